Source: an optimization exercise on an open RTL-to-GDS flow (aim: small area and a short achievable clock period). Production flows keep margins and buffers that such runs may drop.
Where RTL was checked, it was by simulation tests only, not by an equivalence proof against the original.
Runs are listed by start time; runs that overlapped did not see each other's results, and the first one shown may already differ from the original design.
The series may have gaps, and a smaller design here may also do less where the tests do not look.
Function not checked in runs 3 to 6, 10, 12 and 14: the RTL went through the layout flow alone.
Power and IR drop assume default switching activity.

==> flow/design.v <==
module ALU (
    input clk, en,    
    input [7:0] a, b,
    input [3:0] s,    
    output reg [15:0] y,  
    output reg carry , zero  
);
reg [7:0] a_in, b_in;  
reg [1:0] flags;
reg [15:0] out_y;  
always @( posedge clk , posedge en) begin
    if (en) begin
        a_in <= 0; b_in <= 0; y <= 0;
        carry <= 0; zero <= 0;
    end
    else begin  
        a_in <= a; b_in <= b; y <= out_y;
        carry <= flags [0]; zero <= flags [1];
    end
end
always @(a_in, b_in, s) begin
flags = 2'b00;
case (s)
    4'd0: begin
        out_y ={7'd0, ( {1'b0, a_in} + {1'b0, b_in} )};  
        flags [0] = out_y [8] ;  
    end
    4'd1: begin
        out_y ={7'd0, ( {1'b0, a_in} - {1'b0, b_in} )};  
        flags [0] = out_y[8] ;  
    end
    4'd2: begin
        out_y = {7'd0 ,({1'b0, a_in} + 9'd1)};  
        flags [0] = out_y[8];  
    end
    4'd3: begin
        out_y = {7'd0, ({1'b0, a_in} - 9'd1)};  
        flags[0] = out_y[8];  
    end
    4'd4: out_y =( a_in * b_in );  
    4'd5: out_y = (b_in == 8'd0) ? 16'd0 : ( a_in / b_in );  
    4'd6: out_y ={8'd0, ( a_in & b_in )};  
    4'd7: out_y ={8'd0, ( a_in | b_in )};  
    4'd8: out_y ={8'd0, ( a_in ^ b_in )};  
    4'd9: out_y ={8'd0, ~( a_in & b_in )};  
    4'd10: out_y ={8'd0, ~( a_in | b_in )};  
    4'd11: out_y ={8'd0, ~( a_in ^ b_in )};  
    4'd12: begin
        flags[0] = a_in[7];  
        out_y = {8'd0 , (a_in<<1)};  
    end
    4'd13: begin
        flags[0] = a_in[0] ;  
        out_y = {8'd0, (a_in>>1)};  
    end
    4'd14: out_y = {8'd0, a_in [0], a_in [7:1]};  
    4'd15: out_y = {8'd0, a_in [6:0], a_in[7]};  
    default : out_y =16'd0;
    endcase  
    if(!out_y) flags[1] = 1;  
    end
endmodule
==> flow/run.sh <==
#!/bin/bash
# synth_recipe.tcl (not shown) runs the flow's synth.tcl, then flattens the netlist and writes it again
# the make line also repeats each setting of config.mk as NAME=value (left out here)
make -C /OpenROAD-flow-scripts/flow DESIGN_CONFIG=/design/flow/config.mk WORK_HOME=/design/flow/orfs CLKGATE_MAP_FILE= SYNTH_SCRIPT=/design/flow/synth_recipe.tcl finish
==> flow/config.mk <==
export PLATFORM = sky130hd
export DESIGN_NAME = ALU
export DESIGN_NICKNAME = ALU
export VERILOG_FILES = /design/flow/design.v
export SDC_FILE = /design/flow/constraint.sdc
export NUM_CORES = 4
export LEC_CHECK = 0
export CAP_MARGIN = 20
export CORE_MARGIN = 2
export CORE_UTILIZATION = 40
export SLEW_MARGIN = 20
==> flow/constraint.sdc <==
create_clock -name core_clock -period 30.0 [get_ports {clk}]
set_input_delay 6.0000 -clock core_clock [delete_from_list [all_inputs] [get_ports {clk}]]
set_output_delay 6.0000 -clock core_clock [all_outputs]
set_load 0.01 [all_outputs]
==> impl_metrics.tcl, run 1 <==
set metrics [dict create \
    status "no timing/DRC/antenna violations" \
    utilization_pct 45.4 \
    drt_iter0_drc 792 \
    pwr-share-comb_pct 91.7 \
    row_count 58 \
    core_area_um2 25100 \
    synth_top_area_cell "ha_1" \
    crit_type "reg -> reg" \
    worstPathArrival_ps 28180 \
    io_pins 40 \
    setup_tns_ps 0 \
    numCtsBuffers 5 \
    syn_area_per_cell_um2 7.57 \
    ys_types 95 \
    drt_first_pass_iters 5 \
    ys_top_cells_by_area "ha_1 20%, dfrtp_1 8.4%, fa_1 7.5%" \
    synth.most_common_cell "ha_1" \
    antenna_found_initial 0 \
    min_period_ps 27990 \
    path_clk_slew_ps 60 \
    seqPwrFrac_pct 4.2 \
    num_vias 10168 \
    yosysSeqAreaShare_pct 8.36 \
    grt_usage_pct 23.9 \
    grtUsageMet3_pct 3.28 \
    synthTopCellsByCount "165 x ha_1, 163 x nor2_1, 123 x nand2_1, 92 x a21oi_1, 88 x inv_1" \
    total_power_mw 1.35 \
    holdWs_ps 931 \
    setup_slack_ps 2010 \
    ys.flop_type "dfrtp_1" \
    fillers 2544 \
    met2_usage_pct 38.3 \
    cts.sinks 34 \
    cp.required_ps 30190 \
    h-tree-depth 2 \
    max_slew_margin_pct 45.6 \
    placed_cell_area_um2 11000 \
    clockBufferDepth 2 \
    drc 0 \
    start_util_pct 40.5 \
    setup_viol 0 \
    leakagePower_nw 5.24 \
    portBuffers 39 \
    ys.warnings.count 1 \
    critPathCaptureType "flip-flop" \
    power_switching_mw 0.702 \
    synth_edf_count 0 \
    cts_tree "done" \
    finalHoldViolCount 0 \
    worst_pin_slew_ps 814 \
    max_clock_freq_mhz 35.7 \
    vias_per_cell 5.91 \
    clock_skew_ps 6.89 \
    grt_max_degree 46 \
    critPathMaxStageDelay_ps 510 \
    dp_hpwl_um 24400 \
    ys_ff_latch 34 \
    hold_path_class "reg -> reg" \
    p_int_mw 0.643 \
    wl_per_cell_um 18.5 \
    ir_drop_mv 0.255 \
    critPathMostFrequentCell "o21a_1" \
    use_met1_pct 33.9 \
    power.share.clock_pct 4.1 \
    final_cell_count_no_fill 1721 \
    routabilityCongestion 0.908 \
    diodes 0 \
    drv_slew 0 \
    grt_pass1_vias 9682 \
    clk_latency_ps 290 \
    finalCritPeriodShare_pct 93.3 \
    drv_cap 0 \
    slowest_stage "dfrtp_2" \
    pre_cts_ws_ps 178 \
    grt-ovfl-total 0 \
    fp.dieW_um 164 \
    powerDensity_nw_per_um2 118 \
    synthToLayoutAreaGrowth_pct 12.0 \
    cp-start-kind "flip-flop" \
    dp_cells 1697 \
    syn_inst 1344 \
    ant_nets 0 \
    globalRoute.busiestLayer "met2" \
    die_area_um2 26700 \
    final_area_um2 11400 \
    die_h_um 164 \
    netSwitchingFraction_pct 52.2 \
    nets 1615 \
    r2r_slack_ps 2010 \
    root_buffer "clkbuf_16" \
    grt_pass1_wl_um 51200 \
    synthArstFlopShare_pct 100 \
    layout-drive-gt1-share_pct 9.35 \
    crit_fanout 19 \
    wirelength_um 31900 \
    synth_top_area_share_pct 20.3 \
    syn_area_um2 10200 \
]
## layer usage
metal | vias to the layer above | part of all wire (%)
li1 | 4993 | -
met1 | 4764 | 46
met2 | 351 | 44
met3 | 60 | 6.8
met4 | 0 | 2.6
met5 | - | 0
## power groups by stage
| stage | clock [mW] | sequential (mW) | combinational [mW] |
|---|---|---|---|
| 2_1_floorplan | 0 | 0.0562 | 0.939 |
| 6_report | 0.0555 | 0.0563 | 1.23 |
| 3_5_place_dp | 0 | 0.0568 | 1.18 |
| 3_3_place_gp | 0 | 0.0569 | 1.16 |
| 5_1_grt | 0.0578 | 0.0568 | 1.39 |
| 4_1_cts | 0.0561 | 0.0561 | 1.18 |
## layout make-up
type,instances,area [um2],share of cell area (%)
Clock buffer,6,139,1.22
Multi-Input combinational cell,1182,8970,78.7
Timing Repair Buffer,75,661,5.80
Clock inverter,2,12.5,0.110
Inverter,92,345,3.03
Sequential cell,34,855,7.50
Tap cell,330,413,3.62
## placed cells by master, fill, tap and decap left out, types with 23 or more instances in the layout
cell type / count
xnor2_1: 46
nor3_1: 40
fa_1: 38
o21ai_0: 62
buf_4: 36
mux2_2: 23
nand2_1: 120
nor2_1: 160
a21oi_1: 89
o21a_1: 37
dfrtp_1: 31
inv_1: 88
clkdlybuf4s50_1: 39
ha_1: 165
## worst max-delay path, delay by kind of cell, from the launching register on
kind,cells,cell delay [ps]
flops,1,510
fa+ha+maj,13,4200
simple gates,36,7080
compound gates,68,13420
mux,5,1570
buf+inv,6,1070
## state kept, by name, indices dropped and copies added, names as in the netlist
name	flops
y	16
a_in	8
carry	1
b_in	8
zero	1
## logic make-up (layout without fill, tap and decap cells)
family / after synthesis / count (layout) / synth area share, %
xor gates and xnor gates: 61 / 61 / 5.25
muxes: 44 / 44 / 4.68
AOI/OAI and AO/OA: 387 / 387 / 26.3
buffers and inverters: 135 / 175 / 5.14
DFF: 34 / 34 / 8.36
adders and majority gates: 203 / 203 / 27.8
and+or+nand+nor: 479 / 479 / 22.4
other: 1 / 8 / 0.0368
## final timing paths
kind / from / endpoint / cells past startpoint
worst max-delay path: b_in[0]$_DFF_PP0_ / zero$_DFF_PP0_ / 128
worst min-delay path: a_in[0]$_DFF_PP0_ / carry$_DFF_PP0_ / 2
worst max register to register: b_in[0]$_DFF_PP0_ / zero$_DFF_PP0_ / 128
worst min register to register: a_in[0]$_DFF_PP0_ / carry$_DFF_PP0_ / 2
max in group asynchronous: en / b_in[1]$_DFF_PP0_ / 3
min in group asynchronous: en / y[8]$_DFF_PP0_ / 3
## timing repair
action,in CTS,in global routing
hold buffers,0,0
setup buffers,0,16
endpoints found under the setup margin,0,3
resized for setup,0,31
hold endpoints to repair,0,0
==> run 2: changes to the inputs <==
==> flow/design.v (replaced) <==
module ALU (
    input clk, en,
    input [7:0] a, b,
    input [3:0] s,
    output reg [15:0] y,
    output reg carry, zero
);
reg [7:0] a_in, b_in;
always @(posedge clk, posedge en) begin
    if (en) begin
        a_in <= 0; b_in <= 0;
    end else begin
        a_in <= a; b_in <= b;
    end
end
wire       sub = s[0];
wire       use_b = ~s[1];
wire [7:0] opb = use_b ? (b_in ^ {8{sub}}) : {8{sub & ~use_b}};
wire       cin = use_b ? sub : ~sub;
wire [8:0] sum = {1'b0, a_in} + {1'b0, opb} + {8'd0, cin};
wire       c9 = sum[8] ^ sub;
wire [15:0] prod = a_in * b_in;
wire [7:0] q;
wire [7:0] r0 = {7'd0, a_in[7]};
wire g0 = (b_in[7:1] == 0) && (a_in[7] >= b_in[0]);
assign q[7] = g0;
wire [0:0] rr0 = g0 ? (a_in[7] - b_in[0]) : a_in[7];
wire [1:0] t1 = {rr0, a_in[6]};
wire [2:0] d1 = {1'b0, t1} - {1'b0, b_in[1:0]};
wire g1 = (b_in[7:2] == 0) && !d1[2];
assign q[6] = g1;
wire [1:0] rr1 = g1 ? d1[1:0] : t1;
wire [2:0] t2 = {rr1, a_in[5]};
wire [3:0] d2 = {1'b0, t2} - {1'b0, b_in[2:0]};
wire g2 = (b_in[7:3] == 0) && !d2[3];
assign q[5] = g2;
wire [2:0] rr2 = g2 ? d2[2:0] : t2;
wire [3:0] t3 = {rr2, a_in[4]};
wire [4:0] d3 = {1'b0, t3} - {1'b0, b_in[3:0]};
wire g3 = (b_in[7:4] == 0) && !d3[4];
assign q[4] = g3;
wire [3:0] rr3 = g3 ? d3[3:0] : t3;
wire [4:0] t4 = {rr3, a_in[3]};
wire [5:0] d4 = {1'b0, t4} - {1'b0, b_in[4:0]};
wire g4 = (b_in[7:5] == 0) && !d4[5];
assign q[3] = g4;
wire [4:0] rr4 = g4 ? d4[4:0] : t4;
wire [5:0] t5 = {rr4, a_in[2]};
wire [6:0] d5 = {1'b0, t5} - {1'b0, b_in[5:0]};
wire g5 = (b_in[7:6] == 0) && !d5[6];
assign q[2] = g5;
wire [5:0] rr5 = g5 ? d5[5:0] : t5;
wire [6:0] t6 = {rr5, a_in[1]};
wire [7:0] d6 = {1'b0, t6} - {1'b0, b_in[6:0]};
wire g6 = (b_in[7] == 0) && !d6[7];
assign q[1] = g6;
wire [6:0] rr6 = g6 ? d6[6:0] : t6;
wire [7:0] t7 = {rr6, a_in[0]};
wire [8:0] d7 = {1'b0, t7} - {1'b0, b_in};
assign q[0] = !d7[8];
wire bz = (b_in == 0);
reg [15:0] out_y;
reg c;
always @(*) begin
    c = 1'b0;
    case (s)
    4'd0, 4'd1, 4'd2, 4'd3: begin out_y = {7'd0, c9, sum[7:0]}; c = c9; end
    4'd4: out_y = prod;
    4'd5: out_y = bz ? 16'd0 : {8'd0, q};
    4'd6: out_y = {8'd0, a_in & b_in};
    4'd7: out_y = {8'd0, a_in | b_in};
    4'd8: out_y = {8'd0, a_in ^ b_in};
    4'd9: out_y = {8'd0, ~(a_in & b_in)};
    4'd10: out_y = {8'd0, ~(a_in | b_in)};
    4'd11: out_y = {8'd0, ~(a_in ^ b_in)};
    4'd12: begin out_y = {8'd0, a_in[6:0], 1'b0}; c = a_in[7]; end
    4'd13: begin out_y = {9'd0, a_in[7:1]}; c = a_in[0]; end
    4'd14: out_y = {8'd0, a_in[0], a_in[7:1]};
    default: out_y = {8'd0, a_in[6:0], a_in[7]};
    endcase
end
always @(posedge clk, posedge en) begin
    if (en) begin
        y <= 0; carry <= 0; zero <= 0;
    end else begin
        y <= out_y; carry <= c; zero <= (out_y == 0);
    end
end
endmodule
==> impl_metrics.tcl, run 2 <==
set metrics [dict create \
    dp_hpwl_um 14100 \
    ys_types 67 \
    numCtsBuffers 5 \
    h-tree-depth 2 \
    min_period_ps 12100 \
    cp-start-kind "flip-flop" \
    layout-drive-gt1-share_pct 5.70 \
    setup_slack_ps 17900 \
    clock_skew_ps 6.83 \
    drt_iter0_drc 448 \
    portBuffers 39 \
    clk_latency_ps 280 \
    ys_top_cells_by_area "ha_1 22%, fa_1 15%, dfrtp_1 14%" \
    syn_area_per_cell_um2 8.70 \
    die_h_um 126 \
    max_slew_margin_pct 20.3 \
    vias_per_cell 5.83 \
    slowest_stage "o31ai_2" \
    synth.area.mux_share_pct 4.96 \
    drc 0 \
    worstPathArrival_ps 12290 \
    finalHoldViolCount 0 \
    synth_top_area_cell "ha_1" \
    antenna_found_initial 0 \
    clockBufferDepth 2 \
    hold_path_class "reg -> reg" \
    rsz0062_at_grt "false" \
    final_cell_mix "105 x ha_1, 89 x inv_1, 71 x nor2_1, 52 x nand2_1, 44 x fa_1" \
    nets 889 \
    dp_cells 895 \
    syn_inst 687 \
    final_cell_count_no_fill 903 \
    critPathCaptureType "flip-flop" \
    syn_area_um2 5980 \
    fp.dieW_um 126 \
    holdPathStages 2 \
    powerDensity_nw_per_um2 47.0 \
    row_count 44 \
    io_pins 40 \
    postCtsSetupRepairBufs 0 \
    drv_slew 0 \
    finalCritPeriodShare_pct 40.3 \
    grt-ovfl-total 0 \
    synth_top_area_share_pct 22.0 \
    synth_edf_count 0 \
    leakagePower_nw 3.21 \
    synthXorXnorAreaFrac_pct 4.98 \
    cts.sinks 34 \
    regMostFlops "y" \
    yosysSeqAreaShare_pct 14.2 \
    cp.required_ps 30180 \
    synth_compound_area_share_pct 18.3 \
    setup_viol 0 \
    synthToLayoutAreaGrowth_pct 12.7 \
    status "no timing/DRC/antenna violations" \
    top_regs "y x16, a_in x8, b_in x8" \
    placed_cell_area_um2 6550 \
    utilization_pct 46.2 \
    wirelength_um 18200 \
    postCtsHoldBufs 0 \
    core_area_um2 14600 \
    worst_pin_slew_ps 1190 \
    layout_commonest_cell "ha_1" \
    final_area_um2 6740 \
    critPathMaxStageDelay_ps 610 \
    drt_first_pass_iters 6 \
    max_clock_freq_mhz 82.6 \
    synthTopCellsByCount "105 x ha_1, 89 x inv_1, 71 x nor2_1, 52 x nand2_1, 44 x fa_1" \
    start_util_pct 41.0 \
    synthAdderAreaFrac_pct 36.7 \
    largest_reg_flops 16 \
    ys.warnings.count 1 \
    holdWs_ps 893 \
    yosys.area_share.simple_pct 13.9 \
    ir_drop_mv 0.0471 \
    pre_cts_ws_ps 18120 \
    root_buffer "clkbuf_16" \
    path_clk_slew_ps 60 \
    cts_resized 0 \
    grt_pass1_wl_um 29600 \
    setup_tns_ps 0 \
    ys.flop_type "dfrtp_1" \
    synth.most_common_cell "ha_1" \
    synthArstFlopShare_pct 100 \
    routabilityCongestion 0.925 \
    cts_tree "done" \
    grt_max_degree 31 \
    crit_fanout 9 \
    ys_ff_latch 34 \
    drv_cap 0 \
    grt_usage_pct 23.4 \
    ant_nets 0 \
    num_vias 5265 \
    diodes 0 \
    reg2reg_depth 47 \
    die_area_um2 15900 \
    crit_type "reg -> reg" \
    wl_per_cell_um 20.2 \
    total_power_mw 0.317 \
    synth_top_family_by_area "adder cells" \
    grt_pass1_vias 5454 \
    critPathMostFrequentCell "ha_1" \
]
-- run 2: changes by cell type after synthesis, moves of 22 or more --
cell	delta
a21oi_1	-57
ha_1	-60
nand2_1	-71
nor2_1	-92
nor3_1	-34
o21a_1	-31
o21ai_0	-34
o31ai_1	-22
xnor2_1	-23
-- run 2: layout make-up --
cell class	count	area, um2
clock inverters	3	68.8
flip-flops and latches	34	851
inverters	91	342
repair buffers	42	413
multi-input cells	544	4710
clock buffers	5	125
well taps	184	230
fillers	1383	7850
-- run 2: cell families after synthesis --
family          count (synthesis)
simple gates                  179
buf+inv                       109
mux                            27
fa+ha+maj                     149
flops                          34
compound gates                155
xor+xnor                       34
-- run 2: final timing paths --
kind	to	start	slack [ps]
max reg2reg	zero$_DFF_PP0_	a_in[7]$_DFF_PP0_	17900
min in group asynchronous	a_in[2]$_DFF_PP0_	en	5990
max in group asynchronous	b_in[0]$_DFF_PP0_	en	23360
max	zero$_DFF_PP0_	a_in[7]$_DFF_PP0_	17900
min reg2reg	carry$_DFF_PP0_	a_in[7]$_DFF_PP0_	890
min	carry$_DFF_PP0_	a_in[7]$_DFF_PP0_	890
-- run 2: worst max-delay path, delay by kind of cell (launching register included) --
| kind | cells | cell delay, ps |
|---|---|---|
| compound gates | 20 | 5400 |
| fa+ha+maj | 8 | 2680 |
| buf+inv | 3 | 440 |
| flops | 1 | 590 |
| mux | 3 | 1100 |
| simple gates | 13 | 1790 |
-- run 2: report_power, final --
part           internal [mW]  switching, mW
registers             0.0502        0.00607
logic                 0.0814          0.112
clock network         0.0477         0.0196
total                  0.179          0.137
-- run 2: per-layer routing --
layer	vias up	wire length, um	track usage [%]
li1	2438	-	-
met1	2583	8120	32.3
met2	197	8430	38.6
met3	47	1060	2.55
met4	0	623	7.24
met5	-	0	0
==> run 3: changes to the inputs <==
==> flow/design.v (replaced) <==
module ALU (
    input clk, en,
    input [7:0] a, b,
    input [3:0] s,
    output reg [15:0] y,
    output reg carry, zero
);
reg [7:0] a_in, b_in;
reg [1:0] qh;    
reg [1:0] rh;    
always @(posedge clk, posedge en) begin
    if (en) begin
        a_in <= 0; b_in <= 0;
    end else begin
        a_in <= a; b_in <= b;
    end
end
wire       ib_hz = (b[7:2] == 6'd0);
reg  [1:0] iq, ir;
always @(*) begin
    iq = 2'd0; ir = a[7:6];
    if (ib_hz) begin
        case (b[1:0])
        2'd0: begin iq = 2'd3; ir = a[7:6]; end      
        2'd1: begin iq = a[7:6]; ir = 2'd0; end
        2'd2: begin iq = {1'b0, a[7]}; ir = {1'b0, a[6]}; end
        2'd3: begin iq = {1'b0, &a[7:6]}; ir = (&a[7:6]) ? 2'd0 : a[7:6]; end
        endcase
    end
end
always @(posedge clk) begin
    qh <= iq;
    rh <= ir;
end
wire [9:0] b3 = {1'b0, b_in, 1'b0} + {2'b00, b_in};
wire [7:0] q;
assign q[7:6] = qh;
genvar gi;
generate for (gi = 2; gi < 8; gi = gi + 2) begin : dstep
    localparam W = gi + 2;
    wire [gi-1:0] r;
    wire [W-1:0] t = {r, a_in[7-gi], a_in[6-gi]};
    wire [W:0] d1 = {1'b0, t} - {1'b0, b_in[W-1:0]};
    wire [W-1:0] d2 = {1'b0, t[W-1:1]} - {1'b0, b_in[W-2:0]};
    wire [W:0] d3 = {1'b0, t} - {1'b0, b3[W-1:0]};
    wire hz1, hz2, hz3;
    if (W == 8) begin : last
        assign hz1 = 1'b1;
        assign hz2 = ~b_in[7];
    end else begin : nl
        assign hz1 = (b_in[7:W] == 0);
        assign hz2 = (b_in[7:W-1] == 0);
    end
    assign hz3 = (b3[9:W] == 0);
    wire c1 = hz1 & ~d1[W];
    wire c2 = hz2 & ~d2[W-1];
    wire c3 = hz3 & ~d3[W];
    assign q[7-gi] = c2;
    assign q[6-gi] = c2 ? c3 : c1;
    wire [W-1:0] rn = c3 ? d3[W-1:0] : c2 ? {d2[W-2:0], t[0]} : c1 ? d1[W-1:0] : t;
    if (gi == 2) begin : first
        assign r = rh;
    end else begin : nf
        assign r = dstep[gi-2].rn[gi-1:0];
    end
end endgenerate
wire bz = (b_in == 8'd0);
wire [7:0] quo = bz ? 8'd0 : q;
wire [8:0] sum  = {1'b0, a_in} + {1'b0, b_in};
wire [8:0] dif  = {1'b0, a_in} - {1'b0, b_in};
wire [8:0] inc  = {1'b0, a_in} + 9'd1;
wire [8:0] dec  = {1'b0, a_in} - 9'd1;
wire [15:0] prod;
alu_mul u_mul (.x(a_in), .y(b_in), .p(prod));
wire za = (a_in == 8'd0);
wire [15:0] zf;
assign zf[0]  = ((a_in | b_in) == 8'd0);
assign zf[1]  = (a_in == b_in);
assign zf[2]  = 1'b0;
assign zf[3]  = (a_in == 8'd1);
assign zf[4]  = za | bz;
assign zf[5]  = bz | dif[8];
assign zf[6]  = ((a_in & b_in) == 8'd0);
assign zf[7]  = zf[0];
assign zf[8]  = zf[1];
assign zf[9]  = ((a_in & b_in) == 8'hff);
assign zf[10] = ((a_in | b_in) == 8'hff);
assign zf[11] = (a_in == ~b_in);
assign zf[12] = (a_in[6:0] == 7'd0);
assign zf[13] = (a_in[7:1] == 7'd0);
assign zf[14] = za;
assign zf[15] = za;
wire [15:0] out_y;
wire c, z;
alu_omux u_omux (
    .s(s), .a_in(a_in), .b_in(b_in),
    .sum(sum), .dif(dif), .inc(inc), .dec(dec), .prod(prod), .quo(quo), .zf(zf),
    .out_y(out_y), .c(c), .z(z)
);
always @(posedge clk, posedge en) begin
    if (en) begin
        y <= 0; carry <= 0; zero <= 0;
    end else begin
        y <= out_y; carry <= c; zero <= z;
    end
end
endmodule
module alu_mul (input [7:0] x, input [7:0] y, output [15:0] p);
wire pp_0_0 = x[0] & y[0];
wire pp_0_1 = x[1] & y[0];
wire pp_0_2 = x[2] & y[0];
wire pp_0_3 = x[3] & y[0];
wire pp_0_4 = x[4] & y[0];
wire pp_0_5 = x[5] & y[0];
wire pp_0_6 = x[6] & y[0];
wire pp_0_7 = x[7] & y[0];
wire pp_1_0 = x[0] & y[1];
wire pp_1_1 = x[1] & y[1];
wire pp_1_2 = x[2] & y[1];
wire pp_1_3 = x[3] & y[1];
wire pp_1_4 = x[4] & y[1];
wire pp_1_5 = x[5] & y[1];
wire pp_1_6 = x[6] & y[1];
wire pp_1_7 = x[7] & y[1];
wire pp_2_0 = x[0] & y[2];
wire pp_2_1 = x[1] & y[2];
wire pp_2_2 = x[2] & y[2];
wire pp_2_3 = x[3] & y[2];
wire pp_2_4 = x[4] & y[2];
wire pp_2_5 = x[5] & y[2];
wire pp_2_6 = x[6] & y[2];
wire pp_2_7 = x[7] & y[2];
wire pp_3_0 = x[0] & y[3];
wire pp_3_1 = x[1] & y[3];
wire pp_3_2 = x[2] & y[3];
wire pp_3_3 = x[3] & y[3];
wire pp_3_4 = x[4] & y[3];
wire pp_3_5 = x[5] & y[3];
wire pp_3_6 = x[6] & y[3];
wire pp_3_7 = x[7] & y[3];
wire pp_4_0 = x[0] & y[4];
wire pp_4_1 = x[1] & y[4];
wire pp_4_2 = x[2] & y[4];
wire pp_4_3 = x[3] & y[4];
wire pp_4_4 = x[4] & y[4];
wire pp_4_5 = x[5] & y[4];
wire pp_4_6 = x[6] & y[4];
wire pp_4_7 = x[7] & y[4];
wire pp_5_0 = x[0] & y[5];
wire pp_5_1 = x[1] & y[5];
wire pp_5_2 = x[2] & y[5];
wire pp_5_3 = x[3] & y[5];
wire pp_5_4 = x[4] & y[5];
wire pp_5_5 = x[5] & y[5];
wire pp_5_6 = x[6] & y[5];
wire pp_5_7 = x[7] & y[5];
wire pp_6_0 = x[0] & y[6];
wire pp_6_1 = x[1] & y[6];
wire pp_6_2 = x[2] & y[6];
wire pp_6_3 = x[3] & y[6];
wire pp_6_4 = x[4] & y[6];
wire pp_6_5 = x[5] & y[6];
wire pp_6_6 = x[6] & y[6];
wire pp_6_7 = x[7] & y[6];
wire pp_7_0 = x[0] & y[7];
wire pp_7_1 = x[1] & y[7];
wire pp_7_2 = x[2] & y[7];
wire pp_7_3 = x[3] & y[7];
wire pp_7_4 = x[4] & y[7];
wire pp_7_5 = x[5] & y[7];
wire pp_7_6 = x[6] & y[7];
wire pp_7_7 = x[7] & y[7];
wire w1, w2;
assign w1 = pp_0_6 ^ pp_1_5;
assign w2 = pp_0_6 & pp_1_5;
wire w3, w4;
assign w3 = pp_0_7 ^ pp_1_6 ^ pp_2_5;
assign w4 = (pp_0_7 & pp_1_6) | (pp_2_5 & (pp_0_7 ^ pp_1_6));
wire w5, w6;
assign w5 = pp_3_4 ^ pp_4_3;
assign w6 = pp_3_4 & pp_4_3;
wire w7, w8;
assign w7 = pp_1_7 ^ pp_2_6 ^ pp_3_5;
assign w8 = (pp_1_7 & pp_2_6) | (pp_3_5 & (pp_1_7 ^ pp_2_6));
wire w9, w10;
assign w9 = pp_4_4 ^ pp_5_3;
assign w10 = pp_4_4 & pp_5_3;
wire w11, w12;
assign w11 = pp_2_7 ^ pp_3_6 ^ pp_4_5;
assign w12 = (pp_2_7 & pp_3_6) | (pp_4_5 & (pp_2_7 ^ pp_3_6));
wire w13, w14;
assign w13 = pp_0_4 ^ pp_1_3;
assign w14 = pp_0_4 & pp_1_3;
wire w15, w16;
assign w15 = pp_0_5 ^ pp_1_4 ^ pp_2_3;
assign w16 = (pp_0_5 & pp_1_4) | (pp_2_3 & (pp_0_5 ^ pp_1_4));
wire w17, w18;
assign w17 = pp_3_2 ^ pp_4_1;
assign w18 = pp_3_2 & pp_4_1;
wire w19, w20;
assign w19 = pp_2_4 ^ pp_3_3 ^ pp_4_2;
assign w20 = (pp_2_4 & pp_3_3) | (pp_4_2 & (pp_2_4 ^ pp_3_3));
wire w21, w22;
assign w21 = pp_5_1 ^ pp_6_0 ^ w1;
assign w22 = (pp_5_1 & pp_6_0) | (w1 & (pp_5_1 ^ pp_6_0));
wire w23, w24;
assign w23 = pp_5_2 ^ pp_6_1 ^ pp_7_0;
assign w24 = (pp_5_2 & pp_6_1) | (pp_7_0 & (pp_5_2 ^ pp_6_1));
wire w25, w26;
assign w25 = w3 ^ w5 ^ w2;
assign w26 = (w3 & w5) | (w2 & (w3 ^ w5));
wire w27, w28;
assign w27 = pp_6_2 ^ pp_7_1 ^ w7;
assign w28 = (pp_6_2 & pp_7_1) | (w7 & (pp_6_2 ^ pp_7_1));
wire w29, w30;
assign w29 = w9 ^ w4 ^ w6;
assign w30 = (w9 & w4) | (w6 & (w9 ^ w4));
wire w31, w32;
assign w31 = pp_5_4 ^ pp_6_3 ^ pp_7_2;
assign w32 = (pp_5_4 & pp_6_3) | (pp_7_2 & (pp_5_4 ^ pp_6_3));
wire w33, w34;
assign w33 = w11 ^ w8 ^ w10;
assign w34 = (w11 & w8) | (w10 & (w11 ^ w8));
wire w35, w36;
assign w35 = pp_3_7 ^ pp_4_6 ^ pp_5_5;
assign w36 = (pp_3_7 & pp_4_6) | (pp_5_5 & (pp_3_7 ^ pp_4_6));
wire w37, w38;
assign w37 = pp_6_4 ^ pp_7_3 ^ w12;
assign w38 = (pp_6_4 & pp_7_3) | (w12 & (pp_6_4 ^ pp_7_3));
wire w39, w40;
assign w39 = pp_4_7 ^ pp_5_6 ^ pp_6_5;
assign w40 = (pp_4_7 & pp_5_6) | (pp_6_5 & (pp_4_7 ^ pp_5_6));
wire w41, w42;
assign w41 = pp_0_3 ^ pp_1_2;
assign w42 = pp_0_3 & pp_1_2;
wire w43, w44;
assign w43 = pp_2_2 ^ pp_3_1 ^ pp_4_0;
assign w44 = (pp_2_2 & pp_3_1) | (pp_4_0 & (pp_2_2 ^ pp_3_1));
wire w45, w46;
assign w45 = pp_5_0 ^ w15 ^ w17;
assign w46 = (pp_5_0 & w15) | (w17 & (pp_5_0 ^ w15));
wire w47, w48;
assign w47 = w19 ^ w21 ^ w16;
assign w48 = (w19 & w21) | (w16 & (w19 ^ w21));
wire w49, w50;
assign w49 = w23 ^ w25 ^ w20;
assign w50 = (w23 & w25) | (w20 & (w23 ^ w25));
wire w51, w52;
assign w51 = w27 ^ w29 ^ w24;
assign w52 = (w27 & w29) | (w24 & (w27 ^ w29));
wire w53, w54;
assign w53 = w31 ^ w33 ^ w28;
assign w54 = (w31 & w33) | (w28 & (w31 ^ w33));
wire w55, w56;
assign w55 = w35 ^ w37 ^ w32;
assign w56 = (w35 & w37) | (w32 & (w35 ^ w37));
wire w57, w58;
assign w57 = pp_7_4 ^ w39 ^ w36;
assign w58 = (pp_7_4 & w39) | (w36 & (pp_7_4 ^ w39));
wire w59, w60;
assign w59 = pp_5_7 ^ pp_6_6 ^ pp_7_5;
assign w60 = (pp_5_7 & pp_6_6) | (pp_7_5 & (pp_5_7 ^ pp_6_6));
wire w61, w62;
assign w61 = pp_0_2 ^ pp_1_1;
assign w62 = pp_0_2 & pp_1_1;
wire w63, w64;
assign w63 = pp_2_1 ^ pp_3_0 ^ w41;
assign w64 = (pp_2_1 & pp_3_0) | (w41 & (pp_2_1 ^ pp_3_0));
wire w65, w66;
assign w65 = w13 ^ w43 ^ w42;
assign w66 = (w13 & w43) | (w42 & (w13 ^ w43));
wire w67, w68;
assign w67 = w14 ^ w45 ^ w44;
assign w68 = (w14 & w45) | (w44 & (w14 ^ w45));
wire w69, w70;
assign w69 = w18 ^ w47 ^ w46;
assign w70 = (w18 & w47) | (w46 & (w18 ^ w47));
wire w71, w72;
assign w71 = w22 ^ w49 ^ w48;
assign w72 = (w22 & w49) | (w48 & (w22 ^ w49));
wire w73, w74;
assign w73 = w26 ^ w51 ^ w50;
assign w74 = (w26 & w51) | (w50 & (w26 ^ w51));
wire w75, w76;
assign w75 = w30 ^ w53 ^ w52;
assign w76 = (w30 & w53) | (w52 & (w30 ^ w53));
wire w77, w78;
assign w77 = w34 ^ w55 ^ w54;
assign w78 = (w34 & w55) | (w54 & (w34 ^ w55));
wire w79, w80;
assign w79 = w38 ^ w57 ^ w56;
assign w80 = (w38 & w57) | (w56 & (w38 ^ w57));
wire w81, w82;
assign w81 = w40 ^ w59 ^ w58;
assign w82 = (w40 & w59) | (w58 & (w40 ^ w59));
wire w83, w84;
assign w83 = pp_6_7 ^ pp_7_6 ^ w60;
assign w84 = (pp_6_7 & pp_7_6) | (w60 & (pp_6_7 ^ pp_7_6));
wire [15:0] ra = {1'b0, pp_7_7, w83, w81, w79, w77, w75, w73, w71, w69, w67, w65, w63, pp_2_0, pp_0_1, pp_0_0};
wire [15:0] rb = {1'b0, w84, w82, w80, w78, w76, w74, w72, w70, w68, w66, w64, w62, w61, pp_1_0, 1'b0};
assign p = ra + rb;
endmodule
module alu_omux (
    input [3:0] s,
    input [7:0] a_in, b_in,
    input [8:0] sum, dif, inc, dec,
    input [15:0] prod,
    input [7:0] quo,
    input [15:0] zf,
    output [15:0] out_y,
    output c, z
);
wire g_ar = (s[3:2] == 2'd0);                  
wire s4   = (s == 4'd4);
wire s5   = (s == 4'd5);
wire s12  = (s == 4'd12);
wire s13  = (s == 4'd13);
wire s14  = (s == 4'd14);
wire s15  = (s == 4'd15);
reg [3:0] tt;
always @(*) begin
    case (s)
    4'd6:  tt = 4'b1000;
    4'd7:  tt = 4'b1110;
    4'd8:  tt = 4'b0110;
    4'd9:  tt = 4'b0111;
    4'd10: tt = 4'b0001;
    4'd11: tt = 4'b1001;
    default: tt = 4'b0000;
    endcase
end
reg [8:0] ar;
always @(*) begin
    case (s[1:0])
    2'd0: ar = sum;
    2'd1: ar = dif;
    2'd2: ar = inc;
    default: ar = dec;
    endcase
end
wire [8:0] arg = g_ar ? ar : 9'd0;
wire [7:0] lut;
wire [7:0] shl = (s12 | s15) ? {a_in[6:0], s15 & a_in[7]} : 8'd0;
wire [7:0] shr = (s13 | s14) ? {s14 & a_in[0], a_in[7:1]} : 8'd0;
genvar j;
generate for (j = 0; j < 8; j = j + 1) begin : lbit
    assign lut[j] = tt[{a_in[j], b_in[j]}];
end endgenerate
wire [15:0] md = s4 ? prod : s5 ? {8'd0, quo} : 16'd0;
assign out_y = {md[15:9], md[8] | arg[8], md[7:0] | arg[7:0] | lut | shl | shr};
assign c = arg[8] | (s12 & a_in[7]) | (s13 & a_in[0]);
assign z = zf[s];
endmodule
==> flow/flow/run.sh (new file) <==
#!/bin/bash
# Layout flow: the standard flow, with two changes.
#  - ABC maps the logic with an area-oriented script (flow/abc.script)
#    instead of ORFS's delay-oriented one.
#  - Ports are buffered with buf_2 cells rather than the buffer cell that
#    buffer_ports picks by itself.
set -euo pipefail
here=$(pwd)
rm -rf "$here/scripts"
cp -r "$FLOW_HOME/scripts" "$here/scripts"
cp "$here/flow/abc.script" "$here/scripts/abc_speed.script"
bash standard.sh SCRIPTS_DIR="$here/scripts" \
  "BUFFER_PORTS_ARGS=-buffer_cell sky130_fd_sc_hd__buf_2" finish > "$here/flow_make.log" 2>&1
==> flow/flow/abc.script (new file) <==
strash
dch
map -a
topo
==> flow/standard.sh (new file) <==
#!/bin/bash
# synth_recipe.tcl (not shown) runs the flow's synth.tcl, then flattens the netlist and writes it again
# the make line also repeats each setting of config.mk as NAME=value (left out here)
make -C /OpenROAD-flow-scripts/flow DESIGN_CONFIG=/design/flow/config.mk WORK_HOME=/design/flow/orfs CLKGATE_MAP_FILE= SYNTH_SCRIPT=/design/flow/synth_recipe.tcl "${@:-finish}"
--- a/flow/config.mk
+++ b/flow/config.mk
@@ -11 +11,3 @@
 export SLEW_MARGIN = 20
+export SYNTH_HIERARCHICAL = 1
+export SYNTH_MINIMUM_KEEP_SIZE = 0
removed: flow/run.sh
==> impl_metrics.tcl, run 3 <==
set metrics [dict create \
    status "no timing/DRC/antenna violations" \
    hold_path_class "reg -> reg" \
    synthAdderAreaFrac_pct 32.8 \
    wirelength_um 20100 \
    synthXorXnorAreaFrac_pct 6.35 \
    syn_inst 940 \
    cp_cell_sequence "buf_2 > clkinv_1 > nor2_1 > a22oi_1 > clkinv_1 > o21ai_0 > o2111ai_1" \
    ant_nets 0 \
    finalHoldViolCount 0 \
    drt_first_pass_iters 7 \
    synth_top_area_cell "ha_1" \
    start_util_pct 40.4 \
    pre_cts_ws_ps 21950 \
    critPathCaptureType "flip-flop" \
    dp_hpwl_um 16000 \
    vias_per_cell 5.44 \
    drv_cap 0 \
    final_area_um2 7610 \
    grt_pass1_vias 6133 \
    largest_reg_flops 16 \
    synth_top_family_by_area "adder cells" \
    grt-ovfl-total 0 \
    yosys.area_share.simple_pct 18.0 \
    startpoint "s[1]" \
    setup_slack_ps 22170 \
    layout_commonest_cell "clkinv_1" \
    cp.required_ps 30200 \
    syn_area_um2 6900 \
    synth_compound_area_share_pct 19.3 \
    route.met2.wl_um 8840 \
    num_vias 6620 \
    grt_usage_pct 22.7 \
    synth.most_common_cell "clkinv_1" \
    total_power_mw 0.330 \
    wl_per_cell_um 16.5 \
    ys.warnings.count 8 \
    wl_met3_um 1250 \
    synth.area.mux_share_pct 0 \
    drt_iter0_drc 569 \
    routed.top_layer "met4" \
    ys.flop_type "dfrtp_1" \
    core_area_um2 17100 \
    h-tree-depth 2 \
    die_area_um2 18300 \
    clk_latency_ps 290 \
    postCtsSetupRepairBufs 0 \
    finalCritPeriodShare_pct 26.1 \
    drc 0 \
    yosysSeqAreaShare_pct 13.5 \
    clockBufferDepth 2 \
    ys_ff_latch 38 \
    setup_viol 0 \
    critPathMaxStageDelay_ps 830 \
    synthTopCellsByCount "180 x clkinv_1, 128 x nor2_1, 109 x ha_1, 99 x nand2_1, 87 x a21oi_1" \
    grt_max_degree 35 \
    routabilityCongestion 0.953 \
    cts.sinks 38 \
    critPathMostFrequentCell "clkinv_1" \
    crit_type "in -> reg" \
    max_slew_margin_pct 29.5 \
    top_regs "y x16, a_in x8, b_in x8" \
    critical_path_buf_inv_count 3 \
    ir_drop_mv 0.0325 \
    portBuffers 39 \
    synth_edf_count 0 \
    reg2reg_from "b_in[2]$_DFF_PP0_" \
    synth_top_area_share_pct 19.8 \
    die_h_um 135 \
    worst_pin_slew_ps 1050 \
    root_buffer "clkbuf_16" \
    path_clk_slew_ps 60 \
    ys_types 38 \
    setup_tns_ps 0 \
    row_count 48 \
    ys_top_cells_by_area "ha_1 20%, fa_1 13%, dfrtp_1 12%" \
    clock_skew_ps 4.73 \
    max_clock_freq_mhz 128 \
    worstPathArrival_ps 8030 \
    drv_slew 0 \
    wl_met1_um 9620 \
    holdWs_ps 814 \
    postCtsHoldBufs 0 \
    fillers 1781 \
    io_pins 40 \
    grt_pass1_wl_um 32600 \
    syn_area_per_cell_um2 7.34 \
    nets 1168 \
    synthToLayoutAreaGrowth_pct 10.4 \
    rsz0062_at_grt "false" \
    crit_fanout 16 \
    fp.dieW_um 135 \
    final_cell_mix "180 x clkinv_1, 127 x nor2_1, 109 x ha_1, 99 x nand2_1, 87 x a21oi_1" \
    numCtsBuffers 5 \
    antenna_found_initial 0 \
    placed_cell_area_um2 7410 \
    diodes 0 \
    synthArstFlopShare_pct 89.5 \
    powerDensity_nw_per_um2 43.4 \
    min_period_ps 7830 \
    slowest_stage "nor2_1" \
    cp-start-kind "input port" \
    worstHoldStart "a_in[2]$_DFF_PP0_" \
    regMostFlops "y" \
    cts_resized 0 \
    leakagePower_nw 3.31 \
    layout-drive-gt1-share_pct 6.95 \
    cts_tree "done" \
    crit_family "simple AND/OR/NAND/NOR gates" \
]
[run 3: cell count changes in the layout (fill, tap and decap cells not counted), moves of 26 or more]
cell	before	now
a21oi_1	35	87
buf_2	0	40
nor2_1	71	127
clkinv_1	1	180
inv_1	89	0
nand2_1	52	99
clkdlybuf4s50_1	39	0
xor2_1	11	37
[run 3: through the flow]
step / utilization [%] / cells
floorplan: - / 940
global placement: 43.4 / 1209
detailed placement: 43.4 / 1209
CTS: 44.6 / 1217
global route: 44.6 / 1218
finish: 44.6 / 1218
[run 3: cell type report]
type,instances,area [um2],share of cell area (%)
Clock buffer,5,125,1.64
Clock inverter,3,68.8,0.904
Inverter,180,676,8.88
Multi-Input combinational cell,721,5280,69.4
Sequential cell,38,931,12.2
Tap cell,225,282,3.70
Timing Repair Buffer,46,245,3.22
[run 3: report_power, final]
| part | switching (mW) | internal, mW | total [mW] |
|---|---|---|---|
| combinational | 0.123 | 0.0764 | 0.199 |
| clock | 0.0221 | 0.0478 | 0.0699 |
| sequential | 0.00600 | 0.0552 | 0.0612 |
| total | 0.151 | 0.179 | 0.330 |
[run 3: logic make-up after synthesis]
logic type / count (synthesis)
compound gates: 220
fa+ha+maj: 154
simple gates: 296
xor+xnor: 50
flops: 38
other cells: 1
buf+inv: 181
[run 3: final timing paths]
path	to	slack, ps	depth (start not counted)
setup reg to reg	y[0]$_DFF_PP0_	22230	40
setup / recovery	y[5]$_DFF_PP0_	22170	7
min in group asynchronous	y[8]$_DFF_PP0_	5790	3
hold reg to reg	y[3]$_DFF_PP0_	810	3
max in group asynchronous	a_in[6]$_DFF_PP0_	23870	3
hold / removal	y[3]$_DFF_PP0_	810	3
[run 3: layer usage]
metal	global-route usage, %	up-vias
met3	3.18	28
met1	33.2	3099
li1	-	3255
met4	5.32	0
met5	0	-
met2	35.3	238
[run 3: tightest hold or removal path: stages, from the launching register on]
cell       delay [ps]
dfrtp_1           330
buf_4             260
a21oi_1           110
o2111ai_1          60
[run 3: Yosys stat by module (local to each module, per instance)]
module / flops+latches / cells / times used / cell area (um2)
alu_mul: 0 / 254 / 1 / 1860
ALU: 38 / 512 / 1 / 4140
alu_omux: 0 / 174 / 1 / 897
==> run 4: changes to the inputs <==
--- a/flow/design.v
+++ b/flow/design.v
@@ -18,14 +18,10 @@
 wire       ib_hz = (b[7:2] == 6'd0);
-reg  [1:0] iq, ir;
-always @(*) begin
-    iq = 2'd0; ir = a[7:6];
-    if (ib_hz) begin
-        case (b[1:0])
-        2'd0: begin iq = 2'd3; ir = a[7:6]; end      
-        2'd1: begin iq = a[7:6]; ir = 2'd0; end
-        2'd2: begin iq = {1'b0, a[7]}; ir = {1'b0, a[6]}; end
-        2'd3: begin iq = {1'b0, &a[7:6]}; ir = (&a[7:6]) ? 2'd0 : a[7:6]; end
-        endcase
-    end
-end
+wire [1:0] iq = !ib_hz          ? 2'd0 :
+                (b[1:0] == 2'd0) ? 2'd3 :          
+                (b[1:0] == 2'd1) ? a[7:6] :
+                (b[1:0] == 2'd2) ? {1'b0, a[7]} : {1'b0, &a[7:6]};
+wire [1:0] ir = !ib_hz          ? a[7:6] :
+                (b[1:0] == 2'd0) ? a[7:6] :
+                (b[1:0] == 2'd1) ? 2'd0 :
+                (b[1:0] == 2'd2) ? {1'b0, a[6]} : ((&a[7:6]) ? 2'd0 : a[7:6]);
 always @(posedge clk) begin
@@ -34,2 +30,32 @@
 end
+wire [7:0] quo;
+alu_div u_div (.a_in(a_in), .b_in(b_in), .qh(qh), .rh(rh), .quo(quo));
+wire [8:0] sum, dif, inc, dec;
+wire [15:0] zf;
+alu_arith u_arith (.a_in(a_in), .b_in(b_in), .sum(sum), .dif(dif), .inc(inc), .dec(dec), .zf(zf));
+wire [15:0] prod;
+alu_mul u_mul (.x(a_in), .y(b_in), .p(prod));
+wire [15:0] pre_y;
+wire pre_c, z;
+alu_omux u_omux (
+    .s(s), .a_in(a_in), .b_in(b_in),
+    .sum(sum), .dif(dif), .inc(inc), .dec(dec), .prod(prod), .zf(zf),
+    .out_y(pre_y), .c(pre_c), .z(z)
+);
+wire [15:0] out_y;
+alu_qmerge u_qm (.s(s), .pre(pre_y[7:0]), .quo(quo), .y(out_y[7:0]));
+assign out_y[15:8] = pre_y[15:8];
+always @(posedge clk, posedge en) begin
+    if (en) begin
+        y <= 0; carry <= 0; zero <= 0;
+    end else begin
+        y <= out_y; carry <= pre_c; zero <= z;
+    end
+end
+endmodule
+module alu_div (
+    input [7:0] a_in, b_in,
+    input [1:0] qh, rh,
+    output [7:0] quo
+);
 wire [9:0] b3 = {1'b0, b_in, 1'b0} + {2'b00, b_in};
@@ -66,12 +92,15 @@
 end endgenerate
-wire bz = (b_in == 8'd0);
-wire [7:0] quo = bz ? 8'd0 : q;
-wire [8:0] sum  = {1'b0, a_in} + {1'b0, b_in};
-wire [8:0] dif  = {1'b0, a_in} - {1'b0, b_in};
-wire [8:0] inc  = {1'b0, a_in} + 9'd1;
-wire [8:0] dec  = {1'b0, a_in} - 9'd1;
-wire [15:0] prod;
-alu_mul u_mul (.x(a_in), .y(b_in), .p(prod));
+assign quo = (b_in == 8'd0) ? 8'd0 : q;
+endmodule
+module alu_arith (
+    input [7:0] a_in, b_in,
+    output [8:0] sum, dif, inc, dec,
+    output [15:0] zf
+);
+assign sum = {1'b0, a_in} + {1'b0, b_in};
+assign dif = {1'b0, a_in} - {1'b0, b_in};
+assign inc = {1'b0, a_in} + 9'd1;
+assign dec = {1'b0, a_in} - 9'd1;
 wire za = (a_in == 8'd0);
-wire [15:0] zf;
+wire bz = (b_in == 8'd0);
 assign zf[0]  = ((a_in | b_in) == 8'd0);
@@ -92,16 +121,10 @@
 assign zf[15] = za;
-wire [15:0] out_y;
-wire c, z;
-alu_omux u_omux (
-    .s(s), .a_in(a_in), .b_in(b_in),
-    .sum(sum), .dif(dif), .inc(inc), .dec(dec), .prod(prod), .quo(quo), .zf(zf),
-    .out_y(out_y), .c(c), .z(z)
+endmodule
+module alu_qmerge (
+    input [3:0] s,
+    input [7:0] pre, quo,
+    output [7:0] y
 );
-always @(posedge clk, posedge en) begin
-    if (en) begin
-        y <= 0; carry <= 0; zero <= 0;
-    end else begin
-        y <= out_y; carry <= c; zero <= z;
-    end
-end
+wire s5 = (s == 4'd5);
+assign y = pre | (quo & {8{s5}});
 endmodule
@@ -307,3 +330,2 @@
     input [15:0] prod,
-    input [7:0] quo,
     input [15:0] zf,
@@ -314,3 +336,2 @@
 wire s4   = (s == 4'd4);
-wire s5   = (s == 4'd5);
 wire s12  = (s == 4'd12);
@@ -319,23 +340,9 @@
 wire s15  = (s == 4'd15);
-reg [3:0] tt;
-always @(*) begin
-    case (s)
-    4'd6:  tt = 4'b1000;
-    4'd7:  tt = 4'b1110;
-    4'd8:  tt = 4'b0110;
-    4'd9:  tt = 4'b0111;
-    4'd10: tt = 4'b0001;
-    4'd11: tt = 4'b1001;
-    default: tt = 4'b0000;
-    endcase
-end
-reg [8:0] ar;
-always @(*) begin
-    case (s[1:0])
-    2'd0: ar = sum;
-    2'd1: ar = dif;
-    2'd2: ar = inc;
-    default: ar = dec;
-    endcase
-end
+wire [3:0] tt = (s == 4'd6)  ? 4'b1000 :
+                (s == 4'd7)  ? 4'b1110 :
+                (s == 4'd8)  ? 4'b0110 :
+                (s == 4'd9)  ? 4'b0111 :
+                (s == 4'd10) ? 4'b0001 :
+                (s == 4'd11) ? 4'b1001 : 4'b0000;
+wire [8:0] ar = s[1] ? (s[0] ? dec : inc) : (s[0] ? dif : sum);
 wire [8:0] arg = g_ar ? ar : 9'd0;
@@ -348,3 +355,3 @@
 end endgenerate
-wire [15:0] md = s4 ? prod : s5 ? {8'd0, quo} : 16'd0;
+wire [15:0] md = s4 ? prod : 16'd0;
 assign out_y = {md[15:9], md[8] | arg[8], md[7:0] | arg[7:0] | lut | shl | shr};
==> flow/flow/run.sh (replaced) <==
#!/bin/bash
# Layout flow: the standard flow (standard.sh), with these changes.
#  - Synthesis maps the timing-critical modules (divider, result
#    multiplexers) with ORFS's delay-oriented ABC script and the rest with
#    an area-oriented one (flow/abc_area.script).
#  - Ports are buffered with buf_2 cells rather than the buffer cell that
#    buffer_ports picks by itself.
# Everything else, including the constraints, is standard.sh's.
set -euo pipefail
here=$(pwd)
rm -rf "$here/scripts"
cp -r "$FLOW_HOME/scripts" "$here/scripts"
cp "$here/flow/abc_speed.script" "$here/scripts/abc_speed_mod.script"
cp "$here/flow/abc_area.script" "$here/scripts/abc_area_mod.script"
python3 "$here/flow/prep.py" "$here/scripts/synth.tcl" > "$here/prep.log" 2>&1
export ABC_SPEED_MODULES="alu_div alu_omux alu_qmerge"
export ABC_AREA_MODULES="ALU alu_mul alu_arith"
bash standard.sh SCRIPTS_DIR="$here/scripts" \
  "BUFFER_PORTS_ARGS=-buffer_cell sky130_fd_sc_hd__buf_2" finish > "$here/flow_make.log" 2>&1
==> flow/flow/abc_area.script (new file) <==
strash
dch
map -a
topo
==> flow/flow/abc_speed.script (new file) <==
&get -n
&st
&dch
&nf
&st
&syn2
&if -g -K 6
&synch2
&nf
&st
&syn2
&if -g -K 6
&synch2
&nf
&st
&syn2
&if -g -K 6
&synch2
&nf
&st
&syn2
&if -g -K 6
&synch2
&nf
&st
&syn2
&if -g -K 6
&synch2
&nf
&put
buffer -c
topo
stime -c
upsize -c
dnsize -c
==> flow/flow/prep.py (new file) <==
# Edit a copy of ORFS's synth.tcl so ABC maps the modules named in
# ABC_SPEED_MODULES with the delay-oriented script and all others with the
# area-oriented one.
import sys
p = sys.argv[1]
s = open(p).read()
old = "  log_cmd abc {*}$abc_args\n"
assert s.count(old) == 1
new = """  set speed_args [lreplace $abc_args 1 1 $::env(SCRIPTS_DIR)/abc_speed_mod.script]
  set area_args [lreplace $abc_args 1 1 $::env(SCRIPTS_DIR)/abc_area_mod.script]
  log_cmd abc {*}$speed_args {*}$::env(ABC_SPEED_MODULES)
  log_cmd abc {*}$area_args {*}$::env(ABC_AREA_MODULES)
"""
open(p, "w").write(s.replace(old, new))
--- a/flow/config.mk
+++ b/flow/config.mk
@@ -9,3 +9,3 @@
 export CORE_MARGIN = 2
-export CORE_UTILIZATION = 40
+export CORE_UTILIZATION = 55
 export SLEW_MARGIN = 20
removed: flow/flow/abc.script
==> impl_metrics.tcl, run 4 <==
set metrics [dict create \
    start_util_pct 55.8 \
    crit_fanout 15 \
    grt_pass1_vias 6945 \
    diodes 0 \
    dp_hpwl_um 17900 \
    numCtsBuffers 5 \
    vias_per_cell 6.04 \
    layout-drive-gt1-share_pct 8.96 \
    drv_slew 0 \
    synthTopCellsByCount "114 x ha_1, 110 x nor2_1, 99 x clkinv_1, 90 x nand2_1, 50 x a21oi_1" \
    row_count 43 \
    finalHoldViolCount 0 \
    setup_tns_ps 0 \
    yosysSeqAreaShare_pct 12.2 \
    synthToLayoutAreaGrowth_pct 6.13 \
    wl_met1_um 10100 \
    drt_first_pass_iters 5 \
    grt_usage_pct 32.4 \
    grt_pass1_wl_um 37100 \
    ys_top_cells_by_area "ha_1 19%, fa_1 12%, dfrtp_1 11%" \
    route.met2.wl_um 11000 \
    ys_ff_latch 38 \
    synth_top_family_by_area "adder cells" \
    synthAdderAreaFrac_pct 30.5 \
    wl_met3_um 1410 \
    routed.top_layer "met4" \
    nets 1162 \
    synth_compound_area_share_pct 17.7 \
    path_clk_slew_ps 70 \
    final_cell_mix "114 x ha_1, 110 x nor2_1, 99 x clkinv_1, 90 x nand2_1, 50 x a21oi_1" \
    clockBufferDepth 2 \
    root_buffer "clkbuf_16" \
    wl_per_cell_um 20.1 \
    worstPathArrival_ps 8150 \
    postCtsHoldBufs 0 \
    ys.warnings.count 7 \
    wirelength_um 23400 \
    max_slew_margin_pct 35.2 \
    routabilityCongestion 0.962 \
    layout_commonest_cell "ha_1" \
    core_area_um2 13700 \
    synth_top_area_share_pct 18.6 \
    ir_drop_mv 0.0220 \
    leakagePower_nw 3.76 \
    regMostFlops "y" \
    synth.most_common_cell "ha_1" \
    yosys.area_share.simple_pct 18.6 \
    fp.dieW_um 122 \
    die_h_um 122 \
    drt_iter0_drc 489 \
    setup_viol 0 \
    cp.required_ps 30230 \
    postCtsSetupRepairBufs 0 \
    cts.sinks 38 \
    synth_edf_count 0 \
    ys.flop_type "dfrtp_1" \
    synth_top_area_cell "ha_1" \
    fillers 1291 \
    drc 0 \
    powerDensity_nw_per_um2 42.0 \
    min_period_ps 7920 \
    critPathCaptureType "flip-flop" \
    num_vias 7023 \
    status "no timing/DRC/antenna violations" \
    finalCritPeriodShare_pct 26.4 \
    io_pins 40 \
    largest_reg_flops 16 \
    cts_resized 0 \
    clk_latency_ps 290 \
    synthArstFlopShare_pct 89.5 \
    rsz0062_at_grt "false" \
    grt-ovfl-total 0 \
    cp-start-kind "flip-flop" \
    portBuffers 39 \
    die_area_um2 14900 \
    ys_types 77 \
    syn_inst 957 \
    worst_pin_slew_ps 972 \
    synthXorXnorAreaFrac_pct 6.28 \
    cts_tree "done" \
    synth.area.mux_share_pct 5.31 \
    grt_max_degree 48 \
    drv_cap 0 \
    clock_skew_ps 7.05 \
    syn_area_um2 7650 \
    antenna_found_initial 0 \
    top_regs "y x16, a_in x8, b_in x8" \
    hold_path_class "reg -> reg" \
    crit_type "reg -> reg" \
    h-tree-depth 2 \
    max_clock_freq_mhz 126 \
    total_power_mw 0.342 \
    ant_nets 0 \
    syn_area_per_cell_um2 8.00 \
]
[run 4: worst paths after layout]
| check | startpoint | end | slack (ps) | cells past startpoint |
|---|---|---|---|---|
| max in group asynchronous | en | a_in[3]$_DFF_PP0_ | 23840 | 3 |
| worst max-delay path | b_in[3]$_DFF_PP0_ | y[0]$_DFF_PP0_ | 22080 | 26 |
| min in group asynchronous | en | b_in[3]$_DFF_PP0_ | 5810 | 3 |
| worst max register to register | b_in[3]$_DFF_PP0_ | y[0]$_DFF_PP0_ | 22080 | 26 |
| worst min-delay path | qh[0]$_SDFF_PP0_ | y[6]$_DFF_PP0_ | 640 | 2 |
| worst min register to register | qh[0]$_SDFF_PP0_ | y[6]$_DFF_PP0_ | 640 | 2 |
[run 4: metal layers]
layer	up-vias	global-route usage [%]
met5	-	0
met4	0	12.0
met3	48	3.56
met2	275	54.8
met1	3373	42.8
li1	3327	-
[run 4: cells by family (layout without fill, tap and decap cells)]
logic type	count (synthesis)	in the layout
muxes	32	32
and+or+nand+nor	307	307
AOI/OAI and AO/OA	207	207
other	1	1
xor gates and xnor gates	54	54
adders and majority gates	160	160
DFF	38	38
buffers and inverters	158	183
[run 4: power breakdown]
part           internal (mW)  leakage (nW)  switching (mW)
logic                 0.0823          3.21           0.126
registers             0.0554         0.455         0.00584
clock network         0.0479        0.0940          0.0238
[run 4: critical path: stages, from the launching register on]
cell	delay, ps
dfrtp_1	820
inv_1	390
ha_1	450
a211oi_1	370
o21bai_1	140
a21oi_1	270
xor2_1	350
and4b_1	470
mux2i_1	550
ha_1	370
o21a_1	120
o31a_1	110
o21a_1	170
o21ai_0	480
buf_4	250
or2b_1	270
nand2b_1	100
mux2i_1	320
ha_1	290
o21ai_0	80
a21boi_0	110
o21ai_0	180
a21oi_1	100
o31a_1	270
or4_1	510
o21ai_0	190
a21o_1	140
[run 4: layout make-up]
type	instances	area, um2	share of cell area, %
clock buffers	5	125	1.54
repair buffers	50	290	3.57
multi-input cells	761	6010	74.0
well taps	180	225	2.77
inverters	125	469	5.78
clock inverters	3	68.8	0.847
flip-flops and latches	38	931	11.5
[run 4: through the flow]
stage	instance area (um2)	setup slack (ps)	util [%]	hold slack (ps)	std cells
finish	8120	22080	59.2	638	1162
global route	8120	21600	59.2	648	1162
CTS	8100	22230	59.0	642	1161
detailed placement	7900	22000	57.6	615	1153
global placement	7900	22040	57.6	613	1153
floorplan	7650	22740	-	525	957
[run 4: modules after synthesis (local to each module, per instance)]
module	times used	flip-flops and latches	cells	area (um2)
alu_mul	1	0	254	1860
alu_omux	1	0	183	1300
alu_div	1	0	276	2170
ALU	1	38	56	1010
alu_arith	1	0	178	1240
alu_qmerge	1	0	10	83.8
==> run 5: changes to the inputs <==
--- a/flow/design.v
+++ b/flow/design.v
@@ -30,32 +30,2 @@
 end
-wire [7:0] quo;
-alu_div u_div (.a_in(a_in), .b_in(b_in), .qh(qh), .rh(rh), .quo(quo));
-wire [8:0] sum, dif, inc, dec;
-wire [15:0] zf;
-alu_arith u_arith (.a_in(a_in), .b_in(b_in), .sum(sum), .dif(dif), .inc(inc), .dec(dec), .zf(zf));
-wire [15:0] prod;
-alu_mul u_mul (.x(a_in), .y(b_in), .p(prod));
-wire [15:0] pre_y;
-wire pre_c, z;
-alu_omux u_omux (
-    .s(s), .a_in(a_in), .b_in(b_in),
-    .sum(sum), .dif(dif), .inc(inc), .dec(dec), .prod(prod), .zf(zf),
-    .out_y(pre_y), .c(pre_c), .z(z)
-);
-wire [15:0] out_y;
-alu_qmerge u_qm (.s(s), .pre(pre_y[7:0]), .quo(quo), .y(out_y[7:0]));
-assign out_y[15:8] = pre_y[15:8];
-always @(posedge clk, posedge en) begin
-    if (en) begin
-        y <= 0; carry <= 0; zero <= 0;
-    end else begin
-        y <= out_y; carry <= pre_c; zero <= z;
-    end
-end
-endmodule
-module alu_div (
-    input [7:0] a_in, b_in,
-    input [1:0] qh, rh,
-    output [7:0] quo
-);
 wire [9:0] b3 = {1'b0, b_in, 1'b0} + {2'b00, b_in};
@@ -92,15 +62,12 @@
 end endgenerate
-assign quo = (b_in == 8'd0) ? 8'd0 : q;
-endmodule
-module alu_arith (
-    input [7:0] a_in, b_in,
-    output [8:0] sum, dif, inc, dec,
-    output [15:0] zf
-);
-assign sum = {1'b0, a_in} + {1'b0, b_in};
-assign dif = {1'b0, a_in} - {1'b0, b_in};
-assign inc = {1'b0, a_in} + 9'd1;
-assign dec = {1'b0, a_in} - 9'd1;
-wire za = (a_in == 8'd0);
 wire bz = (b_in == 8'd0);
+wire [7:0] quo = bz ? 8'd0 : q;
+wire [8:0] sum  = {1'b0, a_in} + {1'b0, b_in};
+wire [8:0] dif  = {1'b0, a_in} - {1'b0, b_in};
+wire [8:0] inc  = {1'b0, a_in} + 9'd1;
+wire [8:0] dec  = {1'b0, a_in} - 9'd1;
+wire [15:0] prod;
+alu_mul u_mul (.x(a_in), .y(b_in), .p(prod));
+wire za = (a_in == 8'd0);
+wire [15:0] zf;
 assign zf[0]  = ((a_in | b_in) == 8'd0);
@@ -121,10 +88,16 @@
 assign zf[15] = za;
-endmodule
-module alu_qmerge (
-    input [3:0] s,
-    input [7:0] pre, quo,
-    output [7:0] y
+wire [15:0] out_y;
+wire c, z;
+alu_omux u_omux (
+    .s(s), .a_in(a_in), .b_in(b_in),
+    .sum(sum), .dif(dif), .inc(inc), .dec(dec), .prod(prod), .quo(quo), .zf(zf),
+    .out_y(out_y), .c(c), .z(z)
 );
-wire s5 = (s == 4'd5);
-assign y = pre | (quo & {8{s5}});
+always @(posedge clk, posedge en) begin
+    if (en) begin
+        y <= 0; carry <= 0; zero <= 0;
+    end else begin
+        y <= out_y; carry <= c; zero <= z;
+    end
+end
 endmodule
@@ -330,2 +303,3 @@
     input [15:0] prod,
+    input [7:0] quo,
     input [15:0] zf,
@@ -336,2 +310,3 @@
 wire s4   = (s == 4'd4);
+wire s5   = (s == 4'd5);
 wire s12  = (s == 4'd12);
@@ -355,3 +330,3 @@
 end endgenerate
-wire [15:0] md = s4 ? prod : 16'd0;
+wire [15:0] md = s4 ? prod : s5 ? {8'd0, quo} : 16'd0;
 assign out_y = {md[15:9], md[8] | arg[8], md[7:0] | arg[7:0] | lut | shl | shr};
==> flow/flow/run.sh (replaced) <==
#!/bin/bash
# Layout flow: the standard flow, with two changes.
#  - ABC maps the logic with an area-oriented script (flow/abc.script)
#    instead of ORFS's delay-oriented one.
#  - Timing repair aims at a setup slack of 23.2 ns (a 6.8 ns cycle).
#  - Ports are buffered with buf_2 cells rather than the buffer cell that
#    buffer_ports picks by itself.
set -euo pipefail
here=$(pwd)
rm -rf "$here/scripts"
cp -r "$FLOW_HOME/scripts" "$here/scripts"
cp "$here/flow/abc.script" "$here/scripts/abc_speed.script"
bash standard.sh SCRIPTS_DIR="$here/scripts" \
  "BUFFER_PORTS_ARGS=-buffer_cell sky130_fd_sc_hd__buf_2" SETUP_SLACK_MARGIN=23.2 finish > "$here/flow_make.log" 2>&1
==> flow/flow/abc.script (new file) <==
strash
dch
map -a
topo
--- a/flow/config.mk
+++ b/flow/config.mk
@@ -9,3 +9,3 @@
 export CORE_MARGIN = 2
-export CORE_UTILIZATION = 55
+export CORE_UTILIZATION = 40
 export SLEW_MARGIN = 20
removed: flow/flow/abc_area.script
removed: flow/flow/abc_speed.script
removed: flow/flow/prep.py
==> impl_metrics.tcl, run 5 <==
set metrics [dict create \
    status "no timing/DRC/antenna violations" \
    powerDensity_nw_per_um2 41.6 \
    grt-ovfl-total 0 \
    routabilityCongestion 0.921 \
    nets 1194 \
    ys_ff_latch 38 \
    core_area_um2 17100 \
    row_count 48 \
    setup_viol 0 \
    drc 0 \
    synth_edf_count 0 \
    root_buffer "clkbuf_16" \
    syn_area_per_cell_um2 7.39 \
    top_regs "y x16, a_in x8, b_in x8" \
    synth_top_area_cell "ha_1" \
    clockBufferDepth 2 \
    numCtsBuffers 5 \
    syn_inst 936 \
    max_clock_freq_mhz 145 \
    grt_pass1_wl_um 34200 \
    finalCritPeriodShare_pct 22.9 \
    yosysSeqAreaShare_pct 13.5 \
    ys.warnings.count 7 \
    synthArstFlopShare_pct 89.5 \
    power.share.clock_pct 20.8 \
    synth.most_common_cell "clkinv_1" \
    drv_cap 0 \
    antenna_found_initial 0 \
    ant_nets 0 \
    h-tree-depth 2 \
    ys_top_cells_by_area "ha_1 20%, fa_1 13%, dfrtp_1 12%" \
    ir_drop_mv 0.0298 \
    cts_tree "done" \
    synthTopCellsByCount "173 x clkinv_1, 144 x nor2_1, 109 x ha_1, 92 x nand2_1, 79 x a21oi_1" \
    holdWs_ps 686 \
    ys.flop_type "dfrtp_1" \
    grt_max_degree 35 \
    leakagePower_nw 3.65 \
    wirelength_um 21600 \
    start_util_pct 40.4 \
    setup_tns_ps 0 \
    syn_area_um2 6920 \
    path_clk_slew_ps 70 \
    pwr-share-comb_pct 61.7 \
    drv_slew 0 \
    power_switching_mw 0.161 \
    cp-start-kind "input port" \
    ys_types 38 \
    worstPathArrival_ps 7030 \
    wl_per_cell_um 17.4 \
    drt_iter0_drc 526 \
    final_cell_mix "154 x clkinv_1, 134 x nor2_1, 109 x ha_1, 92 x nand2_1, 65 x a21oi_1" \
    layout-drive-gt1-share_pct 17.5 \
    cts.sinks 38 \
    total_power_mw 0.348 \
    multi_input_area_um2 5570 \
    finalHoldViolCount 0 \
    layout_commonest_cell "clkinv_1" \
    crit_fanout 15 \
    seqCellArea_um2 942 \
    grt_pass1_vias 6413 \
    largest_reg_flops 16 \
    fp.dieW_um 135 \
    hold_path_class "reg -> reg" \
    clock_skew_ps 14.4 \
    max_slew_margin_pct 30.0 \
    fillers 1714 \
    synth_top_area_share_pct 19.7 \
    die_h_um 135 \
    dp_hpwl_um 16400 \
    critPathCaptureType "flip-flop" \
    vias_per_cell 5.53 \
    portBuffers 39 \
    io_pins 40 \
    diodes 0 \
    die_area_um2 18400 \
    rsz0062_at_grt "true" \
    clk_latency_ps 300 \
    crit_type "in -> reg" \
    netSwitchingFraction_pct 46.4 \
    p_int_mw 0.187 \
    worst_pin_slew_ps 1050 \
    cp.required_ps 30150 \
    regMostFlops "y" \
    min_period_ps 6870 \
    seqPwrFrac_pct 17.5 \
    num_vias 6876 \
    synthToLayoutAreaGrowth_pct 20.9 \
    drt_first_pass_iters 5 \
    grt_usage_pct 23.9 \
]
-- run 5: cells by family (layout without fill, tap and decap cells) --
family / count (synthesis) / after routing / synth area share [%]
compound gates: 210 / 210 / 19.2
simple gates: 311 / 313 / 18.9
flops: 38 / 38 / 13.5
xor+xnor: 48 / 48 / 6.08
other cells: 1 / 1 / 0.0542
fa+ha+maj: 154 / 154 / 32.7
buf+inv: 174 / 255 / 9.50
-- run 5: path summary, 6_finish.rpt --
| path | to | from | slack (ps) | depth (start not counted) |
|---|---|---|---|---|
| worst min-delay path | y[7]$_DFF_PP0_ | qh[1]$_SDFF_PP0_ | 690 | 4 |
| worst min register to register | y[7]$_DFF_PP0_ | qh[1]$_SDFF_PP0_ | 690 | 4 |
| max in group asynchronous | b_in[0]$_DFF_PP0_ | en | 23830 | 3 |
| worst max-delay path | y[3]$_DFF_PP0_ | s[1] | 23130 | 7 |
| worst max register to register | y[0]$_DFF_PP0_ | b_in[1]$_DFF_PP0_ | 23590 | 36 |
| min in group asynchronous | b_in[4]$_DFF_PP0_ | en | 5800 | 3 |
-- run 5: critical path, stage by stage --
cell      delay (ps)
buf_12           120
clkinv_4          60
nor2_4            40
buf_12           140
a22o_2           230
o21ai_1          280
nand4_1          140
-- run 5: area by class of cell --
class / instances / share of cell area (%)
clock buffers: 5 / 1.50
clock inverters: 3 / 0.823
inverters: 173 / 8.89
multi-input cells: 726 / 66.7
flip-flops and latches: 38 / 11.3
well taps: 225 / 3.37
repair buffers: 74 / 7.48
-- run 5: per-module statistics from Yosys (local to each module, per instance) --
| module | copies in the design | flops+latches | cell area (um2) |
|---|---|---|---|
| ALU | 1 | 38 | 4130 |
| alu_mul | 1 | 0 | 1860 |
| alu_omux | 1 | 0 | 925 |
-- run 5: power groups by stage --
stage                     combinational, mW  clock, mW  sequential (mW)
after floorplan                       0.152          0           0.0623
after global placement                0.201          0           0.0621
after detailed placement              0.202          0           0.0622
after CTS                             0.210     0.0731           0.0613
after global routing                  0.242     0.0751           0.0615
final                                 0.215     0.0724           0.0609
-- run 5: timing repair --
item | CTS | global route
setup endpoints to repair | 24 | 24
hold buffers | 0 | 0
gates cloned | 3 | 0
pin swaps | 17 | 12
gates resized for setup | 57 | 39
setup buffers | 20 | 9
-- run 5: metal layers --
metal  track usage (%)  vias up  routed length (um)
met5                 0        -                   0
met2              37.2      258                9610
li1                  -     3314                   -
met1              34.2     3256                9690
met4              7.58        0                 774
met3              3.52       48                1540
-- run 5: through the flow --
stage	util [%]	instance area [um2]	instances	setup slack (ps)
floorplan	-	7050	936	22870
global placement	44.1	7550	1204	22280
detailed placement	44.1	7550	1204	22240
CTS	47.8	8180	1235	23120
global route	48.8	8360	1244	23090
finish	48.8	8360	1244	23130
==> run 6: changes to the inputs <==
--- a/flow/flow/run.sh
+++ b/flow/flow/run.sh
@@ -4,3 +4,3 @@
 #    instead of ORFS's delay-oriented one.
-#  - Timing repair aims at a setup slack of 23.2 ns (a 6.8 ns cycle).
+#  - Timing repair aims at a setup slack of 22.5 ns (a 7.5 ns cycle).
 #  - Ports are buffered with buf_2 cells rather than the buffer cell that
@@ -13,2 +13,2 @@
 bash standard.sh SCRIPTS_DIR="$here/scripts" \
-  "BUFFER_PORTS_ARGS=-buffer_cell sky130_fd_sc_hd__buf_2" SETUP_SLACK_MARGIN=23.2 finish > "$here/flow_make.log" 2>&1
+  "BUFFER_PORTS_ARGS=-buffer_cell sky130_fd_sc_hd__buf_2" SETUP_SLACK_MARGIN=22.5 finish > "$here/flow_make.log" 2>&1
==> impl_metrics.tcl, run 6 <==
set metrics [dict create \
    status "no timing/DRC/antenna violations" \
    holdPathStages 4 \
    diodes 0 \
    fp.dieW_um 135 \
    critical_path_buf_inv_count 2 \
    synthToLayoutAreaGrowth_pct 11.9 \
    routabilityCongestion 0.916 \
    synth_edf_count 0 \
    clk_latency_ps 300 \
    numCtsBuffers 5 \
    finalCritPeriodShare_pct 24.6 \
    wl_per_cell_um 16.6 \
    syn_inst 936 \
    vias_per_cell 5.37 \
    critPathMaxStageDelay_ps 550 \
    rsz0062_at_grt "false" \
    grt-ovfl-total 0 \
    cts.sinks 38 \
    layout_commonest_cell "clkinv_1" \
    hold_path_class "reg -> reg" \
    crit_family "simple AND/OR/NAND/NOR gates" \
    crit_cells 7 \
    row_count 48 \
    holdWs_ps 699 \
    final_cell_count_no_fill 1218 \
    clock_skew_ps 9.82 \
    die_h_um 135 \
    powerDensity_nw_per_um2 42.5 \
    r2r_slack_ps 23200 \
    drc 0 \
    grt_usage_pct 22.7 \
    min_period_ps 7370 \
    drv_slew 0 \
    max_clock_freq_mhz 136 \
    worstPathArrival_ps 7590 \
    dp_cells 1205 \
    nets 1168 \
    die_area_um2 18400 \
    regMostFlops "y" \
    max_slew_margin_pct 44.7 \
    grt_pass1_wl_um 32500 \
    critPathCaptureType "flip-flop" \
    cp_cell_sequence "buf_2 > clkinv_1 > nor2_2 > o21ai_1 > nor2_1 > a311oi_1 > nand4_1" \
    final_cell_mix "168 x clkinv_1, 138 x nor2_1, 109 x ha_1, 92 x nand2_1, 78 x a21oi_1" \
    setup_viol 0 \
    path_clk_slew_ps 60 \
    dp_hpwl_um 15900 \
    reg2reg_depth 34 \
    cp.required_ps 30220 \
    core_area_um2 17100 \
    yosysSeqAreaShare_pct 13.5 \
    drt_first_pass_iters 5 \
    pre_cts_ws_ps 21810 \
    ys_ff_latch 38 \
    leakagePower_nw 3.41 \
    crit_type "in -> reg" \
    ir_drop_mv 0.0274 \
    layout-drive-gt1-share_pct 10.8 \
    wirelength_um 20300 \
    num_vias 6538 \
    ys_types 38 \
    ys.warnings.count 7 \
    clockBufferDepth 2 \
    syn_area_um2 6920 \
    portBuffers 39 \
    ant_nets 0 \
    cts_tree "done" \
    setup_slack_ps 22630 \
    synth.most_common_cell "clkinv_1" \
    grt_max_degree 35 \
    ys_top_cells_by_area "ha_1 20%, fa_1 13%, dfrtp_1 12%" \
    synth_top_area_share_pct 19.7 \
    top_regs "y x16, a_in x8, b_in x8" \
    cp-start-kind "input port" \
    io_pins 40 \
    grt_pass1_vias 6189 \
    setup_tns_ps 0 \
    slowest_stage "nor2_2" \
    synthArstFlopShare_pct 89.5 \
    finalHoldViolCount 0 \
    worst_pin_slew_ps 829 \
    synth_top_area_cell "ha_1" \
    drt_iter0_drc 523 \
    root_buffer "clkbuf_16" \
    h-tree-depth 2 \
    largest_reg_flops 16 \
    fillers 1729 \
    drv_cap 0 \
    postCtsHoldBufs 0 \
    crit_fanout 15 \
    syn_area_per_cell_um2 7.39 \
    antenna_found_initial 0 \
    total_power_mw 0.329 \
    start_util_pct 40.4 \
    ys.flop_type "dfrtp_1" \
    synthTopCellsByCount "173 x clkinv_1, 144 x nor2_1, 109 x ha_1, 92 x nand2_1, 79 x a21oi_1" \
]
[run 6: changes by cell type in the layout (fill, tap and decap cells not counted), moves of 5 or more]
cell,before,now
a21oi_1,65,78
a21oi_2,14,1
a22oi_1,5,12
a22oi_2,7,0
buf_12,6,0
buf_4,24,11
clkinv_1,154,168
clkinv_4,6,0
nor2_4,10,5
o21ai_0,35,45
o21ai_1,9,1
[run 6: worst register-to-register path, delay by kind of cell, from the launching register on]
| family | cells | cell delay [ps] |
|---|---|---|
| compound gates | 11 | 1870 |
| xor+xnor | 1 | 250 |
| fa+ha+maj | 3 | 1130 |
| buf+inv | 4 | 870 |
| flops | 1 | 590 |
| simple gates | 15 | 2030 |
[run 6: power by group]
| group | internal [mW] | leakage, nW | switching, mW |
|---|---|---|---|
| logic | 0.0777 | 2.88 | 0.127 |
| registers | 0.0553 | 0.447 | 0.00528 |
| clock network | 0.0416 | 0.0841 | 0.0226 |
[run 6: timing repair]
item	in CTS	in global routing
endpoints found under the hold margin	0	0
pin swaps	1	2
setup buffers	0	5
endpoints found under the setup margin	8	8
resized for setup	10	16
[run 6: logic make-up after synthesis]
group,share of synthesized area [%]
AO/OA/AOI/OAI,19.2
XOR/XNOR,6.08
adder cells (fa/ha/maj),32.7
buffers and inverters,9.50
flip-flops,13.5
other,0.0542
AND/OR/NAND/NOR,18.9
[run 6: cell type report]
cell class	count	area (um2)	area share [%]
Clock buffer	7	143	1.84
Clock inverter	1	30.0	0.388
Inverter	173	662	8.55
Multi-Input combinational cell	724	5410	69.9
Sequential cell	38	937	12.1
Tap cell	225	282	3.64
Timing Repair Buffer	50	278	3.59
[run 6: Yosys stat by module (local to each module, per instance)]
module	flip-flops and latches	cell area [um2]	times used	cells inside
ALU	38	4130	1	518
alu_mul	0	1860	1	254
alu_omux	0	925	1	164
[run 6: final timing paths]
| kind | from | to |
|---|---|---|
| min in group asynchronous | en | b_in[4]$_DFF_PP0_ |
| setup / recovery | s[0] | y[0]$_DFF_PP0_ |
| hold reg to reg | qh[1]$_SDFF_PP0_ | y[7]$_DFF_PP0_ |
| setup reg to reg | b_in[2]$_DFF_PP0_ | y[0]$_DFF_PP0_ |
| hold / removal | qh[1]$_SDFF_PP0_ | y[7]$_DFF_PP0_ |
| max in group asynchronous | en | b_in[3]$_DFF_PP0_ |
[run 6: layer usage]
layer / part of all wire (%) / global-route usage [%] / up-vias
li1: - / - / 3257
met1: 48 / 32.1 / 3049
met5: 0 / 0 / -
met2: 44 / 35.6 / 201
met4: 2.2 / 6.48 / 0
met3: 5.6 / 3.89 / 31
[run 6: through the flow]
step / util (%) / cell area, um2
after detailed placement: 43.5 / 7440
after global routing: 45.2 / 7740
final: 45.2 / 7740
after global placement: 43.5 / 7440
after CTS: 44.7 / 7650
after floorplan: - / 6930
==> run 7: changes to the inputs <==
--- a/flow/design.v
+++ b/flow/design.v
@@ -30,2 +30,32 @@
 end
+wire [7:0] quo;
+alu_div u_div (.a_in(a_in), .b_in(b_in), .qh(qh), .rh(rh), .quo(quo));
+wire [8:0] sum, dif, inc, dec;
+wire [15:0] zf;
+alu_arith u_arith (.a_in(a_in), .b_in(b_in), .sum(sum), .dif(dif), .inc(inc), .dec(dec), .zf(zf));
+wire [15:0] prod;
+alu_mul u_mul (.x(a_in), .y(b_in), .p(prod));
+wire [15:0] pre_y;
+wire pre_c, z;
+alu_omux u_omux (
+    .s(s), .a_in(a_in), .b_in(b_in),
+    .sum(sum), .dif(dif), .inc(inc), .dec(dec), .prod(prod), .zf(zf),
+    .out_y(pre_y), .c(pre_c), .z(z)
+);
+wire [15:0] out_y;
+alu_qmerge u_qm (.s(s), .pre(pre_y[7:0]), .quo(quo), .y(out_y[7:0]));
+assign out_y[15:8] = pre_y[15:8];
+always @(posedge clk, posedge en) begin
+    if (en) begin
+        y <= 0; carry <= 0; zero <= 0;
+    end else begin
+        y <= out_y; carry <= pre_c; zero <= z;
+    end
+end
+endmodule
+module alu_div (
+    input [7:0] a_in, b_in,
+    input [1:0] qh, rh,
+    output [7:0] quo
+);
 wire [9:0] b3 = {1'b0, b_in, 1'b0} + {2'b00, b_in};
@@ -62,12 +92,32 @@
 end endgenerate
-wire bz = (b_in == 8'd0);
-wire [7:0] quo = bz ? 8'd0 : q;
-wire [8:0] sum  = {1'b0, a_in} + {1'b0, b_in};
-wire [8:0] dif  = {1'b0, a_in} - {1'b0, b_in};
-wire [8:0] inc  = {1'b0, a_in} + 9'd1;
-wire [8:0] dec  = {1'b0, a_in} - 9'd1;
-wire [15:0] prod;
-alu_mul u_mul (.x(a_in), .y(b_in), .p(prod));
+assign quo = (b_in == 8'd0) ? 8'd0 : q;
+endmodule
+module alu_arith (
+    input [7:0] a_in, b_in,
+    output [8:0] sum, dif, inc, dec,
+    output [15:0] zf
+);
+wire [8:0] ca, cs, ci, cd;    
+assign ca[0] = 1'b0;
+assign cs[0] = 1'b1;
+assign ci[0] = 1'b1;
+assign cd[0] = 1'b0;
+genvar j;
+generate for (j = 0; j < 8; j = j + 1) begin : rc
+    wire x = a_in[j] ^ b_in[j];
+    assign sum[j]  = x ^ ca[j];
+    assign ca[j+1] = (a_in[j] & b_in[j]) | (ca[j] & x);
+    assign dif[j]  = ~x ^ cs[j];
+    assign cs[j+1] = (a_in[j] & ~b_in[j]) | (cs[j] & ~x);
+    assign inc[j]  = a_in[j] ^ ci[j];
+    assign ci[j+1] = a_in[j] & ci[j];
+    assign dec[j]  = ~(a_in[j] ^ cd[j]);
+    assign cd[j+1] = a_in[j] | cd[j];
+end endgenerate
+assign sum[8] = ca[8];
+assign dif[8] = ~cs[8];
+assign inc[8] = ci[8];
+assign dec[8] = ~cd[8];
 wire za = (a_in == 8'd0);
-wire [15:0] zf;
+wire bz = (b_in == 8'd0);
 assign zf[0]  = ((a_in | b_in) == 8'd0);
@@ -88,16 +138,10 @@
 assign zf[15] = za;
-wire [15:0] out_y;
-wire c, z;
-alu_omux u_omux (
-    .s(s), .a_in(a_in), .b_in(b_in),
-    .sum(sum), .dif(dif), .inc(inc), .dec(dec), .prod(prod), .quo(quo), .zf(zf),
-    .out_y(out_y), .c(c), .z(z)
+endmodule
+module alu_qmerge (
+    input [3:0] s,
+    input [7:0] pre, quo,
+    output [7:0] y
 );
-always @(posedge clk, posedge en) begin
-    if (en) begin
-        y <= 0; carry <= 0; zero <= 0;
-    end else begin
-        y <= out_y; carry <= c; zero <= z;
-    end
-end
+wire s5 = (s == 4'd5);
+assign y = pre | (quo & {8{s5}});
 endmodule
@@ -303,3 +347,2 @@
     input [15:0] prod,
-    input [7:0] quo,
     input [15:0] zf,
@@ -310,3 +353,2 @@
 wire s4   = (s == 4'd4);
-wire s5   = (s == 4'd5);
 wire s12  = (s == 4'd12);
@@ -330,3 +372,3 @@
 end endgenerate
-wire [15:0] md = s4 ? prod : s5 ? {8'd0, quo} : 16'd0;
+wire [15:0] md = s4 ? prod : 16'd0;
 assign out_y = {md[15:9], md[8] | arg[8], md[7:0] | arg[7:0] | lut | shl | shr};
==> flow/flow/run.sh (replaced) <==
#!/bin/bash
# Layout flow: the standard flow (standard.sh) with these changes:
#  - ABC maps the logic with an area-oriented script (flow/abc.script)
#    instead of ORFS's delay-oriented one;
#  - timing repair aims at a setup slack of 22.8 ns, so that it sizes and
#    buffers the critical paths (the constraints themselves are unchanged);
#  - ports are buffered with buf_2 cells rather than the buffer cell that
#    buffer_ports picks by itself.
set -euo pipefail
here=$(pwd)
rm -rf "$here/scripts"
cp -r "$FLOW_HOME/scripts" "$here/scripts"
cp "$here/flow/abc.script" "$here/scripts/abc_speed.script"
bash standard.sh SCRIPTS_DIR="$here/scripts" \
  "BUFFER_PORTS_ARGS=-buffer_cell sky130_fd_sc_hd__buf_2" \
  SETUP_SLACK_MARGIN=22.8 finish > "$here/flow_make.log" 2>&1
==> flow/flow/abc.script (replaced) <==
strash
&get -n
&dch -f
&nf -R 1000
&put
topo
--- a/flow/config.mk
+++ b/flow/config.mk
@@ -9,5 +9,3 @@
 export CORE_MARGIN = 2
-export CORE_UTILIZATION = 40
+export CORE_UTILIZATION = 55
 export SLEW_MARGIN = 20
-export SYNTH_HIERARCHICAL = 1
-export SYNTH_MINIMUM_KEEP_SIZE = 0
==> impl_metrics.tcl, run 7 <==
set metrics [dict create \
    ys_types 45 \
    diodes 0 \
    cts_tree "done" \
    grt_max_degree 35 \
    routabilityCongestion 0.955 \
    crit_family "compound AO/OA/AOI/OAI gates" \
    cp-start-kind "input port" \
    io_pins 40 \
    antenna_found_initial 0 \
    min_period_ps 7260 \
    synth_top_area_share_pct 23.9 \
    hold_path_class "reg -> reg" \
    slowest_stage "a221oi_2" \
    die_area_um2 12200 \
    status "no timing/DRC/antenna violations" \
    drv_slew 0 \
    grt_pass1_wl_um 32000 \
    postCtsHoldBufs 0 \
    layout-drive-gt1-share_pct 15.4 \
    crit_fanout 10 \
    top_regs "y x16, a_in x8, b_in x8" \
    synth_top_area_cell "ha_1" \
    synth.most_common_cell "ha_1" \
    synth_top_family_by_area "adder cells" \
    clockBufferDepth 2 \
    finalHoldViolCount 0 \
    max_clock_freq_mhz 138 \
    die_h_um 111 \
    setup_tns_ps 0 \
    synthArstFlopShare_pct 89.5 \
    cp_cell_sequence "buf_8 > nor2_4 > buf_6 > buf_6 > a221oi_1 > o211ai_1 > o211ai_1 > a221oi_2 > o221ai_1" \
    final_cell_count_no_fill 941 \
    synth_compound_area_share_pct 18.5 \
    synthToLayoutAreaGrowth_pct 18.1 \
    finalCritPeriodShare_pct 24.2 \
    nets 998 \
    ys.flop_type "dfrtp_1" \
    synthTopCellsByCount "119 x ha_1, 85 x nand2_1, 72 x a21oi_1, 72 x clkinv_1, 57 x fa_1" \
    cts.sinks 38 \
    wirelength_um 20100 \
    grt_usage_pct 33.5 \
    worstPathArrival_ps 7420 \
    drv_cap 0 \
    h-tree-depth 2 \
    cp.required_ps 30160 \
    critPathMaxStageDelay_ps 290 \
    drt_first_pass_iters 5 \
    drt_iter0_drc 514 \
    num_vias 5910 \
    largest_reg_flops 16 \
    ys_ff_latch 38 \
    setup_viol 0 \
    yosysSeqAreaShare_pct 14.9 \
    worst_pin_slew_ps 780 \
    synthXorXnorAreaFrac_pct 4.07 \
    final_cell_mix "119 x ha_1, 82 x nand2_1, 67 x a21oi_1, 64 x clkinv_1, 57 x fa_1" \
    yosys.area_share.simple_pct 15.4 \
    ant_nets 0 \
    ys.warnings.count 1 \
    vias_per_cell 6.28 \
    syn_area_per_cell_um2 8.61 \
    start_util_pct 57.1 \
    clk_latency_ps 310 \
    wl_per_cell_um 21.3 \
    synthAdderAreaFrac_pct 42.1 \
    root_buffer "clkbuf_16" \
    syn_area_um2 6240 \
    layout_commonest_cell "ha_1" \
    critPathCaptureType "flip-flop" \
    ir_drop_mv 0.0446 \
    max_slew_margin_pct 48.0 \
    core_area_um2 10900 \
    grt-ovfl-total 0 \
    grt_pass1_vias 5839 \
    drc 0 \
    syn_inst 725 \
    total_power_mw 0.307 \
    path_clk_slew_ps 70 \
    dp_cells 909 \
    synth_edf_count 0 \
    leakagePower_nw 3.37 \
    crit_type "in -> reg" \
    numCtsBuffers 5 \
    critical_path_buf_inv_count 3 \
    clock_skew_ps 17.3 \
    fp.dieW_um 111 \
    row_count 38 \
    dp_hpwl_um 14900 \
    rsz0062_at_grt "true" \
    powerDensity_nw_per_um2 41.7 \
    ys_top_cells_by_area "ha_1 24%, fa_1 18%, dfrtp_1 14%" \
    regMostFlops "y" \
    synth.area.mux_share_pct 0.662 \
    holdWs_ps 617 \
    portBuffers 39 \
]
## run 7: cell count changes after synthesis, sizes merged, moves of 11 or more
cell / previous run / this run
xor2: 38 / 13
nor2b: 0 / 11
clkinv: 173 / 72
nand4: 21 / 10
a22o: 16 / 0
fa: 45 / 57
nor2: 144 / 55
## run 7: metrics by stage
step,setup slack [ps],utilization [%],instance area (um2)
after floorplan,22810,-,6290
after detailed placement,21940,61.2,6700
after CTS,22780,65.7,7180
final,22740,67.4,7370
after global routing,22700,67.4,7370
after global placement,21900,61.2,6700
## run 7: repair_timing
action	4_1_cts	5_1_grt
gates cloned	0	1
gates resized for setup	44	38
setup buffers	16	7
setup endpoints to repair	9	8
pin swaps	5	11
## run 7: worst min-delay path: cells and delay by family, from the launching register on
kind / cells / cell delay (ps)
AOI/OAI and AO/OA: 2 / 160
DFF: 1 / 420
## run 7: power by group
| part | internal [mW] | leakage (nW) | switching (mW) | total (mW) |
|---|---|---|---|---|
| sequential | 0.0552 | 0.445 | 0.00588 | 0.0611 |
| clock | 0.0479 | 0.0940 | 0.0255 | 0.0734 |
| combinational | 0.0723 | 2.83 | 0.100 | 0.173 |
| total | 0.175 | 3.37 | 0.132 | 0.307 |
## run 7: worst paths after layout
check	from	slack [ps]	depth (start not counted)	end
worst max-delay path	s[0]	22740	9	y[4]$_DFF_PP0_
worst min-delay path	qh[0]$_SDFF_PP0_	620	2	y[6]$_DFF_PP0_
worst max register to register	b_in[0]$_DFF_PP0_	23370	31	y[0]$_DFF_PP0_
worst min register to register	qh[0]$_SDFF_PP0_	620	2	y[6]$_DFF_PP0_
max in group asynchronous	en	23820	3	a_in[4]$_DFF_PP0_
min in group asynchronous	en	5790	3	a_in[6]$_DFF_PP0_
## run 7: final cells by class
type	instances	area, um2
Multi-Input combinational cell	615	5250
Sequential cell	38	938
Clock buffer	5	125
Inverter	72	285
Timing Repair Buffer	68	532
Fill cell	935	3560
Tap cell	140	175
Clock inverter	3	68.8
## run 7: logic make-up (layout without fill, tap and decap cells)
logic type	after synthesis	in the layout
xor gates and xnor gates	29	29
muxes	4	4
adders and majority gates	176	176
and+or+nand+nor	213	213
buffers and inverters	72	148
DFF	38	38
AOI/OAI and AO/OA	193	193
## run 7: metal layers
layer / GRT usage, % / wire (um) / vias up
li1: - / - / 2723
met1: 46.5 / 8430 / 2877
met2: 52.4 / 9290 / 258
met3: 5.54 / 1610 / 52
met4: 13.3 / 752 / 0
met5: 0 / 0 / -
==> run 8: changes to the inputs <==
--- a/flow/flow/run.sh
+++ b/flow/flow/run.sh
@@ -2,2 +2,5 @@
 # Layout flow: the standard flow (standard.sh) with these changes:
+#  - synthesis leaves adders to ABC: no full/half-adder cell extraction
+#    (ADDER_MAP_FILE empty) and no Kogge-Stone carry lookahead map
+#    (SYNTH_OPERATIONS_ARGS replaces the -extra-map default);
 #  - ABC maps the logic with an area-oriented script (flow/abc.script)
@@ -14,2 +17,3 @@
 bash standard.sh SCRIPTS_DIR="$here/scripts" \
+  ADDER_MAP_FILE= SYNTH_OPERATIONS_ARGS=-nofsm \
   "BUFFER_PORTS_ARGS=-buffer_cell sky130_fd_sc_hd__buf_2" \
==> impl_metrics.tcl, run 8 <==
set metrics [dict create \
    p_int_mw 0.147 \
    netSwitchingFraction_pct 45.0 \
    syn_area_um2 5380 \
    ant_nets 0 \
    worstHoldStart "qh[1]$_SDFF_PP0_" \
    yosysSeqAreaShare_pct 17.3 \
    grt-ovfl-total 0 \
    crit_family "simple AND/OR/NAND/NOR gates" \
    holdWs_ps 596 \
    startpoint "s[0]" \
    core_area_um2 9640 \
    cts_tree "done" \
    drc 0 \
    ir_drop_mv 0.0318 \
    clock_skew_ps 20.1 \
    layout_commonest_cell "nand2_1" \
    antenna_found_initial 0 \
    ys_types 49 \
    dp_cells 960 \
    io_pins 40 \
    pre_cts_ws_ps 21960 \
    drv_cap 0 \
    num_vias 6199 \
    setup_tns_ps 0 \
    grt_max_degree 35 \
    root_buffer "clkbuf_8" \
    worst_pin_slew_ps 862 \
    critical_path_buf_inv_count 2 \
    seqPwrFrac_pct 22.0 \
    rsz0062_at_grt "true" \
    h-tree-depth 2 \
    cp_cell_sequence "buf_16 > inv_16 > nand2_8 > or3_1 > or4_4 > a31o_1 > nand4_1" \
    cp.required_ps 30250 \
    vias_per_cell 6.33 \
    status "no timing/DRC/antenna violations" \
    critPathCaptureType "flip-flop" \
    critPathMaxStageDelay_ps 480 \
    synth.most_common_cell "nand2_1" \
    row_count 36 \
    final_cell_mix "105 x nand2_1, 101 x nor2_1, 87 x xnor2_1, 56 x o21ai_0, 55 x a21oi_1" \
    clk_latency_ps 310 \
    routabilityCongestion 1.05 \
    max_clock_freq_mhz 140 \
    power_switching_mw 0.120 \
    fp.dieW_um 103 \
    synthToLayoutAreaGrowth_pct 19.2 \
    synth_top_area_cell "dfrtp_1" \
    ys.warnings.count 1 \
    diodes 0 \
    grt_pass1_wl_um 29500 \
    final_cell_count_no_fill 980 \
    finalCritPeriodShare_pct 23.9 \
    clockBufferDepth 2 \
    dp_hpwl_um 13600 \
    crit_fanout 13 \
    die_h_um 103 \
    synth_top_area_share_pct 15.8 \
    drv_slew 0 \
    ys_top_cells_by_area "dfrtp_1 16%, xnor2_1 14%, xor2_1 9.0%" \
    cts.sinks 38 \
    path_clk_slew_ps 100 \
    powerDensity_nw_per_um2 41.6 \
    pwr-share-comb_pct 60.1 \
    postCtsHoldBufs 0 \
    wirelength_um 19300 \
    hold_path_class "reg -> reg" \
    worstPathArrival_ps 7400 \
    setup_viol 0 \
    syn_area_per_cell_um2 6.97 \
    numCtsBuffers 5 \
    synthTopCellsByCount "109 x nand2_1, 104 x nor2_1, 87 x xnor2_1, 63 x o21ai_0, 58 x a21oi_1" \
    syn_inst 771 \
    synth_edf_count 0 \
    synthArstFlopShare_pct 89.5 \
    largest_reg_flops 16 \
    cp-start-kind "input port" \
    max_slew_margin_pct 42.5 \
    regMostFlops "y" \
    slowest_stage "or4_4" \
    top_regs "y x16, a_in x8, b_in x8" \
    setup_slack_ps 22840 \
    reg2reg_from "b_in[2]$_DFF_PP0_" \
    ys_ff_latch 38 \
    grt_usage_pct 35.9 \
    die_area_um2 10600 \
    portBuffers 39 \
    leakagePower_nw 2.40 \
    nets 868 \
    final_area_um2 6410 \
    fillers 843 \
    drt_first_pass_iters 7 \
    finalHoldViolCount 0 \
    crit_type "in -> reg" \
    layout-drive-gt1-share_pct 12.3 \
    placed_cell_area_um2 5900 \
    grt_pass1_vias 5811 \
    ys.flop_type "dfrtp_1" \
    power.share.clock_pct 18.0 \
    wl_per_cell_um 19.7 \
    drt_iter0_drc 533 \
    start_util_pct 55.8 \
    min_period_ps 7160 \
]
[run 8: cell types whose count changed in the layout (fill, tap and decap cells not counted), moves of 39 or more]
cell,delta
clkinv_1,-39
fa_1,-57
xnor2_1,+71
xor2_1,+41
ha_1,-119
nor2_1,+51
[run 8: layout make-up]
type,count,area (um2),share of cell area (%)
clock buffers,5,68.8,1.07
clock inverters,3,40.0,0.625
inverters,26,114,1.78
multi-input cells,707,4550,71.1
flip-flops and latches,38,932,14.5
well taps,133,166,2.60
repair buffers,68,533,8.32
[run 8: timing repair]
item	in CTS	in global routing
buffers inserted	3	7
gates cloned	0	2
pin swaps	0	10
endpoints found under the setup margin	10	8
gates resized for setup	25	39
[run 8: cells by family (layout without fill, tap and decap cells)]
logic type	count (synthesis)	after routing	synth area share, %
AO/OA/AOI/OAI	206	206	23.7
XOR/XNOR	142	142	23.1
adder cells (fa/ha/maj)	35	35	6.52
buffers and inverters	26	102	1.82
flip-flops	38	38	17.3
multiplexers	5	5	0.931
AND/OR/NAND/NOR	319	319	26.6
[run 8: path summary, 6_finish.rpt]
kind	endpoint	slack (ps)	cells past startpoint
max	zero$_DFF_PP0_	22840	7
min	y[7]$_DFF_PP0_	600	2
max reg2reg	y[0]$_DFF_PP0_	23060	28
min reg2reg	y[7]$_DFF_PP0_	600	2
max in group asynchronous	b_in[1]$_DFF_PP0_	23880	3
min in group asynchronous	b_in[7]$_DFF_PP0_	5770	3
[run 8: power by group through the flow]
stage,logic [mW],clock network [mW],registers [mW]
2_1_floorplan,0.112,0,0.0634
3_3_place_gp,0.146,0,0.0595
3_5_place_dp,0.150,0,0.0595
4_1_cts,0.153,0.0470,0.0585
5_1_grt,0.176,0.0489,0.0590
6_report,0.160,0.0479,0.0586
[run 8: routing by layer]
metal  wire length (um)  GRT usage, %  vias up
li1                   -             -     2900
met1               7520          42.9     2888
met2               9470          64.2      322
met3               1480          5.76       89
met4                853          14.5        0
met5                  0             0        -
[run 8: per-stage QoR]
step | utilization, % | power (mW)
after global routing | 66.5 | 0.284
final | 66.5 | 0.267
after floorplan | - | 0.175
after CTS | 63.6 | 0.259
after global placement | 61.3 | 0.206
after detailed placement | 61.3 | 0.210
[run 8: worst reg2reg max path: cells and delay by family (launching register included)]
| family | cells | cell delay, ps |
|---|---|---|
| simple gates | 11 | 2690 |
| compound gates | 10 | 1880 |
| fa+ha+maj | 2 | 810 |
| xor+xnor | 3 | 650 |
| buf+inv | 2 | 430 |
| flops | 1 | 390 |
==> run 9: changes to the inputs <==
--- a/flow/flow/run.sh
+++ b/flow/flow/run.sh
@@ -7,3 +7,3 @@
 #    instead of ORFS's delay-oriented one;
-#  - timing repair aims at a setup slack of 22.8 ns, so that it sizes and
+#  - timing repair aims at a setup slack of 22.5 ns, so that it sizes and
 #    buffers the critical paths (the constraints themselves are unchanged);
@@ -19,2 +19,2 @@
   "BUFFER_PORTS_ARGS=-buffer_cell sky130_fd_sc_hd__buf_2" \
-  SETUP_SLACK_MARGIN=22.8 finish > "$here/flow_make.log" 2>&1
+  SETUP_SLACK_MARGIN=22.5 finish > "$here/flow_make.log" 2>&1
==> impl_metrics.tcl, run 9 <==
set metrics [dict create \
    grt-ovfl-total 0 \
    synthTopCellsByCount "109 x nand2_1, 104 x nor2_1, 87 x xnor2_1, 63 x o21ai_0, 58 x a21oi_1" \
    final_cell_mix "107 x nand2_1, 103 x nor2_1, 87 x xnor2_1, 59 x o21ai_0, 56 x a21oi_1" \
    max_clock_freq_mhz 135 \
    postCtsHoldBufs 0 \
    critPathMaxStageDelay_ps 470 \
    h-tree-depth 2 \
    reg2reg_depth 28 \
    syn_area_per_cell_um2 6.97 \
    path_clk_slew_ps 90 \
    fillers 899 \
    cp.required_ps 30180 \
    ys_types 49 \
    r2r_end "y[0]$_DFF_PP0_" \
    syn_inst 771 \
    largest_reg_flops 16 \
    synth.most_common_cell "nand2_1" \
    multi_input_area_um2 4420 \
    grt_pass1_vias 5656 \
    wirelength_um 18900 \
    drv_cap 0 \
    wl_per_cell_um 19.6 \
    synth_top_area_cell "dfrtp_1" \
    worst_pin_slew_ps 917 \
    drv_slew 0 \
    worstPathArrival_ps 7570 \
    drc 0 \
    grt_max_degree 35 \
    cts.sinks 38 \
    reg2reg_from "b_in[2]$_DFF_PP0_" \
    setup_viol 0 \
    regMostFlops "y" \
    r2r_slack_ps 23070 \
    critPathMostFrequentCell "nand2_1" \
    cp-start-kind "input port" \
    core_area_um2 9640 \
    yosysSeqAreaShare_pct 17.3 \
    top_regs "y x16, a_in x8, b_in x8" \
    routabilityCongestion 1.01 \
    hold_path_class "reg -> reg" \
    min_period_ps 7390 \
    numCtsBuffers 5 \
    num_vias 6154 \
    ys.warnings.count 1 \
    synth_compound_area_share_pct 23.7 \
    synthToLayoutAreaGrowth_pct 12.2 \
    finalHoldViolCount 0 \
    synth_edf_count 0 \
    syn_area_um2 5380 \
    max_slew_margin_pct 38.9 \
    setup_tns_ps 0 \
    ant_nets 0 \
    finalCritPeriodShare_pct 24.6 \
    grt_pass1_wl_um 28600 \
    ys_top_cells_by_area "dfrtp_1 16%, xnor2_1 14%, xor2_1 9.0%" \
    total_power_mw 0.261 \
    synthAdderAreaFrac_pct 6.52 \
    nets 852 \
    vias_per_cell 6.38 \
    drt_first_pass_iters 9 \
    layout-drive-gt1-share_pct 9.15 \
    die_area_um2 10600 \
    yosys.area_share.simple_pct 26.6 \
    ys.flop_type "dfrtp_1" \
    grt_usage_pct 35.4 \
    critPathCaptureType "flip-flop" \
    fp.dieW_um 103 \
    clock_skew_ps 11.2 \
    worstHoldStart "qh[1]$_SDFF_PP0_" \
    seqCellArea_um2 933 \
    start_util_pct 55.8 \
    crit_fanout 30 \
    portBuffers 39 \
    holdPathEnd "y[7]$_DFF_PP0_" \
    status "no timing/DRC/antenna violations" \
    cts_tree "done" \
    leakagePower_nw 2.24 \
    ys_ff_latch 38 \
    slowest_stage "or4_1" \
    root_buffer "clkbuf_8" \
    synthArstFlopShare_pct 89.5 \
    clockBufferDepth 2 \
    clk_latency_ps 310 \
    cp_cell_sequence "buf_6 > nand2_1 > nor2_1 > a21o_1 > a222oi_1 > nand2_1 > or4_1" \
    io_pins 40 \
    ir_drop_mv 0.0282 \
    synth.area.mux_share_pct 0.931 \
    crit_type "in -> reg" \
    synth_top_family_by_area "simple AND/OR/NAND/NOR gates" \
    antenna_found_initial 0 \
    dp_hpwl_um 13700 \
    diodes 0 \
    row_count 36 \
    rsz0062_at_grt "true" \
    synth_top_area_share_pct 15.8 \
    holdPathStages 2 \
    powerDensity_nw_per_um2 43.2 \
    layout_commonest_cell "nand2_1" \
    die_h_um 103 \
    synthXorXnorAreaFrac_pct 23.1 \
    drt_iter0_drc 671 \
]
## run 9: cell counts after synthesis
No cell type changed its count.
## run 9: logic make-up (layout without fill, tap and decap cells)
| kind of cell | count (synthesis) | count (layout) |
|---|---|---|
| flip-flops | 38 | 38 |
| AO/OA/AOI/OAI | 206 | 206 |
| multiplexers | 5 | 5 |
| AND/OR/NAND/NOR | 319 | 319 |
| buffers and inverters | 26 | 86 |
| XOR/XNOR | 142 | 142 |
| adder cells (fa/ha/maj) | 35 | 35 |
## run 9: area by class of cell
class | instances | area share [%]
Tap cell | 133 | 2.76
Timing Repair Buffer | 52 | 5.06
Sequential cell | 38 | 15.5
Multi-Input combinational cell | 707 | 73.2
Inverter | 26 | 1.66
Clock buffer | 5 | 1.14
Clock inverter | 3 | 0.746
## run 9: per-layer routing
metal	part of all wire, %	track usage, %	vias up
li1	-	-	2872
met4	4.0	16.3	0
met1	39	42.7	2889
met5	0	0	-
met3	8.1	5.15	70
met2	49	62.1	323
## run 9: worst max-delay path: cells and delay by family
kind,cells,cell delay (ps)
AOI/OAI and AO/OA,2,500
and+or+nand+nor,4,880
buffers and inverters,1,160
## run 9: timing repair
action                                  CTS  global route
resized for setup                         7            20
setup buffers                             0             0
endpoints found under the setup margin   11             8
## run 9: power breakdown
group          switching (mW)  internal [mW]
clock network          0.0228         0.0248
registers             0.00452         0.0551
logic                  0.0905         0.0627
## run 9: stage by stage
step | utilization (%) | setup slack, ps | cell area [um2] | cells | hold WS, ps
6_report | 62.6 | 22610 | 6030 | 964 | 599
5_1_grt | 62.6 | 22460 | 6030 | 964 | 617
4_1_cts | 61.8 | 22470 | 5960 | 964 | 585
3_5_place_dp | 60.5 | 21700 | 5840 | 956 | 568
3_3_place_gp | 60.5 | 21730 | 5840 | 956 | 571
2_1_floorplan | - | 22580 | 5380 | 771 | 428
## run 9: how the worst max path moves through the flow
stage / end / slack, ps / from / depth (start not counted)
finish: y[4]$_DFF_PP0_ / 22610 / s[1] / 7
global route: y[0]$_DFF_PP0_ / 22460 / b_in[3]$_DFF_PP0_ / 27
CTS: y[3]$_DFF_PP0_ / 22470 / s[0] / 10
detailed placement: y[3]$_DFF_PP0_ / 21700 / s[0] / 10
global placement: y[3]$_DFF_PP0_ / 21730 / s[0] / 10
floorplan: y[3]$_DFF_PP0_ / 22580 / s[0] / 9
==> run 10: changes to the inputs <==
--- a/flow/design.v
+++ b/flow/design.v
@@ -5,3 +5,4 @@
     output reg [15:0] y,
-    output reg carry, zero
+    output reg carry,
+    output zero
 );
@@ -33,4 +34,3 @@
 wire [8:0] sum, dif, inc, dec;
-wire [15:0] zf;
-alu_arith u_arith (.a_in(a_in), .b_in(b_in), .sum(sum), .dif(dif), .inc(inc), .dec(dec), .zf(zf));
+alu_arith u_arith (.a_in(a_in), .b_in(b_in), .sum(sum), .dif(dif), .inc(inc), .dec(dec));
 wire [15:0] prod;
@@ -38,7 +38,7 @@
 wire [15:0] pre_y;
-wire pre_c, z;
+wire pre_c;
 alu_omux u_omux (
     .s(s), .a_in(a_in), .b_in(b_in),
-    .sum(sum), .dif(dif), .inc(inc), .dec(dec), .prod(prod), .zf(zf),
-    .out_y(pre_y), .c(pre_c), .z(z)
+    .sum(sum), .dif(dif), .inc(inc), .dec(dec), .prod(prod),
+    .out_y(pre_y), .c(pre_c)
 );
@@ -47,9 +47,11 @@
 assign out_y[15:8] = pre_y[15:8];
+reg yv;
 always @(posedge clk, posedge en) begin
     if (en) begin
-        y <= 0; carry <= 0; zero <= 0;
+        y <= 0; carry <= 0; yv <= 0;
     end else begin
-        y <= out_y; carry <= pre_c; zero <= z;
+        y <= out_y; carry <= pre_c; yv <= 1'b1;
     end
 end
+assign zero = yv & (y == 16'd0);
 endmodule
@@ -96,4 +98,3 @@
     input [7:0] a_in, b_in,
-    output [8:0] sum, dif, inc, dec,
-    output [15:0] zf
+    output [8:0] sum, dif, inc, dec
 );
@@ -120,20 +121,2 @@
 assign dec[8] = ~cd[8];
-wire za = (a_in == 8'd0);
-wire bz = (b_in == 8'd0);
-assign zf[0]  = ((a_in | b_in) == 8'd0);
-assign zf[1]  = (a_in == b_in);
-assign zf[2]  = 1'b0;
-assign zf[3]  = (a_in == 8'd1);
-assign zf[4]  = za | bz;
-assign zf[5]  = bz | dif[8];
-assign zf[6]  = ((a_in & b_in) == 8'd0);
-assign zf[7]  = zf[0];
-assign zf[8]  = zf[1];
-assign zf[9]  = ((a_in & b_in) == 8'hff);
-assign zf[10] = ((a_in | b_in) == 8'hff);
-assign zf[11] = (a_in == ~b_in);
-assign zf[12] = (a_in[6:0] == 7'd0);
-assign zf[13] = (a_in[7:1] == 7'd0);
-assign zf[14] = za;
-assign zf[15] = za;
 endmodule
@@ -347,5 +330,4 @@
     input [15:0] prod,
-    input [15:0] zf,
     output [15:0] out_y,
-    output c, z
+    output c
 );
@@ -375,3 +357,2 @@
 assign c = arg[8] | (s12 & a_in[7]) | (s13 & a_in[0]);
-assign z = zf[s];
 endmodule
--- a/flow/flow/run.sh
+++ b/flow/flow/run.sh
@@ -7,3 +7,3 @@
 #    instead of ORFS's delay-oriented one;
-#  - timing repair aims at a setup slack of 22.5 ns, so that it sizes and
+#  - timing repair aims at a setup slack of 22.8 ns, so that it sizes and
 #    buffers the critical paths (the constraints themselves are unchanged);
@@ -19,2 +19,2 @@
   "BUFFER_PORTS_ARGS=-buffer_cell sky130_fd_sc_hd__buf_2" \
-  SETUP_SLACK_MARGIN=22.5 finish > "$here/flow_make.log" 2>&1
+  SETUP_SLACK_MARGIN=22.8 finish > "$here/flow_make.log" 2>&1
==> impl_metrics.tcl, run 10 <==
set metrics [dict create \
    num_vias 5798 \
    hold_path_class "reg -> reg" \
    placed_cell_area_um2 5690 \
    max_clock_freq_mhz 131 \
    largest_reg_flops 16 \
    worst_pin_slew_ps 1020 \
    path_clk_slew_ps 100 \
    finalCritPeriodShare_pct 25.5 \
    grt_usage_pct 33.8 \
    root_buffer "clkbuf_8" \
    top_regs "y x16, a_in x8, b_in x8" \
    regMostFlops "y" \
    critical_path_buf_inv_count 1 \
    cp.required_ps 24000 \
    portBuffers 39 \
    final_cell_mix "103 x nand2_1, 93 x xnor2_1, 77 x nor2_1, 54 x o21ai_0, 46 x a21oi_1" \
    drt_iter0_drc 400 \
    powerDensity_nw_per_um2 42.5 \
    grt-ovfl-total 0 \
    yosysSeqAreaShare_pct 17.8 \
    h-tree-depth 2 \
    synth.most_common_cell "nand2_1" \
    row_count 35 \
    die_h_um 101 \
    grt_max_degree 35 \
    syn_inst 734 \
    ant_nets 0 \
    max_slew_margin_pct 32.3 \
    cts_tree "done" \
    ys_types 49 \
    wirelength_um 17000 \
    ys.warnings.count 1 \
    grt_pass1_wl_um 27400 \
    diodes 0 \
    rsz0062_at_grt "true" \
    cts.sinks 38 \
    clock_skew_ps 12.6 \
    routabilityCongestion 0.943 \
    critPathMaxStageDelay_ps 550 \
    nets 821 \
    slowest_stage "or4_4" \
    critPathCaptureType "primary output" \
    layout-drive-gt1-share_pct 11.9 \
    clockBufferDepth 2 \
    drv_slew 0 \
    synth_edf_count 0 \
    grt_pass1_vias 5537 \
    setup_tns_ps 0 \
    drt_first_pass_iters 6 \
    crit_type "reg -> out" \
    antenna_found_initial 0 \
    worstPathArrival_ps 1640 \
    wl_per_cell_um 18.3 \
    ys_ff_latch 38 \
    layout_commonest_cell "nand2_1" \
    synthArstFlopShare_pct 89.5 \
    final_area_um2 6070 \
    fp.dieW_um 101 \
    start_util_pct 56.5 \
    numCtsBuffers 5 \
    die_area_um2 10300 \
    min_period_ps 7640 \
    status "no timing/DRC/antenna violations" \
    clk_latency_ps 310 \
    synthToLayoutAreaGrowth_pct 16.3 \
    ir_drop_mv 0.0268 \
    io_pins 40 \
    finalHoldViolCount 0 \
    synthTopCellsByCount "107 x nand2_1, 93 x xnor2_1, 81 x nor2_1, 58 x o21ai_0, 50 x a21oi_1" \
    crit_fanout 2 \
    crit_family "simple AND/OR/NAND/NOR gates" \
    setup_viol 0 \
    cp-start-kind "flip-flop" \
    synth_top_area_cell "dfrtp_1" \
    ys_top_cells_by_area "dfrtp_1 16%, xnor2_1 16%, nand2_1 7.7%" \
    drv_cap 0 \
    total_power_mw 0.258 \
    leakagePower_nw 2.24 \
    dp_hpwl_um 12600 \
    syn_area_um2 5220 \
    ys.flop_type "dfrtp_1" \
    drc 0 \
    syn_area_per_cell_um2 7.11 \
    core_area_um2 9240 \
    synth_top_area_share_pct 16.3 \
    vias_per_cell 6.24 \
    cp_cell_sequence "or4_4 > nor4_4 > buf_2" \
]
run 10: cell types whose count changed in the layout (fill, tap and decap cells not counted), sizes merged, moves of 5 or more:
cell / previous run / this run
o21ai: 63 / 58
nor2: 104 / 81
a21oi: 58 / 50
xor2: 55 / 44
buf: 52 / 57
xnor2: 87 / 93
nor3: 20 / 14
run 10: path summary, 6_finish.rpt:
check / slack (ps) / startpoint / endpoint / cells past startpoint
setup / recovery: 22360 / y[3]$_DFF_PP0_ / zero / 3
hold / removal: 550 / qh[0]$_SDFF_PP0_ / y[6]$_DFF_PP0_ / 2
setup reg to reg: 23200 / b_in[2]$_DFF_PP0_ / y[0]$_DFF_PP0_ / 28
hold reg to reg: 550 / qh[0]$_SDFF_PP0_ / y[6]$_DFF_PP0_ / 2
max in group asynchronous: 23920 / en / y[8]$_DFF_PP0_ / 3
min in group asynchronous: 5760 / en / a_in[4]$_DFF_PP0_ / 3
run 10: cell families after synthesis:
| group | Yosys count | share of synthesized area, % |
|---|---|---|
| DFF | 38 | 17.8 |
| adders and majority gates | 32 | 6.14 |
| muxes | 2 | 0.384 |
| AOI/OAI and AO/OA | 205 | 25.1 |
| buffers and inverters | 23 | 1.65 |
| and+or+nand+nor | 296 | 25.8 |
| xor gates and xnor gates | 137 | 23.0 |
| other | 1 | 0.0719 |
run 10: layout make-up:
class / instances / area (um2)
clock buffer: 5 / 68.8
tap: 129 / 161
inverter: 23 / 93.8
timing repair buffer: 58 / 409
sequential: 38 / 931
multi-input combinational: 673 / 4360
clock inverter: 3 / 45.0
fill: 860 / 3170
run 10: per-layer routing:
layer / part of all wire (%) / GRT usage [%] / vias to the layer above
met5: 0 / 0 / -
li1: - / - / 2758
met4: 4.3 / 14.6 / 0
met3: 7.7 / 4.28 / 54
met2: 49 / 59.1 / 288
met1: 39 / 41.6 / 2698
run 10: through the flow:
step | cells | util [%] | setup WS [ps] | hold slack [ps]
after floorplan | 734 | - | 22800 | 431
after global placement | 914 | 61.5 | 22150 | 533
after detailed placement | 914 | 61.5 | 22060 | 521
after CTS | 923 | 63.9 | 22380 | 538
after global routing | 929 | 65.7 | 22300 | 574
final | 929 | 65.7 | 22360 | 551
run 10: report_power, final:
part	leakage, nW	switching [mW]	internal [mW]	total [mW]
clock	0.0504	0.0215	0.0248	0.0463
sequential	0.452	0.00637	0.0550	0.0614
combinational	1.74	0.0886	0.0613	0.150
total	2.24	0.117	0.141	0.258
run 10: timing repair:
item / CTS / global route
cloned: 0 / 1
hold buffers: 0 / 0
endpoints found under the setup margin: 14 / 10
buffers inserted: 1 / 5
endpoints found under the hold margin: 0 / 0
gates resized for setup: 28 / 29
pin swaps: 6 / 10
run 10: worst register-to-register path, delay by kind of cell (launching register included):
kind | cells | cell delay (ps)
adder cells (fa/ha/maj) | 2 | 800
AO/OA/AOI/OAI | 11 | 2900
AND/OR/NAND/NOR | 10 | 1630
buffers and inverters | 2 | 450
flip-flops | 1 | 370
XOR/XNOR | 3 | 600
==> run 11: changes to the inputs <==
--- a/flow/design.v
+++ b/flow/design.v
@@ -5,4 +5,3 @@
     output reg [15:0] y,
-    output reg carry,
-    output zero
+    output reg carry, zero
 );
@@ -34,3 +33,4 @@
 wire [8:0] sum, dif, inc, dec;
-alu_arith u_arith (.a_in(a_in), .b_in(b_in), .sum(sum), .dif(dif), .inc(inc), .dec(dec));
+wire [15:0] zf;
+alu_arith u_arith (.a_in(a_in), .b_in(b_in), .sum(sum), .dif(dif), .inc(inc), .dec(dec), .zf(zf));
 wire [15:0] prod;
@@ -38,7 +38,7 @@
 wire [15:0] pre_y;
-wire pre_c;
+wire pre_c, z;
 alu_omux u_omux (
     .s(s), .a_in(a_in), .b_in(b_in),
-    .sum(sum), .dif(dif), .inc(inc), .dec(dec), .prod(prod),
-    .out_y(pre_y), .c(pre_c)
+    .sum(sum), .dif(dif), .inc(inc), .dec(dec), .prod(prod), .zf(zf),
+    .out_y(pre_y), .c(pre_c), .z(z)
 );
@@ -47,11 +47,9 @@
 assign out_y[15:8] = pre_y[15:8];
-reg yv;
 always @(posedge clk, posedge en) begin
     if (en) begin
-        y <= 0; carry <= 0; yv <= 0;
+        y <= 0; carry <= 0; zero <= 0;
     end else begin
-        y <= out_y; carry <= pre_c; yv <= 1'b1;
+        y <= out_y; carry <= pre_c; zero <= z;
     end
 end
-assign zero = yv & (y == 16'd0);
 endmodule
@@ -98,3 +96,4 @@
     input [7:0] a_in, b_in,
-    output [8:0] sum, dif, inc, dec
+    output [8:0] sum, dif, inc, dec,
+    output [15:0] zf
 );
@@ -121,2 +120,20 @@
 assign dec[8] = ~cd[8];
+wire za = (a_in == 8'd0);
+wire bz = (b_in == 8'd0);
+assign zf[0]  = ((a_in | b_in) == 8'd0);
+assign zf[1]  = (a_in == b_in);
+assign zf[2]  = 1'b0;
+assign zf[3]  = (a_in == 8'd1);
+assign zf[4]  = za | bz;
+assign zf[5]  = bz | dif[8];
+assign zf[6]  = ((a_in & b_in) == 8'd0);
+assign zf[7]  = zf[0];
+assign zf[8]  = zf[1];
+assign zf[9]  = ((a_in & b_in) == 8'hff);
+assign zf[10] = ((a_in | b_in) == 8'hff);
+assign zf[11] = (a_in == ~b_in);
+assign zf[12] = (a_in[6:0] == 7'd0);
+assign zf[13] = (a_in[7:1] == 7'd0);
+assign zf[14] = za;
+assign zf[15] = za;
 endmodule
@@ -330,4 +347,5 @@
     input [15:0] prod,
+    input [15:0] zf,
     output [15:0] out_y,
-    output c
+    output c, z
 );
@@ -357,2 +375,3 @@
 assign c = arg[8] | (s12 & a_in[7]) | (s13 & a_in[0]);
+assign z = zf[s];
 endmodule
--- a/flow/flow/run.sh
+++ b/flow/flow/run.sh
@@ -7,3 +7,3 @@
 #    instead of ORFS's delay-oriented one;
-#  - timing repair aims at a setup slack of 22.8 ns, so that it sizes and
+#  - timing repair aims at a setup slack of 22.0 ns, so that it sizes and
 #    buffers the critical paths (the constraints themselves are unchanged);
@@ -19,2 +19,2 @@
   "BUFFER_PORTS_ARGS=-buffer_cell sky130_fd_sc_hd__buf_2" \
-  SETUP_SLACK_MARGIN=22.8 finish > "$here/flow_make.log" 2>&1
+  SETUP_SLACK_MARGIN=22.0 finish > "$here/flow_make.log" 2>&1
==> impl_metrics.tcl, run 11 <==
set metrics [dict create \
    status "no timing/DRC/antenna violations" \
    path_clk_slew_ps 90 \
    yosysSeqAreaShare_pct 17.3 \
    drt_first_pass_iters 6 \
    syn_inst 771 \
    max_clock_freq_mhz 128 \
    cp.required_ps 30190 \
    setup_tns_ps 0 \
    crit_fanout 25 \
    syn_area_per_cell_um2 6.97 \
    finalCritPeriodShare_pct 26.1 \
    slowest_stage "buf_2" \
    setup_slack_ps 22180 \
    root_buffer "clkbuf_8" \
    cp_cell_sequence "buf_2 > clkinvlp_4 > nand2_1 > a21oi_1 > a22oi_1 > o21ai_0 > a221oi_1 > o21ai_0 > a21oi_1 > o21ai_0" \
    powerDensity_nw_per_um2 43.4 \
    cts.sinks 38 \
    numCtsBuffers 5 \
    seqCellArea_um2 931 \
    ys.warnings.count 1 \
    crit_family "compound AO/OA/AOI/OAI gates" \
    layout-drive-gt1-share_pct 8.02 \
    layout_commonest_cell "nand2_1" \
    wl_per_cell_um 19.4 \
    die_h_um 103 \
    grt_max_degree 35 \
    synth_top_area_cell "dfrtp_1" \
    multi_input_area_um2 4360 \
    finalHoldViolCount 0 \
    synth_compound_area_share_pct 23.7 \
    crit_type "in -> reg" \
    synthXorXnorAreaFrac_pct 23.1 \
    critPathMostFrequentCell "o21ai_0" \
    syn_area_um2 5380 \
    leakagePower_nw 2.23 \
    wirelength_um 18700 \
    ys_ff_latch 38 \
    ys.flop_type "dfrtp_1" \
    grt-ovfl-total 0 \
    grt_pass1_vias 5654 \
    yosys.area_share.simple_pct 26.6 \
    final_area_um2 5990 \
    critPathCaptureType "flip-flop" \
    top_regs "y x16, a_in x8, b_in x8" \
    synth_edf_count 0 \
    clk_latency_ps 310 \
    core_area_um2 9640 \
    pre_cts_ws_ps 21700 \
    rsz0062_at_grt "true" \
    ant_nets 0 \
    synthTopCellsByCount "109 x nand2_1, 104 x nor2_1, 87 x xnor2_1, 63 x o21ai_0, 58 x a21oi_1" \
    total_power_mw 0.260 \
    clock_skew_ps 11.7 \
    portBuffers 39 \
    ir_drop_mv 0.0290 \
    drt_iter0_drc 660 \
    critPathMaxStageDelay_ps 390 \
    worstPathArrival_ps 8010 \
    dp_hpwl_um 13700 \
    synth.most_common_cell "nand2_1" \
    max_slew_margin_pct 32.2 \
    clockBufferDepth 2 \
    vias_per_cell 6.33 \
    routabilityCongestion 1.01 \
    drc 0 \
    drv_slew 0 \
    drv_cap 0 \
    synth_top_family_by_area "simple AND/OR/NAND/NOR gates" \
    regMostFlops "y" \
    synthAdderAreaFrac_pct 6.52 \
    synth_top_area_share_pct 15.8 \
    min_period_ps 7820 \
    final_cell_mix "108 x nand2_1, 104 x nor2_1, 87 x xnor2_1, 62 x o21ai_0, 58 x a21oi_1" \
    die_area_um2 10600 \
    hold_path_class "reg -> reg" \
    worst_pin_slew_ps 1010 \
    utilization_pct 62.1 \
    ys_types 49 \
    cts_tree "done" \
    row_count 36 \
    synthToLayoutAreaGrowth_pct 11.4 \
    grt_pass1_wl_um 28600 \
    cp-start-kind "input port" \
    num_vias 6132 \
    synth.area.mux_share_pct 0.931 \
    placed_cell_area_um2 5840 \
    nets 856 \
    ys_top_cells_by_area "dfrtp_1 16%, xnor2_1 14%, xor2_1 9.0%" \
    io_pins 40 \
    fillers 912 \
    setup_viol 0 \
    fp.dieW_um 103 \
    synthArstFlopShare_pct 89.5 \
    antenna_found_initial 0 \
    grt_usage_pct 35.4 \
    diodes 0 \
    critical_path_buf_inv_count 2 \
    h-tree-depth 2 \
    largest_reg_flops 16 \
    start_util_pct 55.8 \
]
-- run 11: cell types whose count changed after synthesis, sizes merged, moves of 5 or more --
cell	previous run	this run
nor2	81	104
xor2	44	55
a21oi	50	58
xnor2	93	87
o21ai	58	63
nor3	14	20
-- run 11: cell families after synthesis --
| logic type | count (synthesis) |
|---|---|
| XOR/XNOR | 142 |
| flip-flops | 38 |
| buffers and inverters | 26 |
| AO/OA/AOI/OAI | 206 |
| multiplexers | 5 |
| AND/OR/NAND/NOR | 319 |
| adder cells (fa/ha/maj) | 35 |
-- run 11: metrics by stage --
stage,hold slack [ps],cells
2_1_floorplan,428,771
3_3_place_gp,571,956
3_5_place_dp,568,956
4_1_cts,585,964
5_1_grt,617,968
6_report,591,968
-- run 11: metal layers --
metal | track usage [%] | vias up | part of all wire [%]
li1 | - | 2874 | -
met4 | 16.3 | 0 | 3.8
met5 | 0 | - | 0
met3 | 5.15 | 67 | 9.2
met1 | 42.8 | 2854 | 38
met2 | 62.1 | 337 | 49
-- run 11: report_power, final --
group	switching, mW	total [mW]	leakage (nW)	internal (mW)
combinational	0.0900	0.152	1.73	0.0622
sequential	0.00454	0.0596	0.455	0.0551
clock	0.0234	0.0482	0.0504	0.0248
total	0.118	0.260	2.23	0.142
-- run 11: timing repair --
item / CTS / global route
setup buffers: 0 / 4
resized for setup: 0 / 3
hold buffers: 0 / 0
endpoints found under the setup margin: 0 / 6
-- run 11: worst paths after layout --
path | depth (start not counted) | start | end | slack, ps
max | 10 | s[0] | y[3]$_DFF_PP0_ | 22180
min | 2 | qh[1]$_SDFF_PP0_ | y[7]$_DFF_PP0_ | 590
max reg2reg | 22 | b_in[5]$_DFF_PP0_ | y[0]$_DFF_PP0_ | 22640
min reg2reg | 2 | qh[1]$_SDFF_PP0_ | y[7]$_DFF_PP0_ | 590
max in group asynchronous | 3 | en | y[6]$_DFF_PP0_ | 23880
min in group asynchronous | 3 | en | a_in[2]$_DFF_PP0_ | 5780
-- run 11: cell type report --
type | count | share of cell area, %
Sequential cell | 38 | 15.5
Multi-Input combinational cell | 707 | 72.7
Inverter | 26 | 1.69
Clock buffer | 5 | 1.15
Clock inverter | 3 | 0.752
Tap cell | 133 | 2.78
Timing Repair Buffer | 56 | 5.39
-- run 11: tightest hold or removal path: stages (launching register included) --
cell and delay [ps]:
dfxtp_1 380, a211oi_1 110, o21ai_0 70
==> run 12: changes to the inputs <==
--- a/flow/design.v
+++ b/flow/design.v
@@ -5,3 +5,4 @@
     output reg [15:0] y,
-    output reg carry, zero
+    output reg carry,
+    output zero
 );
@@ -33,4 +34,3 @@
 wire [8:0] sum, dif, inc, dec;
-wire [15:0] zf;
-alu_arith u_arith (.a_in(a_in), .b_in(b_in), .sum(sum), .dif(dif), .inc(inc), .dec(dec), .zf(zf));
+alu_arith u_arith (.a_in(a_in), .b_in(b_in), .sum(sum), .dif(dif), .inc(inc), .dec(dec));
 wire [15:0] prod;
@@ -38,7 +38,7 @@
 wire [15:0] pre_y;
-wire pre_c, z;
+wire pre_c;
 alu_omux u_omux (
     .s(s), .a_in(a_in), .b_in(b_in),
-    .sum(sum), .dif(dif), .inc(inc), .dec(dec), .prod(prod), .zf(zf),
-    .out_y(pre_y), .c(pre_c), .z(z)
+    .sum(sum), .dif(dif), .inc(inc), .dec(dec), .prod(prod),
+    .out_y(pre_y), .c(pre_c)
 );
@@ -47,9 +47,11 @@
 assign out_y[15:8] = pre_y[15:8];
+reg yv;
 always @(posedge clk, posedge en) begin
     if (en) begin
-        y <= 0; carry <= 0; zero <= 0;
+        y <= 0; carry <= 0; yv <= 0;
     end else begin
-        y <= out_y; carry <= pre_c; zero <= z;
+        y <= out_y; carry <= pre_c; yv <= 1'b1;
     end
 end
+alu_zdet u_zdet (.y(y), .v(yv), .zero(zero));
 endmodule
@@ -96,4 +98,3 @@
     input [7:0] a_in, b_in,
-    output [8:0] sum, dif, inc, dec,
-    output [15:0] zf
+    output [8:0] sum, dif, inc, dec
 );
@@ -120,20 +121,9 @@
 assign dec[8] = ~cd[8];
-wire za = (a_in == 8'd0);
-wire bz = (b_in == 8'd0);
-assign zf[0]  = ((a_in | b_in) == 8'd0);
-assign zf[1]  = (a_in == b_in);
-assign zf[2]  = 1'b0;
-assign zf[3]  = (a_in == 8'd1);
-assign zf[4]  = za | bz;
-assign zf[5]  = bz | dif[8];
-assign zf[6]  = ((a_in & b_in) == 8'd0);
-assign zf[7]  = zf[0];
-assign zf[8]  = zf[1];
-assign zf[9]  = ((a_in & b_in) == 8'hff);
-assign zf[10] = ((a_in | b_in) == 8'hff);
-assign zf[11] = (a_in == ~b_in);
-assign zf[12] = (a_in[6:0] == 7'd0);
-assign zf[13] = (a_in[7:1] == 7'd0);
-assign zf[14] = za;
-assign zf[15] = za;
+endmodule
+module alu_zdet (
+    input [15:0] y,
+    input v,
+    output zero
+);
+assign zero = v & (y == 16'd0);
 endmodule
@@ -347,5 +337,4 @@
     input [15:0] prod,
-    input [15:0] zf,
     output [15:0] out_y,
-    output c, z
+    output c
 );
@@ -375,3 +364,2 @@
 assign c = arg[8] | (s12 & a_in[7]) | (s13 & a_in[0]);
-assign z = zf[s];
 endmodule
--- a/flow/flow/run.sh
+++ b/flow/flow/run.sh
@@ -5,5 +5,7 @@
 #    (SYNTH_OPERATIONS_ARGS replaces the -extra-map default);
-#  - ABC maps the logic with an area-oriented script (flow/abc.script)
-#    instead of ORFS's delay-oriented one;
-#  - timing repair aims at a setup slack of 22.0 ns, so that it sizes and
+#  - ABC maps the design with an area-oriented script (flow/abc_area.script),
+#    except the small modules in KEEP_MODULES, which stay modules through
+#    synthesis and get ORFS's delay-oriented script (flow/prep.py edits a
+#    copy of synth.tcl for this; synth_recipe.tcl still flattens the result);
+#  - timing repair aims at a setup slack of 22.5 ns, so that it sizes and
 #    buffers the critical paths (the constraints themselves are unchanged);
@@ -15,3 +17,6 @@
 cp -r "$FLOW_HOME/scripts" "$here/scripts"
-cp "$here/flow/abc.script" "$here/scripts/abc_speed.script"
+cp "$here/flow/abc_speed.script" "$here/scripts/abc_speed_mod.script"
+cp "$here/flow/abc_area.script" "$here/scripts/abc_area_mod.script"
+python3 "$here/flow/prep.py" "$here/scripts/synth.tcl" > "$here/prep.log" 2>&1
+export KEEP_MODULES="alu_zdet"
 bash standard.sh SCRIPTS_DIR="$here/scripts" \
@@ -19,2 +24,2 @@
   "BUFFER_PORTS_ARGS=-buffer_cell sky130_fd_sc_hd__buf_2" \
-  SETUP_SLACK_MARGIN=22.0 finish > "$here/flow_make.log" 2>&1
+  SETUP_SLACK_MARGIN=22.5 finish > "$here/flow_make.log" 2>&1
==> flow/flow/abc_area.script (new file) <==
strash
&get -n
&dch -f
&nf -R 1000
&put
topo
==> flow/flow/abc_speed.script (new file) <==
&get -n
&st
&dch
&nf
&st
&syn2
&if -g -K 6
&synch2
&nf
&st
&syn2
&if -g -K 6
&synch2
&nf
&st
&syn2
&if -g -K 6
&synch2
&nf
&st
&syn2
&if -g -K 6
&synch2
&nf
&st
&syn2
&if -g -K 6
&synch2
&nf
&put
buffer -c
topo
stime -c
upsize -c
dnsize -c
==> flow/flow/prep.py (new file) <==
# Edit a copy of ORFS's synth.tcl:
#  - keep the modules named in KEEP_MODULES as modules through synthesis
#    (synth_recipe.tcl flattens the design afterwards as usual);
#  - ABC maps those modules with abc_speed_mod.script (delay-oriented) and
#    the rest of the design with abc_area_mod.script (area-oriented).
import sys
p = sys.argv[1]
s = open(p).read()
old1 = "  synth -flatten -run :fine {*}$synth_full_args\n"
new1 = ("  foreach m $::env(KEEP_MODULES) { setattr -mod -set keep_hierarchy 1 $m }\n"
        + old1)
old2 = "  log_cmd abc {*}$abc_args\n"
new2 = """  set speed_args [lreplace $abc_args 1 1 $::env(SCRIPTS_DIR)/abc_speed_mod.script]
  set area_args [lreplace $abc_args 1 1 $::env(SCRIPTS_DIR)/abc_area_mod.script]
  log_cmd abc {*}$speed_args {*}$::env(KEEP_MODULES)
  log_cmd abc {*}$area_args $::env(DESIGN_NAME)
"""
for o, n in ((old1, new1), (old2, new2)):
    assert s.count(o) == 1, o
    s = s.replace(o, n)
open(p, "w").write(s)
removed: flow/flow/abc.script
==> impl_metrics.tcl, run 12 <==
set metrics [dict create \
    critPathCaptureType "primary output" \
    grt-ovfl-total 0 \
    powerDensity_nw_per_um2 41.4 \
    ys.warnings.count 1 \
    vias_per_cell 6.29 \
    cts_tree "done" \
    setup_tns_ps 0 \
    power_switching_mw 0.112 \
    status "no timing/DRC/antenna violations" \
    antenna_found_initial 0 \
    drt_iter0_drc 479 \
    root_buffer "clkbuf_8" \
    worstPathArrival_ps 1570 \
    leakagePower_nw 2.18 \
    syn_area_um2 5220 \
    core_area_um2 9240 \
    routabilityCongestion 0.953 \
    clk_latency_ps 290 \
    critPathMaxStageDelay_ps 410 \
    grt_pass1_vias 5507 \
    setup_viol 0 \
    path_clk_slew_ps 80 \
    p_int_mw 0.132 \
    grt_max_degree 35 \
    die_h_um 101 \
    drc 0 \
    cp.required_ps 24000 \
    pwr-share-comb_pct 60.4 \
    final_area_um2 5880 \
    wl_met3_um 1140 \
    nets 815 \
    seqPwrFrac_pct 24.2 \
    startpoint "y[6]$_DFF_PP0_" \
    ys_ff_latch 38 \
    ant_nets 0 \
    route.met2.wl_um 8560 \
    layout_commonest_cell "nand2_1" \
    min_period_ps 7570 \
    multi_input_area_um2 4270 \
    synthArstFlopShare_pct 89.5 \
    row_count 35 \
    postCtsHoldBufs 0 \
    max_slew_margin_pct 37.4 \
    wl_met1_um 6890 \
    synthTopCellsByCount "104 x nand2_1, 87 x xnor2_1, 82 x nor2_1, 66 x o21ai_0, 48 x xor2_1" \
    reg2reg_from "b_in[2]$_DFF_PP0_" \
    reg2reg_depth 26 \
    synthToLayoutAreaGrowth_pct 12.6 \
    crit_type "reg -> out" \
    finalHoldViolCount 0 \
    final_cell_mix "103 x nand2_1, 87 x xnor2_1, 81 x nor2_1, 61 x o21ai_0, 48 x xor2_1" \
    seqCellArea_um2 931 \
    synth_edf_count 0 \
    slowest_stage "dfrtp_1" \
    cts.sinks 38 \
    drt_first_pass_iters 5 \
    r2r_slack_ps 22870 \
    grt_pass1_wl_um 27400 \
    io_pins 40 \
    grt_usage_pct 34.0 \
    wl_per_cell_um 18.8 \
    fp.dieW_um 101 \
    diodes 0 \
    dp_hpwl_um 12500 \
    rsz0062_at_grt "true" \
    largest_reg_flops 16 \
    clock_skew_ps 5.65 \
    top_regs "y x16, a_in x8, b_in x8" \
    utilization_pct 63.6 \
    syn_inst 729 \
    r2r_end "y[0]$_DFF_PP0_" \
    ys_top_cells_by_area "dfrtp_1 16%, xnor2_1 15%, xor2_1 8.1%" \
    regMostFlops "y" \
    layout-drive-gt1-share_pct 9.70 \
    crit_fanout 2 \
    ys.flop_type "dfrtp_1" \
    holdWs_ps 593 \
    yosysSeqAreaShare_pct 17.8 \
    portBuffers 39 \
    synth_top_area_share_pct 16.3 \
    worst_pin_slew_ps 915 \
    drv_cap 0 \
    power.share.clock_pct 15.3 \
    drv_slew 0 \
    h-tree-depth 2 \
    finalCritPeriodShare_pct 25.2 \
    die_area_um2 10300 \
    placed_cell_area_um2 5700 \
    num_vias 5809 \
    endpoint "zero" \
    synth.most_common_cell "nand2_1" \
    wirelength_um 17300 \
    start_util_pct 56.5 \
    synth_top_area_cell "dfrtp_1" \
    hold_path_class "reg -> reg" \
    ys_types 54 \
    ir_drop_mv 0.0357 \
    cp_cell_sequence "nor4_2 > nand4_1 > nor4b_2 > buf_2" \
    max_clock_freq_mhz 132 \
    cp-start-kind "flip-flop" \
    fillers 828 \
    netSwitchingFraction_pct 46.0 \
    routed.top_layer "met4" \
    syn_area_per_cell_um2 7.16 \
    numCtsBuffers 5 \
    clockBufferDepth 2 \
]
## run 12: cell types whose count changed after synthesis, sizes merged, moves of 5 or more
| cell | change |
|---|---|
| nor2 | -22 |
| a21oi | -12 |
| xor2 | -7 |
| nor2b | +6 |
| nor3 | -7 |
| nand2 | -5 |
## run 12: critical path, delay by kind of cell (launching register included)
kind,cells,cell delay [ps]
buf+inv,1,160
flops,1,410
simple gates,3,710
## run 12: stage by stage
stage	total power, mW	instances	worst slack (ps)
6_report	0.244	923	22430
5_1_grt	0.260	923	22320
4_1_cts	0.241	921	22400
3_5_place_dp	0.202	913	21950
3_3_place_gp	0.198	913	21990
2_1_floorplan	0.167	729	22670
## run 12: layout make-up
| type | instances | area share (%) |
|---|---|---|
| well taps | 129 | 2.75 |
| clock inverters | 2 | 0.213 |
| repair buffers | 57 | 5.70 |
| flip-flops and latches | 38 | 15.8 |
| multi-input cells | 669 | 72.7 |
| clock buffers | 6 | 1.40 |
| inverters | 22 | 1.40 |
## run 12: layer usage
layer,track usage [%],vias up
met3,4.42,48
met1,40.3,2749
met4,15.4,0
li1,-,2752
met5,0,-
met2,61.1,260
## run 12: cells by family (layout without fill, tap and decap cells)
group / Yosys count / count (layout) / synth area share [%]
XOR/XNOR: 135 / 135 / 22.7
AO/OA/AOI/OAI: 209 / 209 / 25.4
multiplexers: 5 / 5 / 0.959
flip-flops: 38 / 38 / 17.8
other: 1 / 1 / 0.0718
adder cells (fa/ha/maj): 35 / 35 / 6.71
buffers and inverters: 22 / 87 / 1.58
AND/OR/NAND/NOR: 284 / 284 / 24.8
## run 12: power groups by stage
stage	sequential, mW	clock, mW	combinational, mW
2_1_floorplan	0.0641	0	0.103
3_3_place_gp	0.0596	0	0.139
3_5_place_dp	0.0596	0	0.142
4_1_cts	0.0590	0.0380	0.144
5_1_grt	0.0595	0.0406	0.160
6_report	0.0591	0.0373	0.147
## run 12: repair_timing
| item | 4_1_cts | 5_1_grt |
|---|---|---|
| resized for setup | 7 | 15 |
| setup buffers | 0 | 2 |
| setup endpoints to repair | 8 | 9 |
| pin swaps | 2 | 0 |
## run 12: how the worst min path moves through the flow
stage | start | end | slack [ps] | cells past startpoint
3_5_place_dp | qh[1]$_SDFF_PP0_ | y[7]$_DFF_PP0_ | 540 | 2
6_report | qh[1]$_SDFF_PP0_ | y[7]$_DFF_PP0_ | 590 | 2
5_1_grt | qh[1]$_SDFF_PP0_ | y[7]$_DFF_PP0_ | 590 | 2
4_1_cts | qh[1]$_SDFF_PP0_ | y[7]$_DFF_PP0_ | 560 | 2
2_1_floorplan | qh[1]$_SDFF_PP0_ | y[7]$_DFF_PP0_ | 430 | 2
3_3_place_gp | qh[1]$_SDFF_PP0_ | y[7]$_DFF_PP0_ | 520 | 2
## run 12: per-module statistics from Yosys (local to each module, per instance)
module / cells / flops+latches
ALU: 723 / 38
alu_zdet: 6 / 0
==> run 13: changes to the inputs <==
--- a/flow/design.v
+++ b/flow/design.v
@@ -9,4 +9,4 @@
 reg [7:0] a_in, b_in;
-reg [1:0] qh;    
-reg [1:0] rh;    
+reg [2:0] qh;    
+reg [2:0] rh;    
 always @(posedge clk, posedge en) begin
@@ -18,14 +18,7 @@
 end
-wire       ib_hz = (b[7:2] == 6'd0);
-wire [1:0] iq = !ib_hz          ? 2'd0 :
-                (b[1:0] == 2'd0) ? 2'd3 :          
-                (b[1:0] == 2'd1) ? a[7:6] :
-                (b[1:0] == 2'd2) ? {1'b0, a[7]} : {1'b0, &a[7:6]};
-wire [1:0] ir = !ib_hz          ? a[7:6] :
-                (b[1:0] == 2'd0) ? a[7:6] :
-                (b[1:0] == 2'd1) ? 2'd0 :
-                (b[1:0] == 2'd2) ? {1'b0, a[6]} : ((&a[7:6]) ? 2'd0 : a[7:6]);
+wire [2:0] iq3, irn;
+alu_dpre u_dpre (.a(a[7:5]), .b(b), .q(iq3), .r(irn));
 always @(posedge clk) begin
-    qh <= iq;
-    rh <= ir;
+    qh <= iq3;
+    rh <= irn;
 end
@@ -59,3 +52,3 @@
     input [7:0] a_in, b_in,
-    input [1:0] qh, rh,
+    input [2:0] qh, rh,
     output [7:0] quo
@@ -64,5 +57,9 @@
 wire [7:0] q;
-assign q[7:6] = qh;
+assign q[7:5] = qh;
+wire [3:0] t3  = {rh, a_in[4]};
+wire [4:0] df3 = {1'b0, t3} - {1'b0, b_in[3:0]};
+assign q[4] = (b_in[7:4] == 4'd0) & ~df3[4];
+wire [3:0] r3 = q[4] ? df3[3:0] : t3;
 genvar gi;
-generate for (gi = 2; gi < 8; gi = gi + 2) begin : dstep
+generate for (gi = 4; gi < 8; gi = gi + 2) begin : dstep
     localparam W = gi + 2;
@@ -88,4 +85,4 @@
     wire [W-1:0] rn = c3 ? d3[W-1:0] : c2 ? {d2[W-2:0], t[0]} : c1 ? d1[W-1:0] : t;
-    if (gi == 2) begin : first
-        assign r = rh;
+    if (gi == 4) begin : first
+        assign r = r3;
     end else begin : nf
@@ -122,2 +119,24 @@
 endmodule
+module alu_dpre (
+    input [7:5] a,
+    input [7:0] b,
+    output [2:0] q,
+    output [2:0] r
+);
+wire       ib_hz = (b[7:2] == 6'd0);
+wire [1:0] iq = !ib_hz          ? 2'd0 :
+                (b[1:0] == 2'd0) ? 2'd3 :          
+                (b[1:0] == 2'd1) ? a[7:6] :
+                (b[1:0] == 2'd2) ? {1'b0, a[7]} : {1'b0, &a[7:6]};
+wire [1:0] ir = !ib_hz          ? a[7:6] :
+                (b[1:0] == 2'd0) ? a[7:6] :
+                (b[1:0] == 2'd1) ? 2'd0 :
+                (b[1:0] == 2'd2) ? {1'b0, a[6]} : ((&a[7:6]) ? 2'd0 : a[7:6]);
+wire [2:0] it  = {ir, a[5]};
+wire [3:0] idf = {1'b0, it} - {1'b0, b[2:0]};
+wire       ige = (b[7:3] == 5'd0) & ~idf[3];
+wire [2:0] irn = ige ? idf[2:0] : it;
+assign q = {iq, ige};
+assign r = irn;
+endmodule
 module alu_zdet (
==> impl_metrics.tcl, run 13 <==
set metrics [dict create \
    status "no timing/DRC/antenna violations" \
    worstPathArrival_ps 1560 \
    min_period_ps 7560 \
    path_clk_slew_ps 80 \
    clockBufferDepth 2 \
    regMostFlops "y" \
    final_cell_mix "118 x nand2_1, 88 x xnor2_1, 65 x nor2_1, 56 x o21ai_0, 48 x a21oi_1" \
    root_buffer "clkbuf_8" \
    power.share.clock_pct 23.0 \
    cts.sinks 40 \
    h-tree-depth 2 \
    vias_per_cell 6.12 \
    netSwitchingFraction_pct 39.8 \
    drc 0 \
    portBuffers 39 \
    max_slew_margin_pct 30.0 \
    pwr-share-comb_pct 53.0 \
    reg2reg_depth 21 \
    grt_max_degree 35 \
    dp_hpwl_um 11200 \
    worst_pin_slew_ps 1040 \
    crit_fanout 2 \
    diodes 0 \
    grt_pass1_vias 4966 \
    setup_tns_ps 0 \
    clk_latency_ps 290 \
    synth_top_area_share_pct 16.5 \
    drt_iter0_drc 407 \
    synthArstFlopShare_pct 85.0 \
    synth_top_area_cell "dfrtp_1" \
    syn_area_per_cell_um2 7.17 \
    reg2reg_from "b_in[1]$_DFF_PP0_" \
    syn_area_um2 5140 \
    yosysSeqAreaShare_pct 18.9 \
    crit_type "reg -> out" \
    antenna_found_initial 0 \
    numCtsBuffers 5 \
    wirelength_um 15200 \
    finalHoldViolCount 0 \
    num_vias 5455 \
    wl_per_cell_um 17.0 \
    total_power_mw 0.263 \
    ir_drop_mv 0.0292 \
    grt-ovfl-total 0 \
    max_clock_freq_mhz 132 \
    syn_inst 717 \
    io_pins 40 \
    ys_top_cells_by_area "dfrtp_1 17%, xnor2_1 15%, nand2_1 8.8%" \
    grt_usage_pct 29.9 \
    grt_pass1_wl_um 24100 \
    layout-drive-gt1-share_pct 10.2 \
    finalCritPeriodShare_pct 25.2 \
    ys.warnings.count 1 \
    seqPwrFrac_pct 24.0 \
    ant_nets 0 \
    cts_tree "done" \
    critPathCaptureType "primary output" \
    die_h_um 101 \
    synth.most_common_cell "nand2_1" \
    fp.dieW_um 101 \
    synthToLayoutAreaGrowth_pct 14.4 \
    largest_reg_flops 16 \
    layout_commonest_cell "nand2_1" \
    worstHoldStart "qh[2]$_SDFF_PP0_" \
    power_switching_mw 0.105 \
    ys_types 53 \
    row_count 35 \
    cp-start-kind "flip-flop" \
    setup_viol 0 \
    drv_slew 0 \
    die_area_um2 10100 \
    start_util_pct 56.2 \
    rsz0062_at_grt "true" \
    drt_first_pass_iters 5 \
    fillers 817 \
    top_regs "y x16, a_in x8, b_in x8" \
    hold_path_class "reg -> reg" \
    holdPathStages 2 \
    core_area_um2 9150 \
    clock_skew_ps 7.07 \
    startpoint "y[15]$_DFF_PP0_" \
    holdWs_ps 562 \
    synthTopCellsByCount "120 x nand2_1, 88 x xnor2_1, 68 x nor2_1, 57 x o21ai_0, 50 x a21oi_1" \
    nets 802 \
    ys.flop_type "dfrtp_1" \
    ys_ff_latch 40 \
    synth_edf_count 0 \
    powerDensity_nw_per_um2 44.7 \
    p_int_mw 0.158 \
    drv_cap 0 \
    leakagePower_nw 2.21 \
    routabilityCongestion 0.937 \
    cp.required_ps 24000 \
]
[run 13: cell families after synthesis]
| logic type | synth area share (%) |
|---|---|
| and+or+nand+nor | 24.9 |
| AOI/OAI and AO/OA | 24.2 |
| xor gates and xnor gates | 22.5 |
| DFF | 18.9 |
| adders and majority gates | 7.20 |
| buffers and inverters | 1.90 |
| muxes | 0.389 |
| other | 0.0729 |
[run 13: metrics by stage]
stage	instance area, um2	utilization, %	std cells	setup slack, ps
2_1_floorplan	5180	-	717	22390
3_3_place_gp	5600	61.1	878	22130
3_5_place_dp	5600	61.1	878	22010
4_1_cts	5800	63.3	888	22410
5_1_grt	5880	64.3	892	22390
6_report	5880	64.3	892	22440
[run 13: Yosys stat by module (local to each module, per instance)]
| module | times used | cell area, um2 | cells | flops+latches |
|---|---|---|---|---|
| ALU | 1 | 5100 | 711 | 40 |
| alu_zdet | 1 | 43.8 | 6 | 0 |
[run 13: worst paths after layout]
check	to	slack [ps]
max in group asynchronous	y[5]$_DFF_PP0_	23890
min reg2reg	y[7]$_DFF_PP0_	560
max	zero	22440
max reg2reg	y[0]$_DFF_PP0_	23740
min in group asynchronous	b_in[7]$_DFF_PP0_	5770
min	y[7]$_DFF_PP0_	560
[run 13: final cells by class]
cell class	instances	area (um2)	area share, %
Sequential cell	40	971	16.5
Multi-Input combinational cell	651	4170	70.9
Inverter	26	97.6	1.66
Clock inverter	3	90.1	1.53
Tap cell	111	139	2.36
Timing Repair Buffer	56	344	5.85
Clock buffer	5	68.8	1.17
[run 13: timing repair]
item	CTS	global route
gates resized for setup	6	13
endpoints found under the setup margin	9	8
pin swaps	4	8
hold buffers	0	0
setup buffers	2	4
[run 13: routing by layer]
layer	up-vias	part of all wire, %	track usage, %
li1	2692	-	-
met1	2501	41	37.1
met3	45	6.0	3.74
met5	-	0	0
met4	0	3.1	10.7
met2	217	50	53.0
[run 13: power by group through the flow]
stage	Clock [mW]	Sequential, mW	Combinational, mW
after floorplan	0	0.0667	0.102
after global placement	0	0.0637	0.133
after detailed placement	0	0.0638	0.136
after CTS	0.0617	0.0627	0.138
after global routing	0.0634	0.0637	0.154
final	0.0605	0.0631	0.139
[run 13: worst max-delay path, cell delays in order (launching register included)]
cell     delay (ps)
dfrtp_1         390
nor4_2          320
nand4_1         150
nor4b_2         240
buf_2           170
==> run 14: changes to the inputs <==
--- a/flow/design.v
+++ b/flow/design.v
@@ -40,11 +40,11 @@
 assign out_y[15:8] = pre_y[15:8];
-reg yv;
+reg zh;
 always @(posedge clk, posedge en) begin
     if (en) begin
-        y <= 0; carry <= 0; yv <= 0;
+        y <= 0; carry <= 0; zh <= 0;
     end else begin
-        y <= out_y; carry <= pre_c; yv <= 1'b1;
+        y <= out_y; carry <= pre_c; zh <= (out_y[15:8] == 8'd0);
     end
 end
-alu_zdet u_zdet (.y(y), .v(yv), .zero(zero));
+alu_zdet u_zdet (.y(y[7:0]), .v(zh), .zero(zero));
 endmodule
@@ -142,3 +142,3 @@
 module alu_zdet (
-    input [15:0] y,
+    input [7:0] y,
     input v,
@@ -146,3 +146,3 @@
 );
-assign zero = v & (y == 16'd0);
+assign zero = v & (y == 8'd0);
 endmodule
--- a/flow/flow/run.sh
+++ b/flow/flow/run.sh
@@ -6,5 +6,6 @@
 #  - ABC maps the design with an area-oriented script (flow/abc_area.script),
-#    except the small modules in KEEP_MODULES, which stay modules through
-#    synthesis and get ORFS's delay-oriented script (flow/prep.py edits a
-#    copy of synth.tcl for this; synth_recipe.tcl still flattens the result);
+#    except the zero-flag detector (KEEP_MODULES), which stays a module
+#    through synthesis and gets a delay-oriented one (flow/abc_speed.script);
+#    flow/prep.py edits a copy of synth.tcl for this, and synth_recipe.tcl
+#    still flattens the result;
 #  - timing repair aims at a setup slack of 22.5 ns, so that it sizes and
==> flow/flow/abc_speed.script (replaced) <==
strash
balance
map
topo
==> impl_metrics.tcl, run 14 <==
set metrics [dict create \
    crit_type "in -> reg" \
    die_h_um 101 \
    wirelength_um 15800 \
    ys_ff_latch 40 \
    finalCritPeriodShare_pct 24.9 \
    drv_slew 0 \
    root_buffer "clkbuf_8" \
    ys.warnings.count 1 \
    clockBufferDepth 2 \
    layout-drive-gt1-share_pct 10.2 \
    rsz0062_at_grt "true" \
    hold_path_class "reg -> reg" \
    diodes 0 \
    leakagePower_nw 2.23 \
    drt_iter0_drc 472 \
    antenna_found_initial 0 \
    vias_per_cell 6.23 \
    grt-ovfl-total 0 \
    syn_area_um2 5140 \
    drt_first_pass_iters 5 \
    clk_latency_ps 300 \
    io_pins 40 \
    holdWs_ps 570 \
    placed_cell_area_um2 5590 \
    setup_viol 0 \
    grt_pass1_wl_um 25500 \
    finalHoldViolCount 0 \
    synthArstFlopShare_pct 85.0 \
    cp.required_ps 30190 \
    max_slew_margin_pct 28.0 \
    reg2reg_depth 23 \
    synth_top_area_share_pct 16.6 \
    top_regs "y x16, a_in x8, b_in x8" \
    syn_inst 722 \
    syn_area_per_cell_um2 7.12 \
    power.share.clock_pct 23.7 \
    routabilityCongestion 1.01 \
    h-tree-depth 2 \
    ys.flop_type "dfrtp_1" \
    grtUsageMet3_pct 4.51 \
    setup_tns_ps 0 \
    critPathCaptureType "flip-flop" \
    pwr-share-comb_pct 51.7 \
    holdPathStages 2 \
    final_cell_mix "108 x nand2_1, 81 x nor2_1, 75 x xnor2_1, 61 x o21ai_0, 50 x xor2_1" \
    synth.most_common_cell "nand2_1" \
    core_area_um2 9150 \
    synth_edf_count 0 \
    ant_nets 0 \
    synth_top_area_cell "dfrtp_1" \
    utilization_pct 64.0 \
    regMostFlops "y" \
    fillers 878 \
    final_area_um2 5860 \
    num_vias 5578 \
    yosysSeqAreaShare_pct 18.9 \
    worst_pin_slew_ps 1080 \
    cts_tree "done" \
    grt_usage_pct 31.5 \
    netSwitchingFraction_pct 40.3 \
    largest_reg_flops 16 \
    ys_top_cells_by_area "dfrtp_1 17%, xnor2_1 13%, xor2_1 8.7%" \
    power_switching_mw 0.105 \
    start_util_pct 56.1 \
    max_clock_freq_mhz 134 \
    synthToLayoutAreaGrowth_pct 14.0 \
    grt_pass1_vias 5077 \
    cts.sinks 40 \
    drc 0 \
    total_power_mw 0.262 \
    holdPathEnd "y[7]$_DFF_PP0_" \
    r2r_end "y[1]$_DFF_PP0_" \
    die_area_um2 10100 \
    row_count 35 \
    postCtsHoldBufs 0 \
    r2r_slack_ps 23500 \
    worstPathArrival_ps 7650 \
    globalRoute.busiestLayer "met2" \
    status "no timing/DRC/antenna violations" \
    nets 806 \
    layout_commonest_cell "nand2_1" \
    synthTopCellsByCount "111 x nand2_1, 85 x nor2_1, 75 x xnor2_1, 62 x o21ai_0, 51 x xor2_1" \
    path_clk_slew_ps 90 \
    crit_fanout 5 \
    met2_usage_pct 54.0 \
    clock_skew_ps 5.51 \
    use_met1_pct 41.7 \
    numCtsBuffers 5 \
    fp.dieW_um 101 \
    worstHoldStart "qh[2]$_SDFF_PP0_" \
    reg2reg_from "b_in[0]$_DFF_PP0_" \
    cp-start-kind "input port" \
    wl_per_cell_um 17.7 \
    p_int_mw 0.156 \
    grt_max_degree 35 \
    drv_cap 0 \
    portBuffers 39 \
    min_period_ps 7460 \
    ir_drop_mv 0.0278 \
    dp_hpwl_um 11600 \
    ys_types 51 \
    powerDensity_nw_per_um2 44.7 \
    seqPwrFrac_pct 24.6 \
]
==> run 14: cell count changes after synthesis, sizes merged, moves of 5 or more <==
cell    delta
clkinv     -7
o21ai      +5
nor2      +17
xnor2     -13
xor2       +7
maj3      -10
or2        -6
o21bai     +5
a211oi     +5
o211ai     +5
a222oi     +5
a21oi      -8
nand2      -9
nand3      +7
==> run 14: critical path, stage by stage <==
cell and delay, ps:
buf_2 120, nor3_4 200, nand2_4 80, nor2_4 110
nand3_2 100, nand2_4 90, xor2_2 160, a21oi_1 100
maj3_2 340, nor2_4 160, nand2_1 60, nand2_1 50
o31ai_1 70
==> run 14: kinds of logic after synthesis <==
group / Yosys count / synth area share (%)
compound gates: 203 / 25.3
flops: 40 / 18.9
mux: 4 / 0.804
fa+ha+maj: 27 / 5.26
buf+inv: 19 / 1.39
xor+xnor: 126 / 21.5
simple gates: 303 / 26.9
==> run 14: layout make-up <==
class	instances	area, um2	share of cell area [%]
clock inverters	3	90.1	1.54
multi-input cells	663	4190	71.5
flip-flops and latches	40	971	16.6
well taps	111	139	2.37
clock buffers	5	68.8	1.18
inverters	19	75.1	1.28
repair buffers	55	324	5.53
==> run 14: power groups by stage <==
stage               logic, mW  registers (mW)  clock network (mW)
floorplan               0.101          0.0669                   0
global placement        0.128          0.0653                   0
detailed placement      0.132          0.0654                   0
CTS                     0.133          0.0643              0.0626
global route            0.151          0.0651              0.0643
finish                  0.135          0.0643              0.0620
==> run 14: per-module statistics from Yosys (local to each module, per instance) <==
module	times used	cells inside	cell area, um2
ALU	1	715	5110
alu_zdet	1	7	31.3
==> run 14: routing by layer <==
layer  routed length, um  up-vias
met5                   0        -
met4                 312        0
met3                1120       33
met2                7630      251
met1                6790     2577
li1                    -     2717
==> run 14: stage by stage <==
stage	setup slack, ps	instances
floorplan	22390	722
global placement	22050	882
detailed placement	21990	882
CTS	22500	892
global route	22460	896
finish	22540	896
==> run 14: how the worst max path moves through the flow <==
stage	endpoint	start	cells past startpoint	slack [ps]
finish	rh[0]$_DFF_P_	b[6]	13	22540
global route	rh[0]$_DFF_P_	b[6]	13	22460
CTS	y[0]$_DFF_PP0_	s[0]	8	22500
detailed placement	y[0]$_DFF_PP0_	s[0]	8	21990
global placement	y[0]$_DFF_PP0_	s[0]	8	22050
floorplan	rh[0]$_DFF_P_	b[6]	12	22390
==> run 14: timing repair <==
item,CTS,global route
pin swaps,2,3
resized for setup,8,8
setup endpoints to repair,10,13
setup buffers,2,4
==> run 15: changes to the inputs <==
--- a/flow/design.v
+++ b/flow/design.v
@@ -40,11 +40,11 @@
 assign out_y[15:8] = pre_y[15:8];
-reg zh;
+reg yv;
 always @(posedge clk, posedge en) begin
     if (en) begin
-        y <= 0; carry <= 0; zh <= 0;
+        y <= 0; carry <= 0; yv <= 0;
     end else begin
-        y <= out_y; carry <= pre_c; zh <= (out_y[15:8] == 8'd0);
+        y <= out_y; carry <= pre_c; yv <= 1'b1;
     end
 end
-alu_zdet u_zdet (.y(y[7:0]), .v(zh), .zero(zero));
+alu_zdet u_zdet (.y(y), .v(yv), .zero(zero));
 endmodule
@@ -142,3 +142,3 @@
 module alu_zdet (
-    input [7:0] y,
+    input [15:0] y,
     input v,
@@ -146,3 +146,3 @@
 );
-assign zero = v & (y == 8'd0);
+assign zero = v & (y == 16'd0);
 endmodule
--- a/flow/flow/run.sh
+++ b/flow/flow/run.sh
@@ -6,6 +6,5 @@
 #  - ABC maps the design with an area-oriented script (flow/abc_area.script),
-#    except the zero-flag detector (KEEP_MODULES), which stays a module
-#    through synthesis and gets a delay-oriented one (flow/abc_speed.script);
-#    flow/prep.py edits a copy of synth.tcl for this, and synth_recipe.tcl
-#    still flattens the result;
+#    except the small modules in KEEP_MODULES, which stay modules through
+#    synthesis and get ORFS's delay-oriented script (flow/prep.py edits a
+#    copy of synth.tcl for this; synth_recipe.tcl still flattens the result);
 #  - timing repair aims at a setup slack of 22.5 ns, so that it sizes and
@@ -21,3 +20,3 @@
 python3 "$here/flow/prep.py" "$here/scripts/synth.tcl" > "$here/prep.log" 2>&1
-export KEEP_MODULES="alu_zdet"
+export KEEP_MODULES="alu_zdet alu_dpre"
 bash standard.sh SCRIPTS_DIR="$here/scripts" \
==> flow/flow/abc_speed.script (replaced) <==
&get -n
&st
&dch
&nf
&st
&syn2
&if -g -K 6
&synch2
&nf
&st
&syn2
&if -g -K 6
&synch2
&nf
&st
&syn2
&if -g -K 6
&synch2
&nf
&st
&syn2
&if -g -K 6
&synch2
&nf
&st
&syn2
&if -g -K 6
&synch2
&nf
&put
buffer -c
topo
stime -c
upsize -c
dnsize -c
==> impl_metrics.tcl, run 15 <==
set metrics [dict create \
    crit_family "simple AND/OR/NAND/NOR gates" \
    status "no timing/DRC/antenna violations" \
    start_util_pct 57.1 \
    power.share.clock_pct 15.8 \
    layout_commonest_cell "nand2_1" \
    ys.flop_type "dfrtp_1" \
    pre_cts_ws_ps 22100 \
    ant_nets 0 \
    holdPathStages 2 \
    ys.warnings.count 1 \
    crit_type "reg -> out" \
    worstHoldStart "qh[0]$_DFF_P_" \
    worst_pin_slew_ps 943 \
    largest_reg_flops 16 \
    vias_per_cell 6.25 \
    drv_cap 0 \
    power_switching_mw 0.107 \
    grt_usage_pct 32.4 \
    cp.required_ps 24000 \
    cts.sinks 40 \
    h-tree-depth 2 \
    drt_first_pass_iters 5 \
    dp_hpwl_um 12600 \
    dp_cells 909 \
    p_int_mw 0.134 \
    antenna_found_initial 0 \
    syn_inst 735 \
    holdPathEnd "y[5]$_DFF_PP0_" \
    critPathMaxStageDelay_ps 390 \
    max_slew_margin_pct 37.2 \
    row_count 35 \
    die_area_um2 10400 \
    nets 809 \
    placed_cell_area_um2 5710 \
    clockBufferDepth 2 \
    grt_max_degree 35 \
    top_regs "y x16, a_in x8, b_in x8" \
    worstPathArrival_ps 1540 \
    ys_ff_latch 40 \
    grt_pass1_vias 5073 \
    portBuffers 39 \
    drc 0 \
    grt-ovfl-total 0 \
    cp_cell_sequence "nor4_2 > nand4_1 > nor4b_2 > buf_2" \
    clock_skew_ps 12.1 \
    netSwitchingFraction_pct 44.4 \
    setup_slack_ps 22460 \
    ys_types 66 \
    clk_latency_ps 300 \
    cts_tree "done" \
    ir_drop_mv 0.0282 \
    r2r_slack_ps 23360 \
    diodes 0 \
    max_clock_freq_mhz 133 \
    r2r_end "y[0]$_DFF_PP0_" \
    wl_per_cell_um 18.3 \
    leakagePower_nw 2.17 \
    postCtsSetupRepairBufs 0 \
    root_buffer "clkbuf_8" \
    postCtsHoldBufs 0 \
    layout-drive-gt1-share_pct 9.39 \
    numCtsBuffers 5 \
    synthToLayoutAreaGrowth_pct 10.3 \
    min_period_ps 7540 \
    routabilityCongestion 1.03 \
    crit_fanout 2 \
    setup_viol 0 \
    final_cell_count_no_fill 917 \
    drt_iter0_drc 516 \
    hold_path_class "reg -> reg" \
    final_area_um2 5850 \
    cp-start-kind "flip-flop" \
    powerDensity_nw_per_um2 41.1 \
    num_vias 5729 \
    slowest_stage "dfrtp_1" \
    reg2reg_depth 21 \
    regMostFlops "y" \
    utilization_pct 63.0 \
    synthTopCellsByCount "120 x nand2_1, 84 x xnor2_1, 68 x nor2_1, 57 x o21ai_0, 48 x xor2_1" \
    synthArstFlopShare_pct 85.0 \
    core_area_um2 9280 \
    synth_edf_count 0 \
    finalHoldViolCount 0 \
    ys_top_cells_by_area "dfrtp_1 16%, xnor2_1 14%, nand2_1 8.5%" \
    syn_area_um2 5310 \
    yosysSeqAreaShare_pct 18.3 \
    die_h_um 102 \
    grt_pass1_wl_um 26400 \
    final_cell_mix "119 x nand2_1, 84 x xnor2_1, 67 x nor2_1, 56 x o21ai_0, 48 x xor2_1" \
    seqPwrFrac_pct 26.6 \
    rsz0062_at_grt "true" \
    pwr-share-comb_pct 57.7 \
    finalCritPeriodShare_pct 25.1 \
    setup_tns_ps 0 \
    fp.dieW_um 102 \
    synth.most_common_cell "nand2_1" \
    critPathCaptureType "primary output" \
    synth_top_area_share_pct 16.0 \
    path_clk_slew_ps 80 \
    syn_area_per_cell_um2 7.22 \
    synth_top_area_cell "dfrtp_1" \
    drv_slew 0 \
    wirelength_um 16800 \
    reg2reg_from "b_in[1]$_DFF_PP0_" \
    critical_path_buf_inv_count 1 \
    io_pins 40 \
]
[run 15: changes by cell type after synthesis, moves of 6 or more]
cell / before / now
o211ai_1: 14 / 6
xnor2_1: 75 / 84
nand4_1: 3 / 9
nor2_1: 85 / 68
nand2_1: 111 / 120
and2_0: 13 / 7
maj3_1: 27 / 35
[run 15: worst max path at each step]
stage,from,end,slack [ps],cells past startpoint
2_1_floorplan,s[2],y[1]$_DFF_PP0_,22740,6
3_3_place_gp,s[0],y[1]$_DFF_PP0_,22110,7
3_5_place_dp,s[0],y[1]$_DFF_PP0_,22100,7
4_1_cts,y[10]$_DFF_PP0_,zero,22420,4
5_1_grt,y[1]$_DFF_PP0_,zero,22340,4
6_report,y[1]$_DFF_PP0_,zero,22460,4
[run 15: cell type report]
type / count / area (um2)
Clock buffer: 6 / 82.6
Clock inverter: 2 / 10.0
Fill cell: 885 / 3430
Inverter: 21 / 78.8
Multi-Input combinational cell: 670 / 4270
Sequential cell: 40 / 971
Tap cell: 129 / 161
Timing Repair Buffer: 49 / 273
[run 15: Yosys stat by module, one instance, submodules excluded]
| module | flops+latches | times used | cells | cell area [um2] |
|---|---|---|---|---|
| ALU | 40 | 1 | 685 | 4950 |
| alu_dpre | 0 | 1 | 44 | 307 |
| alu_zdet | 0 | 1 | 6 | 43.8 |
[run 15: logic make-up after synthesis]
kind of cell | count (synthesis) | share of synthesized area (%)
and+or+nand+nor | 301 | 26.6
AOI/OAI and AO/OA | 197 | 23.8
xor gates and xnor gates | 132 | 21.8
DFF | 40 | 18.3
adders and majority gates | 35 | 6.60
buffers and inverters | 25 | 2.03
muxes | 4 | 0.755
other | 1 | 0.0707
[run 15: power by group through the flow]
stage / Sequential [mW] / Combinational (mW) / Clock [mW]
2_1_floorplan: 0.0667 / 0.103 / 0
3_3_place_gp: 0.0644 / 0.133 / 0
3_5_place_dp: 0.0644 / 0.136 / 0
4_1_cts: 0.0636 / 0.137 / 0.0378
5_1_grt: 0.0643 / 0.153 / 0.0403
6_report: 0.0638 / 0.139 / 0.0378
[run 15: repair_timing]
action,CTS,global route
gates cloned,0,0
resized for setup,6,5
endpoints found under the setup margin,7,13
[run 15: worst min-delay path, delay by kind of cell (launching register included)]
kind            cells  cell delay, ps
flops               1             410
compound gates      1              90
simple gates        1              80
[run 15: through the flow]
stage               power (mW)  hold slack (ps)
floorplan                0.169              433
global placement         0.198              583
detailed placement       0.200              577
CTS                      0.239              584
global route             0.258              611
finish                   0.240              593
[run 15: metal layers]
layer	share of wire, %	GRT usage [%]	vias to the layer above
li1	-	-	2744
met1	43	45.7	2671
met2	46	53.1	280
met3	8.3	2.94	34
met5	0	0	-
met4	3.0	8.92	0
==> run 16: changes to the inputs <==
--- a/flow/flow/run.sh
+++ b/flow/flow/run.sh
@@ -9,3 +9,3 @@
 #    copy of synth.tcl for this; synth_recipe.tcl still flattens the result);
-#  - timing repair aims at a setup slack of 22.5 ns, so that it sizes and
+#  - timing repair aims at a setup slack of 22.8 ns, so that it sizes and
 #    buffers the critical paths (the constraints themselves are unchanged);
@@ -24,2 +24,2 @@
   "BUFFER_PORTS_ARGS=-buffer_cell sky130_fd_sc_hd__buf_2" \
-  SETUP_SLACK_MARGIN=22.5 finish > "$here/flow_make.log" 2>&1
+  SETUP_SLACK_MARGIN=22.8 finish > "$here/flow_make.log" 2>&1
--- a/flow/config.mk
+++ b/flow/config.mk
@@ -11 +11,2 @@
 export SLEW_MARGIN = 20
+export TNS_END_PERCENT = 0
==> impl_metrics.tcl, run 16 <==
set metrics [dict create \
    syn_area_per_cell_um2 7.22 \
    min_period_ps 7590 \
    cp_cell_sequence "nor4_2 > nand4_1 > nor4b_2 > buf_2" \
    ys.warnings.count 1 \
    wl_per_cell_um 18.2 \
    root_buffer "clkbuf_8" \
    grt_pass1_vias 5442 \
    setup_viol 0 \
    fp.dieW_um 102 \
    cts.sinks 40 \
    leakagePower_nw 2.17 \
    path_clk_slew_ps 90 \
    top_regs "y x16, a_in x8, b_in x8" \
    dp_hpwl_um 12400 \
    syn_inst 735 \
    cts_tree "done" \
    largest_reg_flops 16 \
    clk_latency_ps 310 \
    row_count 35 \
    critPathMaxStageDelay_ps 410 \
    grt-ovfl-total 0 \
    clockBufferDepth 2 \
    slowest_stage "dfrtp_1" \
    final_area_um2 5860 \
    grt_usage_pct 33.2 \
    drt_iter0_drc 467 \
    synth.most_common_cell "nand2_1" \
    layout-drive-gt1-share_pct 9.01 \
    ys_ff_latch 40 \
    postCtsSetupRepairBufs 0 \
    h-tree-depth 2 \
    finalHoldViolCount 0 \
    cp.required_ps 24000 \
    nets 809 \
    ys_types 66 \
    max_clock_freq_mhz 132 \
    drt_first_pass_iters 6 \
    worst_pin_slew_ps 974 \
    fillers 893 \
    drc 0 \
    postCtsHoldBufs 0 \
    io_pins 40 \
    critPathCaptureType "primary output" \
    final_cell_mix "120 x nand2_1, 84 x xnor2_1, 68 x nor2_1, 57 x o21ai_0, 48 x xor2_1" \
    antenna_found_initial 0 \
    synthArstFlopShare_pct 85.0 \
    synthToLayoutAreaGrowth_pct 10.5 \
    powerDensity_nw_per_um2 42.5 \
    worstPathArrival_ps 1590 \
    hold_path_class "reg -> reg" \
    crit_fanout 2 \
    max_slew_margin_pct 34.4 \
    diodes 0 \
    grt_pass1_wl_um 27000 \
    portBuffers 39 \
    num_vias 5720 \
    finalCritPeriodShare_pct 25.3 \
    vias_per_cell 6.24 \
    die_area_um2 10400 \
    yosysSeqAreaShare_pct 18.3 \
    rsz0062_at_grt "true" \
    clock_skew_ps 12.1 \
    ir_drop_mv 0.0282 \
    crit_type "reg -> out" \
    start_util_pct 57.1 \
    numCtsBuffers 5 \
    drv_slew 0 \
    die_h_um 102 \
    wirelength_um 16700 \
    synth_top_area_share_pct 16.0 \
    synthTopCellsByCount "120 x nand2_1, 84 x xnor2_1, 68 x nor2_1, 57 x o21ai_0, 48 x xor2_1" \
    ys_top_cells_by_area "dfrtp_1 16%, xnor2_1 14%, nand2_1 8.5%" \
    ant_nets 0 \
    synth_edf_count 0 \
    grt_max_degree 35 \
    layout_commonest_cell "nand2_1" \
    core_area_um2 9280 \
    status "no timing/DRC/antenna violations" \
    syn_area_um2 5310 \
    ys.flop_type "dfrtp_1" \
    drv_cap 0 \
    synth_top_area_cell "dfrtp_1" \
    placed_cell_area_um2 5710 \
    routabilityCongestion 0.929 \
    cp-start-kind "flip-flop" \
    setup_tns_ps 0 \
    regMostFlops "y" \
]
-- run 16: cell counts after synthesis --
No cell type changed its count.
-- run 16: worst paths after layout --
kind	startpoint	to	slack [ps]	cells past startpoint
max	y[4]$_DFF_PP0_	zero	22410	4
min	qh[0]$_DFF_P_	y[5]$_DFF_PP0_	560	2
max reg2reg	b_in[7]$_DFF_PP0_	y[0]$_DFF_PP0_	23510	19
min reg2reg	qh[0]$_DFF_P_	y[5]$_DFF_PP0_	560	2
max in group asynchronous	en	y[7]$_DFF_PP0_	23910	3
min in group asynchronous	en	b_in[3]$_DFF_PP0_	5770	3
-- run 16: per-module statistics from Yosys (local to each module, per instance) --
module,flip-flops and latches,area [um2]
alu_dpre,0,307
ALU,40,4950
alu_zdet,0,43.8
-- run 16: what timing repair did --
item	in CTS	in global routing
gates resized for setup	2	4
pin swaps	1	0
endpoints found under the setup margin	13	14
-- run 16: report_power, final --
part | internal (mW) | switching [mW] | total [mW] | leakage (nW)
sequential | 0.0578 | 0.00586 | 0.0637 | 0.469
clock | 0.0246 | 0.0207 | 0.0453 | 0.0541
combinational | 0.0572 | 0.0828 | 0.140 | 1.65
-- run 16: metal layers --
metal  vias to the layer above  wire length [um]  GRT usage (%)
met5                         -                 0              0
met4                         0               619           12.0
met3                        55              1130           3.63
met2                       256              8040           58.8
met1                      2656              6860           41.8
li1                       2753                 -              -
-- run 16: stage by stage --
stage | std cells | utilization [%] | total power [mW] | hold slack [ps] | setup slack, ps
2_1_floorplan | 735 | - | 0.169 | 433 | 22820
3_3_place_gp | 909 | 61.5 | 0.198 | 518 | 22060
3_5_place_dp | 909 | 61.5 | 0.203 | 521 | 22010
4_1_cts | 917 | 62.9 | 0.248 | 550 | 22390
5_1_grt | 917 | 63.1 | 0.268 | 570 | 22340
6_report | 917 | 63.1 | 0.249 | 562 | 22410
-- run 16: final cells by class --
class                      instances  area (um2)  share of cell area, %
tap                              129         161                   2.75
inverter                          21        78.8                   1.34
sequential                        40         971                   16.6
clock inverter                     3        42.5                  0.726
multi-input combinational        670        4270                   72.8
timing repair buffer              49         270                   4.61
clock buffer                       5        68.8                   1.17
-- run 16: critical path: cells and delay by family (launching register included) --
family,cells,cell delay [ps]
AND/OR/NAND/NOR,3,710
flip-flops,1,410
buffers and inverters,1,170
-- run 16: cell families after synthesis --
| family | count (synthesis) | synth area share (%) |
|---|---|---|
| buf+inv | 25 | 2.03 |
| simple gates | 301 | 26.6 |
| compound gates | 197 | 23.8 |
| fa+ha+maj | 35 | 6.60 |
| other cells | 1 | 0.0707 |
| mux | 4 | 0.755 |
| flops | 40 | 18.3 |
| xor+xnor | 132 | 21.8 |
==> run 17: changes to the inputs <==
--- a/flow/design.v
+++ b/flow/design.v
@@ -9,4 +9,4 @@
 reg [7:0] a_in, b_in;
-reg [2:0] qh;    
-reg [2:0] rh;    
+reg [1:0] qh;    
+reg [1:0] rh;    
 always @(posedge clk, posedge en) begin
@@ -18,7 +18,7 @@
 end
-wire [2:0] iq3, irn;
-alu_dpre u_dpre (.a(a[7:5]), .b(b), .q(iq3), .r(irn));
+wire [1:0] iq2, ir2;
+alu_dpre u_dpre (.a(a[7:6]), .b(b), .q(iq2), .r(ir2));
 always @(posedge clk) begin
-    qh <= iq3;
-    rh <= irn;
+    qh <= iq2;
+    rh <= ir2;
 end
@@ -40,11 +40,12 @@
 assign out_y[15:8] = pre_y[15:8];
-reg yv;
+wire ph = (prod[15:8] != 8'd0);
+reg zh;
 always @(posedge clk, posedge en) begin
     if (en) begin
-        y <= 0; carry <= 0; yv <= 0;
+        y <= 0; carry <= 0; zh <= 0;
     end else begin
-        y <= out_y; carry <= pre_c; yv <= 1'b1;
+        y <= out_y; carry <= pre_c; zh <= ~((s == 4'd4) & ph) & ~out_y[8];
     end
 end
-alu_zdet u_zdet (.y(y), .v(yv), .zero(zero));
+alu_zdet u_zdet (.y(y[7:0]), .v(zh), .zero(zero));
 endmodule
@@ -52,3 +53,3 @@
     input [7:0] a_in, b_in,
-    input [2:0] qh, rh,
+    input [1:0] qh, rh,
     output [7:0] quo
@@ -57,4 +58,8 @@
 wire [7:0] q;
-assign q[7:5] = qh;
-wire [3:0] t3  = {rh, a_in[4]};
+assign q[7:6] = qh;
+wire [2:0] t2  = {rh, a_in[5]};
+wire [3:0] df2 = {1'b0, t2} - {1'b0, b_in[2:0]};
+assign q[5] = (b_in[7:3] == 5'd0) & ~df2[3];
+wire [2:0] r2 = q[5] ? df2[2:0] : t2;
+wire [3:0] t3  = {r2, a_in[4]};
 wire [4:0] df3 = {1'b0, t3} - {1'b0, b_in[3:0]};
@@ -120,25 +125,19 @@
 module alu_dpre (
-    input [7:5] a,
+    input [7:6] a,
     input [7:0] b,
-    output [2:0] q,
-    output [2:0] r
+    output [1:0] q,
+    output [1:0] r
 );
-wire       ib_hz = (b[7:2] == 6'd0);
-wire [1:0] iq = !ib_hz          ? 2'd0 :
-                (b[1:0] == 2'd0) ? 2'd3 :          
-                (b[1:0] == 2'd1) ? a[7:6] :
-                (b[1:0] == 2'd2) ? {1'b0, a[7]} : {1'b0, &a[7:6]};
-wire [1:0] ir = !ib_hz          ? a[7:6] :
-                (b[1:0] == 2'd0) ? a[7:6] :
-                (b[1:0] == 2'd1) ? 2'd0 :
-                (b[1:0] == 2'd2) ? {1'b0, a[6]} : ((&a[7:6]) ? 2'd0 : a[7:6]);
-wire [2:0] it  = {ir, a[5]};
-wire [3:0] idf = {1'b0, it} - {1'b0, b[2:0]};
-wire       ige = (b[7:3] == 5'd0) & ~idf[3];
-wire [2:0] irn = ige ? idf[2:0] : it;
-assign q = {iq, ige};
-assign r = irn;
+wire ib_hz = (b[7:2] == 6'd0);
+assign q = !ib_hz          ? 2'd0 :
+           (b[1:0] == 2'd0) ? 2'd3 :          
+           (b[1:0] == 2'd1) ? a[7:6] :
+           (b[1:0] == 2'd2) ? {1'b0, a[7]} : {1'b0, &a[7:6]};
+assign r = !ib_hz          ? a[7:6] :
+           (b[1:0] == 2'd0) ? a[7:6] :
+           (b[1:0] == 2'd1) ? 2'd0 :
+           (b[1:0] == 2'd2) ? {1'b0, a[6]} : ((&a[7:6]) ? 2'd0 : a[7:6]);
 endmodule
 module alu_zdet (
-    input [15:0] y,
+    input [7:0] y,
     input v,
@@ -146,3 +145,3 @@
 );
-assign zero = v & (y == 16'd0);
+assign zero = v & (y == 8'd0);
 endmodule
--- a/flow/flow/run.sh
+++ b/flow/flow/run.sh
@@ -6,6 +6,7 @@
 #  - ABC maps the design with an area-oriented script (flow/abc_area.script),
-#    except the small modules in KEEP_MODULES, which stay modules through
-#    synthesis and get ORFS's delay-oriented script (flow/prep.py edits a
-#    copy of synth.tcl for this; synth_recipe.tcl still flattens the result);
-#  - timing repair aims at a setup slack of 22.8 ns, so that it sizes and
+#    except the zero-flag detector (KEEP_MODULES), which stays a module
+#    through synthesis and gets a delay-oriented one (flow/abc_speed.script);
+#    flow/prep.py edits a copy of synth.tcl for this, and synth_recipe.tcl
+#    still flattens the result;
+#  - timing repair aims at a setup slack of 22.5 ns, so that it sizes and
 #    buffers the critical paths (the constraints themselves are unchanged);
@@ -20,3 +21,3 @@
 python3 "$here/flow/prep.py" "$here/scripts/synth.tcl" > "$here/prep.log" 2>&1
-export KEEP_MODULES="alu_zdet alu_dpre"
+export KEEP_MODULES="alu_zdet"
 bash standard.sh SCRIPTS_DIR="$here/scripts" \
@@ -24,2 +25,2 @@
   "BUFFER_PORTS_ARGS=-buffer_cell sky130_fd_sc_hd__buf_2" \
-  SETUP_SLACK_MARGIN=22.8 finish > "$here/flow_make.log" 2>&1
+  SETUP_SLACK_MARGIN=22.5 finish > "$here/flow_make.log" 2>&1
==> flow/flow/abc_speed.script (replaced) <==
strash
balance
map
topo
--- a/flow/config.mk
+++ b/flow/config.mk
@@ -11,2 +11 @@
 export SLEW_MARGIN = 20
-export TNS_END_PERCENT = 0
==> impl_metrics.tcl, run 17 <==
set metrics [dict create \
    status "no timing/DRC/antenna violations" \
    drv_slew 0 \
    syn_inst 709 \
    drt_first_pass_iters 6 \
    ys_top_cells_by_area "dfrtp_1 17%, xnor2_1 15%, xor2_1 9.1%" \
    cts_tree "done" \
    ir_drop_mv 0.0211 \
    drv_cap 0 \
    root_buffer "clkbuf_8" \
    dp_cells 871 \
    nets 789 \
    io_pins 40 \
    clock_skew_ps 9.72 \
    setup_tns_ps 0 \
    synthTopCellsByCount "97 x nand2_1, 92 x nor2_1, 89 x xnor2_1, 62 x o21ai_0, 53 x xor2_1" \
    ys.warnings.count 1 \
    grt_pass1_wl_um 24900 \
    fp.dieW_um 100 \
    setup_viol 0 \
    synth.area.mux_share_pct 0.785 \
    cp.required_ps 30150 \
    worst_pin_slew_ps 907 \
    vias_per_cell 6.26 \
    wl_met3_um 837 \
    clockBufferDepth 2 \
    ys_types 49 \
    grt-ovfl-total 0 \
    drt_iter0_drc 345 \
    wirelength_um 15100 \
    crit_type "in -> reg" \
    grt_usage_pct 30.8 \
    grt_max_degree 35 \
    die_h_um 100 \
    synth_top_area_cell "dfrtp_1" \
    top_regs "y x16, a_in x8, b_in x8" \
    ys_ff_latch 38 \
    worstPathArrival_ps 7540 \
    postCtsHoldBufs 0 \
    diodes 0 \
    core_area_um2 9110 \
    route.met2.wl_um 7160 \
    portBuffers 39 \
    die_area_um2 10100 \
    regMostFlops "y" \
    h-tree-depth 2 \
    cp-start-kind "input port" \
    synth_top_area_share_pct 16.7 \
    ant_nets 0 \
    clk_latency_ps 300 \
    syn_area_um2 5100 \
    yosys.area_share.simple_pct 23.2 \
    total_power_mw 0.245 \
    hold_path_class "reg -> reg" \
    wl_met1_um 6820 \
    largest_reg_flops 16 \
    crit_fanout 28 \
    max_slew_margin_pct 39.0 \
    num_vias 5499 \
    synthArstFlopShare_pct 89.5 \
    min_period_ps 7380 \
    finalCritPeriodShare_pct 24.6 \
    numCtsBuffers 5 \
    syn_area_per_cell_um2 7.20 \
    synth_compound_area_share_pct 23.0 \
    synth.most_common_cell "nand2_1" \
    antenna_found_initial 0 \
    synth_edf_count 0 \
    wl_per_cell_um 17.2 \
    synth_top_family_by_area "XOR/XNOR gates" \
    max_clock_freq_mhz 135 \
    leakagePower_nw 2.12 \
    finalHoldViolCount 0 \
    powerDensity_nw_per_um2 43.2 \
    rsz0062_at_grt "true" \
    routed.top_layer "met4" \
    path_clk_slew_ps 80 \
    cts.sinks 38 \
    routabilityCongestion 0.944 \
    row_count 35 \
    layout-drive-gt1-share_pct 8.72 \
    final_cell_mix "96 x nand2_1, 91 x nor2_1, 89 x xnor2_1, 61 x o21ai_0, 52 x xor2_1" \
    synthToLayoutAreaGrowth_pct 11.3 \
    synthAdderAreaFrac_pct 8.24 \
    yosysSeqAreaShare_pct 18.2 \
    synthXorXnorAreaFrac_pct 24.4 \
    layout_commonest_cell "nand2_1" \
    dp_hpwl_um 11200 \
    ys.flop_type "dfrtp_1" \
    start_util_pct 56.0 \
    critPathCaptureType "flip-flop" \
    grt_pass1_vias 5119 \
    final_cell_count_no_fill 879 \
    drc 0 \
]
==> run 17: cell families after synthesis <==
kind of cell | count (synthesis)
buf+inv | 29
mux | 4
simple gates | 269
compound gates | 185
flops | 38
xor+xnor | 142
fa+ha+maj | 42
==> run 17: timing repair <==
item	CTS	global route
gates resized for setup	4	13
setup endpoints to repair	7	9
pin swaps	0	1
buffers inserted	0	0
==> run 17: routing by layer <==
| layer | track usage, % | vias up |
|---|---|---|
| met5 | 0 | - |
| met4 | 9.17 | 0 |
| met3 | 3.90 | 29 |
| met2 | 52.0 | 207 |
| met1 | 41.2 | 2622 |
| li1 | - | 2641 |
==> run 17: critical path, stage by stage <==
cell      delay, ps
clkbuf_4        260
nor2_4          240
or2_1           190
nor3_1           70
a41oi_1         180
o21ai_0         110
a221oi_1        220
and3_1          190
o21ai_0          70
==> run 17: Yosys stat by module (local to each module, per instance) <==
module | times used | flops+latches | cells inside
alu_zdet | 1 | 0 | 7
ALU | 1 | 38 | 702
==> run 17: worst paths after layout <==
check                      slack [ps]              start           endpoint  depth (start not counted)
setup / recovery                22620               s[0]     y[7]$_DFF_PP0_                          9
setup reg to reg                23180  b_in[1]$_DFF_PP0_     y[0]$_DFF_PP0_                         32
hold / removal                    660   qh[1]$_SDFF_PP0_     y[7]$_DFF_PP0_                          3
hold reg to reg                   660   qh[1]$_SDFF_PP0_     y[7]$_DFF_PP0_                          3
max in group asynchronous       23880                 en  a_in[5]$_DFF_PP0_                          3
min in group asynchronous        5780                 en  a_in[4]$_DFF_PP0_                          3
==> run 17: cell type report <==
class	instances	area (um2)
inverters	29	109
clock buffers	7	86.3
repair buffers	51	290
fillers	861	3430
multi-input cells	642	4120
clock inverters	1	5.00
well taps	111	139
flip-flops and latches	38	932
==> run 17: metrics by stage <==
step	setup WS, ps	utilization, %	hold slack, ps	area [um2]
after floorplan	22700	-	524	5100
after global placement	21970	60.7	616	5530
after detailed placement	21920	60.7	612	5530
after CTS	22470	61.9	628	5640
after global routing	22470	62.3	675	5680
final	22620	62.3	655	5680
==> run 17: where the power goes <==
group	total [mW]	internal (mW)	switching (mW)	leakage [nW]
Clock	0.0381	0.0186	0.0195	0.0482
Combinational	0.147	0.0615	0.0855	1.62
Sequential	0.0599	0.0554	0.00448	0.450
==> run 18: changes to the inputs <==
--- a/flow/flow/run.sh
+++ b/flow/flow/run.sh
@@ -10,3 +10,3 @@
 #    still flattens the result;
-#  - timing repair aims at a setup slack of 22.5 ns, so that it sizes and
+#  - timing repair aims at a setup slack of 22.8 ns, so that it sizes and
 #    buffers the critical paths (the constraints themselves are unchanged);
@@ -25,2 +25,2 @@
   "BUFFER_PORTS_ARGS=-buffer_cell sky130_fd_sc_hd__buf_2" \
-  SETUP_SLACK_MARGIN=22.5 finish > "$here/flow_make.log" 2>&1
+  SETUP_SLACK_MARGIN=22.8 finish > "$here/flow_make.log" 2>&1
==> impl_metrics.tcl, run 18 <==
set metrics [dict create \
    drt_first_pass_iters 6 \
    grt_max_degree 35 \
    h-tree-depth 2 \
    antenna_found_initial 0 \
    dp_hpwl_um 10900 \
    utilization_pct 65.1 \
    io_pins 40 \
    row_count 35 \
    synthTopCellsByCount "97 x nand2_1, 92 x nor2_1, 89 x xnor2_1, 62 x o21ai_0, 53 x xor2_1" \
    dp_cells 869 \
    multi_input_area_um2 4190 \
    yosysSeqAreaShare_pct 18.2 \
    layout-drive-gt1-share_pct 12.0 \
    cts_tree "done" \
    layout_commonest_cell "nand2_1" \
    cp.required_ps 30170 \
    die_h_um 100 \
    critPathCaptureType "flip-flop" \
    drt_iter0_drc 381 \
    final_cell_count_no_fill 893 \
    hold_path_class "reg -> reg" \
    final_area_um2 5930 \
    portBuffers 39 \
    root_buffer "clkbuf_8" \
    ant_nets 0 \
    max_slew_margin_pct 43.5 \
    synth_edf_count 0 \
    fillers 854 \
    total_power_mw 0.245 \
    pre_cts_ws_ps 22130 \
    placed_cell_area_um2 5520 \
    finalHoldViolCount 0 \
    holdPathStages 3 \
    die_area_um2 10100 \
    largest_reg_flops 16 \
    numCtsBuffers 5 \
    rsz0062_at_grt "true" \
    ys.flop_type "dfrtp_1" \
    drc 0 \
    fp.dieW_um 100 \
    cts.sinks 38 \
    syn_area_per_cell_um2 7.20 \
    diodes 0 \
    grt_pass1_wl_um 24200 \
    wl_per_cell_um 17.2 \
    grt_pass1_vias 4956 \
    ys_types 49 \
    holdWs_ps 647 \
    worstHoldStart "qh[0]$_SDFF_PP0_" \
    nets 803 \
    syn_area_um2 5100 \
    synth_top_area_cell "dfrtp_1" \
    grt-ovfl-total 0 \
    clk_latency_ps 300 \
    ys_top_cells_by_area "dfrtp_1 17%, xnor2_1 15%, xor2_1 9.1%" \
    drv_slew 0 \
    setup_viol 0 \
    syn_inst 709 \
    setup_tns_ps 0 \
    clock_skew_ps 13.2 \
    path_clk_slew_ps 90 \
    clockBufferDepth 2 \
    max_clock_freq_mhz 140 \
    leakagePower_nw 2.25 \
    r2r_end "y[0]$_DFF_PP0_" \
    grt_usage_pct 29.8 \
    wirelength_um 15400 \
    holdPathEnd "y[6]$_DFF_PP0_" \
    regMostFlops "y" \
    cp-start-kind "input port" \
    worst_pin_slew_ps 847 \
    top_regs "y x16, a_in x8, b_in x8" \
    finalCritPeriodShare_pct 23.8 \
    core_area_um2 9110 \
    status "no timing/DRC/antenna violations" \
    synth_top_area_share_pct 16.7 \
    synthArstFlopShare_pct 89.5 \
    synthToLayoutAreaGrowth_pct 16.1 \
    setup_slack_ps 22870 \
    vias_per_cell 6.15 \
    seqCellArea_um2 935 \
    routabilityCongestion 0.900 \
    final_cell_mix "95 x nand2_1, 90 x nor2_1, 89 x xnor2_1, 59 x o21ai_0, 52 x xor2_1" \
    reg2reg_depth 33 \
    synth.most_common_cell "nand2_1" \
    min_period_ps 7130 \
    worstPathArrival_ps 7300 \
    crit_type "in -> reg" \
    ys_ff_latch 38 \
    r2r_slack_ps 23150 \
    ir_drop_mv 0.0272 \
    num_vias 5488 \
    reg2reg_from "b_in[1]$_DFF_PP0_" \
    powerDensity_nw_per_um2 41.4 \
    crit_fanout 8 \
    postCtsHoldBufs 0 \
    start_util_pct 56.0 \
    ys.warnings.count 1 \
    drv_cap 0 \
]
==> run 18: cell counts after synthesis <==
Identical to the previous run, type by type.
==> run 18: what timing repair did <==
item | 4_1_cts | 5_1_grt
setup endpoints to repair | 9 | 9
buffers inserted | 4 | 9
cloned | 0 | 2
gates resized for setup | 20 | 25
pin swaps | 1 | 8
==> run 18: per-module statistics from Yosys, one instance, submodules excluded <==
| module | times used | cell area (um2) | flip-flops and latches |
|---|---|---|---|
| ALU | 1 | 5070 | 38 |
| alu_zdet | 1 | 31.3 | 0 |
==> run 18: cell families after synthesis <==
family	share of synthesized area, %
AO/OA/AOI/OAI	23.0
multiplexers	0.785
adder cells (fa/ha/maj)	8.24
flip-flops	18.2
buffers and inverters	2.13
AND/OR/NAND/NOR	23.2
XOR/XNOR	24.4
==> run 18: per-layer routing <==
layer / up-vias / share of wire [%] / GRT usage [%]
met4: 0 / 2.5 / 7.59
met5: - / 0 / 0
met1: 2526 / 44 / 41.8
li1: 2667 / - / -
met2: 259 / 46 / 49.3
met3: 36 / 7.8 / 2.99
==> run 18: layout make-up <==
cell class | count | area share [%]
clock buffers | 6 | 1.22
multi-input cells | 642 | 70.7
inverters | 29 | 1.84
repair buffers | 65 | 7.94
flip-flops and latches | 38 | 15.8
clock inverters | 2 | 0.169
well taps | 111 | 2.34
==> run 18: worst max path at each step <==
stage / startpoint / depth (start not counted) / to
global route: b_in[1]$_DFF_PP0_ / 32 / y[0]$_DFF_PP0_
finish: s[2] / 9 / y[7]$_DFF_PP0_
floorplan: s[0] / 8 / y[7]$_DFF_PP0_
CTS: s[1] / 7 / y[2]$_DFF_PP0_
detailed placement: s[0] / 8 / y[5]$_DFF_PP0_
global placement: s[0] / 8 / y[5]$_DFF_PP0_
==> run 18: power breakdown <==
group | leakage (nW) | internal [mW] | switching [mW] | total (mW)
combinational | 1.76 | 0.0644 | 0.0841 | 0.148
sequential | 0.448 | 0.0554 | 0.00535 | 0.0607
clock | 0.0450 | 0.0162 | 0.0199 | 0.0360
total | 2.25 | 0.136 | 0.109 | 0.245
==> run 18: critical path, cell delays in order <==
cell	delay, ps
buf_4	140
nand2b_4	170
or2_4	140
nor3_1	40
a41oi_1	210
o21ai_1	100
a221oi_1	220
and3_1	180
o21ai_0	90
==> run 19: changes to the inputs <==
--- a/flow/flow/run.sh
+++ b/flow/flow/run.sh
@@ -10,3 +10,3 @@
 #    still flattens the result;
-#  - timing repair aims at a setup slack of 22.8 ns, so that it sizes and
+#  - timing repair aims at a setup slack of 22.5 ns, so that it sizes and
 #    buffers the critical paths (the constraints themselves are unchanged);
@@ -25,2 +25,2 @@
   "BUFFER_PORTS_ARGS=-buffer_cell sky130_fd_sc_hd__buf_2" \
-  SETUP_SLACK_MARGIN=22.8 finish > "$here/flow_make.log" 2>&1
+  SETUP_SLACK_MARGIN=22.5 finish > "$here/flow_make.log" 2>&1
--- a/flow/config.mk
+++ b/flow/config.mk
@@ -9,3 +9,3 @@
 export CORE_MARGIN = 2
-export CORE_UTILIZATION = 55
+export CORE_UTILIZATION = 62
 export SLEW_MARGIN = 20
==> impl_metrics.tcl, run 19 <==
set metrics [dict create \
    status "no timing/DRC/antenna violations" \
    power.share.clock_pct 14.4 \
    grt_max_degree 35 \
    setup_viol 0 \
    portBuffers 39 \
    syn_inst 709 \
    final_cell_mix "96 x nand2_1, 91 x nor2_1, 89 x xnor2_1, 61 x o21ai_0, 52 x xor2_1" \
    top_regs "y x16, a_in x8, b_in x8" \
    cts_tree "done" \
    grt-ovfl-total 0 \
    wl_per_cell_um 17.6 \
    ys_types 49 \
    rsz0062_at_grt "false" \
    dp_hpwl_um 11400 \
    synthXorXnorAreaFrac_pct 24.4 \
    clock_skew_ps 13.9 \
    grt_usage_pct 34.8 \
    cts.sinks 38 \
    h-tree-depth 2 \
    numCtsBuffers 5 \
    critPathCaptureType "flip-flop" \
    reg2reg_from "b_in[1]$_DFF_PP0_" \
    min_period_ps 7450 \
    placed_cell_area_um2 5510 \
    worstPathArrival_ps 7620 \
    finalHoldViolCount 0 \
    fillers 715 \
    power_switching_mw 0.110 \
    drv_slew 0 \
    worstHoldStart "qh[1]$_SDFF_PP0_" \
    die_h_um 94.7 \
    grt_pass1_vias 5175 \
    crit_fanout 28 \
    reg2reg_depth 33 \
    synth.area.mux_share_pct 0.785 \
    synthArstFlopShare_pct 89.5 \
    start_util_pct 63.0 \
    layout-drive-gt1-share_pct 8.98 \
    row_count 33 \
    multi_input_area_um2 4130 \
    drt_iter0_drc 460 \
    yosys.area_share.simple_pct 23.2 \
    syn_area_um2 5100 \
    die_area_um2 8970 \
    synth_top_area_cell "dfrtp_1" \
    crit_type "in -> reg" \
    seqCellArea_um2 936 \
    io_pins 40 \
    num_vias 5554 \
    wirelength_um 15400 \
    drc 0 \
    max_clock_freq_mhz 134 \
    pwr-share-comb_pct 60.7 \
    grt_pass1_wl_um 24600 \
    r2r_end "y[0]$_DFF_PP0_" \
    clockBufferDepth 2 \
    drv_cap 0 \
    synth_top_family_by_area "XOR/XNOR gates" \
    synthTopCellsByCount "97 x nand2_1, 92 x nor2_1, 89 x xnor2_1, 62 x o21ai_0, 53 x xor2_1" \
    path_clk_slew_ps 70 \
    regMostFlops "y" \
    holdPathStages 3 \
    ys.warnings.count 1 \
    hold_path_class "reg -> reg" \
    dp_cells 864 \
    powerDensity_nw_per_um2 42.8 \
    drt_first_pass_iters 5 \
    setup_tns_ps 0 \
    vias_per_cell 6.36 \
    synth_top_area_share_pct 16.7 \
    nets 789 \
    synthAdderAreaFrac_pct 8.24 \
    largest_reg_flops 16 \
    layout_commonest_cell "nand2_1" \
    worst_pin_slew_ps 1020 \
    diodes 0 \
    cp-start-kind "input port" \
    final_cell_count_no_fill 873 \
    ys_ff_latch 38 \
    yosysSeqAreaShare_pct 18.2 \
    root_buffer "clkbuf_8" \
    final_area_um2 5680 \
    synth_edf_count 0 \
    max_slew_margin_pct 31.1 \
    netSwitchingFraction_pct 45.2 \
    ir_drop_mv 0.0265 \
    seqPwrFrac_pct 24.9 \
    core_area_um2 8090 \
    holdWs_ps 649 \
    synth_compound_area_share_pct 23.0 \
    p_int_mw 0.133 \
    clk_latency_ps 310 \
    ys_top_cells_by_area "dfrtp_1 17%, xnor2_1 15%, xor2_1 9.1%" \
    leakagePower_nw 2.13 \
    antenna_found_initial 0 \
    synthToLayoutAreaGrowth_pct 11.3 \
    synth.most_common_cell "nand2_1" \
    utilization_pct 70.2 \
    finalCritPeriodShare_pct 24.8 \
    routabilityCongestion 0.945 \
    syn_area_per_cell_um2 7.20 \
    ys.flop_type "dfrtp_1" \
    holdPathEnd "y[7]$_DFF_PP0_" \
    fp.dieW_um 94.7 \
    ant_nets 0 \
    cp.required_ps 30170 \
    r2r_slack_ps 23080 \
]
-- run 19: cell counts after synthesis --
Identical to the previous run, type by type.
-- run 19: layout make-up --
class / count / share of cell area [%]
clock inverters: 2 / 0.176
flip-flops and latches: 38 / 16.5
clock buffers: 6 / 1.28
repair buffers: 51 / 5.11
multi-input cells: 642 / 72.7
well taps: 105 / 2.31
inverters: 29 / 1.92
-- run 19: how the worst max path moves through the flow --
stage / startpoint / end / slack, ps
floorplan: s[0] / y[7]$_DFF_PP0_ / 22700
global placement: s[0] / y[0]$_DFF_PP0_ / 22040
detailed placement: s[0] / y[0]$_DFF_PP0_ / 22020
CTS: s[0] / y[0]$_DFF_PP0_ / 22510
global route: s[1] / y[7]$_DFF_PP0_ / 22500
finish: s[0] / y[2]$_DFF_PP0_ / 22550
-- run 19: timing repair --
action / 4_1_cts / 5_1_grt
buffers inserted: 0 / 1
resized for setup: 5 / 18
setup endpoints to repair: 8 / 8
hold buffers: 0 / 0
pin swaps: 0 / 1
-- run 19: kinds of logic (layout without fill, tap and decap cells) --
| kind of cell | after synthesis | after routing |
|---|---|---|
| AO/OA/AOI/OAI | 185 | 185 |
| XOR/XNOR | 142 | 142 |
| adder cells (fa/ha/maj) | 42 | 42 |
| buffers and inverters | 29 | 88 |
| flip-flops | 38 | 38 |
| multiplexers | 4 | 4 |
| AND/OR/NAND/NOR | 269 | 269 |
-- run 19: metal layers --
metal | part of all wire, % | wire, um | track usage, % | vias up
met2 | 46 | 7160 | 57.9 | 268
met5 | 0 | 0 | 0 | -
met4 | 4.4 | 676 | 15.9 | 0
li1 | - | - | - | 2634
met3 | 7.7 | 1190 | 4.71 | 59
met1 | 41 | 6380 | 44.6 | 2593
-- run 19: Yosys stat by module, one instance, submodules excluded --
module    copies in the design  cells inside  flip-flops and latches
ALU                          1           702                      38
alu_zdet                     1             7                       0
-- run 19: stage by stage --
stage	setup slack (ps)	power, mW
after global placement	22040	0.201
after detailed placement	22020	0.205
after floorplan	22700	0.174
final	22550	0.243
after global routing	22500	0.261
after CTS	22510	0.239
-- run 19: power groups by stage --
stage          clock network (mW)  registers (mW)  logic (mW)
2_1_floorplan                   0          0.0642       0.110
3_3_place_gp                    0          0.0613       0.140
3_5_place_dp                    0          0.0615       0.144
4_1_cts                    0.0346          0.0605       0.144
5_1_grt                    0.0372          0.0613       0.162
6_report                   0.0350          0.0606       0.147
-- run 19: critical path: stages --
cell and delay (ps):
buf_4 200, nor2b_1 210, o21ba_1 330, a222oi_1 400, o211ai_1 140, a31oi_1 200, nand3_1 120
==> run 20: changes to the inputs <==
--- a/flow/flow/run.sh
+++ b/flow/flow/run.sh
@@ -12,2 +12,4 @@
 #    buffers the critical paths (the constraints themselves are unchanged);
+#  - clock tree synthesis runs with ORFS's own arguments plus
+#    -dont_use_dummy_load (no extra load cells on the clock tree);
 #  - ports are buffered with buf_2 cells rather than the buffer cell that
@@ -25,2 +27,3 @@
   "BUFFER_PORTS_ARGS=-buffer_cell sky130_fd_sc_hd__buf_2" \
+  "CTS_ARGS=-sink_clustering_enable -repair_clock_nets -dont_use_dummy_load" \
   SETUP_SLACK_MARGIN=22.5 finish > "$here/flow_make.log" 2>&1
--- a/flow/config.mk
+++ b/flow/config.mk
@@ -9,3 +9,3 @@
 export CORE_MARGIN = 2
-export CORE_UTILIZATION = 62
+export CORE_UTILIZATION = 55
 export SLEW_MARGIN = 20
==> impl_metrics.tcl, run 20 <==
set metrics [dict create \
    grt_pass1_vias 5108 \
    netSwitchingFraction_pct 45.1 \
    drv_cap 0 \
    final_cell_mix "96 x nand2_1, 91 x nor2_1, 89 x xnor2_1, 61 x o21ai_0, 52 x xor2_1" \
    die_h_um 100 \
    path_clk_slew_ps 80 \
    ant_nets 0 \
    routabilityCongestion 0.944 \
    finalCritPeriodShare_pct 24.6 \
    setup_tns_ps 0 \
    r2r_end "y[0]$_DFF_PP0_" \
    crit_type "in -> reg" \
    yosys.area_share.simple_pct 23.2 \
    synth.area.mux_share_pct 0.785 \
    grt_pass1_wl_um 24900 \
    crit_fanout 28 \
    reg2reg_depth 33 \
    endpoint "y[5]$_DFF_PP0_" \
    synthTopCellsByCount "97 x nand2_1, 92 x nor2_1, 89 x xnor2_1, 62 x o21ai_0, 53 x xor2_1" \
    synthArstFlopShare_pct 89.5 \
    yosysSeqAreaShare_pct 18.2 \
    pwr-share-comb_pct 61.2 \
    syn_area_um2 5100 \
    wirelength_um 15200 \
    worstPathArrival_ps 7540 \
    portBuffers 39 \
    layout_commonest_cell "nand2_1" \
    syn_area_per_cell_um2 7.20 \
    numCtsBuffers 5 \
    root_buffer "clkbuf_8" \
    regMostFlops "y" \
    io_pins 40 \
    startpoint "s[0]" \
    postCtsHoldBufs 0 \
    postCtsSetupRepairBufs 0 \
    critPathCaptureType "flip-flop" \
    drc 0 \
    ys_ff_latch 38 \
    grt_max_degree 35 \
    ys.flop_type "dfrtp_1" \
    cp.required_ps 30160 \
    final_cell_count_no_fill 876 \
    synthAdderAreaFrac_pct 8.24 \
    max_slew_margin_pct 33.1 \
    seqPwrFrac_pct 24.9 \
    top_regs "y x16, a_in x8, b_in x8" \
    wl_per_cell_um 17.3 \
    row_count 35 \
    clock_skew_ps 5.04 \
    status "no timing/DRC/antenna violations" \
    finalHoldViolCount 0 \
    layout-drive-gt1-share_pct 8.50 \
    setup_viol 0 \
    power_switching_mw 0.109 \
    syn_inst 709 \
    dp_cells 871 \
    synth_compound_area_share_pct 23.0 \
    drt_iter0_drc 351 \
    antenna_found_initial 0 \
    drt_first_pass_iters 5 \
    grt-ovfl-total 0 \
    synth_top_area_cell "dfrtp_1" \
    r2r_slack_ps 23170 \
    largest_reg_flops 16 \
    rsz0062_at_grt "true" \
    cp-start-kind "input port" \
    cts.sinks 38 \
    synth_top_area_share_pct 16.7 \
    synth_edf_count 0 \
    ys_types 49 \
    power.share.clock_pct 13.9 \
    max_clock_freq_mhz 135 \
    clk_latency_ps 290 \
    core_area_um2 9110 \
    synth.most_common_cell "nand2_1" \
    reg2reg_from "a_in[5]$_DFF_PP0_" \
    fp.dieW_um 100 \
    synth_top_family_by_area "XOR/XNOR gates" \
    p_int_mw 0.132 \
    synthXorXnorAreaFrac_pct 24.4 \
    die_area_um2 10100 \
    h-tree-depth 2 \
    powerDensity_nw_per_um2 42.5 \
    vias_per_cell 6.28 \
    grt_usage_pct 30.9 \
    start_util_pct 56.0 \
    worst_pin_slew_ps 995 \
    cts_tree "done" \
    dp_hpwl_um 11200 \
    drv_slew 0 \
    ir_drop_mv 0.0221 \
    ys.warnings.count 1 \
    ys_top_cells_by_area "dfrtp_1 17%, xnor2_1 15%, xor2_1 9.1%" \
    leakagePower_nw 2.11 \
    clockBufferDepth 2 \
    min_period_ps 7390 \
    num_vias 5501 \
    hold_path_class "reg -> reg" \
    nets 789 \
    diodes 0 \
    synthToLayoutAreaGrowth_pct 10.8 \
    fillers 860 \
]
run 20: critical path: stages:
cell,delay (ps)
clkbuf_4,260
nor2b_1,240
o21ba_2,300
a22oi_1,200
o211ai_1,120
a2111oi_1,290
o31ai_1,130
run 20: layout make-up:
| class | instances | area [um2] | share of cell area [%] |
|---|---|---|---|
| multi-input cells | 642 | 4120 | 72.8 |
| well taps | 111 | 139 | 2.46 |
| inverters | 29 | 109 | 1.92 |
| clock buffers | 5 | 68.8 | 1.22 |
| flip-flops and latches | 38 | 932 | 16.5 |
| repair buffers | 51 | 290 | 5.13 |
run 20: cell families after synthesis:
logic type      count (synthesis)
xor+xnor                      142
mux                             4
flops                          38
simple gates                  269
buf+inv                        29
fa+ha+maj                      42
compound gates                185
run 20: metal layers:
| metal | wire length (um) | vias to the layer above | global-route usage [%] |
|---|---|---|---|
| li1 | - | 2640 | - |
| met1 | 6810 | 2620 | 41.0 |
| met2 | 7200 | 222 | 52.7 |
| met3 | 975 | 19 | 3.97 |
| met4 | 193 | 0 | 8.54 |
| met5 | 0 | - | 0 |
run 20: through the flow:
step	hold WS (ps)	utilization [%]	instance area, um2	setup slack [ps]	power, mW
after floorplan	524	-	5100	22700	0.174
after global placement	616	60.7	5530	21970	0.202
after detailed placement	612	60.7	5530	21920	0.205
after CTS	632	61.6	5610	22470	0.239
after global routing	678	62.1	5660	22460	0.258
final	647	62.1	5660	22610	0.240
run 20: power groups by stage:
stage	clock (mW)	combinational (mW)	sequential, mW
after floorplan	0	0.110	0.0642
after global placement	0	0.141	0.0609
after detailed placement	0	0.144	0.0609
after CTS	0.0338	0.145	0.0599
after global routing	0.0356	0.162	0.0606
final	0.0334	0.147	0.0599
run 20: repair_timing:
action / in CTS / in global routing
resized for setup: 4 / 13
setup endpoints to repair: 7 / 9
pin swaps: 0 / 1
run 20: worst min path at each step:
| stage | start | depth (start not counted) | end |
|---|---|---|---|
| after floorplan | qh[0]$_SDFF_PP0_ | 3 | y[6]$_DFF_PP0_ |
| after global placement | qh[0]$_SDFF_PP0_ | 3 | y[6]$_DFF_PP0_ |
| after detailed placement | qh[0]$_SDFF_PP0_ | 3 | y[6]$_DFF_PP0_ |
| after CTS | qh[0]$_SDFF_PP0_ | 3 | y[6]$_DFF_PP0_ |
| after global routing | qh[0]$_SDFF_PP0_ | 3 | y[6]$_DFF_PP0_ |
| final | qh[1]$_SDFF_PP0_ | 3 | y[7]$_DFF_PP0_ |
run 20: Yosys stat by module, one instance, submodules excluded:
module,cell area [um2],cells,flip-flops and latches,times used
alu_zdet,31.3,7,0,1
ALU,5070,702,38,1
==> run 21: changes to the inputs <==
--- a/flow/config.mk
+++ b/flow/config.mk
@@ -10,2 +10,3 @@
 export CORE_UTILIZATION = 55
+export PLACE_DENSITY = 0.75
 export SLEW_MARGIN = 20
==> impl_metrics.tcl, run 21 <==
set metrics [dict create \
    status "no timing/DRC/antenna violations" \
    p_int_mw 0.132 \
    layout_commonest_cell "nand2_1" \
    drt_iter0_drc 471 \
    fillers 861 \
    yosys.area_share.simple_pct 23.2 \
    worstHoldStart "qh[1]$_SDFF_PP0_" \
    synth.area.mux_share_pct 0.785 \
    syn_area_per_cell_um2 7.20 \
    grt-ovfl-total 0 \
    final_cell_mix "96 x nand2_1, 91 x nor2_1, 89 x xnor2_1, 61 x o21ai_0, 52 x xor2_1" \
    path_clk_slew_ps 70 \
    finalHoldViolCount 0 \
    die_h_um 100 \
    diodes 0 \
    ys_top_cells_by_area "dfrtp_1 17%, xnor2_1 15%, xor2_1 9.1%" \
    cts.sinks 38 \
    grt_max_degree 35 \
    powerDensity_nw_per_um2 42.5 \
    setup_slack_ps 22560 \
    ys_ff_latch 38 \
    root_buffer "clkbuf_8" \
    synth_top_area_share_pct 16.7 \
    holdPathStages 3 \
    worst_pin_slew_ps 1060 \
    grt_usage_pct 32.6 \
    syn_inst 709 \
    num_vias 5473 \
    synthXorXnorAreaFrac_pct 24.4 \
    start_util_pct 56.0 \
    netSwitchingFraction_pct 45.2 \
    synth_edf_count 0 \
    crit_type "in -> reg" \
    ys.flop_type "dfrtp_1" \
    syn_area_um2 5100 \
    leakagePower_nw 2.12 \
    rsz0062_at_grt "true" \
    ys_types 49 \
    power.share.clock_pct 13.4 \
    dp_hpwl_um 11900 \
    clock_skew_ps 10.7 \
    top_regs "y x16, a_in x8, b_in x8" \
    synthTopCellsByCount "97 x nand2_1, 92 x nor2_1, 89 x xnor2_1, 62 x o21ai_0, 53 x xor2_1" \
    fp.dieW_um 100 \
    crit_fanout 28 \
    core_area_um2 9110 \
    pwr-share-comb_pct 61.9 \
    drv_cap 0 \
    io_pins 40 \
    hold_path_class "reg -> reg" \
    row_count 35 \
    r2r_slack_ps 23080 \
    cts_resized 8 \
    die_area_um2 10100 \
    postCtsSetupRepairBufs 0 \
    reg2reg_depth 34 \
    synth_compound_area_share_pct 23.0 \
    wl_per_cell_um 18.2 \
    reg2reg_from "b_in[1]$_DFF_PP0_" \
    regMostFlops "y" \
    cts_tree "done" \
    worstPathArrival_ps 7620 \
    portBuffers 39 \
    h-tree-depth 2 \
    synthArstFlopShare_pct 89.5 \
    max_clock_freq_mhz 134 \
    grt_pass1_wl_um 26300 \
    numCtsBuffers 5 \
    wirelength_um 16000 \
    ir_drop_mv 0.0244 \
    layout-drive-gt1-share_pct 8.75 \
    r2r_end "y[0]$_DFF_PP0_" \
    synthAdderAreaFrac_pct 8.24 \
    cp-start-kind "input port" \
    synth_top_family_by_area "XOR/XNOR gates" \
    drt_first_pass_iters 7 \
    setup_viol 0 \
    postCtsHoldBufs 0 \
    power_switching_mw 0.109 \
    seqPwrFrac_pct 24.7 \
    pre_cts_ws_ps 21920 \
    vias_per_cell 6.24 \
    drc 0 \
    antenna_found_initial 0 \
    routabilityCongestion 0.918 \
    clockBufferDepth 2 \
    grt_pass1_vias 5362 \
    finalCritPeriodShare_pct 24.8 \
    drv_slew 0 \
    ant_nets 0 \
    clk_latency_ps 290 \
    cp.required_ps 30190 \
    nets 790 \
    synth.most_common_cell "nand2_1" \
    ys.warnings.count 1 \
    min_period_ps 7440 \
    setup_tns_ps 0 \
    holdPathEnd "y[7]$_DFF_PP0_" \
    critPathCaptureType "flip-flop" \
    synthToLayoutAreaGrowth_pct 11.3 \
    yosysSeqAreaShare_pct 18.2 \
    synth_top_area_cell "dfrtp_1" \
    max_slew_margin_pct 28.9 \
    largest_reg_flops 16 \
]
run 21: cell counts after synthesis:
No cell type changed its count.
run 21: worst max-delay path by stage:
stage / startpoint / slack, ps / end
after floorplan: s[0] / 22700 / y[7]$_DFF_PP0_
after global placement: s[0] / 22000 / y[0]$_DFF_PP0_
after detailed placement: s[0] / 21920 / y[0]$_DFF_PP0_
after CTS: s[1] / 22520 / y[0]$_DFF_PP0_
after global routing: b_in[1]$_DFF_PP0_ / 22420 / y[0]$_DFF_PP0_
final: s[0] / 22560 / y[5]$_DFF_PP0_
run 21: power groups by stage:
stage               Combinational, mW  Clock (mW)  Sequential (mW)
finish                          0.149      0.0323           0.0595
global route                    0.164      0.0339           0.0600
CTS                             0.147      0.0324           0.0594
detailed placement              0.146           0           0.0605
global placement                0.142           0           0.0603
floorplan                       0.110           0           0.0642
run 21: cell type report:
| type | count | area (um2) | area share, % |
|---|---|---|---|
| Clock buffer | 5 | 68.8 | 1.21 |
| Multi-Input combinational cell | 642 | 4130 | 72.8 |
| Inverter | 29 | 109 | 1.92 |
| Timing Repair Buffer | 52 | 298 | 5.25 |
| Sequential cell | 38 | 932 | 16.4 |
| Tap cell | 111 | 139 | 2.45 |
run 21: stage by stage:
step	total power, mW	std cells	utilization, %	cell area, um2	hold slack (ps)
after floorplan	0.174	709	-	5100	524
after global placement	0.202	872	60.8	5530	622
after detailed placement	0.207	872	60.8	5530	612
after CTS	0.239	877	62.0	5640	612
after global routing	0.258	877	62.3	5680	652
final	0.241	877	62.3	5680	610
run 21: routing by layer:
metal	global-route usage, %	up-vias	share of wire [%]
li1	-	2629	-
met1	43.9	2566	44
met2	53.7	238	47
met3	3.41	40	6.2
met4	12.8	0	3.6
met5	0	-	0
run 21: cells by family after synthesis:
family                     after synthesis
and+or+nand+nor                        269
AOI/OAI and AO/OA                      185
xor gates and xnor gates               142
adders and majority gates               42
DFF                                     38
buffers and inverters                   29
muxes                                    4
run 21: critical path, cell delays in order:
cell and delay [ps]:
buf_4 270, nor2b_1 310, nand2_1 140, a31oi_2 480
nand2_1 110, o211ai_1 110, a2111oi_0 90, o31ai_1 100
run 21: per-module statistics from Yosys (local to each module, per instance):
module | area (um2) | flops+latches | cells inside | copies in the design
ALU | 5070 | 38 | 702 | 1
alu_zdet | 31.3 | 0 | 7 | 1
==> run 22: changes to the inputs <==
--- a/flow/flow/run.sh
+++ b/flow/flow/run.sh
@@ -10,3 +10,3 @@
 #    still flattens the result;
-#  - timing repair aims at a setup slack of 22.5 ns, so that it sizes and
+#  - timing repair aims at a setup slack of 22.75 ns, so that it sizes and
 #    buffers the critical paths (the constraints themselves are unchanged);
@@ -28,2 +28,2 @@
   "CTS_ARGS=-sink_clustering_enable -repair_clock_nets -dont_use_dummy_load" \
-  SETUP_SLACK_MARGIN=22.5 finish > "$here/flow_make.log" 2>&1
+  SETUP_SLACK_MARGIN=22.75 finish > "$here/flow_make.log" 2>&1
--- a/flow/config.mk
+++ b/flow/config.mk
@@ -10,3 +10,2 @@
 export CORE_UTILIZATION = 55
-export PLACE_DENSITY = 0.75
 export SLEW_MARGIN = 20
==> impl_metrics.tcl, run 22 <==
set metrics [dict create \
    num_vias 5396 \
    drt_first_pass_iters 6 \
    routabilityCongestion 0.904 \
    numCtsBuffers 5 \
    max_slew_margin_pct 45.5 \
    synth_edf_count 0 \
    final_cell_count_no_fill 885 \
    crit_cells 9 \
    path_clk_slew_ps 80 \
    min_period_ps 7160 \
    max_clock_freq_mhz 140 \
    holdPathStages 3 \
    r2r_end "y[0]$_DFF_PP0_" \
    syn_inst 709 \
    layout_commonest_cell "nand2_1" \
    io_pins 40 \
    die_h_um 100 \
    endpoint "y[7]$_DFF_PP0_" \
    nets 798 \
    synth.most_common_cell "nand2_1" \
    fp.dieW_um 100 \
    largest_reg_flops 16 \
    reg2reg_depth 33 \
    hold_path_class "reg -> reg" \
    grt_pass1_vias 4944 \
    crit_fanout 8 \
    finalHoldViolCount 0 \
    synth_top_area_cell "dfrtp_1" \
    row_count 35 \
    critPathMaxStageDelay_ps 240 \
    status "no timing/DRC/antenna violations" \
    ir_drop_mv 0.0219 \
    regMostFlops "y" \
    grt_pass1_wl_um 24400 \
    syn_area_um2 5100 \
    cp_cell_sequence "clkbuf_4 > nand2b_4 > or2_4 > nor3_1 > a41oi_1 > o21ai_1 > a221oi_1 > and3_1 > o21ai_0" \
    ant_nets 0 \
    final_cell_mix "95 x nand2_1, 90 x nor2_1, 89 x xnor2_1, 60 x o21ai_0, 52 x xor2_1" \
    finalCritPeriodShare_pct 23.9 \
    startpoint "s[2]" \
    slowest_stage "a221oi_1" \
    start_util_pct 56.0 \
    wl_per_cell_um 16.6 \
    cts.sinks 38 \
    grt_usage_pct 29.9 \
    syn_area_per_cell_um2 7.20 \
    cp-start-kind "input port" \
    drv_cap 0 \
    antenna_found_initial 0 \
    reg2reg_from "b_in[1]$_DFF_PP0_" \
    grt-ovfl-total 0 \
    leakagePower_nw 2.20 \
    core_area_um2 9110 \
    crit_family "compound AO/OA/AOI/OAI gates" \
    synthArstFlopShare_pct 89.5 \
    ys.warnings.count 1 \
    worstPathArrival_ps 7310 \
    dp_hpwl_um 10800 \
    layout-drive-gt1-share_pct 11.4 \
    grt_max_degree 35 \
    dp_cells 871 \
    die_area_um2 10100 \
    ys_top_cells_by_area "dfrtp_1 17%, xnor2_1 15%, xor2_1 9.1%" \
    rsz0062_at_grt "true" \
    synthTopCellsByCount "97 x nand2_1, 92 x nor2_1, 89 x xnor2_1, 62 x o21ai_0, 53 x xor2_1" \
    ys_types 49 \
    root_buffer "clkbuf_8" \
    cts_tree "done" \
    drc 0 \
    synthToLayoutAreaGrowth_pct 14.9 \
    wirelength_um 14700 \
    worst_pin_slew_ps 817 \
    total_power_mw 0.241 \
    h-tree-depth 2 \
    synth_top_area_share_pct 16.7 \
    clk_latency_ps 290 \
    crit_type "in -> reg" \
    critical_path_buf_inv_count 1 \
    powerDensity_nw_per_um2 41.0 \
    portBuffers 39 \
    critPathCaptureType "flip-flop" \
    clock_skew_ps 10.8 \
    r2r_slack_ps 23340 \
    cp.required_ps 30160 \
    ys_ff_latch 38 \
    drt_iter0_drc 383 \
    clockBufferDepth 2 \
    drv_slew 0 \
    setup_tns_ps 0 \
    ys.flop_type "dfrtp_1" \
    yosysSeqAreaShare_pct 18.2 \
    setup_viol 0 \
    vias_per_cell 6.10 \
    top_regs "y x16, a_in x8, b_in x8" \
    diodes 0 \
]
-- run 22: how the worst min path moves through the flow --
stage / start / to
2_1_floorplan: qh[0]$_SDFF_PP0_ / y[6]$_DFF_PP0_
4_1_cts: qh[0]$_SDFF_PP0_ / y[6]$_DFF_PP0_
6_report: qh[1]$_SDFF_PP0_ / y[7]$_DFF_PP0_
3_3_place_gp: qh[0]$_SDFF_PP0_ / y[6]$_DFF_PP0_
5_1_grt: qh[1]$_SDFF_PP0_ / y[7]$_DFF_PP0_
3_5_place_dp: qh[1]$_SDFF_PP0_ / y[7]$_DFF_PP0_
-- run 22: metal layers --
layer | vias up | share of wire (%) | global-route usage [%]
li1 | 2658 | - | -
met1 | 2523 | 46 | 41.4
met2 | 195 | 46 | 50.5
met3 | 20 | 6.1 | 3.48
met4 | 0 | 1.3 | 5.80
met5 | - | 0 | 0
-- run 22: report_power, final --
part | leakage [nW] | internal, mW | total [mW] | switching [mW]
clock network | 0.0359 | 0.0150 | 0.0322 | 0.0172
logic | 1.71 | 0.0636 | 0.148 | 0.0847
registers | 0.450 | 0.0554 | 0.0600 | 0.00463
-- run 22: timing repair --
item / 4_1_cts / 5_1_grt
pin swaps: 1 / 4
buffers inserted: 1 / 8
hold buffers: 0 / 0
resized for setup: 17 / 28
setup endpoints to repair: 9 / 9
-- run 22: per-module statistics from Yosys, one instance, submodules excluded --
module	copies in the design	cells	area, um2
alu_zdet	1	7	31.3
ALU	1	702	5070
-- run 22: stage by stage --
step	area (um2)	worst slack [ps]	hold slack [ps]	util [%]
floorplan	5110	22780	524	-
global placement	5530	22000	632	60.7
detailed placement	5530	21920	631	60.7
CTS	5680	22730	649	62.4
global route	5860	22710	692	64.4
finish	5860	22840	663	64.4
-- run 22: cell type report --
class                   instances  area [um2]
repair buffers                 60         389
flip-flops and latches         38         932
well taps                     111         139
inverters                      29         109
multi-input cells             642        4230
fillers                       849        3240
clock buffers                   5        68.8
-- run 22: logic make-up after synthesis --
kind of cell             count (synthesis)  share of synthesized area, %
AO/OA/AOI/OAI                          185                          23.0
XOR/XNOR                               142                          24.4
adder cells (fa/ha/maj)                 42                          8.24
buffers and inverters                   29                          2.13
flip-flops                              38                          18.2
multiplexers                             4                         0.785
AND/OR/NAND/NOR                        269                          23.2
-- run 22: worst min-delay path, delay by kind of cell, from the launching register on --
kind             cells  cell delay, ps
AO/OA/AOI/OAI        1              60
flip-flops           1             330
AND/OR/NAND/NOR      2             220
==> run 23: changes to the inputs <==
--- a/flow/flow/run.sh
+++ b/flow/flow/run.sh
@@ -10,3 +10,3 @@
 #    still flattens the result;
-#  - timing repair aims at a setup slack of 22.75 ns, so that it sizes and
+#  - timing repair aims at a setup slack of 22.65 ns, so that it sizes and
 #    buffers the critical paths (the constraints themselves are unchanged);
@@ -28,2 +28,2 @@
   "CTS_ARGS=-sink_clustering_enable -repair_clock_nets -dont_use_dummy_load" \
-  SETUP_SLACK_MARGIN=22.75 finish > "$here/flow_make.log" 2>&1
+  SETUP_SLACK_MARGIN=22.65 finish > "$here/flow_make.log" 2>&1
==> impl_metrics.tcl, run 23 <==
set metrics [dict create \
    rsz0062_at_grt "true" \
    num_vias 5482 \
    power_switching_mw 0.108 \
    multi_input_area_um2 4120 \
    io_pins 40 \
    ys_types 49 \
    drt_iter0_drc 383 \
    p_int_mw 0.132 \
    yosysSeqAreaShare_pct 18.2 \
    regMostFlops "y" \
    postCtsHoldBufs 0 \
    setup_slack_ps 22740 \
    finalHoldViolCount 0 \
    clock_skew_ps 8.46 \
    diodes 0 \
    total_power_mw 0.241 \
    placed_cell_area_um2 5530 \
    status "no timing/DRC/antenna violations" \
    grt_pass1_vias 5095 \
    cp_cell_sequence "buf_6 > nor2_4 > or2_1 > nor3_1 > a41oi_1 > o21ai_0 > a221oi_1 > and3_1 > o21ai_0" \
    critPathMaxStageDelay_ps 220 \
    grt_usage_pct 30.9 \
    synthToLayoutAreaGrowth_pct 11.7 \
    final_area_um2 5700 \
    dp_hpwl_um 11200 \
    drv_cap 0 \
    largest_reg_flops 16 \
    antenna_found_initial 0 \
    synth.most_common_cell "nand2_1" \
    seqPwrFrac_pct 24.9 \
    top_regs "y x16, a_in x8, b_in x8" \
    ys_ff_latch 38 \
    pre_cts_ws_ps 21920 \
    die_area_um2 10100 \
    row_count 35 \
    synth_top_area_cell "dfrtp_1" \
    drc 0 \
    ys.flop_type "dfrtp_1" \
    final_cell_mix "95 x nand2_1, 91 x nor2_1, 89 x xnor2_1, 61 x o21ai_0, 52 x xor2_1" \
    nets 793 \
    cp.required_ps 30170 \
    numCtsBuffers 5 \
    final_cell_count_no_fill 880 \
    setup_tns_ps 0 \
    vias_per_cell 6.23 \
    syn_area_per_cell_um2 7.20 \
    netSwitchingFraction_pct 45.0 \
    start_util_pct 56.0 \
    synth_edf_count 0 \
    cts_tree "done" \
    core_area_um2 9110 \
    fp.dieW_um 100 \
    layout-drive-gt1-share_pct 9.36 \
    drt_first_pass_iters 6 \
    wl_per_cell_um 17.3 \
    slowest_stage "a221oi_1" \
    powerDensity_nw_per_um2 42.2 \
    power.share.clock_pct 13.8 \
    ys_top_cells_by_area "dfrtp_1 17%, xnor2_1 15%, xor2_1 9.1%" \
    synthTopCellsByCount "97 x nand2_1, 92 x nor2_1, 89 x xnor2_1, 62 x o21ai_0, 53 x xor2_1" \
    cp-start-kind "input port" \
    fillers 865 \
    hold_path_class "reg -> reg" \
    r2r_slack_ps 23190 \
    setup_viol 0 \
    worst_pin_slew_ps 895 \
    clk_latency_ps 290 \
    die_h_um 100 \
    seqCellArea_um2 932 \
    worstPathArrival_ps 7430 \
    dp_cells 871 \
    drv_slew 0 \
    pwr-share-comb_pct 61.3 \
    grt-ovfl-total 0 \
    layout_commonest_cell "nand2_1" \
    cts.sinks 38 \
    max_slew_margin_pct 39.8 \
    finalCritPeriodShare_pct 24.2 \
    ant_nets 0 \
    clockBufferDepth 2 \
    synth_top_area_share_pct 16.7 \
    critical_path_buf_inv_count 1 \
    h-tree-depth 2 \
    routabilityCongestion 0.944 \
    critPathMostFrequentCell "o21ai_0" \
    synthArstFlopShare_pct 89.5 \
    max_clock_freq_mhz 138 \
    root_buffer "clkbuf_8" \
    ir_drop_mv 0.0221 \
    crit_type "in -> reg" \
    grt_max_degree 35 \
    wirelength_um 15200 \
    syn_area_um2 5100 \
    portBuffers 39 \
    grt_pass1_wl_um 24900 \
    crit_fanout 28 \
    min_period_ps 7260 \
    syn_inst 709 \
    crit_family "simple AND/OR/NAND/NOR gates" \
    leakagePower_nw 2.13 \
    path_clk_slew_ps 80 \
    critPathCaptureType "flip-flop" \
    ys.warnings.count 1 \
]
run 23: cell counts after synthesis:
No cell type changed its count.
run 23: metrics by stage:
step                hold WS, ps  utilization (%)
detailed placement          612             60.7
CTS                         632             62.0
global route                678             62.6
global placement            616             60.7
finish                      645             62.6
floorplan                   524                -
run 23: Yosys stat by module, one instance, submodules excluded:
module,copies in the design,flip-flops and latches
ALU,1,38
alu_zdet,1,0
run 23: what timing repair did:
action,4_1_cts,5_1_grt
resized for setup,10,12
buffers inserted,0,4
endpoints found under the setup margin,9,7
pin swaps,0,2
run 23: final timing paths:
path	to	cells after the start	start
worst max-delay path	y[7]$_DFF_PP0_	9	s[0]
worst min-delay path	y[7]$_DFF_PP0_	3	qh[1]$_SDFF_PP0_
worst max register to register	y[0]$_DFF_PP0_	33	a_in[5]$_DFF_PP0_
worst min register to register	y[7]$_DFF_PP0_	3	qh[1]$_SDFF_PP0_
max in group asynchronous	a_in[5]$_DFF_PP0_	3	en
min in group asynchronous	a_in[4]$_DFF_PP0_	3	en
run 23: area by class of cell:
type | count | share of cell area (%)
multi-input cells | 642 | 72.3
flip-flops and latches | 38 | 16.4
well taps | 111 | 2.44
clock buffers | 5 | 1.21
repair buffers | 55 | 5.75
inverters | 29 | 1.91
run 23: power by group through the flow:
stage	clock, mW	combinational, mW	sequential [mW]
floorplan	0	0.110	0.0642
global placement	0	0.141	0.0609
detailed placement	0	0.144	0.0609
CTS	0.0338	0.146	0.0599
global route	0.0356	0.163	0.0606
finish	0.0333	0.148	0.0599
run 23: tightest hold or removal path: cells and delay by family, from the launching register on:
family          cells  cell delay (ps)
compound gates      1               80
simple gates        2              220
flops               1              320
run 23: cells by family (layout without fill, tap and decap cells):
family	Yosys count	in the layout	synth area share [%]
buffers and inverters	29	89	2.13
adders and majority gates	42	42	8.24
muxes	4	4	0.785
xor gates and xnor gates	142	142	24.4
and+or+nand+nor	269	269	23.2
DFF	38	38	18.2
AOI/OAI and AO/OA	185	185	23.0
run 23: metal layers:
metal | global-route usage [%] | wire, um | vias to the layer above
met5 | 0 | 0 | -
met4 | 8.01 | 201 | 0
met3 | 3.97 | 1040 | 26
met2 | 52.9 | 7260 | 215
met1 | 41.0 | 6710 | 2588
li1 | - | - | 2653
==> run 24: changes to the inputs <==
==> flow/flow/abc_area.script (replaced) <==
strash
dch
amap
topo
==> impl_metrics.tcl, run 24 <==
set metrics [dict create \
    top_regs "y x16, a_in x8, b_in x8" \
    p_int_mw 0.109 \
    max_slew_margin_pct 44.5 \
    largest_reg_flops 16 \
    finalHoldViolCount 0 \
    max_clock_freq_mhz 137 \
    utilization_pct 66.8 \
    finalCritPeriodShare_pct 24.4 \
    power.share.clock_pct 16.4 \
    cts_tree "done" \
    ant_nets 0 \
    netSwitchingFraction_pct 47.1 \
    grt_pass1_wl_um 27500 \
    core_area_um2 8260 \
    regMostFlops "y" \
    start_util_pct 57.0 \
    setup_viol 0 \
    die_h_um 96.5 \
    setup_slack_ps 22680 \
    worst_pin_slew_ps 828 \
    min_period_ps 7320 \
    hold_path_class "reg -> reg" \
    seqPwrFrac_pct 29.8 \
    vias_per_cell 6.80 \
    diodes 0 \
    fillers 714 \
    crit_type "in -> reg" \
    drc 0 \
    worstPathArrival_ps 7510 \
    power_switching_mw 0.0966 \
    synth_top_area_cell "dfrtp_1" \
    total_power_mw 0.205 \
    clk_latency_ps 300 \
    ys_types 40 \
    ys.flop_type "dfrtp_1" \
    clock_skew_ps 18.4 \
    num_vias 6574 \
    numCtsBuffers 5 \
    wl_per_cell_um 18.7 \
    cp-start-kind "input port" \
    final_area_um2 5520 \
    leakagePower_nw 2.12 \
    crit_fanout 6 \
    nets 886 \
    path_clk_slew_ps 70 \
    ys.warnings.count 1 \
    syn_area_per_cell_um2 5.89 \
    layout_commonest_cell "nor2_1" \
    grt_usage_pct 38.2 \
    synth_top_area_share_pct 18.1 \
    routabilityCongestion 1.00 \
    synthArstFlopShare_pct 89.5 \
    antenna_found_initial 0 \
    synth_edf_count 0 \
    dp_hpwl_um 12900 \
    syn_area_um2 4700 \
    drt_iter0_drc 924 \
    h-tree-depth 2 \
    cp.required_ps 30190 \
    pwr-share-comb_pct 53.8 \
    clockBufferDepth 2 \
    drv_cap 0 \
    grt_pass1_vias 5660 \
    status "no timing/DRC/antenna violations" \
    synthToLayoutAreaGrowth_pct 17.3 \
    syn_inst 799 \
    row_count 33 \
    dp_cells 944 \
    portBuffers 39 \
    grt-ovfl-total 0 \
    ir_drop_mv 0.0288 \
    die_area_um2 9310 \
    final_cell_count_no_fill 967 \
    pre_cts_ws_ps 21870 \
    holdWs_ps 569 \
    powerDensity_nw_per_um2 37.2 \
    rsz0062_at_grt "true" \
    ys_top_cells_by_area "dfrtp_1 18%, nor2_1 14%, o21ai_0 11%" \
    placed_cell_area_um2 5040 \
    cts.sinks 38 \
    fp.dieW_um 96.5 \
    postCtsHoldBufs 0 \
    drt_first_pass_iters 6 \
    critPathCaptureType "flip-flop" \
    setup_tns_ps 0 \
    ys_ff_latch 38 \
    synth.most_common_cell "nor2_1" \
    grt_max_degree 35 \
    final_cell_mix "170 x nor2_1, 122 x nand2_1, 103 x o21ai_0, 78 x a21oi_1, 57 x clkinv_1" \
    drv_slew 0 \
    synthTopCellsByCount "180 x nor2_1, 126 x nand2_1, 104 x o21ai_0, 80 x a21oi_1, 69 x clkinv_1" \
    yosysSeqAreaShare_pct 19.8 \
    io_pins 40 \
    layout-drive-gt1-share_pct 13.3 \
    wirelength_um 18100 \
    root_buffer "clkbuf_8" \
]
[run 24: changes by cell type in the layout (fill, tap and decap cells not counted), moves of 12 or more]
| cell | change |
|---|---|
| o21ai_0 | +42 |
| clkinv_1 | +28 |
| xor2_1 | -51 |
| nand2_1 | +27 |
| o22ai_1 | +34 |
| nand3_1 | -12 |
| maj3_1 | -42 |
| a21oi_1 | +44 |
| xnor2_1 | -89 |
| o21a_1 | +35 |
| nor2_1 | +79 |
[run 24: worst paths after layout]
kind	depth (start not counted)	startpoint	endpoint	slack (ps)
max	9	s[3]	y[3]$_DFF_PP0_	22680
min	2	qh[1]$_SDFF_PP0_	y[7]$_DFF_PP0_	570
max reg2reg	30	b_in[2]$_DFF_PP0_	y[0]$_DFF_PP0_	22690
min reg2reg	2	qh[1]$_SDFF_PP0_	y[7]$_DFF_PP0_	570
max in group asynchronous	3	en	b_in[6]$_DFF_PP0_	23860
min in group asynchronous	3	en	b_in[0]$_DFF_PP0_	5790
[run 24: cells by family after synthesis]
group,after synthesis,share of synthesized area [%]
flip-flops,38,19.8
XOR/XNOR,1,0.186
buffers and inverters,69,5.51
AO/OA/AOI/OAI,349,45.6
AND/OR/NAND/NOR,342,29.0
[run 24: routing by layer]
layer | GRT usage [%] | part of all wire, % | up-vias
met5 | 0 | 0 | -
met4 | 16.4 | 5.4 | 0
met3 | 8.38 | 14 | 138
met2 | 60.4 | 43 | 530
met1 | 50.4 | 38 | 2856
li1 | - | - | 3050
[run 24: timing repair]
action                     in CTS  in global routing
resized for setup              29                 43
pin swaps                       1                  9
setup buffers                   2                 15
gates cloned                    0                  1
setup endpoints to repair       9                 10
[run 24: final cells by class]
cell class                      instances  area [um2]  area share (%)
Multi-Input combinational cell        692        3720            67.4
Tap cell                              105         131            2.38
Sequential cell                        38         936            17.0
Timing Repair inverter                  1        5.00          0.0907
Clock buffer                            5        68.8            1.25
Timing Repair Buffer                   57         364            6.60
Inverter                               69         292            5.28
[run 24: power by group through the flow]
stage / registers (mW) / clock network [mW] / logic, mW
after floorplan: 0.0604 / 0 / 0.0742
after global placement: 0.0617 / 0 / 0.0953
after detailed placement: 0.0616 / 0 / 0.0985
after CTS: 0.0606 / 0.0333 / 0.101
after global routing: 0.0613 / 0.0355 / 0.121
final: 0.0611 / 0.0336 / 0.110
[run 24: worst max-delay path: stages]
cell and delay, ps:
buf_2 130, clkinvlp_4 130, or2_4 300, nor2_4 220, clkinv_1 190, o32ai_1 250
a2111o_1 150, a21oi_1 50, o31ai_1 100
[run 24: per-module statistics from Yosys, one instance, submodules excluded]
module    flip-flops and latches  cell area [um2]  cells
alu_zdet                       0             31.3      7
ALU                           38             4670    792
==> run 25: changes to the inputs <==
--- a/flow/flow/run.sh
+++ b/flow/flow/run.sh
@@ -10,3 +10,3 @@
 #    still flattens the result;
-#  - timing repair aims at a setup slack of 22.65 ns, so that it sizes and
+#  - timing repair aims at a setup slack of 22.85 ns, so that it sizes and
 #    buffers the critical paths (the constraints themselves are unchanged);
@@ -28,2 +28,2 @@
   "CTS_ARGS=-sink_clustering_enable -repair_clock_nets -dont_use_dummy_load" \
-  SETUP_SLACK_MARGIN=22.65 finish > "$here/flow_make.log" 2>&1
+  SETUP_SLACK_MARGIN=22.85 finish > "$here/flow_make.log" 2>&1
==> impl_metrics.tcl, run 25 <==
set metrics [dict create \
    wirelength_um 19100 \
    ys_ff_latch 38 \
    hold_path_class "reg -> reg" \
    drv_cap 0 \
    synth_edf_count 0 \
    final_cell_mix "167 x nor2_1, 120 x nand2_1, 99 x o21ai_0, 77 x a21oi_1, 55 x clkinv_1" \
    fp.dieW_um 96.5 \
    synthXorXnorAreaFrac_pct 0.186 \
    worstHoldStart "qh[0]$_SDFF_PP0_" \
    syn_inst 799 \
    ir_drop_mv 0.0259 \
    grt_max_degree 35 \
    grt_pass1_vias 5821 \
    start_util_pct 57.0 \
    synth_top_area_cell "dfrtp_1" \
    numCtsBuffers 5 \
    num_vias 6722 \
    clock_skew_ps 39.8 \
    startpoint "s[3]" \
    r2r_end "y[0]$_DFF_PP0_" \
    cp.required_ps 30190 \
    worst_pin_slew_ps 746 \
    layout_commonest_cell "nor2_1" \
    die_area_um2 9310 \
    cp-start-kind "input port" \
    holdPathStages 2 \
    max_slew_margin_pct 49.8 \
    ys.flop_type "dfrtp_1" \
    synth_top_area_share_pct 18.1 \
    powerDensity_nw_per_um2 35.8 \
    portBuffers 39 \
    r2r_slack_ps 22810 \
    setup_viol 0 \
    finalHoldViolCount 0 \
    routabilityCongestion 1.05 \
    setup_tns_ps 0 \
    drc 0 \
    grt_pass1_wl_um 28300 \
    nets 915 \
    io_pins 40 \
    synth_top_family_by_area "compound AO/OA/AOI/OAI gates" \
    layout-drive-gt1-share_pct 18.2 \
    row_count 33 \
    min_period_ps 7230 \
    antenna_found_initial 0 \
    final_cell_count_no_fill 996 \
    cts_tree "done" \
    die_h_um 96.5 \
    reg2reg_from "b_in[4]$_DFF_PP0_" \
    root_buffer "clkbuf_8" \
    largest_reg_flops 16 \
    vias_per_cell 6.75 \
    synthArstFlopShare_pct 89.5 \
    ant_nets 0 \
    synth.most_common_cell "nor2_1" \
    h-tree-depth 2 \
    reg2reg_depth 33 \
    diodes 0 \
    top_regs "y x16, a_in x8, b_in x8" \
    core_area_um2 8260 \
    syn_area_um2 4700 \
    yosys.area_share.simple_pct 29.0 \
    cts.sinks 38 \
    path_clk_slew_ps 110 \
    ys_top_cells_by_area "dfrtp_1 18%, nor2_1 14%, o21ai_0 11%" \
    dp_hpwl_um 13000 \
    drt_iter0_drc 875 \
    synthTopCellsByCount "180 x nor2_1, 126 x nand2_1, 104 x o21ai_0, 80 x a21oi_1, 69 x clkinv_1" \
    status "no timing/DRC/antenna violations" \
    synthAdderAreaFrac_pct 0 \
    finalCritPeriodShare_pct 24.1 \
    worstPathArrival_ps 7420 \
    critPathMaxStageDelay_ps 350 \
    crit_type "in -> reg" \
    leakagePower_nw 2.34 \
    clockBufferDepth 2 \
    clk_latency_ps 320 \
    drv_slew 0 \
    grt_usage_pct 39.7 \
    synth_compound_area_share_pct 45.6 \
    dp_cells 944 \
    utilization_pct 72.5 \
    final_area_um2 5990 \
    cp_cell_sequence "buf_12 > clkinv_8 > or2_4 > o22ai_4 > buf_4 > a221o_1 > a2111oi_2 > o311ai_1" \
    slowest_stage "a221o_1" \
    rsz0062_at_grt "true" \
    ys_types 40 \
    wl_per_cell_um 19.1 \
    drt_first_pass_iters 7 \
    postCtsHoldBufs 0 \
    ys.warnings.count 1 \
    synthToLayoutAreaGrowth_pct 27.3 \
    regMostFlops "y" \
    critPathCaptureType "flip-flop" \
    yosysSeqAreaShare_pct 19.8 \
    syn_area_per_cell_um2 5.89 \
    crit_fanout 3 \
    max_clock_freq_mhz 138 \
    endpoint "y[0]$_DFF_PP0_" \
    synth.area.mux_share_pct 0 \
    placed_cell_area_um2 5090 \
    grt-ovfl-total 0 \
]
## run 25: cell types whose count changed in the layout (fill, tap and decap cells not counted), sizes merged
cell      delta
clkinv       +3
buf         +27
inv          -1
clkinvlp     -2
clkbuf       +2
## run 25: final cells by class
| type | instances | area, um2 |
|---|---|---|
| multi-input combinational | 692 | 3860 |
| clock buffer | 5 | 68.8 |
| sequential | 38 | 937 |
| timing repair buffer | 86 | 661 |
| fill | 713 | 2270 |
| inverter | 69 | 317 |
| timing repair inverter | 1 | 8.76 |
| tap | 105 | 131 |
## run 25: repair_timing
action / 4_1_cts / 5_1_grt
setup endpoints to repair: 18 / 11
setup buffers: 8 / 36
pin swaps: 6 / 22
gates resized for setup: 50 / 59
cloned: 0 / 3
endpoints found under the hold margin: 0 / 0
## run 25: power by group
part | switching [mW] | internal, mW | total [mW] | leakage [nW]
logic | 0.0740 | 0.0436 | 0.118 | 1.86
registers | 0.00670 | 0.0550 | 0.0617 | 0.446
clock network | 0.0201 | 0.0151 | 0.0352 | 0.0359
## run 25: critical path: cells and delay by family
family                 cells  cell delay, ps
AOI/OAI and AO/OA          4             940
and+or+nand+nor            1             160
buffers and inverters      3             330
## run 25: routing by layer
metal  GRT usage (%)  part of all wire [%]
met3            7.21                    14
met5               0                     0
met1            52.9                    37
met2            63.0                    43
met4            17.3                   5.7
## run 25: kinds of logic (layout without fill, tap and decap cells)
family                    Yosys count  after routing
buffers and inverters              69            161
xor gates and xnor gates            1              1
and+or+nand+nor                   342            342
AOI/OAI and AO/OA                 349            349
DFF                                38             38
## run 25: worst min-delay path by stage
stage | to | slack (ps)
global placement | y[6]$_DFF_PP0_ | 520
floorplan | y[6]$_DFF_PP0_ | 430
detailed placement | y[6]$_DFF_PP0_ | 520
global route | y[6]$_DFF_PP0_ | 570
finish | y[6]$_DFF_PP0_ | 560
CTS | y[6]$_DFF_PP0_ | 530
## run 25: stage by stage
| stage | setup slack, ps | hold WS, ps | total power, mW |
|---|---|---|---|
| final | 22770 | 562 | 0.214 |
| after global routing | 22500 | 570 | 0.229 |
| after CTS | 22790 | 535 | 0.199 |
| after detailed placement | 21820 | 515 | 0.161 |
| after global placement | 21970 | 523 | 0.158 |
| after floorplan | 22720 | 426 | 0.135 |
## run 25: modules after synthesis (local to each module, per instance)
module,cells,cell area [um2]
alu_zdet,7,31.3
ALU,792,4670
==> run 26: changes to the inputs <==
--- a/flow/flow/run.sh
+++ b/flow/flow/run.sh
@@ -10,3 +10,3 @@
 #    still flattens the result;
-#  - timing repair aims at a setup slack of 22.85 ns, so that it sizes and
+#  - timing repair aims at a setup slack of 22.8 ns, so that it sizes and
 #    buffers the critical paths (the constraints themselves are unchanged);
@@ -28,2 +28,2 @@
   "CTS_ARGS=-sink_clustering_enable -repair_clock_nets -dont_use_dummy_load" \
-  SETUP_SLACK_MARGIN=22.85 finish > "$here/flow_make.log" 2>&1
+  SETUP_SLACK_MARGIN=22.8 finish > "$here/flow_make.log" 2>&1
==> flow/flow/abc_area.script (replaced) <==
strash
dc2
dch
amap
topo
==> impl_metrics.tcl, run 26 <==
set metrics [dict create \
    status "no timing/DRC/antenna violations" \
    leakagePower_nw 2.42 \
    cts.sinks 38 \
    cp.required_ps 30160 \
    synthTopCellsByCount "210 x nor2_1, 122 x nand2_1, 87 x o21ai_0, 76 x a21oi_1, 66 x clkinv_1" \
    ys_types 42 \
    max_clock_freq_mhz 137 \
    row_count 33 \
    synth_top_family_by_area "compound AO/OA/AOI/OAI gates" \
    pwr-share-comb_pct 55.1 \
    synthArstFlopShare_pct 89.5 \
    ir_drop_mv 0.0289 \
    grt_pass1_vias 5637 \
    final_cell_mix "192 x nor2_1, 119 x nand2_1, 76 x o21ai_0, 72 x a21oi_1, 48 x clkinv_1" \
    synth_compound_area_share_pct 42.2 \
    num_vias 6549 \
    worstPathArrival_ps 7440 \
    crit_type "in -> reg" \
    dp_hpwl_um 13300 \
    rsz0062_at_grt "true" \
    cts_tree "done" \
    setup_tns_ps 0 \
    grt_pass1_wl_um 27900 \
    synthXorXnorAreaFrac_pct 0 \
    regMostFlops "y" \
    netSwitchingFraction_pct 46.4 \
    drv_cap 0 \
    start_util_pct 56.5 \
    grt-ovfl-total 0 \
    ys_ff_latch 38 \
    synth_edf_count 0 \
    h-tree-depth 2 \
    total_power_mw 0.210 \
    core_area_um2 8220 \
    crit_fanout 6 \
    synth_top_area_share_pct 18.3 \
    routabilityCongestion 0.980 \
    wl_per_cell_um 19.0 \
    drt_first_pass_iters 6 \
    clk_latency_ps 300 \
    portBuffers 39 \
    die_h_um 95.9 \
    antenna_found_initial 1 \
    finalCritPeriodShare_pct 24.3 \
    drc 0 \
    die_area_um2 9200 \
    ys.flop_type "dfrtp_1" \
    ys_top_cells_by_area "dfrtp_1 18%, nor2_1 17%, nand2_1 9.9%" \
    top_regs "y x16, a_in x8, b_in x8" \
    critPathCaptureType "flip-flop" \
    drt_iter0_drc 797 \
    fp.dieW_um 95.9 \
    synth.most_common_cell "nor2_1" \
    path_clk_slew_ps 80 \
    syn_area_um2 4650 \
    cp-start-kind "input port" \
    diodes 0 \
    synth.area.mux_share_pct 0 \
    synth_top_area_cell "dfrtp_1" \
    root_buffer "clkbuf_8" \
    syn_inst 796 \
    wirelength_um 18900 \
    hold_path_class "reg -> reg" \
    power.share.clock_pct 15.6 \
    nets 911 \
    power_switching_mw 0.0977 \
    syn_area_per_cell_um2 5.84 \
    min_period_ps 7290 \
    clock_skew_ps 13.6 \
    grt_usage_pct 39.4 \
    largest_reg_flops 16 \
    yosysSeqAreaShare_pct 20.0 \
    seqPwrFrac_pct 29.3 \
    powerDensity_nw_per_um2 35.2 \
    p_int_mw 0.113 \
    drv_slew 0 \
    clockBufferDepth 2 \
    grt_max_degree 35 \
    synthAdderAreaFrac_pct 0 \
    max_slew_margin_pct 48.5 \
    yosys.area_share.simple_pct 32.4 \
    ys.warnings.count 1 \
    io_pins 40 \
    layout_commonest_cell "nor2_1" \
    synthToLayoutAreaGrowth_pct 28.8 \
    ant_nets 0 \
    numCtsBuffers 5 \
    finalHoldViolCount 0 \
    vias_per_cell 6.60 \
    worst_pin_slew_ps 764 \
    layout-drive-gt1-share_pct 20.3 \
    setup_viol 0 \
]
-- run 26: layout make-up --
cell class | instances | area (um2)
flip-flops and latches | 38 | 942
fillers | 679 | 2230
inverters | 66 | 334
clock buffers | 5 | 68.8
repair buffers | 86 | 634
well taps | 105 | 131
multi-input cells | 692 | 3870
-- run 26: per-stage QoR --
step | worst slack [ps] | cells | util (%) | cell area [um2] | hold WS (ps)
finish | 22710 | 992 | 72.8 | 5980 | 683
global route | 22570 | 992 | 72.8 | 5980 | 705
floorplan | 22720 | 796 | - | 4750 | 508
global placement | 21830 | 942 | 62.0 | 5090 | 642
CTS | 22650 | 971 | 68.3 | 5610 | 678
detailed placement | 21980 | 942 | 62.0 | 5090 | 640
-- run 26: what timing repair did --
action,CTS,global route
pin swaps,13,21
buffers inserted,24,21
gates cloned,0,0
endpoints found under the setup margin,11,11
hold buffers,0,0
gates resized for setup,65,67
hold endpoints to repair,0,0
-- run 26: Yosys stat by module (local to each module, per instance) --
module | times used | area [um2] | flops+latches
alu_zdet | 1 | 31.3 | 0
ALU | 1 | 4610 | 38
-- run 26: metal layers --
metal	global-route usage, %	part of all wire, %	vias to the layer above
met1	50.2	38	2840
met4	18.1	5.6	2
met2	63.9	44	530
met5	0	0.069	-
li1	-	-	3056
met3	8.14	13	121
-- run 26: logic make-up (layout without fill, tap and decap cells) --
kind of cell,count (synthesis),after routing
AND/OR/NAND/NOR,377,377
AO/OA/AOI/OAI,315,315
buffers and inverters,66,157
flip-flops,38,38
-- run 26: final timing paths --
path,from,endpoint,slack [ps],cells after the start
max in group asynchronous,en,a_in[5]$_DFF_PP0_,23850,3
worst min register to register,qh[1]$_SDFF_PP0_,y[7]$_DFF_PP0_,680,2
worst min-delay path,qh[1]$_SDFF_PP0_,y[7]$_DFF_PP0_,680,2
worst max register to register,b_in[7]$_DFF_PP0_,y[0]$_DFF_PP0_,23120,36
worst max-delay path,s[0],y[4]$_DFF_PP0_,22710,10
min in group asynchronous,en,b_in[2]$_DFF_PP0_,5790,3
-- run 26: worst max-delay path: stages --
cell and delay [ps]:
buf_12 110, buf_4 170, nor3_4 270, o22ai_2 120
nand2_1 110, o211ai_1 110, nand2_1 100, o221ai_1 100
a21oi_1 210, o21ai_1 140
-- run 26: power by group through the flow --
stage / clock network (mW) / logic (mW) / registers, mW
final: 0.0327 / 0.116 / 0.0617
after global routing: 0.0352 / 0.127 / 0.0619
after CTS: 0.0320 / 0.105 / 0.0611
after detailed placement: 0 / 0.0978 / 0.0619
after global placement: 0 / 0.0954 / 0.0620
after floorplan: 0 / 0.0718 / 0.0605
==> run 27: changes to the inputs <==
--- a/flow/flow/run.sh
+++ b/flow/flow/run.sh
@@ -10,3 +10,3 @@
 #    still flattens the result;
-#  - timing repair aims at a setup slack of 22.8 ns, so that it sizes and
+#  - timing repair aims at a setup slack of 22.65 ns, so that it sizes and
 #    buffers the critical paths (the constraints themselves are unchanged);
@@ -28,2 +28,2 @@
   "CTS_ARGS=-sink_clustering_enable -repair_clock_nets -dont_use_dummy_load" \
-  SETUP_SLACK_MARGIN=22.8 finish > "$here/flow_make.log" 2>&1
+  SETUP_SLACK_MARGIN=22.65 finish > "$here/flow_make.log" 2>&1
==> impl_metrics.tcl, run 27 <==
set metrics [dict create \
    critPathMaxStageDelay_ps 330 \
    cp_cell_sequence "buf_12 > buf_4 > a31oi_2 > nor2_2 > a221oi_1 > o221ai_1 > a31oi_1 > o21ai_0" \
    nets 890 \
    synthXorXnorAreaFrac_pct 0 \
    ys.warnings.count 1 \
    fp.dieW_um 95.9 \
    met2_usage_pct 58.7 \
    grtUsageMet3_pct 8.22 \
    ys.flop_type "dfrtp_1" \
    synth_top_family_by_area "compound AO/OA/AOI/OAI gates" \
    numCtsBuffers 5 \
    die_area_um2 9200 \
    wirelength_um 17300 \
    pre_cts_ws_ps 21640 \
    ant_nets 0 \
    wl_per_cell_um 17.8 \
    layout-drive-gt1-share_pct 16.2 \
    final_cell_mix "194 x nor2_1, 120 x nand2_1, 80 x o21ai_0, 73 x a21oi_1, 46 x clkinv_1" \
    synth_top_area_cell "dfrtp_1" \
    critPathCaptureType "flip-flop" \
    cp.required_ps 30150 \
    synthArstFlopShare_pct 89.5 \
    h-tree-depth 2 \
    utilization_pct 68.5 \
    dp_hpwl_um 12500 \
    synth_compound_area_share_pct 42.2 \
    grt-ovfl-total 0 \
    path_clk_slew_ps 80 \
    drt_iter0_drc 607 \
    use_met1_pct 49.2 \
    synth_edf_count 0 \
    cp-start-kind "input port" \
    syn_area_um2 4650 \
    largest_reg_flops 16 \
    start_util_pct 56.5 \
    core_area_um2 8220 \
    drv_slew 0 \
    synthAdderAreaFrac_pct 0 \
    globalRoute.busiestLayer "met2" \
    status "no timing/DRC/antenna violations" \
    antenna_found_initial 0 \
    synthToLayoutAreaGrowth_pct 21.1 \
    io_pins 40 \
    grt_pass1_vias 5434 \
    diodes 0 \
    postCtsHoldBufs 0 \
    max_clock_freq_mhz 137 \
    rsz0062_at_grt "true" \
    cts_tree "done" \
    yosys.area_share.simple_pct 32.4 \
    grt_usage_pct 37.3 \
    worstPathArrival_ps 7470 \
    vias_per_cell 6.50 \
    row_count 33 \
    total_power_mw 0.204 \
    clk_latency_ps 300 \
    synthTopCellsByCount "210 x nor2_1, 122 x nand2_1, 87 x o21ai_0, 76 x a21oi_1, 66 x clkinv_1" \
    drv_cap 0 \
    finalCritPeriodShare_pct 24.4 \
    max_slew_margin_pct 53.5 \
    top_regs "y x16, a_in x8, b_in x8" \
    cts.sinks 38 \
    syn_inst 796 \
    fillers 762 \
    drc 0 \
    min_period_ps 7320 \
    syn_area_per_cell_um2 5.84 \
    leakagePower_nw 2.25 \
    clockBufferDepth 2 \
    crit_type "in -> reg" \
    hold_path_class "reg -> reg" \
    ys_types 42 \
    slowest_stage "a221oi_1" \
    setup_tns_ps 0 \
    synth.area.mux_share_pct 0 \
    worst_pin_slew_ps 689 \
    setup_slack_ps 22680 \
    grt_max_degree 35 \
    layout_commonest_cell "nor2_1" \
    ys_top_cells_by_area "dfrtp_1 18%, nor2_1 17%, nand2_1 9.9%" \
    grt_pass1_wl_um 26500 \
    drt_first_pass_iters 6 \
    num_vias 6315 \
    regMostFlops "y" \
    ys_ff_latch 38 \
    synth.most_common_cell "nor2_1" \
    finalHoldViolCount 0 \
    setup_viol 0 \
    powerDensity_nw_per_um2 36.2 \
    die_h_um 95.9 \
    portBuffers 39 \
    root_buffer "clkbuf_8" \
    ir_drop_mv 0.0312 \
    routabilityCongestion 1.10 \
    clock_skew_ps 13.7 \
    crit_fanout 11 \
    yosysSeqAreaShare_pct 20.0 \
    synth_top_area_share_pct 18.3 \
]
run 27: repair_timing:
item                                   CTS  global route
endpoints found under the hold margin    0             0
setup buffers                           18             7
setup endpoints to repair               15             9
resized for setup                       52            49
pin swaps                                9            11
run 27: where the power goes:
| part | switching, mW | total [mW] | leakage, nW | internal [mW] |
|---|---|---|---|---|
| Sequential | 0.00621 | 0.0613 | 0.445 | 0.0551 |
| Clock | 0.0184 | 0.0334 | 0.0359 | 0.0150 |
| Combinational | 0.0697 | 0.109 | 1.77 | 0.0392 |
run 27: final cells by class:
type	count	area [um2]	area share, %
tap	105	131	2.33
timing repair buffer	65	439	7.81
sequential	38	938	16.7
multi-input combinational	692	3750	66.6
clock buffer	5	68.8	1.22
inverter	66	302	5.36
run 27: layer usage:
layer	up-vias	part of all wire, %
met3	89	11
li1	3018	-
met4	0	5.3
met2	410	43
met5	-	0
met1	2798	41
run 27: final timing paths:
kind / from / to / slack, ps / cells past startpoint
min in group asynchronous: en / b_in[2]$_DFF_PP0_ / 5780 / 3
worst min-delay path: qh[1]$_SDFF_PP0_ / y[7]$_DFF_PP0_ / 630 / 2
max in group asynchronous: en / b_in[5]$_DFF_PP0_ / 23870 / 3
worst min register to register: qh[1]$_SDFF_PP0_ / y[7]$_DFF_PP0_ / 630 / 2
worst max register to register: b_in[2]$_DFF_PP0_ / y[0]$_DFF_PP0_ / 23080 / 37
worst max-delay path: s[0] / y[3]$_DFF_PP0_ / 22680 / 8
run 27: cells by family after synthesis:
logic type,after synthesis
and+or+nand+nor,377
buffers and inverters,66
AOI/OAI and AO/OA,315
DFF,38
run 27: critical path, delay by kind of cell:
family                 cells  cell delay, ps
AO/OA/AOI/OAI              5            1040
buffers and inverters      2             290
AND/OR/NAND/NOR            1             120
run 27: through the flow:
step           hold slack, ps  instances  cell area, um2
4_1_cts                   628        964            5410
5_1_grt                   697        971            5630
3_3_place_gp              607        941            5020
3_5_place_dp              594        941            5020
2_1_floorplan             508        796            4690
6_report                  633        971            5630
run 27: modules after synthesis, one instance, submodules excluded:
| module | cell area, um2 | times used | flip-flops and latches |
|---|---|---|---|
| alu_zdet | 31.3 | 1 | 0 |
| ALU | 4610 | 1 | 38 |
==> run 28: changes to the inputs <==
--- a/flow/flow/run.sh
+++ b/flow/flow/run.sh
@@ -10,3 +10,3 @@
 #    still flattens the result;
-#  - timing repair aims at a setup slack of 22.65 ns, so that it sizes and
+#  - timing repair aims at a setup slack of 22.55 ns, so that it sizes and
 #    buffers the critical paths (the constraints themselves are unchanged);
@@ -28,2 +28,2 @@
   "CTS_ARGS=-sink_clustering_enable -repair_clock_nets -dont_use_dummy_load" \
-  SETUP_SLACK_MARGIN=22.65 finish > "$here/flow_make.log" 2>&1
+  SETUP_SLACK_MARGIN=22.55 finish > "$here/flow_make.log" 2>&1
==> impl_metrics.tcl, run 28 <==
set metrics [dict create \
    placed_cell_area_um2 5000 \
    max_slew_margin_pct 25.1 \
    synthTopCellsByCount "210 x nor2_1, 122 x nand2_1, 87 x o21ai_0, 76 x a21oi_1, 66 x clkinv_1" \
    pre_cts_ws_ps 21710 \
    clk_latency_ps 300 \
    critPathMaxStageDelay_ps 300 \
    setup_viol 0 \
    row_count 33 \
    ant_nets 0 \
    syn_inst 796 \
    rsz0062_at_grt "true" \
    ys_types 42 \
    portBuffers 39 \
    cts.sinks 38 \
    setup_tns_ps 0 \
    clockBufferDepth 2 \
    synth.most_common_cell "nor2_1" \
    wirelength_um 17300 \
    crit_fanout 5 \
    drt_first_pass_iters 7 \
    core_area_um2 8220 \
    critPathCaptureType "flip-flop" \
    ys_top_cells_by_area "dfrtp_1 18%, nor2_1 17%, nand2_1 9.9%" \
    crit_type "in -> reg" \
    nets 881 \
    die_area_um2 9200 \
    grt-ovfl-total 0 \
    postCtsHoldBufs 0 \
    dp_hpwl_um 12700 \
    fp.dieW_um 95.9 \
    io_pins 40 \
    slowest_stage "a221oi_1" \
    synthArstFlopShare_pct 89.5 \
    start_util_pct 56.5 \
    yosys.area_share.simple_pct 32.4 \
    ir_drop_mv 0.0291 \
    final_area_um2 5510 \
    reg2reg_depth 42 \
    synth_edf_count 0 \
    synth_top_area_share_pct 18.3 \
    vias_per_cell 6.54 \
    root_buffer "clkbuf_8" \
    antenna_found_initial 0 \
    drv_cap 0 \
    leakagePower_nw 2.19 \
    routabilityCongestion 1.08 \
    final_cell_mix "198 x nor2_1, 121 x nand2_1, 84 x o21ai_0, 74 x a21oi_1, 50 x clkinv_1" \
    grt_max_degree 35 \
    num_vias 6287 \
    layout_commonest_cell "nor2_1" \
    status "no timing/DRC/antenna violations" \
    worstPathArrival_ps 7620 \
    clock_skew_ps 12.9 \
    powerDensity_nw_per_um2 36.5 \
    drv_slew 0 \
    cts_tree "done" \
    ys_ff_latch 38 \
    top_regs "y x16, a_in x8, b_in x8" \
    syn_area_per_cell_um2 5.84 \
    synth.area.mux_share_pct 0 \
    wl_per_cell_um 18.0 \
    cp-start-kind "input port" \
    layout-drive-gt1-share_pct 14.1 \
    setup_slack_ps 22510 \
    hold_path_class "reg -> reg" \
    crit_family "compound AO/OA/AOI/OAI gates" \
    holdPathStages 3 \
    die_h_um 95.9 \
    worst_pin_slew_ps 1110 \
    holdWs_ps 682 \
    drc 0 \
    synthAdderAreaFrac_pct 0 \
    ys.warnings.count 1 \
    syn_area_um2 4650 \
    finalHoldViolCount 0 \
    largest_reg_flops 16 \
    min_period_ps 7490 \
    path_clk_slew_ps 70 \
    h-tree-depth 2 \
    synthToLayoutAreaGrowth_pct 18.7 \
    regMostFlops "y" \
    crit_cells 11 \
    numCtsBuffers 5 \
    max_clock_freq_mhz 133 \
    synth_compound_area_share_pct 42.2 \
    critical_path_buf_inv_count 4 \
    yosysSeqAreaShare_pct 20.0 \
    drt_iter0_drc 758 \
    cp.required_ps 30130 \
    synthXorXnorAreaFrac_pct 0 \
    grt_usage_pct 37.4 \
    cp_cell_sequence "clkbuf_4 > clkinvlp_4 > buf_4 > nand3_4 > clkinvlp_4 > nand2_1 > o21ai_0 > a221oi_1 > o221ai_1 > a31oi_1 > o21ai_0" \
    grt_pass1_wl_um 26500 \
    synth_top_family_by_area "compound AO/OA/AOI/OAI gates" \
    diodes 0 \
    ys.flop_type "dfrtp_1" \
    utilization_pct 67.1 \
    synth_top_area_cell "dfrtp_1" \
    finalCritPeriodShare_pct 25.0 \
    grt_pass1_vias 5493 \
]
-- run 28: cells by family after synthesis --
group           Yosys count
compound gates          315
buf+inv                  66
flops                    38
simple gates            377
-- run 28: layout make-up --
class,count,area [um2]
well taps,105,131
repair buffers,56,362
inverters,66,297
clock buffers,5,68.8
multi-input cells,692,3720
flip-flops and latches,38,938
fillers,761,2700
-- run 28: Yosys stat by module, one instance, submodules excluded --
module / cells inside / times used / flops+latches / cell area (um2)
ALU: 789 / 1 / 38 / 4610
alu_zdet: 7 / 1 / 0 / 31.3
-- run 28: metal layers --
layer / GRT usage [%] / part of all wire (%)
met1: 49.3 / 41
met2: 59.4 / 43
met3: 8.07 / 12
met4: 15.4 / 4.2
met5: 0 / 0
-- run 28: worst paths after layout --
| check | start | endpoint | slack, ps |
|---|---|---|---|
| max in group asynchronous | en | y[10]$_DFF_PP0_ | 23890 |
| worst min register to register | qh[0]$_SDFF_PP0_ | y[6]$_DFF_PP0_ | 680 |
| worst max register to register | a_in[5]$_DFF_PP0_ | y[0]$_DFF_PP0_ | 22990 |
| worst max-delay path | s[2] | y[3]$_DFF_PP0_ | 22510 |
| worst min-delay path | qh[0]$_SDFF_PP0_ | y[6]$_DFF_PP0_ | 680 |
| min in group asynchronous | en | b_in[2]$_DFF_PP0_ | 5780 |
-- run 28: where the power goes --
part | internal [mW] | switching [mW]
Sequential | 0.0551 | 0.00634
Combinational | 0.0386 | 0.0691
Clock | 0.0150 | 0.0173
Total | 0.109 | 0.0928
-- run 28: tightest hold or removal path, delay by kind of cell (launching register included) --
kind            cells  cell delay [ps]
simple gates        1               70
compound gates      2              210
flops               1              360
-- run 28: stage by stage --
step | total power, mW | instances
6_report | 0.201 | 962
4_1_cts | 0.192 | 950
2_1_floorplan | 0.131 | 796
5_1_grt | 0.215 | 962
3_3_place_gp | 0.155 | 941
3_5_place_dp | 0.157 | 941
-- run 28: what timing repair did --
item,CTS,global route
endpoints found under the setup margin,18,8
endpoints found under the hold margin,0,0
gates resized for setup,41,49
pin swaps,3,6
buffers inserted,4,12

-- what the ideal ports hide --
No port has a modelled driver above. Below, the same layouts with a new extraction and two added sets of constraints. Step 1: set_driving_cell puts a clkbuf_16 on clk and a buf_2 on each other input, an assumption about the parent block. Step 2 times the ports against the registers' clock, not the clock port: input delays grow and output delays shrink by t, the midpoint of the rising clock arrivals with the driver on. Three values: no drivers, after step 1, after step 2; two values: the first two.
run | t, ns | setup slack, ns | latest minus earliest clock arrival (ns)
run 1 | 0.328 | 2.011 / 2.011 / 2.011 | 0.007 / 0.006
run 2 | 0.305 | 17.896 / 17.896 / 17.896 | 0.007 / 0.006
run 3 | 0.323 | 22.167 / 22.183 / 21.861 | 0.005 / 0.005
run 4 | 0.321 | 22.085 / 22.085 / 22.085 | 0.008 / 0.008
run 5 | 0.329 | 23.127 / 23.091 / 22.774 | 0.015 / 0.015
run 6 | 0.333 | 22.626 / 22.645 / 22.312 | 0.009 / 0.010
run 7 | 0.339 | 22.736 / 22.676 / 22.337 | 0.017 / 0.017
run 8 | 0.339 | 22.844 / 22.788 / 22.450 | 0.021 / 0.021
run 9 | 0.336 | 22.611 / 22.611 / 22.275 | 0.011 / 0.011
run 10 | 0.335 | 22.355 / 22.323 / 22.464 | 0.016 / 0.017
run 11 | 0.340 | 22.177 / 22.187 / 21.848 | 0.011 / 0.011
run 12 | 0.316 | 22.428 / 22.404 / 22.289 | 0.007 / 0.006
run 13 | 0.318 | 22.441 / 22.412 / 22.148 | 0.008 / 0.008
run 14 | 0.327 | 22.540 / 22.551 / 22.224 | 0.008 / 0.008
run 15 | 0.326 | 22.463 / 22.431 / 22.231 | 0.012 / 0.013
run 16 | 0.330 | 22.407 / 22.376 / 22.153 | 0.013 / 0.012
run 17 | 0.328 | 22.616 / 22.629 / 22.302 | 0.011 / 0.011
run 18 | 0.331 | 22.869 / 22.845 / 22.515 | 0.014 / 0.013
run 19 | 0.331 | 22.554 / 22.566 / 22.235 | 0.014 / 0.015
run 20 | 0.326 | 22.614 / 22.628 / 22.303 | 0.006 / 0.007
run 21 | 0.315 | 22.564 / 22.571 / 22.256 | 0.015 / 0.016
run 22 | 0.315 | 22.841 / 22.841 / 22.527 | 0.012 / 0.011
run 23 | 0.325 | 22.740 / 22.743 / 22.419 | 0.010 / 0.009
run 24 | 0.327 | 22.678 / 22.686 / 22.359 | 0.019 / 0.018
run 25 | 0.329 | 22.770 / 22.675 / 22.346 | 0.040 / 0.040
run 26 | 0.316 | 22.713 / 22.674 / 22.358 | 0.013 / 0.014
run 27 | 0.324 | 22.678 / 22.657 / 22.333 | 0.014 / 0.014
run 28 | 0.320 | 22.509 / 22.504 / 22.184 | 0.013 / 0.013
After both steps setup and hold are still met in every run listed. The setup slack of run 25, which loses most, moves by -0.095 ns with the drivers and by -0.424 ns with both steps.
